This is an optimization exercise on Yosys and OpenROAD, whose aim is small area, a short achievable clock period and few clock cycles, not a production implementation. RTL that was checked went through simulation tests only; none was proved equivalent to the original. Runs are listed by start time; runs that overlapped did not see each other's results, and the first one shown may already differ from the original design. Not every run is shown, and edits may drop behaviour that the tests do not exercise. Function not checked in runs 2 to 4, 8, 9 and 12: the RTL went through the layout flow alone.

File: flow/config.mk
export PLATFORM = sky130hd
export DESIGN_NAME = LASER
export DESIGN_NICKNAME = LASER
export VERILOG_FILES = /design/flow/design.v
export SDC_FILE = /design/flow/constraint.sdc
export NUM_CORES = 4
export LEC_CHECK = 0
export CAP_MARGIN = 20
export CORE_MARGIN = 2
export CORE_UTILIZATION = 40
export SLEW_MARGIN = 20
File: flow/constraint.sdc
create_clock -name core_clock -period 11.0 [get_ports {CLK}]
set_input_delay 2.2000 -clock core_clock [delete_from_list [all_inputs] [get_ports {CLK}]]
set_output_delay 2.2000 -clock core_clock [all_outputs]
set_load 0.01 [all_outputs]
File: flow/design.v
module LASER (
input CLK,
input RST,
input [3:0] X,
input [3:0] Y,
output reg [3:0] C1X,
output reg [3:0] C1Y,
output reg [3:0] C2X,
output reg [3:0] C2Y,
output reg DONE);
localparam N_POINTS = 40;
localparam HALF_N_POINTS = 20;
localparam INPUT = 0;
localparam CIC_A = 1;
localparam CIC_B = 2;
localparam OUTPUT = 3;
reg [2:0] state_r, state_w;
reg [3:0] x_r[0:N_POINTS-1], x_w[0:N_POINTS-1];
reg [3:0] y_r[0:N_POINTS-1], y_w[0:N_POINTS-1];
reg [3:0] cx_r, cx_w;
reg [3:0] cy_r, cy_w;
reg counter2_r, counter2_w;
reg prev_covered_r[0:HALF_N_POINTS-1], prev_covered_w[0:HALF_N_POINTS-1];
reg [4:0] prev_covered_count_r, prev_covered_count_w;
wire [5:0] nxt_covered_count;
reg [3:0] max_cx_r[0:1], max_cx_w[0:1];  
reg [3:0] max_cy_r[0:1], max_cy_w[0:1];
reg max_covered_by_r[0:1][0:N_POINTS-1], max_covered_by_w[0:1][0:N_POINTS-1];
reg [5:0] max_covered_count_r[0:1], max_covered_count_w[0:1];
integer i, j;
wire signed [4:0] diff_y;
reg covered[0:HALF_N_POINTS-1];
reg only_covered[0:HALF_N_POINTS-1];
wire new_best;
wire signed [4:0] cx_diff[1:4], cy_diff[1:4];
wire signed [4:0] cx_sum[1:4], cy_sum[1:4];
reg [3:0] last_cx_r, last_cx_w;
reg [3:0] last_cy_r, last_cy_w;
wire converge;
wire [5:0] count;
assign count = {cy_r[1:0], cx_r};
assign new_best = counter2_r == 1 && (nxt_covered_count >= (state_r == CIC_A ? max_covered_count_r[0] : max_covered_count_r[1]));
assign converge = (max_cx_w[(state_r == CIC_A ? 0 : 1)] == last_cx_r) && (max_cy_w[(state_r == CIC_A ? 0 : 1)] == last_cy_r);
reg [3:0] pass_r, pass_w;
wire pass_end;
assign pass_end = cx_r == 15 && cy_r == 15 && counter2_r == 1;
always @(*) begin
    pass_w = pass_r;
    if (state_r == INPUT) begin
        pass_w = 0;
    end
    else if ((state_r == CIC_A || state_r == CIC_B) && pass_end) begin
        pass_w = pass_r + 1;
    end
end
always @(posedge CLK) begin
    pass_r <= pass_w;
end
reg [3:0] diffx[0:HALF_N_POINTS-1], diffy[0:HALF_N_POINTS-1];
always @(*) begin
    for (i=0; i<HALF_N_POINTS; i=i+1) begin
        diffx[i] = x_r[{i, counter2_r}] > cx_r ? x_r[{i, counter2_r}] - cx_r : cx_r - x_r[{i, counter2_r}];
        diffy[i] = y_r[{i, counter2_r}] > cy_r ? y_r[{i, counter2_r}] - cy_r : cy_r - y_r[{i, counter2_r}];
        case(diffx[i])
        0: covered[i] = (diffy[i] == 0) || (diffy[i] == 1) || (diffy[i] == 2) || (diffy[i] == 3) || (diffy[i] == 4);
        1: covered[i] = (diffy[i] == 0) || (diffy[i] == 1) || (diffy[i] == 2) || (diffy[i] == 3);
        2: covered[i] = (diffy[i] == 0) || (diffy[i] == 1) || (diffy[i] == 2) || (diffy[i] == 3);
        3: covered[i] = (diffy[i] == 0) || (diffy[i] == 1) || (diffy[i] == 2);
        4: covered[i] = (diffy[i] == 0);
        default: covered[i] = 0;
        endcase
    end
end
always @(*) begin
    for (i=0; i<HALF_N_POINTS; i=i+1) begin
        if (state_r == CIC_A) begin
            only_covered[i] = covered[i] && !max_covered_by_r[1][{i, counter2_r}];
        end
        else begin
            only_covered[i] = covered[i] && !max_covered_by_r[0][{i, counter2_r}];
        end
    end
end
always @(*) begin
    for (i=0; i<HALF_N_POINTS; i=i+1) begin
        prev_covered_w[i] = prev_covered_r[i];
    end
    if (state_r == INPUT) begin
        for (i=0; i<HALF_N_POINTS; i=i+1) begin
            prev_covered_w[i] = 0;
        end
    end
    else if (state_r == CIC_A || state_r == CIC_B) begin
        for (i=0; i<HALF_N_POINTS; i=i+1) begin
            prev_covered_w[i] = covered[i];
        end
    end
end
always @(posedge CLK) begin
    for (i=0; i<HALF_N_POINTS; i=i+1) begin
        prev_covered_r[i] <= prev_covered_w[i];
    end
end
always @(*) begin
    DONE = state_r == OUTPUT;
end
always @(*) begin
    counter2_w = counter2_r;
    if (state_r == INPUT || state_r == OUTPUT) begin
        counter2_w = 0;
    end
    else if (state_r == CIC_A || state_r == CIC_B) begin
        counter2_w = counter2_r == 1 ? 0 : 1;
    end
end
always @(posedge CLK) begin
    counter2_r <= counter2_w;
end
always @(*) begin
    prev_covered_count_w = prev_covered_count_r;
    if (state_r == INPUT) begin
        prev_covered_count_w = 0;
    end
    else if (state_r == CIC_A || state_r == CIC_B) begin
        prev_covered_count_w = counter2_r == 1 ? 0 : nxt_covered_count;
    end
end
always @(posedge CLK) begin
    prev_covered_count_r <= prev_covered_count_w;
end
assign nxt_covered_count = (prev_covered_count_r +
    (only_covered[0] + only_covered[1] + only_covered[2] + only_covered[3])) +
    ((only_covered[4] + only_covered[5] + only_covered[6] + only_covered[7]) +
    (only_covered[8] + only_covered[9] + only_covered[10] + only_covered[11]) +
    (only_covered[12] + only_covered[13] + only_covered[14] + only_covered[15]) +
    (only_covered[16] + only_covered[17] + only_covered[18] + only_covered[19]));
always @(*) begin
    C1X = max_cx_r[0];
    C1Y = max_cy_r[0];
    C2X = max_cx_r[1];
    C2Y = max_cy_r[1];
end
always @(*) begin
    last_cx_w = last_cx_r;
    last_cy_w = last_cy_r;
    if (state_r == INPUT) begin
        last_cx_w = 0;
        last_cy_w = 0;
    end
    if (state_r == CIC_A) begin
        last_cx_w = pass_end ? max_cx_r[1] : last_cx_r;
        last_cy_w = pass_end ? max_cy_r[1] : last_cy_r;
    end
    else if (state_r == CIC_B) begin
        last_cx_w = pass_end ? max_cx_r[0] : last_cx_r;
        last_cy_w = pass_end ? max_cy_r[0] : last_cy_r;
    end
end
always @(posedge CLK) begin
    last_cx_r <= last_cx_w;
    last_cy_r <= last_cy_w;
end
always @(*) begin  
    for (i=0; i<2; i=i+1) begin
        max_covered_count_w[i] = max_covered_count_r[i];
    end
    if (state_r == INPUT) begin
        for (i=0; i<2; i=i+1) begin
            max_covered_count_w[i] = 0;
        end
    end
    else if (state_r == CIC_A) begin
        max_covered_count_w[0] = new_best ? nxt_covered_count : max_covered_count_r[0];
        max_covered_count_w[1] = cx_r == 15 && cy_r == 15 ? 0 : max_covered_count_r[1];
    end
    else if (state_r == CIC_B) begin
        max_covered_count_w[1] = new_best ? nxt_covered_count : max_covered_count_r[1];
        max_covered_count_w[0] = cx_r == 15 && cy_r == 15 ? 0 : max_covered_count_r[0];
    end
end
always @(posedge CLK) begin
    for (i=0; i<2; i=i+1) begin
        max_covered_count_r[i] <= max_covered_count_w[i];
    end
end
always @(*) begin
    for (i=0; i<2; i=i+1) begin
        max_cx_w[i] = max_cx_r[i];
        max_cy_w[i] = max_cy_r[i];
        for (j=0; j<N_POINTS; j=j+1) begin
            max_covered_by_w[i][j] = max_covered_by_r[i][j];
        end
    end
    if (state_r == INPUT) begin
        for (i=0; i<2; i=i+1) begin
            max_cx_w[i] = 0;
            max_cy_w[i] = 0;
            for (j=0; j<N_POINTS; j=j+1) begin
                max_covered_by_w[i][j] = 0;
            end
        end
    end
    else if (state_r == CIC_A) begin
        max_cx_w[0] = new_best ? cx_r : max_cx_r[0];
        max_cy_w[0] = new_best ? cy_r : max_cy_r[0];
        if (new_best) begin
            for (j=0; j<HALF_N_POINTS; j=j+1) begin
                max_covered_by_w[0][{j, 1'b1}] = covered[j];
                max_covered_by_w[0][{j, 1'b0}] = prev_covered_r[j];
            end
        end
    end
    else if (state_r == CIC_B) begin
        max_cx_w[1] = new_best ? cx_r : max_cx_r[1];
        max_cy_w[1] = new_best ? cy_r : max_cy_r[1];
        if (new_best) begin
            for (j=0; j<HALF_N_POINTS; j=j+1) begin
                max_covered_by_w[1][{j, 1'b1}] = covered[j];
                max_covered_by_w[1][{j, 1'b0}] = prev_covered_r[j];
            end
        end
    end
end
always @(posedge CLK) begin
    for (i=0; i<2; i=i+1) begin
        max_cx_r[i] <= max_cx_w[i];
        max_cy_r[i] <= max_cy_w[i];
        for (j=0; j<N_POINTS; j=j+1) begin
            max_covered_by_r[i][j] <= max_covered_by_w[i][j];
        end
    end
end
always @(*) begin
    cx_w = cx_r;
    cy_w = cy_r;
    if (state_r == INPUT) begin
        if (count == N_POINTS-1) begin
            cx_w = 0;
            cy_w = 0;
        end
        else begin
            cx_w = cx_r + 1;
            cy_w = cx_r == 4'b1111 ? cy_r+1 : cy_r;
        end
    end
    else if (state_r == CIC_A || state_r == CIC_B) begin
        if (counter2_r) begin
            cx_w = (cx_r == 15 ? 1 : cx_r + 1);
            cy_w = (cx_r == 15) ? (cy_r == 15 ? 0 : cy_r + 1) : cy_r;
        end
    end
    else if (state_r == OUTPUT) begin
        cx_w = 0;
        cy_w = 0;
    end
end
always @(posedge CLK) begin
    if (RST) begin
        cx_r <= 0;
        cy_r <= 0;
    end
    else begin
        cx_r <= cx_w;
        cy_r <= cy_w;
    end
end
always @(*) begin
    for (i=0; i<N_POINTS; i=i+1) begin
        x_w[i] = x_r[i];
        y_w[i] = y_r[i];
    end
    if (state_r == INPUT) begin
        x_w[count] = X;
        y_w[count] = Y;
    end
end
always @(posedge CLK) begin
    for (i=0; i<N_POINTS; i=i+1) begin
        x_r[i] <= x_w[i];
        y_r[i] <= y_w[i];
    end
end
always @(*) begin
    case (state_r)
    INPUT:
        state_w = count == N_POINTS-1 ? CIC_A : INPUT;
    CIC_A:
        state_w = pass_end ? (converge || pass_r == 15 ? OUTPUT : CIC_B) : CIC_A;
    CIC_B:
        state_w = pass_end ? (converge || pass_r == 15 ? OUTPUT : CIC_A) : CIC_B;
    OUTPUT:
        state_w = INPUT;
    default:
        state_w = state_r;
    endcase
end
always @(posedge CLK) begin
    if (RST) begin
        state_r <= INPUT;
    end
    else begin
        state_r <= state_w;
    end
end
endmodule
File: flow/run.sh
#!/bin/bash
# synth_recipe.tcl (not shown) runs the flow's synth.tcl, then flattens the netlist and writes it again
# the make line also repeats each setting of config.mk as NAME=value (left out here)
make -C /OpenROAD-flow-scripts/flow DESIGN_CONFIG=/design/flow/config.mk WORK_HOME=/design/flow/orfs CLKGATE_MAP_FILE= SYNTH_SCRIPT=/design/flow/synth_recipe.tcl finish
==> run_results.csv, run 1 <==
group,metric,value,unit
global_routing,overflow,0,
yosys,syn-num-nets,2977,
clocking,hold_buffers,0,
routing,wire_per_inst,21.0,um
yosys,synth_top_area_share,0.328,
yosys,synth.area.top_cells,"edfxtp_1 33%, ha_1 13%, dfxtp_1 9.9%",
floorplan,die_h,278,um
sta,period_minus_slack,10450,ps
job,cap_violations,0,
yosys,synth-seq-area-share,0.427,
sta,finalClockSkew,25.9,ps
status,status,"finished clean",
place,routabilityCongestion,0.816,
critical_path,timing.rr.end,"state_r[1]",
yosys,synth_most_common_cell,"edfxtp_1",
sta,maxClockFrequency,0.0957,GHz
yosys,synth-seq-cells,476,
yosys,synth.avg_cell_area,11.7,um2
clocking,htree_levels,2,
critical_path,critPathCaptureType,"register",
clocking,cts_tree,"yes",
floorplan,die-area,77200,um2
global_routing,grt_antenna_before_repair,1,
floorplan,core,74300,um2
critical_path,slowest_delay,570,ps
clocking,clkSinkCount,476,
floorplan,io-pin-count,27,
yosys,synthArstFlopShare,0,
floorplan,die_x,278,um
yosys,synth_cells,2561,
sta,setup_tns,0,ps
floorplan,initial_core_util,0.404,
routing,dr.pass1.iters,5,
clocking,cts_buffers,53,
routing,route.detailed.drc,0,
yosys,synth_area_leader_cell,"edfxtp_1",
global_routing,grt_pass1_wl,119,mm
worst_hold_path,min-delay-start,"max_covered_by_r[48]",
global_routing,grt_usage,0.197,
global_routing,grt_pass1_vias,20500,
critical_path,cp_common_cell,"fa_1",
sta,setup_viol,0,
clocking,root_buffer,"clkbuf_16",
clocking,cts_max_path_buffers,3,
critical_path,crit_slowest_cell,"fa_1",
routing,drt_iter0_drc,1535,
cells_and_area,antennaDiodeCount,0,
cells_and_area,multi_input_area,16000,um2
clocking,clk_latency,620,ps
worst_hold_path,worstHoldPathType,"register to register",
critical_path,critPathLaunchType,"register",
critical_path,cp_max_fo,12,
cells_and_area,layout.nets,3047,
critical_path,setup.worst_path.class,"register to register",
yosys,syn_area,30000,um2
clocking,path_clk_slew,60,ps
cells_and_area,post_route_cells_drive_above_1_share,0.129,
yosys,ys_types,58,
yosys,yosysWarnings,19,
routing,num_vias,20000,
sta,finalHoldViolations,0,
sta,worstMarginPinSlew,1080,ps
place,io_buffers,26,
sta,rsz0062_at_grt,"false",
cells_and_area,fillers,6765,
sta,relSlewSlack,0.277,
sta,fin_crit_sh,0.950,
critical_path,r2r_setup_slack,550,ps
critical_path,ff2ff_path_depth,37,
routing,viasPerCell,5.49,
critical_path,worst-endpoint-arrival,10970,ps
cells_and_area,syn_to_final_growth,11.7,%
routing,antenna_left,0,
critical_path,crit_required,11520,ps
worst_hold_path,hold_end,"max_covered_by_r[48]",
critical_path,timing.rr.start,"counter2_r",
place,hpwl,51.1,mm
floorplan,rows,100,
routing,wl,76.5,mm
sta,slew_viol_final,0,
yosys,synthFlopType,"edfxtp_1",
worst_hold_path,hold_depth,2,
global_routing,grt_start_max_net_pins,52,
cells_and_area,seq_area,12800,um2
yosys,synth_edf_count,328,
yosys,synthTopCellsByCount,"328 x edfxtp_1, 311 x ha_1, 254 x mux2i_1, 247 x nand2_1, 225 x inv_1",
worst max-delay path: cells and delay by family, from the launching register on:
kind | cells | cell delay (ps)
muxes | 3 | 860
adders and majority gates | 11 | 4490
and+or+nand+nor | 6 | 1730
AOI/OAI and AO/OA | 9 | 1530
xor gates and xnor gates | 2 | 520
DFF | 1 | 470
buffers and inverters | 6 | 760
metrics by stage:
stage                util  instance area [um2]  instances  setup slack (ps)  hold slack [ps]
floorplan               -                30000       2561               107              432
global placement    0.426                31700       3538               543              438
detailed placement  0.426                31700       3540               370              444
CTS                 0.450                33500       3639               349              452
global route        0.451                33500       3644              47.8              472
finish              0.451                33500       3644               552              452
repair_timing:
action                     in CTS  in global routing
setup buffers                   0                  5
setup endpoints to repair       0                 22
resized for setup               0                  6
worst max path at each step:
stage	end	startpoint
floorplan	state_r[1]	cy_r[1]
global placement	state_r[1]	counter2_r
detailed placement	state_r[1]	counter2_r
CTS	state_r[1]	counter2_r
global route	state_r[1]	counter2_r
finish	state_r[1]	counter2_r
placed cells by master, fill, tap and decap left out, types with 64 or more instances in the layout:
master	count
nand3_1	89
mux2i_1	251
fa_1	95
dfxtp_1	141
edfxtp_1	328
a21oi_1	136
ha_1	309
o21ai_0	64
xor2_1	82
nand2_1	244
mux2_2	82
inv_1	222
metal layers:
metal,part of all wire,vias to the layer above,track usage
li1,-,9380,-
met1,0.45,9970,0.259
met2,0.48,490,0.339
met3,0.044,149,0.0255
met4,0.027,0,0.0592
met5,0,-,0
cells by family (layout without fill, tap and decap cells):
| group | Yosys count | count (layout) | synth area share |
|---|---|---|---|
| flops | 476 | 476 | 0.427 |
| buf+inv | 306 | 420 | 0.0393 |
| mux | 357 | 357 | 0.131 |
| xor+xnor | 98 | 98 | 0.0286 |
| simple gates | 515 | 515 | 0.0785 |
| compound gates | 384 | 384 | 0.0959 |
| fa+ha+maj | 425 | 425 | 0.199 |
area by class of cell:
cell class,instances,share of cell area
inverters,226,0.0253
repair buffers,95,0.0246
flip-flops and latches,476,0.383
clock buffers,66,0.0429
well taps,969,0.0362
clock inverters,33,0.00967
multi-input cells,1779,0.479
state kept, by name (all words and copies together), names as in the netlist:
name	count
max_covered_by_r	80
pass_r	4
counter2_r	1
cy_r	4
x_r	160
last_cx_r	4
prev_covered_r	20
last_cy_r	4
prev_covered_count_r	5
max_cy_r	8
max_cx_r	8
state_r	2
max_covered_count_r	12
cx_r	4
y_r	160
Testbench counts, summed over its fixed seeds: cycles 77,904.
Power of run 1 is not shown: the default activity estimate is doubtful for this run.
==> inputs of run 2 (changes only) <==
==> flow/design.v (replaced) <==
module LASER_pcA(input [39:0] a, output [6:0] m);
  wire t1 = a[0] ^ a[1] ^ a[2];
  wire t2 = (a[0] & a[1]) | (a[0] & a[2]) | (a[1] & a[2]);
  wire t3 = a[3] ^ a[4] ^ a[5];
  wire t4 = (a[3] & a[4]) | (a[3] & a[5]) | (a[4] & a[5]);
  wire t5 = a[6] ^ a[7] ^ a[8];
  wire t6 = (a[6] & a[7]) | (a[6] & a[8]) | (a[7] & a[8]);
  wire t7 = a[9] ^ a[10] ^ a[11];
  wire t8 = (a[9] & a[10]) | (a[9] & a[11]) | (a[10] & a[11]);
  wire t9 = a[12] ^ a[13] ^ a[14];
  wire t10 = (a[12] & a[13]) | (a[12] & a[14]) | (a[13] & a[14]);
  wire t11 = a[15] ^ a[16] ^ a[17];
  wire t12 = (a[15] & a[16]) | (a[15] & a[17]) | (a[16] & a[17]);
  wire t13 = a[18] ^ a[19] ^ a[20];
  wire t14 = (a[18] & a[19]) | (a[18] & a[20]) | (a[19] & a[20]);
  wire t15 = a[21] ^ a[22] ^ a[23];
  wire t16 = (a[21] & a[22]) | (a[21] & a[23]) | (a[22] & a[23]);
  wire t17 = a[24] ^ a[25] ^ a[26];
  wire t18 = (a[24] & a[25]) | (a[24] & a[26]) | (a[25] & a[26]);
  wire t19 = a[27] ^ a[28] ^ a[29];
  wire t20 = (a[27] & a[28]) | (a[27] & a[29]) | (a[28] & a[29]);
  wire t21 = a[30] ^ a[31] ^ a[32];
  wire t22 = (a[30] & a[31]) | (a[30] & a[32]) | (a[31] & a[32]);
  wire t23 = a[33] ^ a[34] ^ a[35];
  wire t24 = (a[33] & a[34]) | (a[33] & a[35]) | (a[34] & a[35]);
  wire t25 = a[36] ^ a[37] ^ a[38];
  wire t26 = (a[36] & a[37]) | (a[36] & a[38]) | (a[37] & a[38]);
  wire t27 = t1 ^ t3 ^ t5;
  wire t28 = (t1 & t3) | (t1 & t5) | (t3 & t5);
  wire t29 = t7 ^ t9 ^ t11;
  wire t30 = (t7 & t9) | (t7 & t11) | (t9 & t11);
  wire t31 = t13 ^ t15 ^ t17;
  wire t32 = (t13 & t15) | (t13 & t17) | (t15 & t17);
  wire t33 = t19 ^ t21 ^ t23;
  wire t34 = (t19 & t21) | (t19 & t23) | (t21 & t23);
  wire t35 = t2 ^ t4 ^ t6;
  wire t36 = (t2 & t4) | (t2 & t6) | (t4 & t6);
  wire t37 = t8 ^ t10 ^ t12;
  wire t38 = (t8 & t10) | (t8 & t12) | (t10 & t12);
  wire t39 = t14 ^ t16 ^ t18;
  wire t40 = (t14 & t16) | (t14 & t18) | (t16 & t18);
  wire t41 = t20 ^ t22 ^ t24;
  wire t42 = (t20 & t22) | (t20 & t24) | (t22 & t24);
  wire t43 = t27 ^ t29 ^ t31;
  wire t44 = (t27 & t29) | (t27 & t31) | (t29 & t31);
  wire t45 = t33 ^ t25 ^ a[39];
  wire t46 = (t33 & t25) | (t33 & a[39]) | (t25 & a[39]);
  wire t47 = t28 ^ t30 ^ t32;
  wire t48 = (t28 & t30) | (t28 & t32) | (t30 & t32);
  wire t49 = t34 ^ t35 ^ t37;
  wire t50 = (t34 & t35) | (t34 & t37) | (t35 & t37);
  wire t51 = t39 ^ t41 ^ t26;
  wire t52 = (t39 & t41) | (t39 & t26) | (t41 & t26);
  wire t53 = t36 ^ t38 ^ t40;
  wire t54 = (t36 & t38) | (t36 & t40) | (t38 & t40);
  wire t55 = t44 ^ t46 ^ t47;
  wire t56 = (t44 & t46) | (t44 & t47) | (t46 & t47);
  wire t57 = t48 ^ t50 ^ t52;
  wire t58 = (t48 & t50) | (t48 & t52) | (t50 & t52);
  wire t59 = t55 ^ t49 ^ t51;
  wire t60 = (t55 & t49) | (t55 & t51) | (t49 & t51);
  wire t61 = t56 ^ t57 ^ t53;
  wire t62 = (t56 & t57) | (t56 & t53) | (t57 & t53);
  wire t63 = t60 ^ t61 ^ t42;
  wire t64 = (t60 & t61) | (t60 & t42) | (t61 & t42);
  wire t65 = t62 ^ t58 ^ t54;
  wire t66 = (t62 & t58) | (t62 & t54) | (t58 & t54);
  assign m[0] = t43;   
  assign m[1] = t45;   
  assign m[2] = t59;   
  assign m[3] = t63;   
  assign m[4] = t64;   
  assign m[5] = t65;   
  assign m[6] = t66;   
endmodule
module LASER_pcB(input [6:0] m, output [5:0] s);
  wire t43 = m[0];
  wire t45 = m[1];
  wire t59 = m[2];
  wire t63 = m[3];
  wire t64 = m[4];
  wire t65 = m[5];
  wire t66 = m[6];
  wire f0 = t43 ^ t45 ^ 1'b0;
  wire g0 = (t43 & t45) | (t43 & 1'b0) | (t45 & 1'b0);
  assign s[0] = f0;
  wire f1 = t59 ^ 1'b0 ^ g0;
  wire g1 = (t59 & 1'b0) | (t59 & g0) | (1'b0 & g0);
  assign s[1] = f1;
  wire f2 = t63 ^ 1'b0 ^ g1;
  wire g2 = (t63 & 1'b0) | (t63 & g1) | (1'b0 & g1);
  assign s[2] = f2;
  wire f3 = t64 ^ t65 ^ g2;
  wire g3 = (t64 & t65) | (t64 & g2) | (t65 & g2);
  assign s[3] = f3;
  wire f4 = t66 ^ 1'b0 ^ g3;
  wire g4 = (t66 & 1'b0) | (t66 & g3) | (1'b0 & g3);
  assign s[4] = f4;
  wire f5 = 1'b0 ^ 1'b0 ^ g4;
  wire g5 = (1'b0 & 1'b0) | (1'b0 & g4) | (1'b0 & g4);
  assign s[5] = f5;
endmodule
module LASER (
input CLK,
input RST,
input [3:0] X,
input [3:0] Y,
output [3:0] C1X,
output [3:0] C1Y,
output [3:0] C2X,
output [3:0] C2Y,
output reg DONE);
localparam [255:0] LE_T = {16'hffff, 16'h7fff, 16'h3fff, 16'h1fff, 16'h0fff, 16'h07ff, 16'h03ff, 16'h01ff, 16'h00ff, 16'h007f, 16'h003f, 16'h001f, 16'h000f, 16'h0007, 16'h0003, 16'h0001};
localparam [255:0] GE_T = {16'h8000, 16'hc000, 16'he000, 16'hf000, 16'hf800, 16'hfc00, 16'hfe00, 16'hff00, 16'hff80, 16'hffc0, 16'hffe0, 16'hfff0, 16'hfff8, 16'hfffc, 16'hfffe, 16'hffff};
reg [7:0] ring [0:39];           
reg [39:0] act;
reg run;                         
reg [5:0] icnt;                  
reg [3:0] x;                     
reg [1:0] mode;                  
reg first;                       
reg sfirst;                      
reg cur;                         
reg [3:0] pass;
reg [7:0] cA, cB;                
reg [6:0] part [0:15];     
reg [3:0] xs;                    
reg s2v, s2first, s2last;
reg [5:0] bcnt;                  
reg [7:0] bc;
localparam M_COL = 2'd0, M_DRAIN = 2'd1, M_ACT = 2'd2;
assign C1X = cA[3:0];
assign C1Y = cA[7:4];
assign C2X = cB[3:0];
assign C2Y = cB[7:4];
function [4:0] f_sub(input [3:0] a, input [3:0] b);
    integer i;
    reg br;
    begin
        br = 1'b0;
        for (i = 0; i < 4; i = i + 1) begin
            f_sub[i] = a[i] ^ b[i] ^ br;
            br = (~a[i] & b[i]) | (~(a[i] ^ b[i]) & br);
        end
        f_sub[4] = br;
    end
endfunction
function [4:0] f_add(input [3:0] a, input [2:0] b);
    integer i;
    reg c;
    reg [3:0] bb;
    begin
        c = 1'b0;
        bb = {1'b0, b};
        for (i = 0; i < 4; i = i + 1) begin
            f_add[i] = a[i] ^ bb[i] ^ c;
            c = (a[i] & bb[i]) | ((a[i] ^ bb[i]) & c);
        end
        f_add[4] = c;
    end
endfunction
function f_ge7(input [6:0] a, input [6:0] b);
    integer i;
    begin
        f_ge7 = 1'b1;
        for (i = 0; i < 7; i = i + 1) f_ge7 = (a[i] & ~b[i]) | (~(a[i] ^ b[i]) & f_ge7);
    end
endfunction
function f_ge10(input [9:0] a, input [9:0] b);
    integer i;
    begin
        f_ge10 = 1'b1;
        for (i = 0; i < 10; i = i + 1) f_ge10 = (a[i] & ~b[i]) | (~(a[i] ^ b[i]) & f_ge10);
    end
endfunction
function f_le4(input [3:0] a, input [3:0] b);
    integer i;
    begin
        f_le4 = 1'b1;
        for (i = 0; i < 4; i = i + 1) f_le4 = (~a[i] & b[i]) | (~(a[i] ^ b[i]) & f_le4);
    end
endfunction
integer k;
always @(posedge CLK) begin
    for (k = 0; k < 39; k = k + 1) ring[k] <= ring[k+1];
    ring[39] <= run ? ring[0] : {Y, X};
end
wire [7:0] oth = cur ? cA : cB;    
wire [3:0] xc = mode == M_ACT ? oth[3:0] : x;
wire [39:0] cv [0:15];
wire [39:0] ocv;
genvar gk, gu;
generate
for (gk = 0; gk < 40; gk = gk + 1) begin : pt
    wire [3:0] px = ring[gk][3:0];
    wire [3:0] py = ring[gk][7:4];
    wire [4:0] d = f_sub(px, xc);
    reg [2:0] g;
    reg ok;
    always @(*) begin
        ok = 1'b1;
        case (d)
        5'd0: g = 3'd4;
        5'd1, 5'd2, 5'h1f, 5'h1e: g = 3'd3;
        5'd3, 5'h1d: g = 3'd2;
        5'd4, 5'h1c: g = 3'd0;
        default: begin g = 3'd0; ok = 1'b0; end
        endcase
    end
    wire [4:0] lo = f_sub(py, {1'b0, g});    
    wire [4:0] hi = f_add(py, g);              
    wire okc = ok & (first | act[gk]);
    for (gu = 0; gu < 16; gu = gu + 1) begin : un
        localparam [15:0] LEY = LE_T[16*gu +: 16];
        localparam [15:0] GEY = GE_T[16*gu +: 16];
        assign cv[gu][gk] = okc & (lo[4] | LEY[lo[3:0]]) & (hi[4] | GEY[hi[3:0]]);
    end
    assign ocv[gk] = ok & (lo[4] | f_le4(lo[3:0], oth[7:4])) & (hi[4] | f_le4(oth[7:4], hi[3:0]));
end
endgenerate
wire [6:0] pa [0:15];
wire [5:0] cnt [0:15];
generate
for (gu = 0; gu < 16; gu = gu + 1) begin : pcs
    LASER_pcA ua (.a(cv[gu]), .m(pa[gu]));
    LASER_pcB ub (.m(part[gu]), .s(cnt[gu]));
end
endgenerate
wire [6:0] k0 = {1'b1, cnt[0]};
wire [6:0] k1 = {xs != 0, cnt[1]};
wire [6:0] k2 = {xs != 0, cnt[2]};
wire [6:0] k3 = {xs != 0, cnt[3]};
wire [6:0] k4 = {xs != 0, cnt[4]};
wire [6:0] k5 = {xs != 0, cnt[5]};
wire [6:0] k6 = {xs != 0, cnt[6]};
wire [6:0] k7 = {xs != 0, cnt[7]};
wire [6:0] k8 = {xs != 0, cnt[8]};
wire [6:0] k9 = {xs != 0, cnt[9]};
wire [6:0] k10 = {xs != 0, cnt[10]};
wire [6:0] k11 = {xs != 0, cnt[11]};
wire [6:0] k12 = {xs != 0, cnt[12]};
wire [6:0] k13 = {xs != 0, cnt[13]};
wire [6:0] k14 = {xs != 0, cnt[14]};
wire [6:0] k15 = {xs != 0, cnt[15]};
wire ge1 = f_ge7(k1, k0);
wire [6:0] mk1 = ge1 ? k1 : k0;
wire [3:0] mi1 = ge1 ? 4'd1 : 4'd0;
wire ge2 = f_ge7(k3, k2);
wire [6:0] mk2 = ge2 ? k3 : k2;
wire [3:0] mi2 = ge2 ? 4'd3 : 4'd2;
wire ge3 = f_ge7(k5, k4);
wire [6:0] mk3 = ge3 ? k5 : k4;
wire [3:0] mi3 = ge3 ? 4'd5 : 4'd4;
wire ge4 = f_ge7(k7, k6);
wire [6:0] mk4 = ge4 ? k7 : k6;
wire [3:0] mi4 = ge4 ? 4'd7 : 4'd6;
wire ge5 = f_ge7(k9, k8);
wire [6:0] mk5 = ge5 ? k9 : k8;
wire [3:0] mi5 = ge5 ? 4'd9 : 4'd8;
wire ge6 = f_ge7(k11, k10);
wire [6:0] mk6 = ge6 ? k11 : k10;
wire [3:0] mi6 = ge6 ? 4'd11 : 4'd10;
wire ge7 = f_ge7(k13, k12);
wire [6:0] mk7 = ge7 ? k13 : k12;
wire [3:0] mi7 = ge7 ? 4'd13 : 4'd12;
wire ge8 = f_ge7(k15, k14);
wire [6:0] mk8 = ge8 ? k15 : k14;
wire [3:0] mi8 = ge8 ? 4'd15 : 4'd14;
wire ge9 = f_ge7(mk2, mk1);
wire [6:0] mk9 = ge9 ? mk2 : mk1;
wire [3:0] mi9 = ge9 ? mi2 : mi1;
wire ge10 = f_ge7(mk4, mk3);
wire [6:0] mk10 = ge10 ? mk4 : mk3;
wire [3:0] mi10 = ge10 ? mi4 : mi3;
wire ge11 = f_ge7(mk6, mk5);
wire [6:0] mk11 = ge11 ? mk6 : mk5;
wire [3:0] mi11 = ge11 ? mi6 : mi5;
wire ge12 = f_ge7(mk8, mk7);
wire [6:0] mk12 = ge12 ? mk8 : mk7;
wire [3:0] mi12 = ge12 ? mi8 : mi7;
wire ge13 = f_ge7(mk10, mk9);
wire [6:0] mk13 = ge13 ? mk10 : mk9;
wire [3:0] mi13 = ge13 ? mi10 : mi9;
wire ge14 = f_ge7(mk12, mk11);
wire [6:0] mk14 = ge14 ? mk12 : mk11;
wire [3:0] mi14 = ge14 ? mi12 : mi11;
wire ge15 = f_ge7(mk14, mk13);
wire [6:0] mk15 = ge15 ? mk14 : mk13;
wire [3:0] mi15 = ge15 ? mi14 : mi13;
wire [5:0] ccnt = mk15[5:0];
wire [3:0] cy = mi15;
wire take = s2first || f_ge10({ccnt, cy}, {bcnt, bc[7:4]});
wire [7:0] win = take ? {cy, xs} : bc;
wire [7:0] mine = cur ? cB : cA;
integer u;
always @(posedge CLK) begin
    for (u = 0; u < 16; u = u + 1) part[u] <= pa[u];
    xs <= x;
    s2v <= run && mode == M_COL && !DONE;
    s2first <= sfirst;
    s2last <= x == 15;
    if (s2v) begin
        bcnt <= take ? ccnt : bcnt;
        bc <= win;
    end
    if (run && mode == M_ACT) begin
        for (k = 0; k < 39; k = k + 1) act[k] <= ~ocv[k+1];
        act[39] <= ~ocv[0];
    end else begin
        for (k = 0; k < 39; k = k + 1) act[k] <= act[k+1];
        act[39] <= act[0];
    end
    DONE <= 1'b0;
    if (RST) begin
        run <= 1'b0;
        icnt <= 0;
        s2v <= 1'b0;
    end else if (!run) begin
        icnt <= icnt + 1;
        if (icnt == 39) begin
            run <= 1'b1;
            x <= 0;
            mode <= M_COL;
            first <= 1'b1;
            sfirst <= 1'b1;
            cur <= 1'b0;
            pass <= 0;
            cA <= 0;
            cB <= 0;
        end
    end else if (DONE) begin
        run <= 1'b0;
        icnt <= 0;
        s2v <= 1'b0;
    end else begin
        sfirst <= 1'b0;
        case (mode)
        M_COL: begin
            if (x == 15) mode <= M_DRAIN;
            else x <= x + 1;
        end
        M_DRAIN: begin
            mode <= M_ACT;
            first <= 1'b0;
        end
        default: begin
            mode <= M_COL;
            x <= 1;
            sfirst <= 1'b1;
        end
        endcase
        if (s2v && s2last) begin
            if (cur) cB <= win; else cA <= win;
            cur <= ~cur;
            pass <= pass + 1;
            DONE <= win == mine || pass == 15;
        end
    end
end
endmodule
==> run_results.csv, run 2 <==
group,metric,value,unit
sta,relSlewSlack,0.240,
critical_path,slowest_delay,440,ps
global_routing,grt_pass1_vias,49200,
routing,dr.pass1.iters,8,
routing,wl,222,mm
routing,met1_length,91.8,mm
clocking,cts_max_path_buffers,3,
yosys,syn-num-nets,8405,
cells_and_area,post_route_cells_drive_above_1_share,0.0418,
status,status,"finished clean",
floorplan,die_x,394,um
place,routabilityCongestion,1.06,
sta,finalHoldViolations,0,
floorplan,die_h,394,um
sta,slew_viol_final,0,
global_routing,overflow,0,
routing,antenna_left,0,
critical_path,setup.worst_path.class,"register to register",
yosys,ys_types,90,
place,hpwl,182,mm
yosys,yosysWarnings,5,
yosys,synth-seq-cells,530,
yosys,synth_cells,6850,
clocking,htree_levels,3,
clocking,hold_buffers,0,
clocking,root_buffer,"clkbuf_16",
cells_and_area,layout.nets,8349,
clocking,cts_buffers,71,
critical_path,path_buf_inv,5,
yosys,synth_edf_count,43,
critical_path,r2r_setup_slack,680,ps
cells_and_area,largest_registers,"ring x320, part x112, act x40",
routing,drt_iter0_drc,5296,
job,cap_violations,0,
yosys,syn_area,61000,um2
global_routing,grt_antenna_before_repair,9,
critical_path,crit_required,11620,ps
sta,worstMarginPinSlew,1130,ps
yosys,synth.area.top_cells,"fa_1 27%, dfxtp_1 16%, ha_1 15%",
global_routing,grt_pass1_wl,328,mm
clocking,clkSinkCount,530,
routing,wl_met2,96.8,mm
critical_path,cp_common_cell,"ha_1",
floorplan,core,152000,um2
sta,hold_slack,347,ps
sta,fin_crit_sh,0.939,
sta,setup_tns,0,ps
cells_and_area,multi_input_area,44300,um2
critical_path,critPathLaunchType,"register",
critical_path,worst-endpoint-arrival,10940,ps
yosys,synthArstFlopShare,0,
yosys,synthFlopType,"dfxtp_1",
yosys,synth_area_leader_cell,"fa_1",
sta,period_minus_slack,10320,ps
floorplan,io-pin-count,27,
yosys,synth-seq-area-share,0.181,
yosys,synth_most_common_cell,"inv_1",
cells_and_area,seq_area,11000,um2
global_routing,grt_start_max_net_pins,50,
cells_and_area,largest_reg_flops,320,
routing,highest_layer,"met5",
sta,setup_viol,0,
cells_and_area,syn_to_final_growth,8.31,%
cells_and_area,final_common_cell,"inv_1",
routing,route.detailed.drc,0,
global_routing,grt_usage,0.286,
worst_hold_path,worstHoldPathType,"register to register",
floorplan,rows,143,
critical_path,cp_max_fo,8,
sta,finalClockSkew,53.3,ps
clocking,path_clk_slew,60,ps
critical_path,crit_slowest_cell,"fa_1",
clocking,cts_tree,"yes",
floorplan,die-area,156000,um2
cells_and_area,largest_register,"ring",
yosys,synthTopCellsByCount,"1310 x inv_1, 824 x fa_1, 721 x ha_1, 487 x dfxtp_1, 422 x nor2_1",
routing,wire_per_inst,25.0,um
critical_path,critPathCaptureType,"register",
cells_and_area,fillers,15000,
routing,viasPerCell,5.60,
sta,maxClockFrequency,0.0969,GHz
floorplan,initial_core_util,0.402,
routing,num_vias,49700,
yosys,synth.avg_cell_area,8.90,um2
routing,dr_wl_met3,17.0,mm
critical_path,path_delay_family,"compound AO/OA/AOI/OAI gates",
cells_and_area,mostFrequentLayoutCells,"1307 x inv_1, 824 x fa_1, 721 x ha_1",
clocking,clk_latency,720,ps
place,io_buffers,26,
yosys,synth_top_area_share,0.271,
## run 2: repair_timing
action                                  CTS  global route
endpoints found under the setup margin    0            31
gates resized for setup                   0            13
buffers inserted                          0             2
## run 2: layout make-up
type                       instances  share of cell area
clock inverter                    44             0.00775
antenna                            4            0.000152
timing repair buffer              83              0.0112
multi-input combinational       4796               0.671
inverter                        1312              0.0747
sequential                       530               0.167
tap                             2030              0.0385
clock buffer                      85              0.0294
## run 2: cell families after synthesis
| kind of cell | after synthesis | share of synthesized area |
|---|---|---|
| multiplexers | 56 | 0.00979 |
| AO/OA/AOI/OAI | 1451 | 0.156 |
| buffers and inverters | 1524 | 0.0940 |
| flip-flops | 530 | 0.181 |
| AND/OR/NAND/NOR | 1730 | 0.139 |
| adder cells (fa/ha/maj) | 1545 | 0.418 |
| XOR/XNOR | 14 | 0.00224 |
## run 2: path summary, 6_finish.rpt
check | startpoint | end | cells after the start
max | part[0][0] | DONE | 52
min | ring[1][1] | ring[0][1] | 0
min reg2reg | ring[1][1] | ring[0][1] | 0
max reg2reg | part[0][0] | DONE | 52
## run 2: per-stage QoR
stage / instances / util / area [um2] / worst slack, ps
global placement: 8749 / 0.419 / 63500 / 272
detailed placement: 8749 / 0.419 / 63500 / 135
global route: 8880 / 0.435 / 66000 / -57.2
finish: 8884 / 0.435 / 66000 / 676
CTS: 8878 / 0.435 / 66000 / 98.5
floorplan: 6850 / - / 61000 / 250
## run 2: layer usage
metal	vias to the layer above	GRT usage
met2	2261	0.438
met1	24300	0.377
met3	505	0.0430
met4	2	0.182
li1	22700	-
met5	-	0
Power of run 2 is not shown: the default activity estimate is doubtful for this run.
==> inputs of run 3 (changes only) <==
--- a/flow/design.v
+++ b/flow/design.v
@@ -1,4 +1,4 @@
-module LASER_pcA(input [39:0] a, output [6:0] m);
+module LASER_pcA(input [39:0] a, output [10:0] m);
   wire t1 = a[0] ^ a[1] ^ a[2];
   wire t2 = (a[0] & a[1]) | (a[0] & a[2]) | (a[1] & a[2]);
   wire t3 = a[3] ^ a[4] ^ a[5];
@@ -57,6 +57,30 @@
   wire t56 = (t44 & t46) | (t44 & t47) | (t46 & t47);
   wire t57 = t48 ^ t50 ^ t52;
   wire t58 = (t48 & t50) | (t48 & t52) | (t50 & t52);
+  assign m[0] = t43;   
+  assign m[1] = t45;   
+  assign m[2] = t55;   
+  assign m[3] = t49;   
+  assign m[4] = t51;   
+  assign m[5] = t56;   
+  assign m[6] = t57;   
+  assign m[7] = t53;   
+  assign m[8] = t42;   
+  assign m[9] = t58;   
+  assign m[10] = t54;   
+endmodule
+module LASER_pcB(input [10:0] m, output [5:0] s);
+  wire t43 = m[0];
+  wire t45 = m[1];
+  wire t55 = m[2];
+  wire t49 = m[3];
+  wire t51 = m[4];
+  wire t56 = m[5];
+  wire t57 = m[6];
+  wire t53 = m[7];
+  wire t42 = m[8];
+  wire t58 = m[9];
+  wire t54 = m[10];
   wire t59 = t55 ^ t49 ^ t51;
   wire t60 = (t55 & t49) | (t55 & t51) | (t49 & t51);
   wire t61 = t56 ^ t57 ^ t53;
@@ -65,22 +89,6 @@
   wire t64 = (t60 & t61) | (t60 & t42) | (t61 & t42);
   wire t65 = t62 ^ t58 ^ t54;
   wire t66 = (t62 & t58) | (t62 & t54) | (t58 & t54);
-  assign m[0] = t43;   
-  assign m[1] = t45;   
-  assign m[2] = t59;   
-  assign m[3] = t63;   
-  assign m[4] = t64;   
-  assign m[5] = t65;   
-  assign m[6] = t66;   
-endmodule
-module LASER_pcB(input [6:0] m, output [5:0] s);
-  wire t43 = m[0];
-  wire t45 = m[1];
-  wire t59 = m[2];
-  wire t63 = m[3];
-  wire t64 = m[4];
-  wire t65 = m[5];
-  wire t66 = m[6];
   wire f0 = t43 ^ t45 ^ 1'b0;
   wire g0 = (t43 & t45) | (t43 & 1'b0) | (t45 & 1'b0);
   assign s[0] = f0;
@@ -123,12 +131,14 @@
 reg cur;                         
 reg [3:0] pass;
 reg [7:0] cA, cB;                
-reg [6:0] part [0:15];     
+reg [10:0] part [0:15];     
 reg [3:0] xs;                    
 reg s2v, s2first, s2last;
+reg [3:0] xs3;                   
+reg s3v, s3first, s3last;
 reg [5:0] bcnt;                  
 reg [7:0] bc;
-localparam M_COL = 2'd0, M_DRAIN = 2'd1, M_ACT = 2'd2;
+localparam M_COL = 2'd0, M_DRAIN = 2'd1, M_ACT = 2'd2, M_DRAIN2 = 2'd3;
 assign C1X = cA[3:0];
 assign C1Y = cA[7:4];
 assign C2X = cB[3:0];
@@ -218,7 +228,7 @@
     assign ocv[gk] = ok & (lo[4] | f_le4(lo[3:0], oth[7:4])) & (hi[4] | f_le4(oth[7:4], hi[3:0]));
 end
 endgenerate
-wire [6:0] pa [0:15];
+wire [10:0] pa [0:15];
 wire [5:0] cnt [0:15];
 generate
 for (gu = 0; gu < 16; gu = gu + 1) begin : pcs
@@ -248,49 +258,61 @@
 wire ge2 = f_ge7(k3, k2);
 wire [6:0] mk2 = ge2 ? k3 : k2;
 wire [3:0] mi2 = ge2 ? 4'd3 : 4'd2;
-wire ge3 = f_ge7(k5, k4);
-wire [6:0] mk3 = ge3 ? k5 : k4;
-wire [3:0] mi3 = ge3 ? 4'd5 : 4'd4;
-wire ge4 = f_ge7(k7, k6);
-wire [6:0] mk4 = ge4 ? k7 : k6;
-wire [3:0] mi4 = ge4 ? 4'd7 : 4'd6;
-wire ge5 = f_ge7(k9, k8);
-wire [6:0] mk5 = ge5 ? k9 : k8;
-wire [3:0] mi5 = ge5 ? 4'd9 : 4'd8;
-wire ge6 = f_ge7(k11, k10);
-wire [6:0] mk6 = ge6 ? k11 : k10;
-wire [3:0] mi6 = ge6 ? 4'd11 : 4'd10;
-wire ge7 = f_ge7(k13, k12);
-wire [6:0] mk7 = ge7 ? k13 : k12;
-wire [3:0] mi7 = ge7 ? 4'd13 : 4'd12;
-wire ge8 = f_ge7(k15, k14);
-wire [6:0] mk8 = ge8 ? k15 : k14;
-wire [3:0] mi8 = ge8 ? 4'd15 : 4'd14;
-wire ge9 = f_ge7(mk2, mk1);
-wire [6:0] mk9 = ge9 ? mk2 : mk1;
-wire [3:0] mi9 = ge9 ? mi2 : mi1;
-wire ge10 = f_ge7(mk4, mk3);
-wire [6:0] mk10 = ge10 ? mk4 : mk3;
-wire [3:0] mi10 = ge10 ? mi4 : mi3;
-wire ge11 = f_ge7(mk6, mk5);
-wire [6:0] mk11 = ge11 ? mk6 : mk5;
-wire [3:0] mi11 = ge11 ? mi6 : mi5;
-wire ge12 = f_ge7(mk8, mk7);
-wire [6:0] mk12 = ge12 ? mk8 : mk7;
-wire [3:0] mi12 = ge12 ? mi8 : mi7;
-wire ge13 = f_ge7(mk10, mk9);
-wire [6:0] mk13 = ge13 ? mk10 : mk9;
-wire [3:0] mi13 = ge13 ? mi10 : mi9;
-wire ge14 = f_ge7(mk12, mk11);
-wire [6:0] mk14 = ge14 ? mk12 : mk11;
-wire [3:0] mi14 = ge14 ? mi12 : mi11;
+wire ge3 = f_ge7(mk2, mk1);
+wire [6:0] mk3 = ge3 ? mk2 : mk1;
+wire [3:0] mi3 = ge3 ? mi2 : mi1;
+wire ge4 = f_ge7(k5, k4);
+wire [6:0] mk4 = ge4 ? k5 : k4;
+wire [3:0] mi4 = ge4 ? 4'd5 : 4'd4;
+wire ge5 = f_ge7(k7, k6);
+wire [6:0] mk5 = ge5 ? k7 : k6;
+wire [3:0] mi5 = ge5 ? 4'd7 : 4'd6;
+wire ge6 = f_ge7(mk5, mk4);
+wire [6:0] mk6 = ge6 ? mk5 : mk4;
+wire [3:0] mi6 = ge6 ? mi5 : mi4;
+wire ge7 = f_ge7(k9, k8);
+wire [6:0] mk7 = ge7 ? k9 : k8;
+wire [3:0] mi7 = ge7 ? 4'd9 : 4'd8;
+wire ge8 = f_ge7(k11, k10);
+wire [6:0] mk8 = ge8 ? k11 : k10;
+wire [3:0] mi8 = ge8 ? 4'd11 : 4'd10;
+wire ge9 = f_ge7(mk8, mk7);
+wire [6:0] mk9 = ge9 ? mk8 : mk7;
+wire [3:0] mi9 = ge9 ? mi8 : mi7;
+wire ge10 = f_ge7(k13, k12);
+wire [6:0] mk10 = ge10 ? k13 : k12;
+wire [3:0] mi10 = ge10 ? 4'd13 : 4'd12;
+wire ge11 = f_ge7(k15, k14);
+wire [6:0] mk11 = ge11 ? k15 : k14;
+wire [3:0] mi11 = ge11 ? 4'd15 : 4'd14;
+wire ge12 = f_ge7(mk11, mk10);
+wire [6:0] mk12 = ge12 ? mk11 : mk10;
+wire [3:0] mi12 = ge12 ? mi11 : mi10;
+reg [6:0] gk3 [0:3];
+reg [3:0] gi3 [0:3];
+always @(posedge CLK) begin
+    gk3[0] <= mk3;
+    gi3[0] <= mi3;
+    gk3[1] <= mk6;
+    gi3[1] <= mi6;
+    gk3[2] <= mk9;
+    gi3[2] <= mi9;
+    gk3[3] <= mk12;
+    gi3[3] <= mi12;
+end
+wire ge13 = f_ge7(gk3[1], gk3[0]);
+wire [6:0] mk13 = ge13 ? gk3[1] : gk3[0];
+wire [3:0] mi13 = ge13 ? gi3[1] : gi3[0];
+wire ge14 = f_ge7(gk3[3], gk3[2]);
+wire [6:0] mk14 = ge14 ? gk3[3] : gk3[2];
+wire [3:0] mi14 = ge14 ? gi3[3] : gi3[2];
 wire ge15 = f_ge7(mk14, mk13);
 wire [6:0] mk15 = ge15 ? mk14 : mk13;
 wire [3:0] mi15 = ge15 ? mi14 : mi13;
 wire [5:0] ccnt = mk15[5:0];
 wire [3:0] cy = mi15;
-wire take = s2first || f_ge10({ccnt, cy}, {bcnt, bc[7:4]});
-wire [7:0] win = take ? {cy, xs} : bc;
+wire take = s3first || f_ge10({ccnt, cy}, {bcnt, bc[7:4]});
+wire [7:0] win = take ? {cy, xs3} : bc;
 wire [7:0] mine = cur ? cB : cA;
 integer u;
 always @(posedge CLK) begin
@@ -299,7 +321,11 @@
     s2v <= run && mode == M_COL && !DONE;
     s2first <= sfirst;
     s2last <= x == 15;
-    if (s2v) begin
+    xs3 <= xs;
+    s3v <= s2v && !DONE;
+    s3first <= s2first;
+    s3last <= s2last;
+    if (s3v) begin
         bcnt <= take ? ccnt : bcnt;
         bc <= win;
     end
@@ -315,6 +341,7 @@
         run <= 1'b0;
         icnt <= 0;
         s2v <= 1'b0;
+        s3v <= 1'b0;
     end else if (!run) begin
         icnt <= icnt + 1;
         if (icnt == 39) begin
@@ -332,6 +359,7 @@
         run <= 1'b0;
         icnt <= 0;
         s2v <= 1'b0;
+        s3v <= 1'b0;
     end else begin
         sfirst <= 1'b0;
         case (mode)
@@ -340,16 +368,19 @@
             else x <= x + 1;
         end
         M_DRAIN: begin
-            mode <= M_ACT;
+            mode <= M_DRAIN2;
             first <= 1'b0;
         end
+        M_DRAIN2: begin
+            mode <= M_ACT;
+        end
         default: begin
             mode <= M_COL;
             x <= 1;
             sfirst <= 1'b1;
         end
         endcase
-        if (s2v && s2last) begin
+        if (s3v && s3last) begin
             if (cur) cB <= win; else cA <= win;
             cur <= ~cur;
             pass <= pass + 1;
--- a/flow/config.mk
+++ b/flow/config.mk
@@ -5,7 +5,8 @@
 export SDC_FILE = /design/flow/constraint.sdc
 export NUM_CORES = 4
 export LEC_CHECK = 0
+export ABC_CLOCK_PERIOD_IN_PS = 4500
 export CAP_MARGIN = 20
 export CORE_MARGIN = 2
-export CORE_UTILIZATION = 40
+export CORE_UTILIZATION = 50
 export SLEW_MARGIN = 20
==> run_results.csv, run 3 <==
group,metric,value,unit
clocking,clk_latency,700,ps
place,routabilityCongestion,1.01,
job,cap_violations,0,
cells_and_area,mostFrequentLayoutCells,"1258 x inv_1, 824 x fa_1, 725 x ha_1",
cells_and_area,final_common_cell,"inv_1",
sta,rsz0062_at_grt,"false",
routing,antenna_left,0,
yosys,ys_types,75,
yosys,synthTopCellsByCount,"1261 x inv_1, 824 x fa_1, 725 x ha_1, 592 x dfxtp_1, 448 x nor2_1",
global_routing,grt_start_max_net_pins,42,
clocking,cts_resized,0,
yosys,synth-seq-cells,635,
cells_and_area,fillers,11300,
sta,setup_tns,0,ps
yosys,yosysWarnings,9,
floorplan,die-area,128000,um2
critical_path,slowest_delay,920,ps
routing,route.detailed.drc,0,
worst_hold_path,min-delay-start,"s2last",
cells_and_area,layout.nets,8302,
sta,period_minus_slack,8570,ps
yosys,synth.avg_cell_area,9.18,um2
critical_path,timing.rr.end,"part[10][2]",
routing,dr.pass1.iters,6,
sta,relSlewSlack,0.201,
cells_and_area,seq_area,13100,um2
critical_path,worst-endpoint-arrival,9140,ps
place,io_buffers,26,
global_routing,grt_pass1_vias,47700,
yosys,synth_most_common_cell,"inv_1",
floorplan,die_x,358,um
critical_path,critPathCaptureType,"register",
cells_and_area,multi_input_area,44000,um2
cells_and_area,largest_register,"ring",
sta,slew_viol_final,0,
yosys,synthArstFlopShare,0,
yosys,synth_edf_count,43,
sta,finalHoldViolations,0,
routing,viasPerCell,5.75,
cells_and_area,post-route-cell-area,67200,um2
critical_path,crit_chain,"mux2i_1 -> o21ai_4 -> buf_4 -> ha_1 -> fa_1 -> inv_1 -> fa_1 -> fa_1 -> nor3b_1 -> a32o_1 -> ha_1 -> inv_1 -> fa_1 -> inv_1 -> fa_1 -> inv_1 -> ha_1 -> a21oi_1 -> a2111oi_0 -> fa_1 -> fa_1 -> fa_1 -> fa_1",
yosys,synth_cells,6809,
sta,setup_viol,0,
critical_path,cp_common_cell,"fa_1",
sta,worstMarginPinSlew,1170,ps
critical_path,r2r_setup_slack,2430,ps
routing,drt_iter0_drc,4776,
critical_path,setup.worst_path.class,"register to register",
sta,fin_ws,2430,ps
routing,num_vias,48500,
yosys,synth-seq-area-share,0.210,
yosys,syn_area,62500,um2
sta,fin_crit_sh,0.779,
clocking,path_clk_slew,60,ps
worst_hold_path,hold_end,"s3last",
floorplan,die_h,358,um
global_routing,grt_pass1_wl,308,mm
cells_and_area,syn_to_final_growth,7.47,%
clocking,hold_buffers,0,
floorplan,initial_core_util,0.504,
worst_hold_path,hold_depth,0,
critical_path,cp_max_fo,18,
yosys,syn-num-nets,8368,
critical_path,crit_slowest_cell,"edfxtp_1",
global_routing,grt_antenna_before_repair,7,
status,status,"finished clean",
clocking,cts_buffers,78,
clocking,postCtsSetupRepairBufs,0,
yosys,synth_area_leader_cell,"fa_1",
worst_hold_path,worstHoldPathType,"register to register",
critical_path,timing.rr.start,"cur",
place,dp_slack,2550,ps
yosys,synthFlopType,"dfxtp_1",
sta,maxClockFrequency,0.117,GHz
clocking,cts_tree,"yes",
critical_path,critPathLaunchType,"register",
critical_path,crit_required,11570,ps
floorplan,rows,129,
floorplan,core,124000,um2
cells_and_area,post_route_cells_drive_above_1_share,0.0355,
place,hpwl,171,mm
critical_path,ff2ff_path_depth,23,
yosys,synth_top_area_share,0.264,
sta,finalClockSkew,30.0,ps
clocking,cts_max_path_buffers,3,
clocking,clkSinkCount,635,
routing,wl,206,mm
cells_and_area,largest_registers,"ring x320, part x176, act x40",
clocking,root_buffer,"clkbuf_16",
clocking,htree_levels,3,
yosys,synth.area.top_cells,"fa_1 26%, dfxtp_1 19%, ha_1 15%",
floorplan,io-pin-count,27,
global_routing,grt_usage,0.325,
place,place_area,64400,um2
global_routing,overflow,0,
cells_and_area,largest_reg_flops,320,
routing,wire_per_inst,24.4,um
sta,hold_slack,329,ps
[run 3: cell types whose count changed after synthesis, moves of 44 or more]
cell,delta
a211oi_1,-44
dfxtp_1,+105
inv_1,-49
nor3_1,-59
o21ai_0,-45
[run 3: kinds of logic (layout without fill, tap and decap cells)]
group                      count (synthesis)  in the layout  synth area share
other                                      1              5         0.0000600
xor gates and xnor gates                  13             13           0.00182
adders and majority gates               1549           1549             0.409
DFF                                      635            635             0.210
AOI/OAI and AO/OA                       1394           1394             0.149
muxes                                     81             81            0.0135
and+or+nand+nor                         1672           1672             0.128
buffers and inverters                   1464           1463            0.0879
[run 3: metal layers]
metal  wire [um]  GRT usage
met1       90700      0.453
met5          37          0
met3       12900     0.0446
met4        9660      0.134
met2       92500      0.512
[run 3: through the flow]
stage | std cells | utilization
floorplan | 6809 | -
global placement | 8299 | 0.519
detailed placement | 8300 | 0.520
CTS | 8445 | 0.542
global route | 8445 | 0.542
finish | 8449 | 0.542
[run 3: worst max path at each step]
stage,end,depth (start not counted),start
finish,part[10][2],23,cur
global route,part[10][2],23,cur
CTS,part[10][2],23,cur
detailed placement,part[10][2],23,cur
global placement,part[8][2],23,cur
floorplan,part[10][2],24,cur
[run 3: cell type report]
type                       instances  area share
clock buffer                     102      0.0322
timing repair buffer              56     0.00756
multi-input combinational       4710       0.654
clock inverter                    43     0.00937
tap                             1637      0.0305
sequential                       635       0.196
antenna                            4    0.000149
inverter                        1262      0.0706
[run 3: critical path, delay by kind of cell (launching register included)]
kind	cells	cell delay (ps)
adder cells (fa/ha/maj)	12	4460
buffers and inverters	5	560
multiplexers	1	230
AO/OA/AOI/OAI	4	1850
flip-flops	1	920
AND/OR/NAND/NOR	1	380
Power of run 3 is not shown: the default activity estimate is doubtful for this run.
==> inputs of run 4 (changes only) <==
--- a/flow/config.mk
+++ b/flow/config.mk
@@ -9,4 +9,5 @@
 export CAP_MARGIN = 20
 export CORE_MARGIN = 2
 export CORE_UTILIZATION = 50
+export SETUP_SLACK_MARGIN = 5
 export SLEW_MARGIN = 20
==> run_results.csv, run 4 <==
group,metric,value,unit
sta,maxClockFrequency,0.141,GHz
job,cap_violations,0,
critical_path,setup.worst_path.class,"register to register",
routing,num_vias,51700,
yosys,synthTopCellsByCount,"1261 x inv_1, 824 x fa_1, 725 x ha_1, 592 x dfxtp_1, 448 x nor2_1",
cells_and_area,layout.nets,8742,
cells_and_area,seq_area,13200,um2
place,dp_slack,2100,ps
global_routing,grt_start_max_net_pins,48,
sta,period_minus_slack,7090,ps
place,io_buffers,26,
cells_and_area,final_common_cell,"inv_1",
critical_path,crit_required,11650,ps
place,hpwl,174,mm
global_routing,grt_pass1_vias,49700,
yosys,synth_area_leader_cell,"fa_1",
clocking,root_buffer,"clkbuf_16",
yosys,synthArstFlopShare,0,
routing,antenna_left,0,
yosys,yosysWarnings,9,
place,placedCellCount,8302,
cells_and_area,syn_to_final_growth,26.9,%
global_routing,grt_pass1_wl,321,mm
cells_and_area,fillers,10000,
clocking,cts_tree,"yes",
sta,worstMarginPinSlew,1380,ps
global_routing,grt_antenna_before_repair,5,
yosys,ys_types,75,
cells_and_area,largest_reg_flops,320,
yosys,syn_area,62500,um2
critical_path,critPathLaunchType,"register",
sta,finalClockSkew,39.2,ps
yosys,synth_top_area_share,0.264,
yosys,syn-num-nets,8368,
clocking,clkSinkCount,635,
cells_and_area,largest_register,"ring",
floorplan,core,124000,um2
global_routing,overflow,0,
routing,drt_iter0_drc,4644,
routing,viasPerCell,5.82,
sta,setup_tns,0,ps
critical_path,worst-endpoint-arrival,7740,ps
status,status,"finished clean",
cells_and_area,multi_input_area,51900,um2
floorplan,die_x,358,um
routing,dr.pass1.iters,6,
sta,slew_viol_final,0,
floorplan,initial_core_util,0.504,
yosys,synth-seq-area-share,0.210,
routing,wire_per_inst,25.7,um
yosys,synth_edf_count,43,
clocking,htree_levels,3,
cells_and_area,largest_registers,"ring x320, part x176, act x40",
critical_path,critPathCaptureType,"register",
place,routabilityCongestion,1.03,
sta,relSlewSlack,0.0748,
cells_and_area,mostFrequentLayoutCells,"1014 x inv_1, 581 x dfxtp_1, 562 x ha_1",
sta,finalHoldViolations,0,
worst_hold_path,worstHoldPathType,"register to register",
floorplan,rows,129,
yosys,synth-seq-cells,635,
floorplan,io-pin-count,27,
yosys,synth_cells,6809,
sta,fin_crit_sh,0.645,
sta,fin_ws,3910,ps
yosys,synth.avg_cell_area,9.18,um2
clocking,clk_latency,720,ps
yosys,synthFlopType,"dfxtp_1",
clocking,cts_max_path_buffers,3,
cells_and_area,final_cells,8888,
cells_and_area,post_route_cells_drive_above_1_share,0.323,
floorplan,die-area,128000,um2
clocking,path_clk_slew,60,ps
yosys,synth.area.top_cells,"fa_1 26%, dfxtp_1 19%, ha_1 15%",
sta,rsz0062_at_grt,"true",
routing,wl,228,mm
critical_path,cp_max_fo,6,
sta,setup_viol,0,
floorplan,die_h,358,um
yosys,synth_most_common_cell,"inv_1",
routing,route.detailed.drc,0,
global_routing,grt_usage,0.341,
clocking,cts_buffers,79,
## run 4: layer usage
metal,track usage,vias to the layer above,routed length [um]
met2,0.554,2113,104000
li1,-,23400,-
met3,0.0516,573,16400
met5,0,-,26
met4,0.141,4,13800
met1,0.457,25700,94000
## run 4: path summary, 6_finish.rpt
kind	from	end	slack, ps	depth (start not counted)
min	s2last	s3last	330	0
max	cur	part[9][2]	3910	26
max reg2reg	cur	part[9][2]	3910	26
min reg2reg	s2last	s3last	330	0
## run 4: per-stage QoR
| step | cell area (um2) | util | hold WS [ps] |
|---|---|---|---|
| finish | 79400 | 0.640 | 326 |
| CTS | 71600 | 0.578 | 328 |
| global route | 79400 | 0.640 | 333 |
| detailed placement | 64900 | 0.524 | 312 |
| global placement | 64900 | 0.524 | 315 |
| floorplan | 63100 | - | 310 |
## run 4: timing repair
action | CTS | global route
hold buffers | 0 | 0
setup buffers | 91 | 332
setup endpoints to repair | 242 | 197
pin swaps | 102 | 338
endpoints found under the hold margin | 0 | 0
gates cloned | 2 | 8
gates resized for setup | 776 | 1400
## run 4: logic make-up after synthesis
family / share of synthesized area
simple gates: 0.128
other cells: 0.0000600
mux: 0.0135
flops: 0.210
compound gates: 0.149
buf+inv: 0.0879
fa+ha+maj: 0.409
xor+xnor: 0.00182
## run 4: area by class of cell
cell class,count,area share
diodes,2,0.0000631
clock inverters,46,0.00845
repair buffers,494,0.0574
inverters,1262,0.0603
clock buffers,101,0.0279
well taps,1637,0.0258
flip-flops and latches,635,0.166
multi-input cells,4711,0.654
## run 4: worst max-delay path: stages, from the launching register on
cell      delay, ps
edfxtp_1        470
buf_6           170
mux2i_4         180
o21ai_4         150
buf_12          150
buf_12          150
buf_16          150
fa_2            230
inv_2            60
fa_2            420
fa_2            480
nor3b_4         260
a32o_2          230
ha_4            150
inv_2            30
fa_2            350
inv_2            80
fa_2            510
nor2b_4         180
o32ai_2         320
nor3_2           80
fa_2            580
inv_1            70
fa_1            520
inv_2            70
fa_2            400
fa_2            570
Power of run 4 is not shown: the default activity estimate is doubtful for this run.
==> inputs of run 5 (changes only) <==
--- a/flow/design.v
+++ b/flow/design.v
@@ -1,4 +1,4 @@
-module LASER_pcA(input [39:0] a, output [10:0] m);
+module LASER_pcA(input [39:0] a, output [6:0] m);
   wire t1 = a[0] ^ a[1] ^ a[2];
   wire t2 = (a[0] & a[1]) | (a[0] & a[2]) | (a[1] & a[2]);
   wire t3 = a[3] ^ a[4] ^ a[5];
@@ -57,30 +57,6 @@
   wire t56 = (t44 & t46) | (t44 & t47) | (t46 & t47);
   wire t57 = t48 ^ t50 ^ t52;
   wire t58 = (t48 & t50) | (t48 & t52) | (t50 & t52);
-  assign m[0] = t43;   
-  assign m[1] = t45;   
-  assign m[2] = t55;   
-  assign m[3] = t49;   
-  assign m[4] = t51;   
-  assign m[5] = t56;   
-  assign m[6] = t57;   
-  assign m[7] = t53;   
-  assign m[8] = t42;   
-  assign m[9] = t58;   
-  assign m[10] = t54;   
-endmodule
-module LASER_pcB(input [10:0] m, output [5:0] s);
-  wire t43 = m[0];
-  wire t45 = m[1];
-  wire t55 = m[2];
-  wire t49 = m[3];
-  wire t51 = m[4];
-  wire t56 = m[5];
-  wire t57 = m[6];
-  wire t53 = m[7];
-  wire t42 = m[8];
-  wire t58 = m[9];
-  wire t54 = m[10];
   wire t59 = t55 ^ t49 ^ t51;
   wire t60 = (t55 & t49) | (t55 & t51) | (t49 & t51);
   wire t61 = t56 ^ t57 ^ t53;
@@ -89,20 +65,29 @@
   wire t64 = (t60 & t61) | (t60 & t42) | (t61 & t42);
   wire t65 = t62 ^ t58 ^ t54;
   wire t66 = (t62 & t58) | (t62 & t54) | (t58 & t54);
-  wire f0 = t43 ^ t45 ^ 1'b0;
-  wire g0 = (t43 & t45) | (t43 & 1'b0) | (t45 & 1'b0);
+  assign m[0] = t43;   
+  assign m[1] = t45;   
+  assign m[2] = t59;   
+  assign m[3] = t63;   
+  assign m[4] = t64;   
+  assign m[5] = t65;   
+  assign m[6] = t66;   
+endmodule
+module LASER_pcB(input [6:0] m, output [5:0] s);
+  wire f0 = m[0] ^ m[1] ^ 1'b0;
+  wire g0 = (m[0] & m[1]) | (m[0] & 1'b0) | (m[1] & 1'b0);
   assign s[0] = f0;
-  wire f1 = t59 ^ 1'b0 ^ g0;
-  wire g1 = (t59 & 1'b0) | (t59 & g0) | (1'b0 & g0);
+  wire f1 = m[2] ^ 1'b0 ^ g0;
+  wire g1 = (m[2] & 1'b0) | (m[2] & g0) | (1'b0 & g0);
   assign s[1] = f1;
-  wire f2 = t63 ^ 1'b0 ^ g1;
-  wire g2 = (t63 & 1'b0) | (t63 & g1) | (1'b0 & g1);
+  wire f2 = m[3] ^ 1'b0 ^ g1;
+  wire g2 = (m[3] & 1'b0) | (m[3] & g1) | (1'b0 & g1);
   assign s[2] = f2;
-  wire f3 = t64 ^ t65 ^ g2;
-  wire g3 = (t64 & t65) | (t64 & g2) | (t65 & g2);
+  wire f3 = m[4] ^ m[5] ^ g2;
+  wire g3 = (m[4] & m[5]) | (m[4] & g2) | (m[5] & g2);
   assign s[3] = f3;
-  wire f4 = t66 ^ 1'b0 ^ g3;
-  wire g4 = (t66 & 1'b0) | (t66 & g3) | (1'b0 & g3);
+  wire f4 = m[6] ^ 1'b0 ^ g3;
+  wire g4 = (m[6] & 1'b0) | (m[6] & g3) | (1'b0 & g3);
   assign s[4] = f4;
   wire f5 = 1'b0 ^ 1'b0 ^ g4;
   wire g5 = (1'b0 & 1'b0) | (1'b0 & g4) | (1'b0 & g4);
@@ -120,25 +105,27 @@
 output reg DONE);
 localparam [255:0] LE_T = {16'hffff, 16'h7fff, 16'h3fff, 16'h1fff, 16'h0fff, 16'h07ff, 16'h03ff, 16'h01ff, 16'h00ff, 16'h007f, 16'h003f, 16'h001f, 16'h000f, 16'h0007, 16'h0003, 16'h0001};
 localparam [255:0] GE_T = {16'h8000, 16'hc000, 16'he000, 16'hf000, 16'hf800, 16'hfc00, 16'hfe00, 16'hff00, 16'hff80, 16'hffc0, 16'hffe0, 16'hfff0, 16'hfff8, 16'hfffc, 16'hfffe, 16'hffff};
+localparam M_PRE = 3'd0, M_COL = 3'd1, M_D1 = 3'd2, M_D2 = 3'd3, M_ACT0 = 3'd4, M_ACT = 3'd5;
 reg [7:0] ring [0:39];           
+reg [7:0] lohi [0:39];           
 reg [39:0] act;
 reg run;                         
 reg [5:0] icnt;                  
+reg [2:0] mode;
+reg [3:0] xn;                    
 reg [3:0] x;                     
-reg [1:0] mode;                  
 reg first;                       
 reg sfirst;                      
 reg cur;                         
 reg [3:0] pass;
 reg [7:0] cA, cB;                
-reg [10:0] part [0:15];     
+reg [6:0] part [0:15];       
 reg [3:0] xs;                    
 reg s2v, s2first, s2last;
 reg [3:0] xs3;                   
 reg s3v, s3first, s3last;
 reg [5:0] bcnt;                  
 reg [7:0] bc;
-localparam M_COL = 2'd0, M_DRAIN = 2'd1, M_ACT = 2'd2, M_DRAIN2 = 2'd3;
 assign C1X = cA[3:0];
 assign C1Y = cA[7:4];
 assign C2X = cB[3:0];
@@ -196,15 +183,13 @@
     ring[39] <= run ? ring[0] : {Y, X};
 end
 wire [7:0] oth = cur ? cA : cB;    
-wire [3:0] xc = mode == M_ACT ? oth[3:0] : x;
 wire [39:0] cv [0:15];
 wire [39:0] ocv;
 genvar gk, gu;
 generate
 for (gk = 0; gk < 40; gk = gk + 1) begin : pt
-    wire [3:0] px = ring[gk][3:0];
-    wire [3:0] py = ring[gk][7:4];
-    wire [4:0] d = f_sub(px, xc);
+    wire [7:0] nx = ring[(gk + 1) % 40];
+    wire [4:0] d = f_sub(nx[3:0], xn);
     reg [2:0] g;
     reg ok;
     always @(*) begin
@@ -217,18 +202,23 @@
         default: begin g = 3'd0; ok = 1'b0; end
         endcase
     end
-    wire [4:0] lo = f_sub(py, {1'b0, g});    
-    wire [4:0] hi = f_add(py, g);              
-    wire okc = ok & (first | act[gk]);
+    wire [4:0] lo = f_sub(nx[7:4], {1'b0, g});    
+    wire [4:0] hi = f_add(nx[7:4], g);              
+    wire [3:0] loc = !ok ? 4'd15 : lo[4] ? 4'd0 : lo[3:0];
+    wire [3:0] hic = !ok ? 4'd0 : hi[4] ? 4'd15 : hi[3:0];
+    always @(posedge CLK) lohi[gk] <= {hic, loc};
+    wire [3:0] l = lohi[gk][3:0];
+    wire [3:0] h = lohi[gk][7:4];
+    wire en = first | act[gk];
     for (gu = 0; gu < 16; gu = gu + 1) begin : un
         localparam [15:0] LEY = LE_T[16*gu +: 16];
         localparam [15:0] GEY = GE_T[16*gu +: 16];
-        assign cv[gu][gk] = okc & (lo[4] | LEY[lo[3:0]]) & (hi[4] | GEY[hi[3:0]]);
+        assign cv[gu][gk] = en & LEY[l] & GEY[h];
     end
-    assign ocv[gk] = ok & (lo[4] | f_le4(lo[3:0], oth[7:4])) & (hi[4] | f_le4(oth[7:4], hi[3:0]));
+    assign ocv[gk] = f_le4(l, oth[7:4]) & f_le4(oth[7:4], h);
 end
 endgenerate
-wire [10:0] pa [0:15];
+wire [6:0] pa [0:15];
 wire [5:0] cnt [0:15];
 generate
 for (gu = 0; gu < 16; gu = gu + 1) begin : pcs
@@ -346,10 +336,9 @@
         icnt <= icnt + 1;
         if (icnt == 39) begin
             run <= 1'b1;
-            x <= 0;
-            mode <= M_COL;
+            mode <= M_PRE;
+            xn <= 0;
             first <= 1'b1;
-            sfirst <= 1'b1;
             cur <= 1'b0;
             pass <= 0;
             cA <= 0;
@@ -363,21 +352,28 @@
     end else begin
         sfirst <= 1'b0;
         case (mode)
+        M_PRE, M_ACT: begin
+            mode <= M_COL;
+            x <= xn;
+            xn <= xn + 1;
+            sfirst <= 1'b1;
+        end
         M_COL: begin
-            if (x == 15) mode <= M_DRAIN;
-            else x <= x + 1;
+            x <= xn;
+            xn <= xn + 1;
+            if (x == 15) mode <= M_D1;
         end
-        M_DRAIN: begin
-            mode <= M_DRAIN2;
+        M_D1: begin
+            mode <= M_D2;
             first <= 1'b0;
         end
-        M_DRAIN2: begin
-            mode <= M_ACT;
+        M_D2: begin
+            mode <= M_ACT0;
+            xn <= win[3:0];
         end
-        default: begin
-            mode <= M_COL;
-            x <= 1;
-            sfirst <= 1'b1;
+        default: begin   
+            mode <= M_ACT;
+            xn <= 1;
         end
         endcase
         if (s3v && s3last) begin
==> flow/config.mk (replaced) <==
export PLATFORM = sky130hd
export DESIGN_NAME = LASER
export DESIGN_NICKNAME = LASER
export VERILOG_FILES = /design/flow/design.v
export SDC_FILE = /design/flow/constraint.sdc
export NUM_CORES = 4
export LEC_CHECK = 0
export ABC_CLOCK_PERIOD_IN_PS = 4000
export CAP_MARGIN = 20
export CORE_MARGIN = 2
export CORE_UTILIZATION = 50
export SLEW_MARGIN = 20
==> run_results.csv, run 5 <==
group,metric,value,unit
status,status,"finished clean",
sta,worstMarginPinSlew,1100,ps
floorplan,die_x,367,um
routing,dr.pass1.iters,6,
clocking,clkSinkCount,896,
floorplan,rows,133,
clocking,cts_buffers,103,
yosys,synthMuxAreaShare,0.0109,
global_routing,grt_usage,0.298,
sta,relSlewSlack,0.250,
job,cap_violations,0,
critical_path,critPathLaunch,"gk3[2][2]",
clocking,cts_tree,"yes",
yosys,synth_area_leader_cell,"dfxtp_1",
cells_and_area,finalCoreUtilization,0.544,
place,io_buffers,26,
cells_and_area,syn_to_final_growth,8.32,%
global_routing,grt_pass1_wl,303,mm
critical_path,worst-endpoint-arrival,7510,ps
worst_hold_path,min-delay-start,"s2first",
worst_hold_path,worstHoldPathType,"register to register",
critical_path,critPathLaunchType,"register",
yosys,synthArstFlopShare,0,
yosys,synth_xor_xnor_area_share,0.000932,
critical_path,cp_max_fo,18,
yosys,synthAdderAreaFrac,0.363,
floorplan,initial_core_util,0.502,
sta,rsz0062_at_grt,"false",
yosys,syn_area,65800,um2
clocking,cts_resized,0,
routing,wl,198,mm
clocking,postCtsSetupRepairBufs,0,
routing,viasPerCell,5.57,
sta,slew_viol_final,0,
global_routing,overflow,0,
cells_and_area,layout.nets,8380,
sta,fin_crit_sh,0.625,
cells_and_area,fillers,11900,
sta,setup_viol,0,
floorplan,die_h,367,um
global_routing,grt_antenna_before_repair,6,
yosys,synth_cells,7043,
cells_and_area,post_route_cells_drive_above_1_share,0.0399,
clocking,hold_buffers,0,
sta,setup_tns,0,ps
global_routing,grt_start_max_net_pins,46,
yosys,synth_top_area_share,0.258,
critical_path,timing.rr.start,"gk3[2][2]",
routing,drt_iter0_drc,4709,
yosys,synthTopCellsByCount,"1199 x inv_1, 848 x dfxtp_1, 824 x fa_1, 593 x ha_1, 551 x nor2_1",
clocking,path_clk_slew,60,ps
place,hpwl,163,mm
sta,finalClockSkew,50.2,ps
yosys,synth-seq-area-share,0.280,
clocking,htree_levels,3,
yosys,synthFlopType,"dfxtp_1",
yosys,yosysWarnings,11,
yosys,synth.avg_cell_area,9.34,um2
routing,wire_per_inst,22.5,um
sta,finalHoldViolations,0,
yosys,synth.area.top_cells,"dfxtp_1 26%, fa_1 25%, ha_1 11%",
yosys,synth_edf_count,48,
routing,num_vias,49000,
yosys,synth_most_common_cell,"inv_1",
cells_and_area,mostFrequentLayoutCells,"1194 x inv_1, 847 x dfxtp_1, 824 x fa_1",
global_routing,grt_pass1_vias,48400,
floorplan,io-pin-count,27,
floorplan,die-area,135000,um2
critical_path,critPathCaptureType,"register",
clocking,clk_latency,740,ps
yosys,synth_top_family_by_area,"adder cells",
sta,maxClockFrequency,0.145,GHz
clocking,root_buffer,"clkbuf_16",
place,routabilityCongestion,1.06,
routing,antenna_left,0,
critical_path,crit_required,11640,ps
cells_and_area,largest_registers,"lohi x320, ring x320, part x112",
yosys,synth_compound_area_frac,0.147,
floorplan,core,131000,um2
routing,route.detailed.drc,0,
cells_and_area,final_common_cell,"inv_1",
sta,period_minus_slack,6880,ps
yosys,ys_types,71,
clocking,cts_max_path_buffers,3,
critical_path,setup.worst_path.class,"register to register",
yosys,synth-seq-cells,896,
yosys,synth_simple_gate_area_frac,0.115,
yosys,syn-num-nets,8470,
==> run 5: changes by cell type in the layout (fill, tap and decap cells not counted), moves of 96 or more <==
cell     change
nand2_1     +96
fa_1       +501
dfxtp_1    +266
ha_4       -117
inv_1      +180
buf_4      -332
a21oi_1    +186
nor2_1     +212
o21ai_0    +243
fa_2       -501
inv_2      -230
==> run 5: layout make-up <==
| type | instances | area, um2 | area share |
|---|---|---|---|
| Antenna cell | 3 | 7.51 | 0.000105 |
| Timing Repair Buffer | 48 | 425 | 0.00597 |
| Inverter | 1199 | 4510 | 0.0633 |
| Tap cell | 1755 | 2200 | 0.0308 |
| Clock inverter | 53 | 727 | 0.0102 |
| Clock buffer | 138 | 2970 | 0.0417 |
| Multi-Input combinational cell | 4705 | 42000 | 0.590 |
| Sequential cell | 896 | 18400 | 0.258 |
==> run 5: path summary, 6_finish.rpt <==
kind	slack (ps)	end	cells after the start
setup / recovery	4120	DONE	24
hold / removal	320	s3first	0
setup reg to reg	4120	DONE	24
hold reg to reg	320	s3first	0
==> run 5: through the flow <==
step | area (um2) | hold slack [ps] | setup slack, ps | instances
6_report | 71300 | 325 | 4120 | 8797
5_1_grt | 71300 | 342 | 3370 | 8794
4_1_cts | 71300 | 326 | 4100 | 8794
3_5_place_dp | 67600 | 313 | 4130 | 8603
3_3_place_gp | 67600 | 312 | 4270 | 8603
2_1_floorplan | 65800 | 310 | 5100 | 7043
==> run 5: kinds of logic (layout without fill, tap and decap cells) <==
group                    Yosys count  count (layout)
AND/OR/NAND/NOR                 1644            1644
AO/OA/AOI/OAI                   1567            1567
buffers and inverters           1442            1438
adder cells (fa/ha/maj)         1417            1417
flip-flops                       896             896
multiplexers                      69              69
XOR/XNOR                           7               7
other                              1               4
==> run 5: worst max-delay path, cell delays in order (launching register included) <==
cell and delay [ps]:
dfxtp_1 320, inv_1 40, ha_1 300, a21oi_1 140, o21ai_1 100, a31oi_1 320
o21a_1 470, mux2_2 430, ha_1 230, or2_2 310, o221a_4 240, o31ai_4 740
nor3_1 90, a21oi_1 210, ha_1 280, a21o_1 160, a2111oi_0 420, o21a_1 200
and3_1 200, a41oi_1 430, nand2_1 340, nor3_1 100, a2111oi_2 370, nand4_1 170
a211oi_2 190
==> run 5: routing by layer <==
layer	track usage	vias up	share of wire
met1	0.417	23800	0.44
li1	-	23000	-
met3	0.0416	344	0.068
met4	0.126	2	0.047
met5	0	-	0.000066
met2	0.464	1843	0.45
Testbench counts for the RTL of run 5, summed over its fixed seeds: cycles 4,970.
Power of run 5 is not shown: the default activity estimate is doubtful for this run.
==> inputs of run 6 (changes only) <==
--- a/flow/design.v
+++ b/flow/design.v
@@ -1,4 +1,4 @@
-module LASER_pcA(input [39:0] a, output [6:0] m);
+module LASER_pcA(input [39:0] a, output [10:0] m);
   wire t1 = a[0] ^ a[1] ^ a[2];
   wire t2 = (a[0] & a[1]) | (a[0] & a[2]) | (a[1] & a[2]);
   wire t3 = a[3] ^ a[4] ^ a[5];
@@ -57,37 +57,41 @@
   wire t56 = (t44 & t46) | (t44 & t47) | (t46 & t47);
   wire t57 = t48 ^ t50 ^ t52;
   wire t58 = (t48 & t50) | (t48 & t52) | (t50 & t52);
-  wire t59 = t55 ^ t49 ^ t51;
-  wire t60 = (t55 & t49) | (t55 & t51) | (t49 & t51);
-  wire t61 = t56 ^ t57 ^ t53;
-  wire t62 = (t56 & t57) | (t56 & t53) | (t57 & t53);
-  wire t63 = t60 ^ t61 ^ t42;
-  wire t64 = (t60 & t61) | (t60 & t42) | (t61 & t42);
-  wire t65 = t62 ^ t58 ^ t54;
-  wire t66 = (t62 & t58) | (t62 & t54) | (t58 & t54);
   assign m[0] = t43;   
   assign m[1] = t45;   
-  assign m[2] = t59;   
-  assign m[3] = t63;   
-  assign m[4] = t64;   
-  assign m[5] = t65;   
-  assign m[6] = t66;   
+  assign m[2] = t55;   
+  assign m[3] = t49;   
+  assign m[4] = t51;   
+  assign m[5] = t56;   
+  assign m[6] = t57;   
+  assign m[7] = t53;   
+  assign m[8] = t42;   
+  assign m[9] = t58;   
+  assign m[10] = t54;   
 endmodule
-module LASER_pcB(input [6:0] m, output [5:0] s);
+module LASER_pcB(input [10:0] m, output [5:0] s);
+  wire u1 = m[2] ^ m[3] ^ m[4];
+  wire u2 = (m[2] & m[3]) | (m[2] & m[4]) | (m[3] & m[4]);
+  wire u3 = m[5] ^ m[6] ^ m[7];
+  wire u4 = (m[5] & m[6]) | (m[5] & m[7]) | (m[6] & m[7]);
+  wire u5 = u2 ^ u3 ^ m[8];
+  wire u6 = (u2 & u3) | (u2 & m[8]) | (u3 & m[8]);
+  wire u7 = u4 ^ m[9] ^ m[10];
+  wire u8 = (u4 & m[9]) | (u4 & m[10]) | (m[9] & m[10]);
   wire f0 = m[0] ^ m[1] ^ 1'b0;
   wire g0 = (m[0] & m[1]) | (m[0] & 1'b0) | (m[1] & 1'b0);
   assign s[0] = f0;
-  wire f1 = m[2] ^ 1'b0 ^ g0;
-  wire g1 = (m[2] & 1'b0) | (m[2] & g0) | (1'b0 & g0);
+  wire f1 = u1 ^ 1'b0 ^ g0;
+  wire g1 = (u1 & 1'b0) | (u1 & g0) | (1'b0 & g0);
   assign s[1] = f1;
-  wire f2 = m[3] ^ 1'b0 ^ g1;
-  wire g2 = (m[3] & 1'b0) | (m[3] & g1) | (1'b0 & g1);
+  wire f2 = u5 ^ 1'b0 ^ g1;
+  wire g2 = (u5 & 1'b0) | (u5 & g1) | (1'b0 & g1);
   assign s[2] = f2;
-  wire f3 = m[4] ^ m[5] ^ g2;
-  wire g3 = (m[4] & m[5]) | (m[4] & g2) | (m[5] & g2);
+  wire f3 = u6 ^ u7 ^ g2;
+  wire g3 = (u6 & u7) | (u6 & g2) | (u7 & g2);
   assign s[3] = f3;
-  wire f4 = m[6] ^ 1'b0 ^ g3;
-  wire g4 = (m[6] & 1'b0) | (m[6] & g3) | (1'b0 & g3);
+  wire f4 = u8 ^ 1'b0 ^ g3;
+  wire g4 = (u8 & 1'b0) | (u8 & g3) | (1'b0 & g3);
   assign s[4] = f4;
   wire f5 = 1'b0 ^ 1'b0 ^ g4;
   wire g5 = (1'b0 & 1'b0) | (1'b0 & g4) | (1'b0 & g4);
@@ -119,7 +123,7 @@
 reg cur;                         
 reg [3:0] pass;
 reg [7:0] cA, cB;                
-reg [6:0] part [0:15];       
+reg [10:0] part [0:15];       
 reg [3:0] xs;                    
 reg s2v, s2first, s2last;
 reg [3:0] xs3;                   
@@ -218,7 +222,7 @@
     assign ocv[gk] = f_le4(l, oth[7:4]) & f_le4(oth[7:4], h);
 end
 endgenerate
-wire [6:0] pa [0:15];
+wire [10:0] pa [0:15];
 wire [5:0] cnt [0:15];
 generate
 for (gu = 0; gu < 16; gu = gu + 1) begin : pcs
@@ -242,68 +246,90 @@
 wire [6:0] k13 = {xs != 0, cnt[13]};
 wire [6:0] k14 = {xs != 0, cnt[14]};
 wire [6:0] k15 = {xs != 0, cnt[15]};
-wire ge1 = f_ge7(k1, k0);
-wire [6:0] mk1 = ge1 ? k1 : k0;
-wire [3:0] mi1 = ge1 ? 4'd1 : 4'd0;
-wire ge2 = f_ge7(k3, k2);
-wire [6:0] mk2 = ge2 ? k3 : k2;
-wire [3:0] mi2 = ge2 ? 4'd3 : 4'd2;
-wire ge3 = f_ge7(mk2, mk1);
-wire [6:0] mk3 = ge3 ? mk2 : mk1;
-wire [3:0] mi3 = ge3 ? mi2 : mi1;
-wire ge4 = f_ge7(k5, k4);
-wire [6:0] mk4 = ge4 ? k5 : k4;
-wire [3:0] mi4 = ge4 ? 4'd5 : 4'd4;
-wire ge5 = f_ge7(k7, k6);
-wire [6:0] mk5 = ge5 ? k7 : k6;
-wire [3:0] mi5 = ge5 ? 4'd7 : 4'd6;
-wire ge6 = f_ge7(mk5, mk4);
-wire [6:0] mk6 = ge6 ? mk5 : mk4;
-wire [3:0] mi6 = ge6 ? mi5 : mi4;
-wire ge7 = f_ge7(k9, k8);
-wire [6:0] mk7 = ge7 ? k9 : k8;
-wire [3:0] mi7 = ge7 ? 4'd9 : 4'd8;
-wire ge8 = f_ge7(k11, k10);
-wire [6:0] mk8 = ge8 ? k11 : k10;
-wire [3:0] mi8 = ge8 ? 4'd11 : 4'd10;
-wire ge9 = f_ge7(mk8, mk7);
-wire [6:0] mk9 = ge9 ? mk8 : mk7;
-wire [3:0] mi9 = ge9 ? mi8 : mi7;
-wire ge10 = f_ge7(k13, k12);
-wire [6:0] mk10 = ge10 ? k13 : k12;
-wire [3:0] mi10 = ge10 ? 4'd13 : 4'd12;
-wire ge11 = f_ge7(k15, k14);
-wire [6:0] mk11 = ge11 ? k15 : k14;
-wire [3:0] mi11 = ge11 ? 4'd15 : 4'd14;
-wire ge12 = f_ge7(mk11, mk10);
-wire [6:0] mk12 = ge12 ? mk11 : mk10;
-wire [3:0] mi12 = ge12 ? mi11 : mi10;
+wire c0_1 = f_ge7(k1, k0);
+wire c0_2 = f_ge7(k2, k0);
+wire c0_3 = f_ge7(k3, k0);
+wire c1_2 = f_ge7(k2, k1);
+wire c1_3 = f_ge7(k3, k1);
+wire c2_3 = f_ge7(k3, k2);
+wire w0 = ~c0_1 & ~c0_2 & ~c0_3;
+wire w1 = c0_1 & ~c1_2 & ~c1_3;
+wire w2 = c0_2 & c1_2 & ~c2_3;
+wire w3 = c0_3 & c1_3 & c2_3;
+wire [6:0] grk0 = ({7{w0}} & k0) | ({7{w1}} & k1) | ({7{w2}} & k2) | ({7{w3}} & k3);
+wire [1:0] grl0 = ({2{w1}} & 2'd1) | ({2{w2}} & 2'd2) | ({2{w3}} & 2'd3);
+wire c4_5 = f_ge7(k5, k4);
+wire c4_6 = f_ge7(k6, k4);
+wire c4_7 = f_ge7(k7, k4);
+wire c5_6 = f_ge7(k6, k5);
+wire c5_7 = f_ge7(k7, k5);
+wire c6_7 = f_ge7(k7, k6);
+wire w4 = ~c4_5 & ~c4_6 & ~c4_7;
+wire w5 = c4_5 & ~c5_6 & ~c5_7;
+wire w6 = c4_6 & c5_6 & ~c6_7;
+wire w7 = c4_7 & c5_7 & c6_7;
+wire [6:0] grk1 = ({7{w4}} & k4) | ({7{w5}} & k5) | ({7{w6}} & k6) | ({7{w7}} & k7);
+wire [1:0] grl1 = ({2{w5}} & 2'd1) | ({2{w6}} & 2'd2) | ({2{w7}} & 2'd3);
+wire c8_9 = f_ge7(k9, k8);
+wire c8_10 = f_ge7(k10, k8);
+wire c8_11 = f_ge7(k11, k8);
+wire c9_10 = f_ge7(k10, k9);
+wire c9_11 = f_ge7(k11, k9);
+wire c10_11 = f_ge7(k11, k10);
+wire w8 = ~c8_9 & ~c8_10 & ~c8_11;
+wire w9 = c8_9 & ~c9_10 & ~c9_11;
+wire w10 = c8_10 & c9_10 & ~c10_11;
+wire w11 = c8_11 & c9_11 & c10_11;
+wire [6:0] grk2 = ({7{w8}} & k8) | ({7{w9}} & k9) | ({7{w10}} & k10) | ({7{w11}} & k11);
+wire [1:0] grl2 = ({2{w9}} & 2'd1) | ({2{w10}} & 2'd2) | ({2{w11}} & 2'd3);
+wire c12_13 = f_ge7(k13, k12);
+wire c12_14 = f_ge7(k14, k12);
+wire c12_15 = f_ge7(k15, k12);
+wire c13_14 = f_ge7(k14, k13);
+wire c13_15 = f_ge7(k15, k13);
+wire c14_15 = f_ge7(k15, k14);
+wire w12 = ~c12_13 & ~c12_14 & ~c12_15;
+wire w13 = c12_13 & ~c13_14 & ~c13_15;
+wire w14 = c12_14 & c13_14 & ~c14_15;
+wire w15 = c12_15 & c13_15 & c14_15;
+wire [6:0] grk3 = ({7{w12}} & k12) | ({7{w13}} & k13) | ({7{w14}} & k14) | ({7{w15}} & k15);
+wire [1:0] grl3 = ({2{w13}} & 2'd1) | ({2{w14}} & 2'd2) | ({2{w15}} & 2'd3);
 reg [6:0] gk3 [0:3];
 reg [3:0] gi3 [0:3];
 always @(posedge CLK) begin
-    gk3[0] <= mk3;
-    gi3[0] <= mi3;
-    gk3[1] <= mk6;
-    gi3[1] <= mi6;
-    gk3[2] <= mk9;
-    gi3[2] <= mi9;
-    gk3[3] <= mk12;
-    gi3[3] <= mi12;
+    gk3[0] <= grk0;
+    gi3[0] <= {2'd0, grl0};
+    gk3[1] <= grk1;
+    gi3[1] <= {2'd1, grl1};
+    gk3[2] <= grk2;
+    gi3[2] <= {2'd2, grl2};
+    gk3[3] <= grk3;
+    gi3[3] <= {2'd3, grl3};
 end
-wire ge13 = f_ge7(gk3[1], gk3[0]);
-wire [6:0] mk13 = ge13 ? gk3[1] : gk3[0];
-wire [3:0] mi13 = ge13 ? gi3[1] : gi3[0];
-wire ge14 = f_ge7(gk3[3], gk3[2]);
-wire [6:0] mk14 = ge14 ? gk3[3] : gk3[2];
-wire [3:0] mi14 = ge14 ? gi3[3] : gi3[2];
-wire ge15 = f_ge7(mk14, mk13);
-wire [6:0] mk15 = ge15 ? mk14 : mk13;
-wire [3:0] mi15 = ge15 ? mi14 : mi13;
-wire [5:0] ccnt = mk15[5:0];
-wire [3:0] cy = mi15;
-wire take = s3first || f_ge10({ccnt, cy}, {bcnt, bc[7:4]});
-wire [7:0] win = take ? {cy, xs3} : bc;
 wire [7:0] mine = cur ? cB : cA;
+wire d0_1 = f_ge7(gk3[1], gk3[0]);
+wire d0_2 = f_ge7(gk3[2], gk3[0]);
+wire d0_3 = f_ge7(gk3[3], gk3[0]);
+wire d1_2 = f_ge7(gk3[2], gk3[1]);
+wire d1_3 = f_ge7(gk3[3], gk3[1]);
+wire d2_3 = f_ge7(gk3[3], gk3[2]);
+wire v0 = ~d0_1 & ~d0_2 & ~d0_3;
+wire tb0 = f_ge10({gk3[0][5:0], gi3[0]}, {bcnt, bc[7:4]});
+wire eq0 = {gi3[0], xs3} == mine;
+wire v1 = d0_1 & ~d1_2 & ~d1_3;
+wire tb1 = f_ge10({gk3[1][5:0], gi3[1]}, {bcnt, bc[7:4]});
+wire eq1 = {gi3[1], xs3} == mine;
+wire v2 = d0_2 & d1_2 & ~d2_3;
+wire tb2 = f_ge10({gk3[2][5:0], gi3[2]}, {bcnt, bc[7:4]});
+wire eq2 = {gi3[2], xs3} == mine;
+wire v3 = d0_3 & d1_3 & d2_3;
+wire tb3 = f_ge10({gk3[3][5:0], gi3[3]}, {bcnt, bc[7:4]});
+wire eq3 = {gi3[3], xs3} == mine;
+wire take = s3first | (v0 & tb0) | (v1 & tb1) | (v2 & tb2) | (v3 & tb3);
+wire [5:0] ccnt = ({6{v0}} & gk3[0][5:0]) | ({6{v1}} & gk3[1][5:0]) | ({6{v2}} & gk3[2][5:0]) | ({6{v3}} & gk3[3][5:0]);
+wire [3:0] cy = ({4{v0}} & gi3[0]) | ({4{v1}} & gi3[1]) | ({4{v2}} & gi3[2]) | ({4{v3}} & gi3[3]);
+wire ceq = take ? ((v0 & eq0) | (v1 & eq1) | (v2 & eq2) | (v3 & eq3)) : bc == mine;
+wire [7:0] win = take ? {cy, xs3} : bc;
 integer u;
 always @(posedge CLK) begin
     for (u = 0; u < 16; u = u + 1) part[u] <= pa[u];
@@ -380,7 +406,7 @@
             if (cur) cB <= win; else cA <= win;
             cur <= ~cur;
             pass <= pass + 1;
-            DONE <= win == mine || pass == 15;
+            DONE <= ceq || pass == 15;
         end
     end
 end
==> run_results.csv, run 6 <==
group,metric,value,unit
status,status,"finished clean",
sta,setup_tns,0,ps
routing,num_vias,51000,
global_routing,grt_start_max_net_pins,62,
routing,wl,211,mm
sta,period_minus_slack,4870,ps
worst_hold_path,worstHoldPathType,"register to register",
yosys,synth_top_area_share,0.269,
sta,setup_viol,0,
critical_path,worst-endpoint-arrival,5570,ps
critical_path,critPathLaunchType,"register",
yosys,synthTopCellsByCount,"1146 x inv_1, 914 x dfxtp_1, 824 x fa_1, 677 x ha_1, 525 x nand2_1",
routing,wire_per_inst,23.7,um
yosys,synth-seq-area-share,0.290,
global_routing,overflow,0,
yosys,ys_types,67,
routing,route.detailed.drc,0,
critical_path,setup.worst_path.class,"register to register",
cells_and_area,post_route_cells_drive_above_1_share,0.0367,
clocking,htree_levels,3,
routing,viasPerCell,5.71,
sta,worstMarginPinSlew,1010,ps
clocking,path_clk_slew,70,ps
sta,finalClockSkew,35.1,ps
clocking,cts_tree,"yes",
cells_and_area,final_common_cell,"inv_1",
cells_and_area,multi_input_area,43200,um2
yosys,synth_edf_count,48,
clocking,root_buffer,"clkbuf_16",
sta,rsz0062_at_grt,"false",
floorplan,io-pin-count,27,
clocking,postCtsSetupRepairBufs,0,
place,io_buffers,26,
floorplan,die-area,139000,um2
job,cap_violations,0,
place,routabilityCongestion,1.08,
floorplan,core,135000,um2
place,place_area,70000,um2
cells_and_area,fillers,12000,
floorplan,die_h,373,um
cells_and_area,post-route-cell-area,73700,um2
global_routing,grt_pass1_wl,317,mm
floorplan,die_x,373,um
sta,hold_slack,326,ps
critical_path,crit_required,11700,ps
clocking,clk_latency,750,ps
cells_and_area,largest_registers,"lohi x320, ring x320, part x176",
yosys,yosysWarnings,11,
critical_path,cp_max_fo,61,
clocking,cts_max_path_buffers,3,
sta,relSlewSlack,0.323,
yosys,synth_most_common_cell,"inv_1",
sta,fin_crit_sh,0.443,
sta,finalHoldViolations,0,
global_routing,grt_antenna_before_repair,9,
yosys,synthFlopType,"dfxtp_1",
critical_path,critPathCaptureType,"register",
clocking,cts_buffers,106,
sta,fin_ws,6130,ps
cells_and_area,syn_to_final_growth,8.29,%
sta,slew_viol_final,0,
cells_and_area,seq_area,19700,um2
routing,dr.pass1.iters,8,
clocking,clkSinkCount,962,
clocking,cts_resized,0,
yosys,synth.avg_cell_area,9.58,um2
clocking,hold_buffers,0,
floorplan,rows,135,
routing,drt_iter0_drc,5561,
place,dp_slack,6200,ps
global_routing,grt_usage,0.305,
cells_and_area,layout.nets,8561,
yosys,syn-num-nets,8612,
yosys,synthArstFlopShare,0,
yosys,synth_cells,7101,
yosys,synth_area_leader_cell,"dfxtp_1",
yosys,synth-seq-cells,962,
yosys,syn_area,68000,um2
global_routing,grt_pass1_vias,50400,
floorplan,initial_core_util,0.503,
sta,maxClockFrequency,0.205,GHz
routing,antenna_left,0,
cells_and_area,mostFrequentLayoutCells,"1141 x inv_1, 914 x dfxtp_1, 824 x fa_1",
yosys,synth.area.top_cells,"dfxtp_1 27%, fa_1 24%, ha_1 12%",
place,hpwl,173,mm
run 6: metrics by stage:
| stage | utilization | cells |
|---|---|---|
| after floorplan | - | 7101 |
| after global placement | 0.517 | 8723 |
| after detailed placement | 0.517 | 8723 |
| after CTS | 0.544 | 8919 |
| after global routing | 0.544 | 8919 |
| final | 0.544 | 8921 |
run 6: critical path, stage by stage, from the launching register on:
cell and delay, ps:
edfxtp_1 320, buf_4 360, buf_4 710, o21ai_0 400
a221oi_1 690, fa_1 670, fa_1 520, fa_1 460
fa_1 530
run 6: layout make-up:
type                    count  area share
repair buffers             53     0.00629
clock inverters            46     0.00848
diodes                      2   0.0000680
inverters                1147      0.0586
well taps                1781      0.0303
clock buffers             150      0.0415
multi-input cells        4780       0.587
flip-flops and latches    962       0.268
run 6: worst paths after layout:
kind	from	to	slack (ps)	depth (start not counted)
setup / recovery	first	part[5][2]	6130	8
hold / removal	s2first	s3first	330	0
setup reg to reg	first	part[5][2]	6130	8
hold reg to reg	s2first	s3first	330	0
run 6: cell families (layout without fill, tap and decap cells):
| logic type | after synthesis | count (layout) | share of synthesized area |
|---|---|---|---|
| AOI/OAI and AO/OA | 1611 | 1611 | 0.149 |
| xor gates and xnor gates | 27 | 27 | 0.00348 |
| adders and majority gates | 1501 | 1501 | 0.367 |
| buffers and inverters | 1359 | 1396 | 0.0751 |
| DFF | 962 | 962 | 0.290 |
| muxes | 29 | 29 | 0.00447 |
| other | 0 | 2 | 0 |
| and+or+nand+nor | 1612 | 1612 | 0.111 |
run 6: metal layers:
layer	global-route usage	wire, um
met3	0.0697	19600
met2	0.448	89000
met5	0	50
met4	0.111	8360
met1	0.439	94200
Testbench counts for the RTL of run 6, summed over its fixed seeds: cycles 4,970.
Power of run 6 is not shown: the default activity estimate is doubtful for this run.
==> inputs of run 7 (changes only) <==
==> flow/config.mk (replaced) <==
export PLATFORM = sky130hd
export DESIGN_NAME = LASER
export DESIGN_NICKNAME = LASER
export VERILOG_FILES = /design/flow/design.v
export SDC_FILE = /design/flow/constraint.sdc
export NUM_CORES = 4
export LEC_CHECK = 0
export ABC_CLOCK_PERIOD_IN_PS = 3500
export CAP_MARGIN = 20
export CORE_MARGIN = 2
export CORE_UTILIZATION = 65
export SLEW_MARGIN = 20
==> run_results.csv, run 7 <==
group,metric,value,unit
sta,setup_viol,0,
place,place_area,69500,um2
yosys,synth_most_common_cell,"inv_1",
floorplan,io-pin-count,27,
routing,wire_per_inst,23.9,um
routing,route.detailed.drc,0,
yosys,synthArstFlopShare,0,
global_routing,grt_pass1_vias,51000,
sta,finalClockSkew,34.4,ps
place,dp_slack,6220,ps
routing,wl,203,mm
critical_path,cp_common_cell,"fa_1",
clocking,cts_tree,"yes",
routing,num_vias,51700,
floorplan,rows,118,
global_routing,grt_antenna_before_repair,4,
cells_and_area,syn_to_final_growth,7.44,%
yosys,synth_cells,7101,
place,io_buffers,26,
yosys,synthTopCellsByCount,"1146 x inv_1, 914 x dfxtp_1, 824 x fa_1, 677 x ha_1, 525 x nand2_1",
global_routing,grt_pass1_wl,306,mm
yosys,synth-seq-area-share,0.290,
cells_and_area,post_route_cells_drive_above_1_share,0.0364,
yosys,synth.area.top_cells,"dfxtp_1 27%, fa_1 24%, ha_1 12%",
clocking,clk_latency,710,ps
global_routing,grt_start_max_net_pins,45,
routing,antenna_left,0,
worst_hold_path,hold_depth,0,
yosys,synth-seq-cells,962,
place,routabilityCongestion,1.06,
clocking,path_clk_slew,60,ps
critical_path,cp_max_fo,23,
clocking,cts_max_path_buffers,3,
sta,fin_ws,6200,ps
clocking,hold_buffers,0,
yosys,syn_area,68000,um2
clocking,cts_resized,0,
worst_hold_path,worstHoldPathType,"register to register",
cells_and_area,layout.nets,8557,
cells_and_area,mostFrequentLayoutCells,"1141 x inv_1, 914 x dfxtp_1, 824 x fa_1",
floorplan,die-area,107000,um2
floorplan,core,104000,um2
job,cap_violations,0,
clocking,htree_levels,3,
critical_path,crit_chain,"buf_4 -> buf_4 -> fa_1 -> inv_1 -> fa_1 -> fa_1 -> nand2b_1 -> nor2_1 -> nand2_1 -> o21ai_0 -> ha_1 -> fa_1 -> inv_1 -> fa_1 -> o21ai_0 -> nand2_1",
critical_path,crit_required,11550,ps
sta,finalHoldViolations,0,
global_routing,overflow,0,
yosys,yosysWarnings,11,
sta,period_minus_slack,4800,ps
yosys,synth_edf_count,48,
cells_and_area,post-route-cell-area,73100,um2
sta,slew_viol_final,0,
critical_path,critPathLaunchType,"register",
yosys,ys_types,67,
clocking,postCtsSetupRepairBufs,0,
status,status,"finished clean",
cells_and_area,finalCoreUtilization,0.705,
place,hpwl,166,mm
sta,worstMarginPinSlew,956,ps
floorplan,die_h,327,um
yosys,synth_area_leader_cell,"dfxtp_1",
yosys,syn-num-nets,8612,
critical_path,setup.worst_path.class,"register to register",
clocking,cts_buffers,102,
cells_and_area,final_common_cell,"inv_1",
critical_path,critPathCaptureType,"register",
critical_path,worst-endpoint-arrival,5360,ps
routing,dr.pass1.iters,8,
routing,viasPerCell,6.07,
sta,relSlewSlack,0.357,
yosys,synth.avg_cell_area,9.58,um2
critical_path,r2r_setup_slack,6200,ps
clocking,clkSinkCount,962,
yosys,synth_top_area_share,0.269,
yosys,synthFlopType,"dfxtp_1",
sta,rsz0062_at_grt,"false",
floorplan,initial_core_util,0.656,
sta,fin_crit_sh,0.437,
cells_and_area,largest_registers,"lohi x320, ring x320, part x176",
critical_path,ff2ff_path_depth,16,
floorplan,die_x,327,um
clocking,root_buffer,"clkbuf_16",
sta,setup_tns,0,ps
critical_path,crit_slowest_cell,"buf_4",
critical_path,slowest_delay,680,ps
global_routing,grt_usage,0.382,
routing,drt_iter0_drc,6474,
sta,maxClockFrequency,0.208,GHz
-- run 7: cell counts after synthesis --
Identical to the previous run, type by type.
-- run 7: critical path: cells and delay by family (launching register included) --
family                     cells  cell delay [ps]
and+or+nand+nor                4              370
AOI/OAI and AO/OA              2              230
DFF                            1              320
buffers and inverters          4             1390
adders and majority gates      6             2200
-- run 7: cell families after synthesis --
group / synth area share
simple gates: 0.111
compound gates: 0.149
fa+ha+maj: 0.367
buf+inv: 0.0751
flops: 0.290
mux: 0.00447
xor+xnor: 0.00348
-- run 7: final cells by class --
type / count / area [um2]
multi-input combinational: 4780 / 43200
antenna: 2 / 5.00
timing repair buffer: 53 / 463
sequential: 962 / 19700
tap: 1380 / 1730
clock inverter: 50 / 663
fill: 7949 / 30600
inverter: 1147 / 4310
clock buffer: 142 / 2940
-- run 7: worst paths after layout --
path	startpoint	end
hold / removal	s2first	s3first
setup / recovery	xn[1]	lohi[19][2]
setup reg to reg	xn[1]	lohi[19][2]
hold reg to reg	s2first	s3first
-- run 7: through the flow --
step           std cells  hold WS, ps
2_1_floorplan       7101          310
3_5_place_dp        8322          312
4_1_cts             8514          326
6_report            8516          327
5_1_grt             8514          346
3_3_place_gp        8322          311
-- run 7: per-layer routing --
layer  GRT usage  share of wire
met1       0.532           0.41
met2       0.568           0.43
met3      0.0959           0.11
met4       0.165          0.052
met5           0       0.000054
Power of run 7 is not shown: the default activity estimate is doubtful for this run.
==> inputs of run 8 (changes only) <==
--- a/flow/design.v
+++ b/flow/design.v
@@ -392,10 +392,11 @@
         M_D1: begin
             mode <= M_D2;
             first <= 1'b0;
+            xn <= win[3:0];
         end
         M_D2: begin
-            mode <= M_ACT0;
-            xn <= win[3:0];
+            mode <= take ? M_ACT0 : M_ACT;
+            xn <= take ? 4'd15 : 4'd1;
         end
         default: begin   
             mode <= M_ACT;
--- a/flow/config.mk
+++ b/flow/config.mk
@@ -5,7 +5,8 @@
 export SDC_FILE = /design/flow/constraint.sdc
 export NUM_CORES = 4
 export LEC_CHECK = 0
-export ABC_CLOCK_PERIOD_IN_PS = 3500
+export ABC_AREA = 1
+export ABC_CLOCK_PERIOD_IN_PS = 4500
 export CAP_MARGIN = 20
 export CORE_MARGIN = 2
 export CORE_UTILIZATION = 65
==> run_results.csv, run 8 <==
group,metric,value,unit
cells_and_area,layout.nets,9262,
critical_path,critPathLaunchType,"register",
clocking,cts_max_path_buffers,3,
clocking,cts_buffers,102,
cells_and_area,fillers,8027,
critical_path,worst-endpoint-arrival,5590,ps
yosys,synthMuxAreaShare,0.000146,
routing,route.detailed.drc,0,
routing,antenna_left,0,
cells_and_area,mostFrequentLayoutCells,"1848 x inv_1, 924 x nand2_1, 914 x dfxtp_1",
yosys,syn-num-nets,9154,
yosys,synth_xor_xnor_area_share,0.00179,
yosys,syn_area,68400,um2
sta,period_minus_slack,4970,ps
clocking,path_clk_slew,60,ps
yosys,synth_top_family_by_area,"adder cells",
global_routing,overflow,0,
job,cap_violations,0,
critical_path,cp_max_fo,23,
sta,setup_viol,0,
cells_and_area,final_cells,9218,
yosys,synth_simple_gate_area_frac,0.106,
cells_and_area,final_common_cell,"inv_1",
critical_path,crit_slowest_cell,"buf_4",
place,place_area,70400,um2
yosys,synth_edf_count,48,
floorplan,io-pin-count,27,
routing,dr.pass1.iters,9,
yosys,synth.avg_cell_area,8.95,um2
clocking,hold_buffers,0,
critical_path,slowest_delay,710,ps
sta,rsz0062_at_grt,"false",
clocking,postCtsSetupRepairBufs,0,
clocking,root_buffer,"clkbuf_16",
routing,num_vias,53400,
clocking,cts_tree,"yes",
yosys,synth_top_area_share,0.268,
sta,slew_viol_final,0,
yosys,yosysWarnings,11,
routing,wl,208,mm
floorplan,die_x,328,um
floorplan,rows,118,
sta,maxClockFrequency,0.201,GHz
yosys,synth.area.top_cells,"dfxtp_1 27%, fa_1 24%, ha_1 12%",
critical_path,cp_common_cell,"fa_1",
global_routing,grt_pass1_wl,313,mm
cells_and_area,syn_to_final_growth,8.49,%
sta,setup_tns,0,ps
yosys,synth_compound_area_frac,0.133,
yosys,synthAdderAreaFrac,0.366,
cells_and_area,finalCoreUtilization,0.714,
yosys,ys_types,56,
global_routing,grt_antenna_before_repair,5,
sta,fin_crit_sh,0.452,
yosys,synthFlopType,"dfxtp_1",
yosys,synth-seq-cells,962,
status,status,"finished clean",
clocking,cts_resized,0,
cells_and_area,largest_registers,"lohi x320, ring x320, part x176",
critical_path,crit_required,11620,ps
global_routing,grt_usage,0.390,
place,routabilityCongestion,1.08,
place,io_buffers,26,
sta,relSlewSlack,0.363,
floorplan,die_h,328,um
routing,drt_iter0_drc,6060,
yosys,synth_cells,7640,
worst_hold_path,worstHoldPathType,"register to register",
floorplan,die-area,108000,um2
clocking,clkSinkCount,962,
yosys,synth-seq-area-share,0.289,
floorplan,core,104000,um2
critical_path,crit_chain,"buf_4 -> buf_4 -> fa_1 -> inv_1 -> fa_1 -> fa_1 -> nor3_1 -> inv_1 -> a21oi_1 -> fa_1 -> inv_1 -> fa_1 -> or2_2 -> a21oi_1",
place,hpwl,169,mm
sta,worstMarginPinSlew,956,ps
clocking,clk_latency,720,ps
sta,finalClockSkew,35.8,ps
yosys,synth_area_leader_cell,"dfxtp_1",
critical_path,setup.worst_path.class,"register to register",
floorplan,initial_core_util,0.658,
place,placedCellCount,9023,
yosys,synthTopCellsByCount,"1854 x inv_1, 925 x nand2_1, 914 x dfxtp_1, 824 x fa_1, 680 x ha_1",
sta,finalHoldViolations,0,
critical_path,critPathCaptureType,"register",
yosys,synthArstFlopShare,0,
routing,viasPerCell,5.79,
routing,wire_per_inst,22.5,um
global_routing,grt_start_max_net_pins,52,
global_routing,grt_pass1_vias,53000,
cells_and_area,post_route_cells_drive_above_1_share,0.0379,
cells_and_area,post-route-cell-area,74200,um2
clocking,htree_levels,3,
yosys,synth_most_common_cell,"inv_1",
## run 8: cell types whose count changed after synthesis, sizes merged, moves of 64 or more
cell,change
clkbuf,-136
nand2b,-199
o211ai,+77
nand2,+409
a21oi,-100
a211oi,+71
nor3,+64
nor2b,-75
inv,+717
## run 8: cell families after synthesis
kind of cell,Yosys count
and+or+nand+nor,1773
DFF,962
AOI/OAI and AO/OA,1476
buffers and inverters,1910
adders and majority gates,1504
muxes,1
xor gates and xnor gates,14
## run 8: routing by layer
| layer | vias to the layer above | track usage | share of wire |
|---|---|---|---|
| met1 | 25800 | 0.532 | 0.41 |
| met2 | 2650 | 0.586 | 0.43 |
| met5 | - | 0 | 0.000058 |
| met4 | 2 | 0.158 | 0.045 |
| met3 | 452 | 0.112 | 0.11 |
| li1 | 24500 | - | - |
## run 8: layout make-up
| type | instances | area [um2] | area share |
|---|---|---|---|
| diodes | 2 | 5.00 | 0.0000674 |
| clock buffers | 139 | 2920 | 0.0394 |
| clock inverters | 53 | 831 | 0.0112 |
| inverters | 1863 | 7000 | 0.0943 |
| multi-input cells | 4768 | 41500 | 0.560 |
| flip-flops and latches | 962 | 19700 | 0.266 |
| well taps | 1380 | 1730 | 0.0233 |
| repair buffers | 51 | 460 | 0.00620 |
## run 8: through the flow
| step | hold slack [ps] | setup slack [ps] |
|---|---|---|
| after floorplan | 310 | 5210 |
| after global placement | 314 | 6280 |
| after detailed placement | 313 | 6090 |
| after CTS | 333 | 6000 |
| after global routing | 346 | 5670 |
| final | 330 | 6030 |
## run 8: path summary, 6_finish.rpt
| check | from | to | slack, ps | depth (start not counted) |
|---|---|---|---|---|
| setup / recovery | xn[1] | lohi[25][6] | 6030 | 14 |
| hold / removal | s2first | s3first | 330 | 0 |
| setup reg to reg | xn[1] | lohi[25][6] | 6030 | 14 |
| hold reg to reg | s2first | s3first | 330 | 0 |
## run 8: worst max-delay path: cells and delay by family (launching register included)
kind / cells / cell delay [ps]
adder cells (fa/ha/maj): 5 / 1780
buffers and inverters: 5 / 1500
AND/OR/NAND/NOR: 2 / 670
AO/OA/AOI/OAI: 2 / 490
flip-flops: 1 / 330
Power of run 8 is not shown: the default activity estimate is doubtful for this run.
==> inputs of run 9 (changes only) <==
--- a/flow/config.mk
+++ b/flow/config.mk
@@ -5,8 +5,7 @@
 export SDC_FILE = /design/flow/constraint.sdc
 export NUM_CORES = 4
 export LEC_CHECK = 0
-export ABC_AREA = 1
-export ABC_CLOCK_PERIOD_IN_PS = 4500
+export ABC_CLOCK_PERIOD_IN_PS = 3500
 export CAP_MARGIN = 20
 export CORE_MARGIN = 2
 export CORE_UTILIZATION = 65
==> run_results.csv, run 9 <==
group,metric,value,unit
status,status,"finished clean",
routing,viasPerCell,6.10,
yosys,ys_types,65,
global_routing,grt_usage,0.377,
routing,wl,201,mm
sta,rsz0062_at_grt,"false",
sta,fin_crit_sh,0.449,
clocking,cts_tree,"yes",
clocking,root_buffer,"clkbuf_16",
critical_path,slowest_delay,600,ps
routing,num_vias,52000,
critical_path,crit_required,11620,ps
floorplan,die-area,107000,um2
clocking,postCtsSetupRepairBufs,0,
routing,dr.pass1.iters,9,
critical_path,worst-endpoint-arrival,5570,ps
clocking,htree_levels,3,
sta,finalClockSkew,19.3,ps
routing,route.detailed.drc,0,
clocking,hold_buffers,0,
sta,relSlewSlack,0.197,
global_routing,grt_start_max_net_pins,46,
yosys,synth-seq-cells,962,
critical_path,setup.worst_path.class,"register to register",
yosys,synth.avg_cell_area,9.56,um2
sta,slew_viol_final,0,
floorplan,initial_core_util,0.657,
cells_and_area,syn_to_final_growth,7.19,%
sta,period_minus_slack,4940,ps
cells_and_area,largest_registers,"lohi x320, ring x320, part x176",
yosys,synth_area_leader_cell,"dfxtp_1",
sta,finalHoldViolations,0,
yosys,synth_edf_count,48,
worst_hold_path,worstHoldPathType,"register to register",
yosys,synth.area.top_cells,"dfxtp_1 27%, fa_1 24%, ha_1 12%",
critical_path,critPathLaunchType,"register",
routing,antenna_left,0,
cells_and_area,layout.nets,8575,
yosys,synthFlopType,"dfxtp_1",
place,io_buffers,26,
critical_path,critPathCaptureType,"register",
critical_path,crit_slowest_cell,"buf_4",
floorplan,rows,118,
critical_path,crit_chain,"buf_4 -> buf_4 -> ha_1 -> fa_1 -> inv_1 -> fa_1 -> fa_1 -> nor3b_1 -> nand2_1 -> o21ai_0 -> ha_1 -> fa_1 -> inv_1 -> fa_1 -> nand2b_1 -> a22oi_1",
cells_and_area,mostFrequentLayoutCells,"1126 x inv_1, 914 x dfxtp_1, 824 x fa_1",
clocking,clk_latency,720,ps
clocking,clkSinkCount,962,
clocking,cts_max_path_buffers,3,
cells_and_area,post_route_cells_drive_above_1_share,0.0339,
yosys,syn_area,68100,um2
yosys,synth_cells,7120,
floorplan,die_x,328,um
global_routing,grt_antenna_before_repair,6,
sta,maxClockFrequency,0.202,GHz
yosys,synth_most_common_cell,"inv_1",
clocking,cts_buffers,102,
place,hpwl,164,mm
yosys,synthArstFlopShare,0,
yosys,syn-num-nets,8634,
routing,wire_per_inst,23.6,um
global_routing,grt_pass1_wl,305,mm
yosys,synthTopCellsByCount,"1131 x inv_1, 914 x dfxtp_1, 824 x fa_1, 680 x ha_1, 530 x nand2_1",
yosys,synth-seq-area-share,0.290,
clocking,path_clk_slew,60,ps
floorplan,die_h,328,um
critical_path,cp_common_cell,"fa_1",
floorplan,io-pin-count,27,
routing,drt_iter0_drc,5993,
critical_path,cp_max_fo,28,
job,cap_violations,0,
yosys,yosysWarnings,11,
clocking,cts_resized,0,
sta,setup_viol,0,
global_routing,grt_pass1_vias,51000,
place,routabilityCongestion,1.14,
sta,setup_tns,0,ps
floorplan,core,104000,um2
global_routing,overflow,0,
yosys,synth_top_area_share,0.269,
cells_and_area,final_common_cell,"inv_1",
sta,worstMarginPinSlew,1200,ps
cells_and_area,fillers,7933,
-- run 9: changes by cell type in the layout (fill, tap and decap cells not counted), moves of 70 or more --
cell,change
o211ai_1,-70
nand2_1,-394
a21oi_1,+114
inv_1,-722
nor2b_1,+76
nand2b_1,+199
-- run 9: final timing paths --
path | depth (start not counted) | endpoint | slack [ps] | from
setup / recovery | 16 | lohi[0][4] | 6060 | xn[0]
hold / removal | 0 | s3last | 330 | s2last
setup reg to reg | 16 | lohi[0][4] | 6060 | xn[0]
hold reg to reg | 0 | s3last | 330 | s2last
-- run 9: per-stage QoR --
stage	cell area, um2	setup WS (ps)	std cells	hold WS (ps)	utilization
after floorplan	68100	5640	7120	310	-
after global placement	69500	6280	8337	311	0.671
after detailed placement	69500	6210	8337	313	0.671
after CTS	73000	6190	8517	327	0.704
after global routing	73000	5950	8517	337	0.704
final	73000	6060	8519	327	0.704
-- run 9: cell type report --
class / count / area [um2] / share of cell area
Clock buffer: 143 / 2920 / 0.0400
Tap cell: 1380 / 1730 / 0.0237
Sequential cell: 962 / 19700 / 0.270
Antenna cell: 2 / 5.00 / 0.0000686
Clock inverter: 37 / 507 / 0.00694
Timing Repair Buffer: 54 / 470 / 0.00645
Inverter: 1131 / 4250 / 0.0582
Multi-Input combinational cell: 4810 / 43400 / 0.594
-- run 9: layer usage --
metal  global-route usage  share of wire
met1                0.538           0.43
met2                0.555           0.42
met3               0.0915           0.10
met4                0.155          0.051
met5                    0              0
-- run 9: worst max-delay path, delay by kind of cell, from the launching register on --
family | cells | cell delay [ps]
fa+ha+maj | 7 | 2120
simple gates | 3 | 880
compound gates | 2 | 310
flops | 1 | 330
buf+inv | 4 | 1170
-- run 9: logic make-up (layout without fill, tap and decap cells) --
logic type | count (synthesis) | count (layout) | synth area share
compound gates | 1645 | 1645 | 0.151
simple gates | 1615 | 1615 | 0.111
fa+ha+maj | 1504 | 1504 | 0.367
buf+inv | 1348 | 1365 | 0.0744
flops | 962 | 962 | 0.290
xor+xnor | 25 | 25 | 0.00322
mux | 21 | 21 | 0.00327
other cells | 0 | 2 | 0
Power of run 9 is not shown: the default activity estimate is doubtful for this run.
==> inputs of run 10 (changes only) <==
--- a/flow/design.v
+++ b/flow/design.v
@@ -231,21 +231,21 @@
 end
 endgenerate
 wire [6:0] k0 = {1'b1, cnt[0]};
-wire [6:0] k1 = {xs != 0, cnt[1]};
-wire [6:0] k2 = {xs != 0, cnt[2]};
-wire [6:0] k3 = {xs != 0, cnt[3]};
-wire [6:0] k4 = {xs != 0, cnt[4]};
-wire [6:0] k5 = {xs != 0, cnt[5]};
-wire [6:0] k6 = {xs != 0, cnt[6]};
-wire [6:0] k7 = {xs != 0, cnt[7]};
-wire [6:0] k8 = {xs != 0, cnt[8]};
-wire [6:0] k9 = {xs != 0, cnt[9]};
-wire [6:0] k10 = {xs != 0, cnt[10]};
-wire [6:0] k11 = {xs != 0, cnt[11]};
-wire [6:0] k12 = {xs != 0, cnt[12]};
-wire [6:0] k13 = {xs != 0, cnt[13]};
-wire [6:0] k14 = {xs != 0, cnt[14]};
-wire [6:0] k15 = {xs != 0, cnt[15]};
+wire [6:0] k1 = {1'b1, cnt[1]};
+wire [6:0] k2 = {1'b1, cnt[2]};
+wire [6:0] k3 = {1'b1, cnt[3]};
+wire [6:0] k4 = {1'b1, cnt[4]};
+wire [6:0] k5 = {1'b1, cnt[5]};
+wire [6:0] k6 = {1'b1, cnt[6]};
+wire [6:0] k7 = {1'b1, cnt[7]};
+wire [6:0] k8 = {1'b1, cnt[8]};
+wire [6:0] k9 = {1'b1, cnt[9]};
+wire [6:0] k10 = {1'b1, cnt[10]};
+wire [6:0] k11 = {1'b1, cnt[11]};
+wire [6:0] k12 = {1'b1, cnt[12]};
+wire [6:0] k13 = {1'b1, cnt[13]};
+wire [6:0] k14 = {1'b1, cnt[14]};
+wire [6:0] k15 = {1'b1, cnt[15]};
 wire c0_1 = f_ge7(k1, k0);
 wire c0_2 = f_ge7(k2, k0);
 wire c0_3 = f_ge7(k3, k0);
@@ -363,7 +363,7 @@
         if (icnt == 39) begin
             run <= 1'b1;
             mode <= M_PRE;
-            xn <= 0;
+            xn <= 1;
             first <= 1'b1;
             cur <= 1'b0;
             pass <= 0;
==> run_results.csv, run 10 <==
group,metric,value,unit
status,status,"finished clean",
worst_hold_path,hold_end,"s3last",
routing,dr.pass1.iters,8,
global_routing,grt_pass1_wl,308,mm
yosys,synth_compound_area_frac,0.151,
clocking,cts_max_path_buffers,3,
cells_and_area,mostFrequentLayoutCells,"1138 x inv_1, 914 x dfxtp_1, 824 x fa_1",
yosys,synth.avg_cell_area,9.62,um2
sta,rsz0062_at_grt,"false",
critical_path,setup.worst_path.class,"register to register",
global_routing,grt_start_max_net_pins,45,
place,io_buffers,26,
floorplan,initial_core_util,0.656,
yosys,syn_area,67900,um2
sta,setup_viol,0,
yosys,synth_area_leader_cell,"dfxtp_1",
sta,setup_tns,0,ps
clocking,clk_latency,710,ps
cells_and_area,final_common_cell,"inv_1",
critical_path,critPathLaunchType,"register",
cells_and_area,seq_area,19700,um2
critical_path,timing.rr.start,"first",
cells_and_area,post_route_cells_drive_above_1_share,0.0368,
floorplan,die-area,107000,um2
clocking,path_clk_slew,70,ps
yosys,synthTopCellsByCount,"1143 x inv_1, 914 x dfxtp_1, 824 x fa_1, 679 x ha_1, 507 x nand2_1",
job,cap_violations,0,
yosys,synth_xor_xnor_area_share,0.00336,
routing,route.detailed.drc,0,
critical_path,timing.rr.end,"part[1][2]",
sta,finalHoldViolations,0,
global_routing,grt_pass1_vias,51000,
yosys,synth_most_common_cell,"inv_1",
cells_and_area,layout.nets,8520,
critical_path,ff2ff_path_depth,9,
clocking,htree_levels,3,
sta,relSlewSlack,0.317,
routing,num_vias,51700,
yosys,syn-num-nets,8570,
clocking,cts_resized,0,
worst_hold_path,worstHoldPathType,"register to register",
sta,finalClockSkew,31.6,ps
yosys,synthArstFlopShare,0,
global_routing,grt_usage,0.384,
cells_and_area,multi_input_area,43100,um2
yosys,synth.area.top_cells,"dfxtp_1 27%, fa_1 24%, ha_1 13%",
floorplan,die_x,327,um
global_routing,overflow,0,
worst_hold_path,min-delay-start,"s2last",
routing,drt_iter0_drc,6151,
sta,fin_crit_sh,0.444,
floorplan,core,103000,um2
place,hpwl,165,mm
sta,slew_viol_final,0,
critical_path,worst-endpoint-arrival,5460,ps
yosys,yosysWarnings,11,
yosys,synth_simple_gate_area_frac,0.107,
clocking,cts_buffers,101,
floorplan,rows,118,
routing,viasPerCell,6.09,
floorplan,io-pin-count,27,
yosys,synth_edf_count,48,
critical_path,crit_required,11580,ps
yosys,synthFlopType,"dfxtp_1",
global_routing,grt_antenna_before_repair,9,
place,routabilityCongestion,1.10,
cells_and_area,fillers,7905,
routing,antenna_left,0,
yosys,ys_types,69,
yosys,synth-seq-area-share,0.291,
cells_and_area,syn_to_final_growth,7.42,%
clocking,cts_tree,"yes",
critical_path,r2r_setup_slack,6120,ps
clocking,hold_buffers,0,
yosys,synth-seq-cells,962,
clocking,clkSinkCount,962,
critical_path,cp_max_fo,44,
critical_path,critPathCaptureType,"register",
floorplan,die_h,327,um
yosys,synthMuxAreaShare,0.00430,
yosys,synth_cells,7057,
sta,worstMarginPinSlew,1020,ps
sta,maxClockFrequency,0.205,GHz
routing,wl,203,mm
routing,wire_per_inst,24.0,um
yosys,synth_top_area_share,0.270,
yosys,synthAdderAreaFrac,0.368,
sta,period_minus_slack,4880,ps
yosys,synth_top_family_by_area,"adder cells",
worst_hold_path,hold_depth,0,
cells_and_area,largest_registers,"lohi x320, ring x320, part x176",
clocking,root_buffer,"clkbuf_16",
clocking,postCtsSetupRepairBufs,0,
## run 10: cell count changes in the layout (fill, tap and decap cells not counted), sizes merged, moves of 8 or more
cell,change
a21o,+51
nand2,-23
o21ai,-20
nor2b,-12
a22oi,-11
clkinv,+11
inv,+10
o211ai,-10
a21oi,-9
nand3,-9
mux2i,+8
nor2,+8
## run 10: how the worst max path moves through the flow
stage | depth (start not counted) | slack, ps | start | end
3_5_place_dp | 14 | 6280 | xn[1] | lohi[6][4]
6_report | 9 | 6120 | first | part[1][2]
4_1_cts | 15 | 6200 | xn[1] | lohi[7][5]
5_1_grt | 15 | 5860 | xn[1] | lohi[21][1]
3_3_place_gp | 16 | 6380 | xn[1] | lohi[26][2]
2_1_floorplan | 11 | 5910 | cur | act[32]
## run 10: cells by family after synthesis
group / after synthesis
AO/OA/AOI/OAI: 1633
AND/OR/NAND/NOR: 1554
adder cells (fa/ha/maj): 1503
buffers and inverters: 1351
flip-flops: 962
multiplexers: 28
XOR/XNOR: 26
## run 10: metal layers
layer / share of wire / wire length [um] / global-route usage / vias up
met2: 0.42 / 86000 / 0.561 / 2683
met4: 0.048 / 9660 / 0.162 / 4
met3: 0.11 / 23100 / 0.106 / 454
li1: - / - / - / 23300
met5: 0.00066 / 134 / 0.00710 / -
met1: 0.42 / 84500 / 0.538 / 25200
## run 10: critical path, stage by stage, from the launching register on
cell,delay [ps]
edfxtp_1,330
buf_4,480
buf_4,620
nor2_1,140
or3_1,400
a211oi_1,390
fa_1,570
fa_1,650
fa_1,540
fa_1,490
## run 10: metrics by stage
stage	utilization	instance area, um2	setup slack (ps)	hold slack [ps]	cells
final	0.704	72900	6120	325	8477
after global placement	0.670	69300	6380	311	8284
after floorplan	-	67900	5910	310	7057
after CTS	0.704	72900	6200	326	8473
after detailed placement	0.670	69300	6280	312	8284
after global routing	0.704	72900	5860	344	8474
## run 10: final cells by class
cell class	count	area share
Sequential cell	962	0.271
Antenna cell	4	0.000137
Inverter	1143	0.0590
Clock inverter	53	0.00944
Multi-Input combinational cell	4744	0.591
Timing Repair Buffer	55	0.00656
Tap cell	1380	0.0237
Clock buffer	136	0.0395
Testbench counts for the RTL of run 10, summed over its fixed seeds: cycles 4,812.
Power of run 10 is not shown: the default activity estimate is doubtful for this run.
==> inputs of run 11 (changes only) <==
--- a/flow/config.mk
+++ b/flow/config.mk
@@ -5,7 +5,7 @@
 export SDC_FILE = /design/flow/constraint.sdc
 export NUM_CORES = 4
 export LEC_CHECK = 0
-export ABC_CLOCK_PERIOD_IN_PS = 3500
+export ABC_CLOCK_PERIOD_IN_PS = 3000
 export CAP_MARGIN = 20
 export CORE_MARGIN = 2
 export CORE_UTILIZATION = 65
==> run_results.csv, run 11 <==
group,metric,value,unit
worst_hold_path,worstHoldPathType,"register to register",
yosys,synthArstFlopShare,0,
cells_and_area,post-route-cell-area,72900,um2
yosys,ys_types,69,
sta,finalClockSkew,31.6,ps
global_routing,grt_pass1_vias,51000,
job,cap_violations,0,
floorplan,die-area,107000,um2
routing,route.detailed.drc,0,
yosys,synth-seq-area-share,0.291,
place,routabilityCongestion,1.10,
cells_and_area,final_cells,8477,
clocking,postCtsSetupRepairBufs,0,
clocking,clk_latency,710,ps
clocking,cts_resized,0,
critical_path,path_delay_family,"adder cells",
cells_and_area,mostFrequentLayoutCells,"1138 x inv_1, 914 x dfxtp_1, 824 x fa_1",
sta,worstMarginPinSlew,1020,ps
sta,slew_viol_final,0,
clocking,root_buffer,"clkbuf_16",
critical_path,crit_slowest_cell,"fa_1",
clocking,hold_buffers,0,
yosys,syn-num-nets,8570,
critical_path,worst-endpoint-arrival,5460,ps
floorplan,initial_core_util,0.656,
critical_path,cp_common_cell,"fa_1",
critical_path,critPathCaptureType,"register",
sta,rsz0062_at_grt,"false",
clocking,clkSinkCount,962,
cells_and_area,layout.nets,8520,
place,place_area,69300,um2
cells_and_area,final_common_cell,"inv_1",
clocking,path_clk_slew,70,ps
yosys,synth_most_common_cell,"inv_1",
floorplan,die_x,327,um
status,status,"finished clean",
routing,wl,203,mm
critical_path,critPathLaunchType,"register",
clocking,cts_max_path_buffers,3,
yosys,synth_cells,7057,
cells_and_area,post_route_cells_drive_above_1_share,0.0368,
critical_path,crit_chain,"buf_4 -> buf_4 -> nor2_1 -> or3_1 -> a211oi_1 -> fa_1 -> fa_1 -> fa_1 -> fa_1",
critical_path,setup.worst_path.class,"register to register",
routing,drt_iter0_drc,6151,
routing,antenna_left,0,
sta,fin_crit_sh,0.444,
clocking,cts_tree,"yes",
sta,setup_viol,0,
floorplan,rows,118,
critical_path,slowest_delay,650,ps
yosys,synth_area_leader_cell,"dfxtp_1",
yosys,yosysWarnings,11,
global_routing,grt_usage,0.384,
yosys,synth-seq-cells,962,
yosys,syn_area,67900,um2
sta,setup_tns,0,ps
sta,maxClockFrequency,0.205,GHz
yosys,synth.avg_cell_area,9.62,um2
yosys,synthTopCellsByCount,"1143 x inv_1, 914 x dfxtp_1, 824 x fa_1, 679 x ha_1, 507 x nand2_1",
critical_path,cp_max_fo,44,
sta,relSlewSlack,0.317,
critical_path,crit_required,11580,ps
clocking,htree_levels,3,
place,hpwl,165,mm
yosys,synth_edf_count,48,
sta,finalHoldViolations,0,
yosys,synth.area.top_cells,"dfxtp_1 27%, fa_1 24%, ha_1 13%",
clocking,cts_buffers,101,
global_routing,grt_pass1_wl,308,mm
routing,wire_per_inst,24.0,um
cells_and_area,largest_registers,"lohi x320, ring x320, part x176",
floorplan,io-pin-count,27,
critical_path,path_buf_inv,2,
routing,viasPerCell,6.09,
floorplan,core,103000,um2
cells_and_area,syn_to_final_growth,7.42,%
floorplan,die_h,327,um
global_routing,grt_start_max_net_pins,45,
yosys,synth_top_area_share,0.270,
routing,num_vias,51700,
global_routing,overflow,0,
sta,period_minus_slack,4880,ps
global_routing,grt_antenna_before_repair,9,
yosys,synthFlopType,"dfxtp_1",
routing,dr.pass1.iters,8,
place,placedCellCount,8284,
cells_and_area,fillers,7905,
place,io_buffers,26,
## run 11: cell counts after synthesis
Identical to the previous run, type by type.
## run 11: worst register-to-register path: stages (launching register included)
cell	delay (ps)
edfxtp_1	330
buf_4	480
buf_4	690
nor2_1	200
or3_1	400
a211oi_1	390
fa_1	570
fa_1	650
fa_1	550
fa_1	490
## run 11: final timing paths
kind              cells past startpoint    endpoint    from  slack [ps]
setup / recovery                      9  part[1][2]   first        6120
hold / removal                        0      s3last  s2last         330
setup reg to reg                      9  part[1][2]   first        6120
hold reg to reg                       0      s3last  s2last         330
## run 11: metrics by stage
stage	util	setup slack, ps	hold slack, ps
2_1_floorplan	-	5910	310
3_3_place_gp	0.670	6380	311
3_5_place_dp	0.670	6280	312
4_1_cts	0.704	6200	326
5_1_grt	0.704	5860	344
6_report	0.704	6120	325
## run 11: layer usage
metal	vias up	track usage	wire length [um]
met4	4	0.162	9660
met3	454	0.106	23100
met2	2683	0.561	86000
met5	-	0.00710	134
met1	25200	0.538	84500
li1	23300	-	-
## run 11: cell type report
cell class	instances	area (um2)	area share
diodes	4	10.0	0.000137
clock buffers	136	2880	0.0395
clock inverters	53	688	0.00944
inverters	1143	4300	0.0590
multi-input cells	4744	43100	0.591
flip-flops and latches	962	19700	0.271
well taps	1380	1730	0.0237
repair buffers	55	478	0.00656
## run 11: cell families (layout without fill, tap and decap cells)
| logic type | after synthesis | count (layout) | share of synthesized area |
|---|---|---|---|
| buffers and inverters | 1351 | 1387 | 0.0753 |
| xor gates and xnor gates | 26 | 26 | 0.00336 |
| DFF | 962 | 962 | 0.291 |
| other | 0 | 4 | 0 |
| muxes | 28 | 28 | 0.00430 |
| and+or+nand+nor | 1554 | 1554 | 0.107 |
| AOI/OAI and AO/OA | 1633 | 1633 | 0.151 |
| adders and majority gates | 1503 | 1503 | 0.368 |
Power of run 11 is not shown: the default activity estimate is doubtful for this run.
==> inputs of run 12 (changes only) <==
--- a/flow/design.v
+++ b/flow/design.v
@@ -1,4 +1,4 @@
-module LASER_pcA(input [39:0] a, output [10:0] m);
+module LASER_pcA(input [39:0] a, output [12:0] m);
   wire t1 = a[0] ^ a[1] ^ a[2];
   wire t2 = (a[0] & a[1]) | (a[0] & a[2]) | (a[1] & a[2]);
   wire t3 = a[3] ^ a[4] ^ a[5];
@@ -53,49 +53,36 @@
   wire t52 = (t39 & t41) | (t39 & t26) | (t41 & t26);
   wire t53 = t36 ^ t38 ^ t40;
   wire t54 = (t36 & t38) | (t36 & t40) | (t38 & t40);
-  wire t55 = t44 ^ t46 ^ t47;
-  wire t56 = (t44 & t46) | (t44 & t47) | (t46 & t47);
-  wire t57 = t48 ^ t50 ^ t52;
-  wire t58 = (t48 & t50) | (t48 & t52) | (t50 & t52);
   assign m[0] = t43;   
   assign m[1] = t45;   
-  assign m[2] = t55;   
-  assign m[3] = t49;   
-  assign m[4] = t51;   
-  assign m[5] = t56;   
-  assign m[6] = t57;   
-  assign m[7] = t53;   
-  assign m[8] = t42;   
-  assign m[9] = t58;   
-  assign m[10] = t54;   
+  assign m[2] = t44;   
+  assign m[3] = t46;   
+  assign m[4] = t47;   
+  assign m[5] = t49;   
+  assign m[6] = t51;   
+  assign m[7] = t48;   
+  assign m[8] = t50;   
+  assign m[9] = t52;   
+  assign m[10] = t53;   
+  assign m[11] = t42;   
+  assign m[12] = t54;   
 endmodule
-module LASER_pcB(input [10:0] m, output [5:0] s);
+module LASER_pcB(input [12:0] m, output [5:0] s);
   wire u1 = m[2] ^ m[3] ^ m[4];
   wire u2 = (m[2] & m[3]) | (m[2] & m[4]) | (m[3] & m[4]);
-  wire u3 = m[5] ^ m[6] ^ m[7];
-  wire u4 = (m[5] & m[6]) | (m[5] & m[7]) | (m[6] & m[7]);
-  wire u5 = u2 ^ u3 ^ m[8];
-  wire u6 = (u2 & u3) | (u2 & m[8]) | (u3 & m[8]);
-  wire u7 = u4 ^ m[9] ^ m[10];
-  wire u8 = (u4 & m[9]) | (u4 & m[10]) | (m[9] & m[10]);
-  wire f0 = m[0] ^ m[1] ^ 1'b0;
-  wire g0 = (m[0] & m[1]) | (m[0] & 1'b0) | (m[1] & 1'b0);
-  assign s[0] = f0;
-  wire f1 = u1 ^ 1'b0 ^ g0;
-  wire g1 = (u1 & 1'b0) | (u1 & g0) | (1'b0 & g0);
-  assign s[1] = f1;
-  wire f2 = u5 ^ 1'b0 ^ g1;
-  wire g2 = (u5 & 1'b0) | (u5 & g1) | (1'b0 & g1);
-  assign s[2] = f2;
-  wire f3 = u6 ^ u7 ^ g2;
-  wire g3 = (u6 & u7) | (u6 & g2) | (u7 & g2);
-  assign s[3] = f3;
-  wire f4 = u8 ^ 1'b0 ^ g3;
-  wire g4 = (u8 & 1'b0) | (u8 & g3) | (1'b0 & g3);
-  assign s[4] = f4;
-  wire f5 = 1'b0 ^ 1'b0 ^ g4;
-  wire g5 = (1'b0 & 1'b0) | (1'b0 & g4) | (1'b0 & g4);
-  assign s[5] = f5;
+  wire u3 = m[7] ^ m[8] ^ m[9];
+  wire u4 = (m[7] & m[8]) | (m[7] & m[9]) | (m[8] & m[9]);
+  wire u5 = u1 ^ m[5] ^ m[6];
+  wire u6 = (u1 & m[5]) | (u1 & m[6]) | (m[5] & m[6]);
+  wire u7 = u2 ^ u3 ^ m[10];
+  wire u8 = (u2 & u3) | (u2 & m[10]) | (u3 & m[10]);
+  wire u9 = u6 ^ u7 ^ m[11];
+  wire u10 = (u6 & u7) | (u6 & m[11]) | (u7 & m[11]);
+  wire u11 = u8 ^ u4 ^ m[12];
+  wire u12 = (u8 & u4) | (u8 & m[12]) | (u4 & m[12]);
+  wire [5:0] r0 = {1'b0, u12, u10, u9, u5, m[0]};
+  wire [5:0] r1 = {1'b0, 1'b0, u11, 1'b0, 1'b0, m[1]};
+  assign s = r0 + r1;
 endmodule
 module LASER (
 input CLK,
@@ -123,7 +110,7 @@
 reg cur;                         
 reg [3:0] pass;
 reg [7:0] cA, cB;                
-reg [10:0] part [0:15];       
+reg [12:0] part [0:15];       
 reg [3:0] xs;                    
 reg s2v, s2first, s2last;
 reg [3:0] xs3;                   
@@ -193,7 +180,7 @@
 generate
 for (gk = 0; gk < 40; gk = gk + 1) begin : pt
     wire [7:0] nx = ring[(gk + 1) % 40];
-    wire [4:0] d = f_sub(nx[3:0], xn);
+    wire [4:0] d = {1'b0, nx[3:0]} - {1'b0, xn};
     reg [2:0] g;
     reg ok;
     always @(*) begin
@@ -206,8 +193,8 @@
         default: begin g = 3'd0; ok = 1'b0; end
         endcase
     end
-    wire [4:0] lo = f_sub(nx[7:4], {1'b0, g});    
-    wire [4:0] hi = f_add(nx[7:4], g);              
+    wire [4:0] lo = {1'b0, nx[7:4]} - {2'b00, g};    
+    wire [4:0] hi = {1'b0, nx[7:4]} + {2'b00, g};    
     wire [3:0] loc = !ok ? 4'd15 : lo[4] ? 4'd0 : lo[3:0];
     wire [3:0] hic = !ok ? 4'd0 : hi[4] ? 4'd15 : hi[3:0];
     always @(posedge CLK) lohi[gk] <= {hic, loc};
@@ -222,7 +209,7 @@
     assign ocv[gk] = f_le4(l, oth[7:4]) & f_le4(oth[7:4], h);
 end
 endgenerate
-wire [10:0] pa [0:15];
+wire [12:0] pa [0:15];
 wire [5:0] cnt [0:15];
 generate
 for (gu = 0; gu < 16; gu = gu + 1) begin : pcs
--- a/flow/config.mk
+++ b/flow/config.mk
@@ -5,7 +5,7 @@
 export SDC_FILE = /design/flow/constraint.sdc
 export NUM_CORES = 4
 export LEC_CHECK = 0
-export ABC_CLOCK_PERIOD_IN_PS = 3000
+export ABC_CLOCK_PERIOD_IN_PS = 3500
 export CAP_MARGIN = 20
 export CORE_MARGIN = 2
 export CORE_UTILIZATION = 65
==> run_results.csv, run 12 <==
group,metric,value,unit
clocking,htree_levels,3,
cells_and_area,syn_to_final_growth,6.99,%
sta,relSlewSlack,0.326,
yosys,synth_area_leader_cell,"dfxtp_1",
sta,finalClockSkew,34.0,ps
floorplan,io-pin-count,27,
floorplan,rows,124,
yosys,syn-num-nets,9933,
critical_path,crit_slowest_cell,"a21oi_1",
cells_and_area,mostFrequentLayoutCells,"1200 x inv_1, 946 x dfxtp_1, 942 x ha_1",
floorplan,core,115000,um2
status,status,"finished clean",
critical_path,timing.rr.start,"part[6][7]",
routing,num_vias,60600,
sta,rsz0062_at_grt,"false",
routing,highest_layer,"met5",
yosys,ys_types,65,
yosys,synth-seq-cells,994,
critical_path,cp_common_cell,"fa_1",
sta,fin_crit_sh,0.416,
clocking,path_clk_slew,60,ps
cells_and_area,fillers,8929,
critical_path,worst-endpoint-arrival,5150,ps
yosys,synth-seq-area-share,0.270,
worst_hold_path,hold_depth,0,
critical_path,ff2ff_path_depth,12,
sta,worstMarginPinSlew,1000,ps
worst_hold_path,min-delay-start,"s2last",
critical_path,setup.worst_path.class,"register to register",
critical_path,path_buf_inv,1,
sta,setup_tns,0,ps
clocking,root_buffer,"clkbuf_16",
clocking,cts_resized,0,
sta,period_minus_slack,4570,ps
yosys,synthTopCellsByCount,"1206 x inv_1, 946 x dfxtp_1, 942 x ha_1, 697 x nor2_1, 694 x a21oi_1",
clocking,cts_tree,"yes",
critical_path,r2r_setup_slack,6430,ps
routing,dr.pass1.iters,8,
routing,viasPerCell,6.16,
global_routing,grt_pass1_wl,346,mm
yosys,synth_cells,8333,
worst_hold_path,worstHoldPathType,"register to register",
cells_and_area,largest_registers,"lohi x320, ring x320, part x208",
routing,wire_per_inst,23.0,um
yosys,synth_edf_count,48,
floorplan,die_x,345,um
yosys,synthFlopType,"dfxtp_1",
routing,wl,226,mm
routing,route.detailed.drc,0,
clocking,cts_max_path_buffers,3,
yosys,yosysWarnings,11,
sta,finalHoldViolations,0,
place,routabilityCongestion,1.11,
yosys,synth_most_common_cell,"inv_1",
clocking,clkSinkCount,994,
global_routing,grt_start_max_net_pins,44,
critical_path,critPathLaunchType,"register",
job,cap_violations,0,
critical_path,path_delay_family,"adder cells",
sta,maxClockFrequency,0.219,GHz
global_routing,grt_pass1_vias,58600,
cells_and_area,finalCoreUtilization,0.704,
routing,drt_iter0_drc,6307,
critical_path,crit_chain,"fa_1 -> fa_1 -> fa_1 -> ha_1 -> a31oi_1 -> xor2_1 -> inv_1 -> ha_1 -> a21o_1 -> a21oi_1 -> or3_1 -> o2111ai_1",
yosys,synth.area.top_cells,"dfxtp_1 25%, fa_1 17%, ha_1 16%",
yosys,synthArstFlopShare,0,
critical_path,critPathCaptureType,"register",
routing,wl_met2,98.1,mm
critical_path,crit_required,11580,ps
critical_path,slowest_delay,700,ps
floorplan,initial_core_util,0.658,
yosys,synth_top_area_share,0.251,
cells_and_area,post_route_cells_drive_above_1_share,0.0456,
sta,slew_viol_final,0,
critical_path,cp_max_fo,12,
yosys,syn_area,75400,um2
global_routing,grt_usage,0.382,
place,io_buffers,26,
worst_hold_path,hold_end,"s3last",
critical_path,timing.rr.end,"gk3[1][1]",
clocking,clk_latency,740,ps
floorplan,die-area,119000,um2
cells_and_area,layout.nets,9826,
routing,dr_wl_met3,20.8,mm
global_routing,overflow,0,
clocking,postCtsSetupRepairBufs,0,
clocking,cts_buffers,108,
cells_and_area,final_common_cell,"inv_1",
clocking,hold_buffers,0,
floorplan,die_h,345,um
yosys,synth.avg_cell_area,9.05,um2
place,hpwl,183,mm
routing,met1_length,95.2,mm
sta,setup_viol,0,
routing,antenna_left,0,
global_routing,grt_antenna_before_repair,7,
==> run 12: changes by cell type in the layout (fill, tap and decap cells not counted), sizes merged, moves of 138 or more <==
cell / delta
a21o: +139
a21oi: +243
nor2: +210
ha: +263
fa: -176
xnor2: +138
==> run 12: worst register-to-register path, stage by stage (launching register included) <==
cell and delay, ps:
dfxtp_1 320, fa_1 490, fa_1 400, fa_1 520, ha_1 370, a31oi_1 240, xor2_1 400, inv_1 130
ha_1 300, a21o_1 160, a21oi_1 700, or3_1 280, o2111ai_1 120
==> run 12: layout make-up <==
cell class	instances	area, um2	share of cell area
flip-flops and latches	994	20400	0.253
inverters	1207	4540	0.0563
clock inverters	63	870	0.0108
clock buffers	135	3010	0.0373
repair buffers	49	433	0.00536
well taps	1512	1890	0.0234
multi-input cells	5866	49600	0.614
diodes	2	5.00	0.0000620
==> run 12: how the worst max path moves through the flow <==
stage	to	start	cells past startpoint
2_1_floorplan	lohi[34][7]	xn[1]	15
3_3_place_gp	pass[1]	RST	3
3_5_place_dp	pass[3]	RST	3
4_1_cts	gk3[1][1]	part[6][7]	12
5_1_grt	lohi[21][7]	xn[0]	16
6_report	gk3[1][1]	part[6][7]	12
==> run 12: cells by family after synthesis <==
| group | Yosys count | synth area share |
|---|---|---|
| compound gates | 2022 | 0.171 |
| simple gates | 1991 | 0.126 |
| fa+ha+maj | 1590 | 0.328 |
| buf+inv | 1473 | 0.0735 |
| flops | 994 | 0.270 |
| xor+xnor | 232 | 0.0269 |
| mux | 31 | 0.00431 |
==> run 12: layer usage <==
metal	global-route usage	vias to the layer above
li1	-	28100
met1	0.529	29100
met2	0.579	2907
met3	0.0724	526
met4	0.178	4
met5	0	-
==> run 12: stage by stage <==
step | worst slack [ps] | hold slack (ps) | std cells | area, um2
final | 6430 | 326 | 9828 | 80700
after CTS | 6550 | 327 | 9826 | 80700
after floorplan | 5480 | 310 | 8333 | 75400
after global placement | 6440 | 311 | 9628 | 76800
after global routing | 6290 | 332 | 9826 | 80700
after detailed placement | 6330 | 314 | 9628 | 76800
Power of run 12 is not shown: the default activity estimate is doubtful for this run.
==> inputs of run 13 (changes only) <==
--- a/flow/design.v
+++ b/flow/design.v
@@ -1,4 +1,4 @@
-module LASER_pcA(input [39:0] a, output [12:0] m);
+module LASER_pcA(input [39:0] a, output [10:0] m);
   wire t1 = a[0] ^ a[1] ^ a[2];
   wire t2 = (a[0] & a[1]) | (a[0] & a[2]) | (a[1] & a[2]);
   wire t3 = a[3] ^ a[4] ^ a[5];
@@ -53,35 +53,33 @@
   wire t52 = (t39 & t41) | (t39 & t26) | (t41 & t26);
   wire t53 = t36 ^ t38 ^ t40;
   wire t54 = (t36 & t38) | (t36 & t40) | (t38 & t40);
+  wire t55 = t44 ^ t46 ^ t47;
+  wire t56 = (t44 & t46) | (t44 & t47) | (t46 & t47);
+  wire t57 = t48 ^ t50 ^ t52;
+  wire t58 = (t48 & t50) | (t48 & t52) | (t50 & t52);
   assign m[0] = t43;   
   assign m[1] = t45;   
-  assign m[2] = t44;   
-  assign m[3] = t46;   
-  assign m[4] = t47;   
-  assign m[5] = t49;   
-  assign m[6] = t51;   
-  assign m[7] = t48;   
-  assign m[8] = t50;   
-  assign m[9] = t52;   
-  assign m[10] = t53;   
-  assign m[11] = t42;   
-  assign m[12] = t54;   
+  assign m[2] = t55;   
+  assign m[3] = t49;   
+  assign m[4] = t51;   
+  assign m[5] = t56;   
+  assign m[6] = t57;   
+  assign m[7] = t53;   
+  assign m[8] = t42;   
+  assign m[9] = t58;   
+  assign m[10] = t54;   
 endmodule
-module LASER_pcB(input [12:0] m, output [5:0] s);
+module LASER_pcB(input [10:0] m, output [5:0] s);
   wire u1 = m[2] ^ m[3] ^ m[4];
   wire u2 = (m[2] & m[3]) | (m[2] & m[4]) | (m[3] & m[4]);
-  wire u3 = m[7] ^ m[8] ^ m[9];
-  wire u4 = (m[7] & m[8]) | (m[7] & m[9]) | (m[8] & m[9]);
-  wire u5 = u1 ^ m[5] ^ m[6];
-  wire u6 = (u1 & m[5]) | (u1 & m[6]) | (m[5] & m[6]);
-  wire u7 = u2 ^ u3 ^ m[10];
-  wire u8 = (u2 & u3) | (u2 & m[10]) | (u3 & m[10]);
-  wire u9 = u6 ^ u7 ^ m[11];
-  wire u10 = (u6 & u7) | (u6 & m[11]) | (u7 & m[11]);
-  wire u11 = u8 ^ u4 ^ m[12];
-  wire u12 = (u8 & u4) | (u8 & m[12]) | (u4 & m[12]);
-  wire [5:0] r0 = {1'b0, u12, u10, u9, u5, m[0]};
-  wire [5:0] r1 = {1'b0, 1'b0, u11, 1'b0, 1'b0, m[1]};
+  wire u3 = m[5] ^ m[6] ^ m[7];
+  wire u4 = (m[5] & m[6]) | (m[5] & m[7]) | (m[6] & m[7]);
+  wire u5 = u2 ^ u3 ^ m[8];
+  wire u6 = (u2 & u3) | (u2 & m[8]) | (u3 & m[8]);
+  wire u7 = u4 ^ m[9] ^ m[10];
+  wire u8 = (u4 & m[9]) | (u4 & m[10]) | (m[9] & m[10]);
+  wire [5:0] r0 = {1'b0, u8, u6, u5, u1, m[0]};
+  wire [5:0] r1 = {1'b0, 1'b0, u7, 1'b0, 1'b0, m[1]};
   assign s = r0 + r1;
 endmodule
 module LASER (
@@ -110,7 +108,7 @@
 reg cur;                         
 reg [3:0] pass;
 reg [7:0] cA, cB;                
-reg [12:0] part [0:15];       
+reg [10:0] part [0:15];       
 reg [3:0] xs;                    
 reg s2v, s2first, s2last;
 reg [3:0] xs3;                   
@@ -180,7 +178,7 @@
 generate
 for (gk = 0; gk < 40; gk = gk + 1) begin : pt
     wire [7:0] nx = ring[(gk + 1) % 40];
-    wire [4:0] d = {1'b0, nx[3:0]} - {1'b0, xn};
+    wire [4:0] d = f_sub(nx[3:0], xn);
     reg [2:0] g;
     reg ok;
     always @(*) begin
@@ -193,8 +191,8 @@
         default: begin g = 3'd0; ok = 1'b0; end
         endcase
     end
-    wire [4:0] lo = {1'b0, nx[7:4]} - {2'b00, g};    
-    wire [4:0] hi = {1'b0, nx[7:4]} + {2'b00, g};    
+    wire [4:0] lo = f_sub(nx[7:4], {1'b0, g});    
+    wire [4:0] hi = f_add(nx[7:4], g);              
     wire [3:0] loc = !ok ? 4'd15 : lo[4] ? 4'd0 : lo[3:0];
     wire [3:0] hic = !ok ? 4'd0 : hi[4] ? 4'd15 : hi[3:0];
     always @(posedge CLK) lohi[gk] <= {hic, loc};
@@ -209,7 +207,7 @@
     assign ocv[gk] = f_le4(l, oth[7:4]) & f_le4(oth[7:4], h);
 end
 endgenerate
-wire [12:0] pa [0:15];
+wire [10:0] pa [0:15];
 wire [5:0] cnt [0:15];
 generate
 for (gu = 0; gu < 16; gu = gu + 1) begin : pcs
==> run_results.csv, run 13 <==
group,metric,value,unit
status,status,"finished clean",
global_routing,grt_pass1_vias,53200,
floorplan,die-area,108000,um2
routing,num_vias,53200,
sta,hold_slack,327,ps
yosys,synth-seq-area-share,0.289,
critical_path,cp_max_fo,54,
global_routing,grt_start_max_net_pins,55,
yosys,synth_cells,7091,
sta,finalHoldViolations,0,
routing,met1_length,84.8,mm
clocking,cts_max_path_buffers,3,
routing,dr_wl_met3,21.1,mm
routing,drt_iter0_drc,6360,
routing,route.detailed.drc,0,
routing,antenna_left,0,
floorplan,initial_core_util,0.658,
cells_and_area,post_route_cells_drive_above_1_share,0.0340,
clocking,postCtsSetupRepairBufs,0,
yosys,ys_types,67,
yosys,synthFlopType,"dfxtp_1",
worst_hold_path,worstHoldPathType,"register to register",
yosys,synth_most_common_cell,"inv_1",
clocking,path_clk_slew,60,ps
global_routing,grt_usage,0.401,
yosys,synth.avg_cell_area,9.63,um2
sta,setup_tns,0,ps
yosys,synth_top_area_share,0.268,
sta,fin_crit_sh,0.434,
global_routing,grt_antenna_before_repair,3,
yosys,synthArstFlopShare,0,
yosys,synth-seq-cells,962,
place,io_buffers,26,
clocking,root_buffer,"clkbuf_16",
sta,finalClockSkew,46.4,ps
cells_and_area,mostFrequentLayoutCells,"1025 x inv_1, 914 x dfxtp_1, 808 x fa_1",
yosys,yosysWarnings,11,
sta,rsz0062_at_grt,"false",
critical_path,crit_required,11580,ps
place,routabilityCongestion,1.12,
critical_path,critPathCaptureType,"register",
clocking,cts_buffers,102,
clocking,clkSinkCount,962,
routing,wire_per_inst,25.0,um
sta,setup_viol,0,
clocking,hold_buffers,0,
cells_and_area,fillers,7767,
yosys,synth_edf_count,48,
cells_and_area,syn_to_final_growth,7.27,%
job,cap_violations,0,
clocking,clk_latency,710,ps
sta,maxClockFrequency,0.209,GHz
cells_and_area,final_common_cell,"inv_1",
cells_and_area,final_cells,8512,
yosys,synthTopCellsByCount,"1030 x inv_1, 914 x dfxtp_1, 808 x fa_1, 657 x ha_1, 504 x nand2_1",
cells_and_area,largest_registers,"lohi x320, ring x320, part x176",
clocking,cts_tree,"yes",
floorplan,die_x,328,um
place,placedCellCount,8321,
cells_and_area,layout.nets,8520,
cells_and_area,finalCoreUtilization,0.705,
critical_path,critPathLaunchType,"register",
yosys,syn-num-nets,8566,
routing,wl,212,mm
routing,viasPerCell,6.24,
routing,wl_met2,93.5,mm
critical_path,worst-endpoint-arrival,5360,ps
floorplan,io-pin-count,27,
yosys,synth.area.top_cells,"dfxtp_1 27%, fa_1 24%, ha_1 12%",
critical_path,setup.worst_path.class,"register to register",
routing,dr.pass1.iters,9,
sta,worstMarginPinSlew,919,ps
sta,relSlewSlack,0.387,
sta,period_minus_slack,4780,ps
place,hpwl,171,mm
clocking,htree_levels,3,
global_routing,overflow,0,
floorplan,die_h,328,um
clocking,cts_resized,0,
routing,highest_layer,"met4",
yosys,syn_area,68300,um2
floorplan,rows,118,
global_routing,grt_pass1_wl,322,mm
sta,slew_viol_final,0,
floorplan,core,104000,um2
yosys,synth_area_leader_cell,"dfxtp_1",
-- run 13: cell types whose count changed after synthesis, sizes merged, moves of 127 or more --
cell   previous run  this run
xnor2           160        33
o21ai           342       472
a21o            251       122
a21oi           694       410
nor2            697       474
ha              942       657
inv            1206      1030
fa              648       808
-- run 13: metal layers --
layer  GRT usage  up-vias
li1            -    23800
met5           0        -
met3      0.0943      578
met4       0.201        0
met1       0.532    26000
met2       0.618     2821
-- run 13: worst paths after layout --
| path | end | from | cells past startpoint | slack, ps |
|---|---|---|---|---|
| max | part[9][2] | first | 11 | 6220 |
| min | xs3[2] | xs[2] | 0 | 330 |
| max reg2reg | part[9][2] | first | 11 | 6220 |
| min reg2reg | xs3[2] | xs[2] | 0 | 330 |
-- run 13: final cells by class --
cell class,instances,area [um2],area share
multi-input cells,4898,44000,0.600
flip-flops and latches,962,19700,0.270
inverters,1031,3880,0.0530
clock buffers,137,2840,0.0387
well taps,1380,1730,0.0236
clock inverters,50,624,0.00853
repair buffers,50,440,0.00602
diodes,4,10.0,0.000137
-- run 13: kinds of logic (layout without fill, tap and decap cells) --
group / after synthesis / count (layout) / share of synthesized area
other: 0 / 4 / 0
adder cells (fa/ha/maj): 1465 / 1465 / 0.357
flip-flops: 962 / 962 / 0.289
XOR/XNOR: 72 / 72 / 0.00924
buffers and inverters: 1231 / 1268 / 0.0677
AND/OR/NAND/NOR: 1724 / 1724 / 0.123
multiplexers: 28 / 28 / 0.00429
AO/OA/AOI/OAI: 1609 / 1609 / 0.149
-- run 13: metrics by stage --
step,cell area [um2],worst slack [ps]
floorplan,68300,5660
global placement,69700,6310
detailed placement,69700,6300
CTS,73200,6290
global route,73200,6060
finish,73200,6220
-- run 13: worst max-delay path, stage by stage (launching register included) --
cell      delay [ps]
edfxtp_1         320
buf_4            340
buf_4            650
nor2_1           180
nor2b_1          370
a21boi_0         360
o311ai_0         250
fa_1             560
inv_1             80
fa_1             500
fa_1             470
fa_1             490
Testbench counts for the RTL of run 13, summed over its fixed seeds: cycles 4,812.
Power of run 13 is not shown: the default activity estimate is doubtful for this run.

-- static timing again, ports no longer ideal --
No port has a modelled driver above. Below, the same layouts with a new extraction and two added sets of constraints. Step 1 (the two cells are an assumption about what drives the block):
set clk [get_ports {CLK}]
set_driving_cell -lib_cell sky130_fd_sc_hd__clkbuf_16 $clk
set_driving_cell -lib_cell sky130_fd_sc_hd__buf_2 [delete_from_list [all_inputs] $clk]
Step 2 moves the port delays by t, midway between the first and last clock arrival at a register: inputs arrive t later, outputs are due t later. That takes back most of the time a late clock gives input paths. Three values: ideal, step 1, step 2; two values: the first two.
| run | shift t [ns] | setup WS [ns] | worst hold slack (ns) |
|---|---|---|---|
| run 1 | 0.669 | 0.552 / 0.552 / 0.552 | 0.452 / 0.452 / 0.452 |
| run 2 | 0.780 | 0.676 / 0.676 / 0.676 | 0.347 / 0.347 / 0.347 |
| run 3 | 0.760 | 2.427 / 2.427 / 2.427 | 0.329 / 0.329 / 0.329 |
| run 4 | 0.774 | 3.909 / 3.909 / 3.909 | 0.326 / 0.326 / 0.326 |
| run 5 | 0.799 | 4.122 / 4.122 / 4.122 | 0.325 / 0.325 / 0.325 |
| run 6 | 0.816 | 6.129 / 6.129 / 6.129 | 0.326 / 0.326 / 0.326 |
| run 7 | 0.778 | 6.195 / 6.195 / 6.195 | 0.327 / 0.327 / 0.327 |
| run 8 | 0.782 | 6.031 / 6.031 / 6.031 | 0.330 / 0.330 / 0.330 |
| run 9 | 0.790 | 6.058 / 6.058 / 6.058 | 0.327 / 0.327 / 0.327 |
| run 10 | 0.778 | 6.119 / 6.119 / 6.119 | 0.325 / 0.325 / 0.325 |
| run 11 | 0.778 | 6.119 / 6.119 / 6.119 | 0.325 / 0.325 / 0.325 |
| run 12 | 0.801 | 6.425 / 6.425 / 6.348 | 0.326 / 0.326 / 0.326 |
| run 13 | 0.766 | 6.222 / 6.222 / 6.222 | 0.327 / 0.327 / 0.327 |
After both steps setup and hold are still met in every run listed. The setup slack of run 12, which loses most, moves by 0.000 ns with the drivers and by -0.077 ns with both steps.
